This design comes from an exercise in tuning for small area and a short achievable clock period on the open sky130 flow, not from production work.
At most, simulation tests tie the RTL to the original design; equivalence was not proved.
Order is by start time. A run may have started before the one above it ended, and the first run may already hold edits.
The series may have gaps, and a smaller design here may also do less where the tests do not look.
The RTL of run 2 was laid out without a check of its function.

$ cat flow/config.mk
export PLATFORM = sky130hd
export DESIGN_NAME = fmac_top
export DESIGN_NICKNAME = fmac_top
export VERILOG_FILES = /design/flow/design.v
export SDC_FILE = /design/flow/constraint.sdc
export NUM_CORES = 4
export LEC_CHECK = 0
export ABC_AREA = 1
export CAP_MARGIN = 20
export CORE_MARGIN = 2
export CORE_UTILIZATION = 40
export SLEW_MARGIN = 20
$ cat flow/constraint.sdc
create_clock -name core_clock -period 26.0 [get_ports {clk}]
set_input_delay 5.2000 -clock core_clock [delete_from_list [all_inputs] [get_ports {clk}]]
set_output_delay 5.2000 -clock core_clock [all_outputs]
set_load 0.01 [all_outputs]
$ cat flow/design.v
package fpu_defs_fmac;
   parameter C_RM            = 2;
   parameter C_RM_NEAREST    = 2'h0;
   parameter C_RM_TRUNC      = 2'h1;
   parameter C_RM_PLUSINF    = 2'h2;
   parameter C_RM_MINUSINF   = 2'h3;
   parameter C_OP            = 32;
   parameter C_MANT          = 23;
   parameter C_EXP           = 8;
   parameter C_BIAS          = 127;
endpackage : fpu_defs_fmac
module mul_add (
  input  logic [23:0] mb,
  input  logic [12:0] x1, x2, ng,
  input  logic [75:0] madd,
  output logic [75:0] s0,
  output logic [75:0] s1,
  output logic [75:0] tx,
  output logic [75:0] ty
);
  wire pp1 = (((x1[0] & mb[0])) ^ ng[0]);
  wire pp2 = (((x1[0] & mb[1]) | (x2[0] & mb[0])) ^ ng[0]);
  wire pp3 = (((x1[0] & mb[2]) | (x2[0] & mb[1])) ^ ng[0]);
  wire pp4 = (((x1[0] & mb[3]) | (x2[0] & mb[2])) ^ ng[0]);
  wire pp5 = (((x1[0] & mb[4]) | (x2[0] & mb[3])) ^ ng[0]);
  wire pp6 = (((x1[0] & mb[5]) | (x2[0] & mb[4])) ^ ng[0]);
  wire pp7 = (((x1[0] & mb[6]) | (x2[0] & mb[5])) ^ ng[0]);
  wire pp8 = (((x1[0] & mb[7]) | (x2[0] & mb[6])) ^ ng[0]);
  wire pp9 = (((x1[0] & mb[8]) | (x2[0] & mb[7])) ^ ng[0]);
  wire pp10 = (((x1[0] & mb[9]) | (x2[0] & mb[8])) ^ ng[0]);
  wire pp11 = (((x1[0] & mb[10]) | (x2[0] & mb[9])) ^ ng[0]);
  wire pp12 = (((x1[0] & mb[11]) | (x2[0] & mb[10])) ^ ng[0]);
  wire pp13 = (((x1[0] & mb[12]) | (x2[0] & mb[11])) ^ ng[0]);
  wire pp14 = (((x1[0] & mb[13]) | (x2[0] & mb[12])) ^ ng[0]);
  wire pp15 = (((x1[0] & mb[14]) | (x2[0] & mb[13])) ^ ng[0]);
  wire pp16 = (((x1[0] & mb[15]) | (x2[0] & mb[14])) ^ ng[0]);
  wire pp17 = (((x1[0] & mb[16]) | (x2[0] & mb[15])) ^ ng[0]);
  wire pp18 = (((x1[0] & mb[17]) | (x2[0] & mb[16])) ^ ng[0]);
  wire pp19 = (((x1[0] & mb[18]) | (x2[0] & mb[17])) ^ ng[0]);
  wire pp20 = (((x1[0] & mb[19]) | (x2[0] & mb[18])) ^ ng[0]);
  wire pp21 = (((x1[0] & mb[20]) | (x2[0] & mb[19])) ^ ng[0]);
  wire pp22 = (((x1[0] & mb[21]) | (x2[0] & mb[20])) ^ ng[0]);
  wire pp23 = (((x1[0] & mb[22]) | (x2[0] & mb[21])) ^ ng[0]);
  wire pp24 = (((x1[0] & mb[23]) | (x2[0] & mb[22])) ^ ng[0]);
  wire pp25 = (((x2[0] & mb[23])) ^ ng[0]);
  wire pp26 = (((x1[1] & mb[0])) ^ ng[1]);
  wire pp27 = (((x1[1] & mb[1]) | (x2[1] & mb[0])) ^ ng[1]);
  wire pp28 = (((x1[1] & mb[2]) | (x2[1] & mb[1])) ^ ng[1]);
  wire pp29 = (((x1[1] & mb[3]) | (x2[1] & mb[2])) ^ ng[1]);
  wire pp30 = (((x1[1] & mb[4]) | (x2[1] & mb[3])) ^ ng[1]);
  wire pp31 = (((x1[1] & mb[5]) | (x2[1] & mb[4])) ^ ng[1]);
  wire pp32 = (((x1[1] & mb[6]) | (x2[1] & mb[5])) ^ ng[1]);
  wire pp33 = (((x1[1] & mb[7]) | (x2[1] & mb[6])) ^ ng[1]);
  wire pp34 = (((x1[1] & mb[8]) | (x2[1] & mb[7])) ^ ng[1]);
  wire pp35 = (((x1[1] & mb[9]) | (x2[1] & mb[8])) ^ ng[1]);
  wire pp36 = (((x1[1] & mb[10]) | (x2[1] & mb[9])) ^ ng[1]);
  wire pp37 = (((x1[1] & mb[11]) | (x2[1] & mb[10])) ^ ng[1]);
  wire pp38 = (((x1[1] & mb[12]) | (x2[1] & mb[11])) ^ ng[1]);
  wire pp39 = (((x1[1] & mb[13]) | (x2[1] & mb[12])) ^ ng[1]);
  wire pp40 = (((x1[1] & mb[14]) | (x2[1] & mb[13])) ^ ng[1]);
  wire pp41 = (((x1[1] & mb[15]) | (x2[1] & mb[14])) ^ ng[1]);
  wire pp42 = (((x1[1] & mb[16]) | (x2[1] & mb[15])) ^ ng[1]);
  wire pp43 = (((x1[1] & mb[17]) | (x2[1] & mb[16])) ^ ng[1]);
  wire pp44 = (((x1[1] & mb[18]) | (x2[1] & mb[17])) ^ ng[1]);
  wire pp45 = (((x1[1] & mb[19]) | (x2[1] & mb[18])) ^ ng[1]);
  wire pp46 = (((x1[1] & mb[20]) | (x2[1] & mb[19])) ^ ng[1]);
  wire pp47 = (((x1[1] & mb[21]) | (x2[1] & mb[20])) ^ ng[1]);
  wire pp48 = (((x1[1] & mb[22]) | (x2[1] & mb[21])) ^ ng[1]);
  wire pp49 = (((x1[1] & mb[23]) | (x2[1] & mb[22])) ^ ng[1]);
  wire pp50 = (((x2[1] & mb[23])) ^ ng[1]);
  wire pp51 = (((x1[2] & mb[0])) ^ ng[2]);
  wire pp52 = (((x1[2] & mb[1]) | (x2[2] & mb[0])) ^ ng[2]);
  wire pp53 = (((x1[2] & mb[2]) | (x2[2] & mb[1])) ^ ng[2]);
  wire pp54 = (((x1[2] & mb[3]) | (x2[2] & mb[2])) ^ ng[2]);
  wire pp55 = (((x1[2] & mb[4]) | (x2[2] & mb[3])) ^ ng[2]);
  wire pp56 = (((x1[2] & mb[5]) | (x2[2] & mb[4])) ^ ng[2]);
  wire pp57 = (((x1[2] & mb[6]) | (x2[2] & mb[5])) ^ ng[2]);
  wire pp58 = (((x1[2] & mb[7]) | (x2[2] & mb[6])) ^ ng[2]);
  wire pp59 = (((x1[2] & mb[8]) | (x2[2] & mb[7])) ^ ng[2]);
  wire pp60 = (((x1[2] & mb[9]) | (x2[2] & mb[8])) ^ ng[2]);
  wire pp61 = (((x1[2] & mb[10]) | (x2[2] & mb[9])) ^ ng[2]);
  wire pp62 = (((x1[2] & mb[11]) | (x2[2] & mb[10])) ^ ng[2]);
  wire pp63 = (((x1[2] & mb[12]) | (x2[2] & mb[11])) ^ ng[2]);
  wire pp64 = (((x1[2] & mb[13]) | (x2[2] & mb[12])) ^ ng[2]);
  wire pp65 = (((x1[2] & mb[14]) | (x2[2] & mb[13])) ^ ng[2]);
  wire pp66 = (((x1[2] & mb[15]) | (x2[2] & mb[14])) ^ ng[2]);
  wire pp67 = (((x1[2] & mb[16]) | (x2[2] & mb[15])) ^ ng[2]);
  wire pp68 = (((x1[2] & mb[17]) | (x2[2] & mb[16])) ^ ng[2]);
  wire pp69 = (((x1[2] & mb[18]) | (x2[2] & mb[17])) ^ ng[2]);
  wire pp70 = (((x1[2] & mb[19]) | (x2[2] & mb[18])) ^ ng[2]);
  wire pp71 = (((x1[2] & mb[20]) | (x2[2] & mb[19])) ^ ng[2]);
  wire pp72 = (((x1[2] & mb[21]) | (x2[2] & mb[20])) ^ ng[2]);
  wire pp73 = (((x1[2] & mb[22]) | (x2[2] & mb[21])) ^ ng[2]);
  wire pp74 = (((x1[2] & mb[23]) | (x2[2] & mb[22])) ^ ng[2]);
  wire pp75 = (((x2[2] & mb[23])) ^ ng[2]);
  wire pp76 = (((x1[3] & mb[0])) ^ ng[3]);
  wire pp77 = (((x1[3] & mb[1]) | (x2[3] & mb[0])) ^ ng[3]);
  wire pp78 = (((x1[3] & mb[2]) | (x2[3] & mb[1])) ^ ng[3]);
  wire pp79 = (((x1[3] & mb[3]) | (x2[3] & mb[2])) ^ ng[3]);
  wire pp80 = (((x1[3] & mb[4]) | (x2[3] & mb[3])) ^ ng[3]);
  wire pp81 = (((x1[3] & mb[5]) | (x2[3] & mb[4])) ^ ng[3]);
  wire pp82 = (((x1[3] & mb[6]) | (x2[3] & mb[5])) ^ ng[3]);
  wire pp83 = (((x1[3] & mb[7]) | (x2[3] & mb[6])) ^ ng[3]);
  wire pp84 = (((x1[3] & mb[8]) | (x2[3] & mb[7])) ^ ng[3]);
  wire pp85 = (((x1[3] & mb[9]) | (x2[3] & mb[8])) ^ ng[3]);
  wire pp86 = (((x1[3] & mb[10]) | (x2[3] & mb[9])) ^ ng[3]);
  wire pp87 = (((x1[3] & mb[11]) | (x2[3] & mb[10])) ^ ng[3]);
  wire pp88 = (((x1[3] & mb[12]) | (x2[3] & mb[11])) ^ ng[3]);
  wire pp89 = (((x1[3] & mb[13]) | (x2[3] & mb[12])) ^ ng[3]);
  wire pp90 = (((x1[3] & mb[14]) | (x2[3] & mb[13])) ^ ng[3]);
  wire pp91 = (((x1[3] & mb[15]) | (x2[3] & mb[14])) ^ ng[3]);
  wire pp92 = (((x1[3] & mb[16]) | (x2[3] & mb[15])) ^ ng[3]);
  wire pp93 = (((x1[3] & mb[17]) | (x2[3] & mb[16])) ^ ng[3]);
  wire pp94 = (((x1[3] & mb[18]) | (x2[3] & mb[17])) ^ ng[3]);
  wire pp95 = (((x1[3] & mb[19]) | (x2[3] & mb[18])) ^ ng[3]);
  wire pp96 = (((x1[3] & mb[20]) | (x2[3] & mb[19])) ^ ng[3]);
  wire pp97 = (((x1[3] & mb[21]) | (x2[3] & mb[20])) ^ ng[3]);
  wire pp98 = (((x1[3] & mb[22]) | (x2[3] & mb[21])) ^ ng[3]);
  wire pp99 = (((x1[3] & mb[23]) | (x2[3] & mb[22])) ^ ng[3]);
  wire pp100 = (((x2[3] & mb[23])) ^ ng[3]);
  wire pp101 = (((x1[4] & mb[0])) ^ ng[4]);
  wire pp102 = (((x1[4] & mb[1]) | (x2[4] & mb[0])) ^ ng[4]);
  wire pp103 = (((x1[4] & mb[2]) | (x2[4] & mb[1])) ^ ng[4]);
  wire pp104 = (((x1[4] & mb[3]) | (x2[4] & mb[2])) ^ ng[4]);
  wire pp105 = (((x1[4] & mb[4]) | (x2[4] & mb[3])) ^ ng[4]);
  wire pp106 = (((x1[4] & mb[5]) | (x2[4] & mb[4])) ^ ng[4]);
  wire pp107 = (((x1[4] & mb[6]) | (x2[4] & mb[5])) ^ ng[4]);
  wire pp108 = (((x1[4] & mb[7]) | (x2[4] & mb[6])) ^ ng[4]);
  wire pp109 = (((x1[4] & mb[8]) | (x2[4] & mb[7])) ^ ng[4]);
  wire pp110 = (((x1[4] & mb[9]) | (x2[4] & mb[8])) ^ ng[4]);
  wire pp111 = (((x1[4] & mb[10]) | (x2[4] & mb[9])) ^ ng[4]);
  wire pp112 = (((x1[4] & mb[11]) | (x2[4] & mb[10])) ^ ng[4]);
  wire pp113 = (((x1[4] & mb[12]) | (x2[4] & mb[11])) ^ ng[4]);
  wire pp114 = (((x1[4] & mb[13]) | (x2[4] & mb[12])) ^ ng[4]);
  wire pp115 = (((x1[4] & mb[14]) | (x2[4] & mb[13])) ^ ng[4]);
  wire pp116 = (((x1[4] & mb[15]) | (x2[4] & mb[14])) ^ ng[4]);
  wire pp117 = (((x1[4] & mb[16]) | (x2[4] & mb[15])) ^ ng[4]);
  wire pp118 = (((x1[4] & mb[17]) | (x2[4] & mb[16])) ^ ng[4]);
  wire pp119 = (((x1[4] & mb[18]) | (x2[4] & mb[17])) ^ ng[4]);
  wire pp120 = (((x1[4] & mb[19]) | (x2[4] & mb[18])) ^ ng[4]);
  wire pp121 = (((x1[4] & mb[20]) | (x2[4] & mb[19])) ^ ng[4]);
  wire pp122 = (((x1[4] & mb[21]) | (x2[4] & mb[20])) ^ ng[4]);
  wire pp123 = (((x1[4] & mb[22]) | (x2[4] & mb[21])) ^ ng[4]);
  wire pp124 = (((x1[4] & mb[23]) | (x2[4] & mb[22])) ^ ng[4]);
  wire pp125 = (((x2[4] & mb[23])) ^ ng[4]);
  wire pp126 = (((x1[5] & mb[0])) ^ ng[5]);
  wire pp127 = (((x1[5] & mb[1]) | (x2[5] & mb[0])) ^ ng[5]);
  wire pp128 = (((x1[5] & mb[2]) | (x2[5] & mb[1])) ^ ng[5]);
  wire pp129 = (((x1[5] & mb[3]) | (x2[5] & mb[2])) ^ ng[5]);
  wire pp130 = (((x1[5] & mb[4]) | (x2[5] & mb[3])) ^ ng[5]);
  wire pp131 = (((x1[5] & mb[5]) | (x2[5] & mb[4])) ^ ng[5]);
  wire pp132 = (((x1[5] & mb[6]) | (x2[5] & mb[5])) ^ ng[5]);
  wire pp133 = (((x1[5] & mb[7]) | (x2[5] & mb[6])) ^ ng[5]);
  wire pp134 = (((x1[5] & mb[8]) | (x2[5] & mb[7])) ^ ng[5]);
  wire pp135 = (((x1[5] & mb[9]) | (x2[5] & mb[8])) ^ ng[5]);
  wire pp136 = (((x1[5] & mb[10]) | (x2[5] & mb[9])) ^ ng[5]);
  wire pp137 = (((x1[5] & mb[11]) | (x2[5] & mb[10])) ^ ng[5]);
  wire pp138 = (((x1[5] & mb[12]) | (x2[5] & mb[11])) ^ ng[5]);
  wire pp139 = (((x1[5] & mb[13]) | (x2[5] & mb[12])) ^ ng[5]);
  wire pp140 = (((x1[5] & mb[14]) | (x2[5] & mb[13])) ^ ng[5]);
  wire pp141 = (((x1[5] & mb[15]) | (x2[5] & mb[14])) ^ ng[5]);
  wire pp142 = (((x1[5] & mb[16]) | (x2[5] & mb[15])) ^ ng[5]);
  wire pp143 = (((x1[5] & mb[17]) | (x2[5] & mb[16])) ^ ng[5]);
  wire pp144 = (((x1[5] & mb[18]) | (x2[5] & mb[17])) ^ ng[5]);
  wire pp145 = (((x1[5] & mb[19]) | (x2[5] & mb[18])) ^ ng[5]);
  wire pp146 = (((x1[5] & mb[20]) | (x2[5] & mb[19])) ^ ng[5]);
  wire pp147 = (((x1[5] & mb[21]) | (x2[5] & mb[20])) ^ ng[5]);
  wire pp148 = (((x1[5] & mb[22]) | (x2[5] & mb[21])) ^ ng[5]);
  wire pp149 = (((x1[5] & mb[23]) | (x2[5] & mb[22])) ^ ng[5]);
  wire pp150 = (((x2[5] & mb[23])) ^ ng[5]);
  wire pp151 = (((x1[6] & mb[0])) ^ ng[6]);
  wire pp152 = (((x1[6] & mb[1]) | (x2[6] & mb[0])) ^ ng[6]);
  wire pp153 = (((x1[6] & mb[2]) | (x2[6] & mb[1])) ^ ng[6]);
  wire pp154 = (((x1[6] & mb[3]) | (x2[6] & mb[2])) ^ ng[6]);
  wire pp155 = (((x1[6] & mb[4]) | (x2[6] & mb[3])) ^ ng[6]);
  wire pp156 = (((x1[6] & mb[5]) | (x2[6] & mb[4])) ^ ng[6]);
  wire pp157 = (((x1[6] & mb[6]) | (x2[6] & mb[5])) ^ ng[6]);
  wire pp158 = (((x1[6] & mb[7]) | (x2[6] & mb[6])) ^ ng[6]);
  wire pp159 = (((x1[6] & mb[8]) | (x2[6] & mb[7])) ^ ng[6]);
  wire pp160 = (((x1[6] & mb[9]) | (x2[6] & mb[8])) ^ ng[6]);
  wire pp161 = (((x1[6] & mb[10]) | (x2[6] & mb[9])) ^ ng[6]);
  wire pp162 = (((x1[6] & mb[11]) | (x2[6] & mb[10])) ^ ng[6]);
  wire pp163 = (((x1[6] & mb[12]) | (x2[6] & mb[11])) ^ ng[6]);
  wire pp164 = (((x1[6] & mb[13]) | (x2[6] & mb[12])) ^ ng[6]);
  wire pp165 = (((x1[6] & mb[14]) | (x2[6] & mb[13])) ^ ng[6]);
  wire pp166 = (((x1[6] & mb[15]) | (x2[6] & mb[14])) ^ ng[6]);
  wire pp167 = (((x1[6] & mb[16]) | (x2[6] & mb[15])) ^ ng[6]);
  wire pp168 = (((x1[6] & mb[17]) | (x2[6] & mb[16])) ^ ng[6]);
  wire pp169 = (((x1[6] & mb[18]) | (x2[6] & mb[17])) ^ ng[6]);
  wire pp170 = (((x1[6] & mb[19]) | (x2[6] & mb[18])) ^ ng[6]);
  wire pp171 = (((x1[6] & mb[20]) | (x2[6] & mb[19])) ^ ng[6]);
  wire pp172 = (((x1[6] & mb[21]) | (x2[6] & mb[20])) ^ ng[6]);
  wire pp173 = (((x1[6] & mb[22]) | (x2[6] & mb[21])) ^ ng[6]);
  wire pp174 = (((x1[6] & mb[23]) | (x2[6] & mb[22])) ^ ng[6]);
  wire pp175 = (((x2[6] & mb[23])) ^ ng[6]);
  wire pp176 = (((x1[7] & mb[0])) ^ ng[7]);
  wire pp177 = (((x1[7] & mb[1]) | (x2[7] & mb[0])) ^ ng[7]);
  wire pp178 = (((x1[7] & mb[2]) | (x2[7] & mb[1])) ^ ng[7]);
  wire pp179 = (((x1[7] & mb[3]) | (x2[7] & mb[2])) ^ ng[7]);
  wire pp180 = (((x1[7] & mb[4]) | (x2[7] & mb[3])) ^ ng[7]);
  wire pp181 = (((x1[7] & mb[5]) | (x2[7] & mb[4])) ^ ng[7]);
  wire pp182 = (((x1[7] & mb[6]) | (x2[7] & mb[5])) ^ ng[7]);
  wire pp183 = (((x1[7] & mb[7]) | (x2[7] & mb[6])) ^ ng[7]);
  wire pp184 = (((x1[7] & mb[8]) | (x2[7] & mb[7])) ^ ng[7]);
  wire pp185 = (((x1[7] & mb[9]) | (x2[7] & mb[8])) ^ ng[7]);
  wire pp186 = (((x1[7] & mb[10]) | (x2[7] & mb[9])) ^ ng[7]);
  wire pp187 = (((x1[7] & mb[11]) | (x2[7] & mb[10])) ^ ng[7]);
  wire pp188 = (((x1[7] & mb[12]) | (x2[7] & mb[11])) ^ ng[7]);
  wire pp189 = (((x1[7] & mb[13]) | (x2[7] & mb[12])) ^ ng[7]);
  wire pp190 = (((x1[7] & mb[14]) | (x2[7] & mb[13])) ^ ng[7]);
  wire pp191 = (((x1[7] & mb[15]) | (x2[7] & mb[14])) ^ ng[7]);
  wire pp192 = (((x1[7] & mb[16]) | (x2[7] & mb[15])) ^ ng[7]);
  wire pp193 = (((x1[7] & mb[17]) | (x2[7] & mb[16])) ^ ng[7]);
  wire pp194 = (((x1[7] & mb[18]) | (x2[7] & mb[17])) ^ ng[7]);
  wire pp195 = (((x1[7] & mb[19]) | (x2[7] & mb[18])) ^ ng[7]);
  wire pp196 = (((x1[7] & mb[20]) | (x2[7] & mb[19])) ^ ng[7]);
  wire pp197 = (((x1[7] & mb[21]) | (x2[7] & mb[20])) ^ ng[7]);
  wire pp198 = (((x1[7] & mb[22]) | (x2[7] & mb[21])) ^ ng[7]);
  wire pp199 = (((x1[7] & mb[23]) | (x2[7] & mb[22])) ^ ng[7]);
  wire pp200 = (((x2[7] & mb[23])) ^ ng[7]);
  wire pp201 = (((x1[8] & mb[0])) ^ ng[8]);
  wire pp202 = (((x1[8] & mb[1]) | (x2[8] & mb[0])) ^ ng[8]);
  wire pp203 = (((x1[8] & mb[2]) | (x2[8] & mb[1])) ^ ng[8]);
  wire pp204 = (((x1[8] & mb[3]) | (x2[8] & mb[2])) ^ ng[8]);
  wire pp205 = (((x1[8] & mb[4]) | (x2[8] & mb[3])) ^ ng[8]);
  wire pp206 = (((x1[8] & mb[5]) | (x2[8] & mb[4])) ^ ng[8]);
  wire pp207 = (((x1[8] & mb[6]) | (x2[8] & mb[5])) ^ ng[8]);
  wire pp208 = (((x1[8] & mb[7]) | (x2[8] & mb[6])) ^ ng[8]);
  wire pp209 = (((x1[8] & mb[8]) | (x2[8] & mb[7])) ^ ng[8]);
  wire pp210 = (((x1[8] & mb[9]) | (x2[8] & mb[8])) ^ ng[8]);
  wire pp211 = (((x1[8] & mb[10]) | (x2[8] & mb[9])) ^ ng[8]);
  wire pp212 = (((x1[8] & mb[11]) | (x2[8] & mb[10])) ^ ng[8]);
  wire pp213 = (((x1[8] & mb[12]) | (x2[8] & mb[11])) ^ ng[8]);
  wire pp214 = (((x1[8] & mb[13]) | (x2[8] & mb[12])) ^ ng[8]);
  wire pp215 = (((x1[8] & mb[14]) | (x2[8] & mb[13])) ^ ng[8]);
  wire pp216 = (((x1[8] & mb[15]) | (x2[8] & mb[14])) ^ ng[8]);
  wire pp217 = (((x1[8] & mb[16]) | (x2[8] & mb[15])) ^ ng[8]);
  wire pp218 = (((x1[8] & mb[17]) | (x2[8] & mb[16])) ^ ng[8]);
  wire pp219 = (((x1[8] & mb[18]) | (x2[8] & mb[17])) ^ ng[8]);
  wire pp220 = (((x1[8] & mb[19]) | (x2[8] & mb[18])) ^ ng[8]);
  wire pp221 = (((x1[8] & mb[20]) | (x2[8] & mb[19])) ^ ng[8]);
  wire pp222 = (((x1[8] & mb[21]) | (x2[8] & mb[20])) ^ ng[8]);
  wire pp223 = (((x1[8] & mb[22]) | (x2[8] & mb[21])) ^ ng[8]);
  wire pp224 = (((x1[8] & mb[23]) | (x2[8] & mb[22])) ^ ng[8]);
  wire pp225 = (((x2[8] & mb[23])) ^ ng[8]);
  wire pp226 = (((x1[9] & mb[0])) ^ ng[9]);
  wire pp227 = (((x1[9] & mb[1]) | (x2[9] & mb[0])) ^ ng[9]);
  wire pp228 = (((x1[9] & mb[2]) | (x2[9] & mb[1])) ^ ng[9]);
  wire pp229 = (((x1[9] & mb[3]) | (x2[9] & mb[2])) ^ ng[9]);
  wire pp230 = (((x1[9] & mb[4]) | (x2[9] & mb[3])) ^ ng[9]);
  wire pp231 = (((x1[9] & mb[5]) | (x2[9] & mb[4])) ^ ng[9]);
  wire pp232 = (((x1[9] & mb[6]) | (x2[9] & mb[5])) ^ ng[9]);
  wire pp233 = (((x1[9] & mb[7]) | (x2[9] & mb[6])) ^ ng[9]);
  wire pp234 = (((x1[9] & mb[8]) | (x2[9] & mb[7])) ^ ng[9]);
  wire pp235 = (((x1[9] & mb[9]) | (x2[9] & mb[8])) ^ ng[9]);
  wire pp236 = (((x1[9] & mb[10]) | (x2[9] & mb[9])) ^ ng[9]);
  wire pp237 = (((x1[9] & mb[11]) | (x2[9] & mb[10])) ^ ng[9]);
  wire pp238 = (((x1[9] & mb[12]) | (x2[9] & mb[11])) ^ ng[9]);
  wire pp239 = (((x1[9] & mb[13]) | (x2[9] & mb[12])) ^ ng[9]);
  wire pp240 = (((x1[9] & mb[14]) | (x2[9] & mb[13])) ^ ng[9]);
  wire pp241 = (((x1[9] & mb[15]) | (x2[9] & mb[14])) ^ ng[9]);
  wire pp242 = (((x1[9] & mb[16]) | (x2[9] & mb[15])) ^ ng[9]);
  wire pp243 = (((x1[9] & mb[17]) | (x2[9] & mb[16])) ^ ng[9]);
  wire pp244 = (((x1[9] & mb[18]) | (x2[9] & mb[17])) ^ ng[9]);
  wire pp245 = (((x1[9] & mb[19]) | (x2[9] & mb[18])) ^ ng[9]);
  wire pp246 = (((x1[9] & mb[20]) | (x2[9] & mb[19])) ^ ng[9]);
  wire pp247 = (((x1[9] & mb[21]) | (x2[9] & mb[20])) ^ ng[9]);
  wire pp248 = (((x1[9] & mb[22]) | (x2[9] & mb[21])) ^ ng[9]);
  wire pp249 = (((x1[9] & mb[23]) | (x2[9] & mb[22])) ^ ng[9]);
  wire pp250 = (((x2[9] & mb[23])) ^ ng[9]);
  wire pp251 = (((x1[10] & mb[0])) ^ ng[10]);
  wire pp252 = (((x1[10] & mb[1]) | (x2[10] & mb[0])) ^ ng[10]);
  wire pp253 = (((x1[10] & mb[2]) | (x2[10] & mb[1])) ^ ng[10]);
  wire pp254 = (((x1[10] & mb[3]) | (x2[10] & mb[2])) ^ ng[10]);
  wire pp255 = (((x1[10] & mb[4]) | (x2[10] & mb[3])) ^ ng[10]);
  wire pp256 = (((x1[10] & mb[5]) | (x2[10] & mb[4])) ^ ng[10]);
  wire pp257 = (((x1[10] & mb[6]) | (x2[10] & mb[5])) ^ ng[10]);
  wire pp258 = (((x1[10] & mb[7]) | (x2[10] & mb[6])) ^ ng[10]);
  wire pp259 = (((x1[10] & mb[8]) | (x2[10] & mb[7])) ^ ng[10]);
  wire pp260 = (((x1[10] & mb[9]) | (x2[10] & mb[8])) ^ ng[10]);
  wire pp261 = (((x1[10] & mb[10]) | (x2[10] & mb[9])) ^ ng[10]);
  wire pp262 = (((x1[10] & mb[11]) | (x2[10] & mb[10])) ^ ng[10]);
  wire pp263 = (((x1[10] & mb[12]) | (x2[10] & mb[11])) ^ ng[10]);
  wire pp264 = (((x1[10] & mb[13]) | (x2[10] & mb[12])) ^ ng[10]);
  wire pp265 = (((x1[10] & mb[14]) | (x2[10] & mb[13])) ^ ng[10]);
  wire pp266 = (((x1[10] & mb[15]) | (x2[10] & mb[14])) ^ ng[10]);
  wire pp267 = (((x1[10] & mb[16]) | (x2[10] & mb[15])) ^ ng[10]);
  wire pp268 = (((x1[10] & mb[17]) | (x2[10] & mb[16])) ^ ng[10]);
  wire pp269 = (((x1[10] & mb[18]) | (x2[10] & mb[17])) ^ ng[10]);
  wire pp270 = (((x1[10] & mb[19]) | (x2[10] & mb[18])) ^ ng[10]);
  wire pp271 = (((x1[10] & mb[20]) | (x2[10] & mb[19])) ^ ng[10]);
  wire pp272 = (((x1[10] & mb[21]) | (x2[10] & mb[20])) ^ ng[10]);
  wire pp273 = (((x1[10] & mb[22]) | (x2[10] & mb[21])) ^ ng[10]);
  wire pp274 = (((x1[10] & mb[23]) | (x2[10] & mb[22])) ^ ng[10]);
  wire pp275 = (((x2[10] & mb[23])) ^ ng[10]);
  wire pp276 = (((x1[11] & mb[0])) ^ ng[11]);
  wire pp277 = (((x1[11] & mb[1]) | (x2[11] & mb[0])) ^ ng[11]);
  wire pp278 = (((x1[11] & mb[2]) | (x2[11] & mb[1])) ^ ng[11]);
  wire pp279 = (((x1[11] & mb[3]) | (x2[11] & mb[2])) ^ ng[11]);
  wire pp280 = (((x1[11] & mb[4]) | (x2[11] & mb[3])) ^ ng[11]);
  wire pp281 = (((x1[11] & mb[5]) | (x2[11] & mb[4])) ^ ng[11]);
  wire pp282 = (((x1[11] & mb[6]) | (x2[11] & mb[5])) ^ ng[11]);
  wire pp283 = (((x1[11] & mb[7]) | (x2[11] & mb[6])) ^ ng[11]);
  wire pp284 = (((x1[11] & mb[8]) | (x2[11] & mb[7])) ^ ng[11]);
  wire pp285 = (((x1[11] & mb[9]) | (x2[11] & mb[8])) ^ ng[11]);
  wire pp286 = (((x1[11] & mb[10]) | (x2[11] & mb[9])) ^ ng[11]);
  wire pp287 = (((x1[11] & mb[11]) | (x2[11] & mb[10])) ^ ng[11]);
  wire pp288 = (((x1[11] & mb[12]) | (x2[11] & mb[11])) ^ ng[11]);
  wire pp289 = (((x1[11] & mb[13]) | (x2[11] & mb[12])) ^ ng[11]);
  wire pp290 = (((x1[11] & mb[14]) | (x2[11] & mb[13])) ^ ng[11]);
  wire pp291 = (((x1[11] & mb[15]) | (x2[11] & mb[14])) ^ ng[11]);
  wire pp292 = (((x1[11] & mb[16]) | (x2[11] & mb[15])) ^ ng[11]);
  wire pp293 = (((x1[11] & mb[17]) | (x2[11] & mb[16])) ^ ng[11]);
  wire pp294 = (((x1[11] & mb[18]) | (x2[11] & mb[17])) ^ ng[11]);
  wire pp295 = (((x1[11] & mb[19]) | (x2[11] & mb[18])) ^ ng[11]);
  wire pp296 = (((x1[11] & mb[20]) | (x2[11] & mb[19])) ^ ng[11]);
  wire pp297 = (((x1[11] & mb[21]) | (x2[11] & mb[20])) ^ ng[11]);
  wire pp298 = (((x1[11] & mb[22]) | (x2[11] & mb[21])) ^ ng[11]);
  wire pp299 = (((x1[11] & mb[23]) | (x2[11] & mb[22])) ^ ng[11]);
  wire pp300 = (((x2[11] & mb[23])) ^ ng[11]);
  wire pp301 = (x1[12] & mb[0]);
  wire pp302 = (x1[12] & mb[1]);
  wire pp303 = (x1[12] & mb[2]);
  wire pp304 = (x1[12] & mb[3]);
  wire pp305 = (x1[12] & mb[4]);
  wire pp306 = (x1[12] & mb[5]);
  wire pp307 = (x1[12] & mb[6]);
  wire pp308 = (x1[12] & mb[7]);
  wire pp309 = (x1[12] & mb[8]);
  wire pp310 = (x1[12] & mb[9]);
  wire pp311 = (x1[12] & mb[10]);
  wire pp312 = (x1[12] & mb[11]);
  wire pp313 = (x1[12] & mb[12]);
  wire pp314 = (x1[12] & mb[13]);
  wire pp315 = (x1[12] & mb[14]);
  wire pp316 = (x1[12] & mb[15]);
  wire pp317 = (x1[12] & mb[16]);
  wire pp318 = (x1[12] & mb[17]);
  wire pp319 = (x1[12] & mb[18]);
  wire pp320 = (x1[12] & mb[19]);
  wire pp321 = (x1[12] & mb[20]);
  wire pp322 = (x1[12] & mb[21]);
  wire pp323 = (x1[12] & mb[22]);
  wire pp324 = (x1[12] & mb[23]);
  wire hs325, hc326;
  wire hs327, hc328;
  wire fs329, fc330;
  wire fs331, fc332;
  wire hs333, hc334;
  wire fs335, fc336;
  wire hs337, hc338;
  wire fs339, fc340;
  wire hs341, hc342;
  wire hs343, hc344;
  wire hs345, hc346;
  wire fs347, fc348;
  wire hs349, hc350;
  wire fs351, fc352;
  wire hs353, hc354;
  wire fs355, fc356;
  wire fs357, fc358;
  wire hs359, hc360;
  wire fs361, fc362;
  wire fs363, fc364;
  wire hs365, hc366;
  wire fs367, fc368;
  wire fs369, fc370;
  wire fs371, fc372;
  wire hs373, hc374;
  wire fs375, fc376;
  wire fs377, fc378;
  wire fs379, fc380;
  wire hs381, hc382;
  wire fs383, fc384;
  wire fs385, fc386;
  wire fs387, fc388;
  wire fs389, fc390;
  wire fs391, fc392;
  wire fs393, fc394;
  wire fs395, fc396;
  wire fs397, fc398;
  wire fs399, fc400;
  wire fs401, fc402;
  wire fs403, fc404;
  wire fs405, fc406;
  wire fs407, fc408;
  wire fs409, fc410;
  wire fs411, fc412;
  wire fs413, fc414;
  wire fs415, fc416;
  wire fs417, fc418;
  wire fs419, fc420;
  wire fs421, fc422;
  wire fs423, fc424;
  wire fs425, fc426;
  wire fs427, fc428;
  wire fs429, fc430;
  wire fs431, fc432;
  wire fs433, fc434;
  wire fs435, fc436;
  wire fs437, fc438;
  wire fs439, fc440;
  wire fs441, fc442;
  wire fs443, fc444;
  wire fs445, fc446;
  wire fs447, fc448;
  wire fs449, fc450;
  wire fs451, fc452;
  wire hs453, hc454;
  wire fs455, fc456;
  wire fs457, fc458;
  wire fs459, fc460;
  wire fs461, fc462;
  wire fs463, fc464;
  wire hs465, hc466;
  wire fs467, fc468;
  wire fs469, fc470;
  wire fs471, fc472;
  wire hs473, hc474;
  wire fs475, fc476;
  wire hs477, hc478;
  wire hs479, hc480;
  wire hs481, hc482;
  wire fs483, fc484;
  wire hs485, hc486;
  wire fs487, fc488;
  wire hs489, hc490;
  wire fs491, fc492;
  wire fs493, fc494;
  wire hs495, hc496;
  wire fs497, fc498;
  wire fs499, fc500;
  wire hs501, hc502;
  wire fs503, fc504;
  wire fs505, fc506;
  wire fs507, fc508;
  wire fs509, fc510;
  wire fs511, fc512;
  wire fs513, fc514;
  wire fs515, fc516;
  wire fs517, fc518;
  wire fs519, fc520;
  wire fs521, fc522;
  wire fs523, fc524;
  wire fs525, fc526;
  wire fs527, fc528;
  wire fs529, fc530;
  wire fs531, fc532;
  wire fs533, fc534;
  wire fs535, fc536;
  wire fs537, fc538;
  wire fs539, fc540;
  wire fs541, fc542;
  wire fs543, fc544;
  wire fs545, fc546;
  wire fs547, fc548;
  wire fs549, fc550;
  wire fs551, fc552;
  wire fs553, fc554;
  wire fs555, fc556;
  wire fs557, fc558;
  wire fs559, fc560;
  wire fs561, fc562;
  wire fs563, fc564;
  wire fs565, fc566;
  wire fs567, fc568;
  wire fs569, fc570;
  wire fs571, fc572;
  wire fs573, fc574;
  wire fs575, fc576;
  wire fs577, fc578;
  wire fs579, fc580;
  wire fs581, fc582;
  wire fs583, fc584;
  wire fs585, fc586;
  wire fs587, fc588;
  wire fs589, fc590;
  wire fs591, fc592;
  wire fs593, fc594;
  wire fs595, fc596;
  wire fs597, fc598;
  wire fs599, fc600;
  wire fs601, fc602;
  wire fs603, fc604;
  wire fs605, fc606;
  wire fs607, fc608;
  wire fs609, fc610;
  wire fs611, fc612;
  wire fs613, fc614;
  wire fs615, fc616;
  wire fs617, fc618;
  wire fs619, fc620;
  wire fs621, fc622;
  wire fs623, fc624;
  wire fs625, fc626;
  wire fs627, fc628;
  wire fs629, fc630;
  wire fs631, fc632;
  wire fs633, fc634;
  wire fs635, fc636;
  wire fs637, fc638;
  wire fs639, fc640;
  wire fs641, fc642;
  wire fs643, fc644;
  wire fs645, fc646;
  wire fs647, fc648;
  wire fs649, fc650;
  wire hs651, hc652;
  wire fs653, fc654;
  wire fs655, fc656;
  wire fs657, fc658;
  wire hs659, hc660;
  wire fs661, fc662;
  wire hs663, hc664;
  wire hs665, hc666;
  wire hs667, hc668;
  wire fs669, fc670;
  wire hs671, hc672;
  wire fs673, fc674;
  wire hs675, hc676;
  wire fs677, fc678;
  wire fs679, fc680;
  wire fs681, fc682;
  wire fs683, fc684;
  wire fs685, fc686;
  wire fs687, fc688;
  wire fs689, fc690;
  wire fs691, fc692;
  wire fs693, fc694;
  wire fs695, fc696;
  wire fs697, fc698;
  wire fs699, fc700;
  wire fs701, fc702;
  wire fs703, fc704;
  wire fs705, fc706;
  wire fs707, fc708;
  wire fs709, fc710;
  wire fs711, fc712;
  wire fs713, fc714;
  wire fs715, fc716;
  wire fs717, fc718;
  wire fs719, fc720;
  wire fs721, fc722;
  wire fs723, fc724;
  wire fs725, fc726;
  wire fs727, fc728;
  wire fs729, fc730;
  wire fs731, fc732;
  wire fs733, fc734;
  wire fs735, fc736;
  wire fs737, fc738;
  wire fs739, fc740;
  wire fs741, fc742;
  wire fs743, fc744;
  wire fs745, fc746;
  wire fs747, fc748;
  wire fs749, fc750;
  wire fs751, fc752;
  wire fs753, fc754;
  wire fs755, fc756;
  wire fs757, fc758;
  wire fs759, fc760;
  wire fs761, fc762;
  wire fs763, fc764;
  wire fs765, fc766;
  wire fs767, fc768;
  wire fs769, fc770;
  wire fs771, fc772;
  wire fs773, fc774;
  wire fs775, fc776;
  wire fs777, fc778;
  wire fs779, fc780;
  wire fs781, fc782;
  wire fs783, fc784;
  wire fs785, fc786;
  wire fs787, fc788;
  wire fs789, fc790;
  wire fs791, fc792;
  wire fs793, fc794;
  wire fs795, fc796;
  wire fs797, fc798;
  wire fs799, fc800;
  wire fs801, fc802;
  wire fs803, fc804;
  wire fs805, fc806;
  wire fs807, fc808;
  wire fs809, fc810;
  wire fs811, fc812;
  wire fs813, fc814;
  wire fs815, fc816;
  wire fs817, fc818;
  wire fs819, fc820;
  wire fs821, fc822;
  wire hs823, hc824;
  wire fs825, fc826;
  wire hs827, hc828;
  wire hs829, hc830;
  wire hs831, hc832;
  wire fs833, fc834;
  wire fs835, fc836;
  wire fs837, fc838;
  wire fs839, fc840;
  wire fs841, fc842;
  wire fs843, fc844;
  wire fs845, fc846;
  wire fs847, fc848;
  wire fs849, fc850;
  wire fs851, fc852;
  wire fs853, fc854;
  wire fs855, fc856;
  wire fs857, fc858;
  wire fs859, fc860;
  wire fs861, fc862;
  wire fs863, fc864;
  wire fs865, fc866;
  wire fs867, fc868;
  wire fs869, fc870;
  wire fs871, fc872;
  wire fs873, fc874;
  wire fs875, fc876;
  wire fs877, fc878;
  wire fs879, fc880;
  wire fs881, fc882;
  wire fs883, fc884;
  wire fs885, fc886;
  wire fs887, fc888;
  wire fs889, fc890;
  wire fs891, fc892;
  wire fs893, fc894;
  wire fs895, fc896;
  wire fs897, fc898;
  wire fs899, fc900;
  wire fs901, fc902;
  wire fs903, fc904;
  wire fs905, fc906;
  wire fs907, fc908;
  wire fs909, fc910;
  wire fs911, fc912;
  wire fs913, fc914;
  wire fs915, fc916;
  wire fs917, fc918;
  wire fs919, fc920;
  wire fs921, fc922;
  wire hs923, hc924;
  wire fs925, fc926;
  wire fs927, fc928;
  wire fs929, fc930;
  wire fs931, fc932;
  wire fs933, fc934;
  wire fs935, fc936;
  wire fs937, fc938;
  wire fs939, fc940;
  wire fs941, fc942;
  wire fs943, fc944;
  wire fs945, fc946;
  wire fs947, fc948;
  wire fs949, fc950;
  wire fs951, fc952;
  wire fs953, fc954;
  wire fs955, fc956;
  wire fs957, fc958;
  wire fs959, fc960;
  wire fs961, fc962;
  wire fs963, fc964;
  wire fs965, fc966;
  wire fs967, fc968;
  wire fs969, fc970;
  wire fs971, fc972;
  wire fs973, fc974;
  wire fs975, fc976;
  wire fs977, fc978;
  wire fs979, fc980;
  wire fs981, fc982;
  wire fs983, fc984;
  wire fs985, fc986;
  wire fs987, fc988;
  wire fs989, fc990;
  wire fs991, fc992;
  wire fs993, fc994;
  wire fs995, fc996;
  wire fs997, fc998;
  wire fs999, fc1000;
  wire fs1001, fc1002;
  wire fs1003, fc1004;
  wire fs1005, fc1006;
  wire fs1007, fc1008;
  wire fs1009, fc1010;
  wire fs1011, fc1012;
  wire fs1013, fc1014;
  wire fs1015, fc1016;
  wire hs1017, hc1018;
  assign hs325 = ng[11] ^ pp23;
  assign hc326 = ng[11] & pp23;
  assign hs327 = pp24 ^ pp47;
  assign hc328 = pp24 & pp47;
  assign fs329 = pp25 ^ pp48 ^ pp71;
  assign fc330 = (pp25 & pp48) | (pp25 & pp71) | (pp48 & pp71);
  assign fs331 = 1'b1 ^ ~ng[0] ^ pp49;
  assign fc332 = (1'b1 & ~ng[0]) | (1'b1 & pp49) | (~ng[0] & pp49);
  assign hs333 = pp72 ^ pp95;
  assign hc334 = pp72 & pp95;
  assign fs335 = 1'b1 ^ pp50 ^ pp73;
  assign fc336 = (1'b1 & pp50) | (1'b1 & pp73) | (pp50 & pp73);
  assign hs337 = pp96 ^ pp119;
  assign hc338 = pp96 & pp119;
  assign fs339 = ~ng[1] ^ pp74 ^ pp97;
  assign fc340 = (~ng[1] & pp74) | (~ng[1] & pp97) | (pp74 & pp97);
  assign hs341 = 1'b1 ^ pp75;
  assign hc342 = 1'b1 & pp75;
  assign hs343 = ng[7] ^ pp15;
  assign hc344 = ng[7] & pp15;
  assign hs345 = pp16 ^ pp39;
  assign hc346 = pp16 & pp39;
  assign fs347 = ng[8] ^ pp17 ^ pp40;
  assign fc348 = (ng[8] & pp17) | (ng[8] & pp40) | (pp17 & pp40);
  assign hs349 = pp63 ^ pp86;
  assign hc350 = pp63 & pp86;
  assign fs351 = pp18 ^ pp41 ^ pp64;
  assign fc352 = (pp18 & pp41) | (pp18 & pp64) | (pp41 & pp64);
  assign hs353 = pp87 ^ pp110;
  assign hc354 = pp87 & pp110;
  assign fs355 = ng[9] ^ pp19 ^ pp42;
  assign fc356 = (ng[9] & pp19) | (ng[9] & pp42) | (pp19 & pp42);
  assign fs357 = pp65 ^ pp88 ^ pp111;
  assign fc358 = (pp65 & pp88) | (pp65 & pp111) | (pp88 & pp111);
  assign hs359 = pp134 ^ pp157;
  assign hc360 = pp134 & pp157;
  assign fs361 = pp20 ^ pp43 ^ pp66;
  assign fc362 = (pp20 & pp43) | (pp20 & pp66) | (pp43 & pp66);
  assign fs363 = pp89 ^ pp112 ^ pp135;
  assign fc364 = (pp89 & pp112) | (pp89 & pp135) | (pp112 & pp135);
  assign hs365 = pp158 ^ pp181;
  assign hc366 = pp158 & pp181;
  assign fs367 = ng[10] ^ pp21 ^ pp44;
  assign fc368 = (ng[10] & pp21) | (ng[10] & pp44) | (pp21 & pp44);
  assign fs369 = pp67 ^ pp90 ^ pp113;
  assign fc370 = (pp67 & pp90) | (pp67 & pp113) | (pp90 & pp113);
  assign fs371 = pp136 ^ pp159 ^ pp182;
  assign fc372 = (pp136 & pp159) | (pp136 & pp182) | (pp159 & pp182);
  assign hs373 = pp205 ^ pp228;
  assign hc374 = pp205 & pp228;
  assign fs375 = pp22 ^ pp45 ^ pp68;
  assign fc376 = (pp22 & pp45) | (pp22 & pp68) | (pp45 & pp68);
  assign fs377 = pp91 ^ pp114 ^ pp137;
  assign fc378 = (pp91 & pp114) | (pp91 & pp137) | (pp114 & pp137);
  assign fs379 = pp160 ^ pp183 ^ pp206;
  assign fc380 = (pp160 & pp183) | (pp160 & pp206) | (pp183 & pp206);
  assign hs381 = pp229 ^ pp252;
  assign hc382 = pp229 & pp252;
  assign fs383 = pp46 ^ pp69 ^ pp92;
  assign fc384 = (pp46 & pp69) | (pp46 & pp92) | (pp69 & pp92);
  assign fs385 = pp115 ^ pp138 ^ pp161;
  assign fc386 = (pp115 & pp138) | (pp115 & pp161) | (pp138 & pp161);
  assign fs387 = pp184 ^ pp207 ^ pp230;
  assign fc388 = (pp184 & pp207) | (pp184 & pp230) | (pp207 & pp230);
  assign fs389 = pp253 ^ pp276 ^ hs325;
  assign fc390 = (pp253 & pp276) | (pp253 & hs325) | (pp276 & hs325);
  assign fs391 = pp70 ^ pp93 ^ pp116;
  assign fc392 = (pp70 & pp93) | (pp70 & pp116) | (pp93 & pp116);
  assign fs393 = pp139 ^ pp162 ^ pp185;
  assign fc394 = (pp139 & pp162) | (pp139 & pp185) | (pp162 & pp185);
  assign fs395 = pp208 ^ pp231 ^ pp254;
  assign fc396 = (pp208 & pp231) | (pp208 & pp254) | (pp231 & pp254);
  assign fs397 = pp277 ^ hc326 ^ hs327;
  assign fc398 = (pp277 & hc326) | (pp277 & hs327) | (hc326 & hs327);
  assign fs399 = pp94 ^ pp117 ^ pp140;
  assign fc400 = (pp94 & pp117) | (pp94 & pp140) | (pp117 & pp140);
  assign fs401 = pp163 ^ pp186 ^ pp209;
  assign fc402 = (pp163 & pp186) | (pp163 & pp209) | (pp186 & pp209);
  assign fs403 = pp232 ^ pp255 ^ pp278;
  assign fc404 = (pp232 & pp255) | (pp232 & pp278) | (pp255 & pp278);
  assign fs405 = pp301 ^ hc328 ^ fs329;
  assign fc406 = (pp301 & hc328) | (pp301 & fs329) | (hc328 & fs329);
  assign fs407 = pp118 ^ pp141 ^ pp164;
  assign fc408 = (pp118 & pp141) | (pp118 & pp164) | (pp141 & pp164);
  assign fs409 = pp187 ^ pp210 ^ pp233;
  assign fc410 = (pp187 & pp210) | (pp187 & pp233) | (pp210 & pp233);
  assign fs411 = pp256 ^ pp279 ^ pp302;
  assign fc412 = (pp256 & pp279) | (pp256 & pp302) | (pp279 & pp302);
  assign fs413 = hs333 ^ fc330 ^ fs331;
  assign fc414 = (hs333 & fc330) | (hs333 & fs331) | (fc330 & fs331);
  assign fs415 = pp142 ^ pp165 ^ pp188;
  assign fc416 = (pp142 & pp165) | (pp142 & pp188) | (pp165 & pp188);
  assign fs417 = pp211 ^ pp234 ^ pp257;
  assign fc418 = (pp211 & pp234) | (pp211 & pp257) | (pp234 & pp257);
  assign fs419 = pp280 ^ pp303 ^ hc334;
  assign fc420 = (pp280 & pp303) | (pp280 & hc334) | (pp303 & hc334);
  assign fs421 = hs337 ^ fc332 ^ fs335;
  assign fc422 = (hs337 & fc332) | (hs337 & fs335) | (fc332 & fs335);
  assign fs423 = pp120 ^ pp143 ^ pp166;
  assign fc424 = (pp120 & pp143) | (pp120 & pp166) | (pp143 & pp166);
  assign fs425 = pp189 ^ pp212 ^ pp235;
  assign fc426 = (pp189 & pp212) | (pp189 & pp235) | (pp212 & pp235);
  assign fs427 = pp258 ^ pp281 ^ pp304;
  assign fc428 = (pp258 & pp281) | (pp258 & pp304) | (pp281 & pp304);
  assign fs429 = hc338 ^ fc336 ^ fs339;
  assign fc430 = (hc338 & fc336) | (hc338 & fs339) | (fc336 & fs339);
  assign fs431 = pp98 ^ pp121 ^ pp144;
  assign fc432 = (pp98 & pp121) | (pp98 & pp144) | (pp121 & pp144);
  assign fs433 = pp167 ^ pp190 ^ pp213;
  assign fc434 = (pp167 & pp190) | (pp167 & pp213) | (pp190 & pp213);
  assign fs435 = pp236 ^ pp259 ^ pp282;
  assign fc436 = (pp236 & pp259) | (pp236 & pp282) | (pp259 & pp282);
  assign fs437 = pp305 ^ hs341 ^ fc340;
  assign fc438 = (pp305 & hs341) | (pp305 & fc340) | (hs341 & fc340);
  assign fs439 = ~ng[2] ^ pp99 ^ pp122;
  assign fc440 = (~ng[2] & pp99) | (~ng[2] & pp122) | (pp99 & pp122);
  assign fs441 = pp145 ^ pp168 ^ pp191;
  assign fc442 = (pp145 & pp168) | (pp145 & pp191) | (pp168 & pp191);
  assign fs443 = pp214 ^ pp237 ^ pp260;
  assign fc444 = (pp214 & pp237) | (pp214 & pp260) | (pp237 & pp260);
  assign fs445 = pp283 ^ pp306 ^ hc342;
  assign fc446 = (pp283 & pp306) | (pp283 & hc342) | (pp306 & hc342);
  assign fs447 = 1'b1 ^ pp100 ^ pp123;
  assign fc448 = (1'b1 & pp100) | (1'b1 & pp123) | (pp100 & pp123);
  assign fs449 = pp146 ^ pp169 ^ pp192;
  assign fc450 = (pp146 & pp169) | (pp146 & pp192) | (pp169 & pp192);
  assign fs451 = pp215 ^ pp238 ^ pp261;
  assign fc452 = (pp215 & pp238) | (pp215 & pp261) | (pp238 & pp261);
  assign hs453 = pp284 ^ pp307;
  assign hc454 = pp284 & pp307;
  assign fs455 = ~ng[3] ^ pp124 ^ pp147;
  assign fc456 = (~ng[3] & pp124) | (~ng[3] & pp147) | (pp124 & pp147);
  assign fs457 = pp170 ^ pp193 ^ pp216;
  assign fc458 = (pp170 & pp193) | (pp170 & pp216) | (pp193 & pp216);
  assign fs459 = pp239 ^ pp262 ^ pp285;
  assign fc460 = (pp239 & pp262) | (pp239 & pp285) | (pp262 & pp285);
  assign fs461 = 1'b1 ^ pp125 ^ pp148;
  assign fc462 = (1'b1 & pp125) | (1'b1 & pp148) | (pp125 & pp148);
  assign fs463 = pp171 ^ pp194 ^ pp217;
  assign fc464 = (pp171 & pp194) | (pp171 & pp217) | (pp194 & pp217);
  assign hs465 = pp240 ^ pp263;
  assign hc466 = pp240 & pp263;
  assign fs467 = ~ng[4] ^ pp149 ^ pp172;
  assign fc468 = (~ng[4] & pp149) | (~ng[4] & pp172) | (pp149 & pp172);
  assign fs469 = pp195 ^ pp218 ^ pp241;
  assign fc470 = (pp195 & pp218) | (pp195 & pp241) | (pp218 & pp241);
  assign fs471 = 1'b1 ^ pp150 ^ pp173;
  assign fc472 = (1'b1 & pp150) | (1'b1 & pp173) | (pp150 & pp173);
  assign hs473 = pp196 ^ pp219;
  assign hc474 = pp196 & pp219;
  assign fs475 = ~ng[5] ^ pp174 ^ pp197;
  assign fc476 = (~ng[5] & pp174) | (~ng[5] & pp197) | (pp174 & pp197);
  assign hs477 = 1'b1 ^ pp175;
  assign hc478 = 1'b1 & pp175;
  assign hs479 = ng[4] ^ pp9;
  assign hc480 = ng[4] & pp9;
  assign hs481 = pp10 ^ pp33;
  assign hc482 = pp10 & pp33;
  assign fs483 = ng[5] ^ pp11 ^ pp34;
  assign fc484 = (ng[5] & pp11) | (ng[5] & pp34) | (pp11 & pp34);
  assign hs485 = pp57 ^ pp80;
  assign hc486 = pp57 & pp80;
  assign fs487 = pp12 ^ pp35 ^ pp58;
  assign fc488 = (pp12 & pp35) | (pp12 & pp58) | (pp35 & pp58);
  assign hs489 = pp81 ^ pp104;
  assign hc490 = pp81 & pp104;
  assign fs491 = ng[6] ^ pp13 ^ pp36;
  assign fc492 = (ng[6] & pp13) | (ng[6] & pp36) | (pp13 & pp36);
  assign fs493 = pp59 ^ pp82 ^ pp105;
  assign fc494 = (pp59 & pp82) | (pp59 & pp105) | (pp82 & pp105);
  assign hs495 = pp128 ^ pp151;
  assign hc496 = pp128 & pp151;
  assign fs497 = pp14 ^ pp37 ^ pp60;
  assign fc498 = (pp14 & pp37) | (pp14 & pp60) | (pp37 & pp60);
  assign fs499 = pp83 ^ pp106 ^ pp129;
  assign fc500 = (pp83 & pp106) | (pp83 & pp129) | (pp106 & pp129);
  assign hs501 = pp152 ^ madd[13];
  assign hc502 = pp152 & madd[13];
  assign fs503 = pp38 ^ pp61 ^ pp84;
  assign fc504 = (pp38 & pp61) | (pp38 & pp84) | (pp61 & pp84);
  assign fs505 = pp107 ^ pp130 ^ pp153;
  assign fc506 = (pp107 & pp130) | (pp107 & pp153) | (pp130 & pp153);
  assign fs507 = pp176 ^ hs343 ^ madd[14];
  assign fc508 = (pp176 & hs343) | (pp176 & madd[14]) | (hs343 & madd[14]);
  assign fs509 = pp62 ^ pp85 ^ pp108;
  assign fc510 = (pp62 & pp85) | (pp62 & pp108) | (pp85 & pp108);
  assign fs511 = pp131 ^ pp154 ^ pp177;
  assign fc512 = (pp131 & pp154) | (pp131 & pp177) | (pp154 & pp177);
  assign fs513 = hc344 ^ hs345 ^ madd[15];
  assign fc514 = (hc344 & hs345) | (hc344 & madd[15]) | (hs345 & madd[15]);
  assign fs515 = pp109 ^ pp132 ^ pp155;
  assign fc516 = (pp109 & pp132) | (pp109 & pp155) | (pp132 & pp155);
  assign fs517 = pp178 ^ pp201 ^ hc346;
  assign fc518 = (pp178 & pp201) | (pp178 & hc346) | (pp201 & hc346);
  assign fs519 = hs349 ^ fs347 ^ madd[16];
  assign fc520 = (hs349 & fs347) | (hs349 & madd[16]) | (fs347 & madd[16]);
  assign fs521 = pp133 ^ pp156 ^ pp179;
  assign fc522 = (pp133 & pp156) | (pp133 & pp179) | (pp156 & pp179);
  assign fs523 = pp202 ^ hc350 ^ hs353;
  assign fc524 = (pp202 & hc350) | (pp202 & hs353) | (hc350 & hs353);
  assign fs525 = fc348 ^ fs351 ^ madd[17];
  assign fc526 = (fc348 & fs351) | (fc348 & madd[17]) | (fs351 & madd[17]);
  assign fs527 = pp180 ^ pp203 ^ pp226;
  assign fc528 = (pp180 & pp203) | (pp180 & pp226) | (pp203 & pp226);
  assign fs529 = hc354 ^ hs359 ^ fc352;
  assign fc530 = (hc354 & hs359) | (hc354 & fc352) | (hs359 & fc352);
  assign fs531 = fs355 ^ fs357 ^ madd[18];
  assign fc532 = (fs355 & fs357) | (fs355 & madd[18]) | (fs357 & madd[18]);
  assign fs533 = pp204 ^ pp227 ^ hc360;
  assign fc534 = (pp204 & pp227) | (pp204 & hc360) | (pp227 & hc360);
  assign fs535 = hs365 ^ fc356 ^ fc358;
  assign fc536 = (hs365 & fc356) | (hs365 & fc358) | (fc356 & fc358);
  assign fs537 = fs361 ^ fs363 ^ madd[19];
  assign fc538 = (fs361 & fs363) | (fs361 & madd[19]) | (fs363 & madd[19]);
  assign fs539 = pp251 ^ hc366 ^ hs373;
  assign fc540 = (pp251 & hc366) | (pp251 & hs373) | (hc366 & hs373);
  assign fs541 = fc362 ^ fc364 ^ fs367;
  assign fc542 = (fc362 & fc364) | (fc362 & fs367) | (fc364 & fs367);
  assign fs543 = fs369 ^ fs371 ^ madd[20];
  assign fc544 = (fs369 & fs371) | (fs369 & madd[20]) | (fs371 & madd[20]);
  assign fs545 = hc374 ^ hs381 ^ fc368;
  assign fc546 = (hc374 & hs381) | (hc374 & fc368) | (hs381 & fc368);
  assign fs547 = fc370 ^ fc372 ^ fs375;
  assign fc548 = (fc370 & fc372) | (fc370 & fs375) | (fc372 & fs375);
  assign fs549 = fs377 ^ fs379 ^ madd[21];
  assign fc550 = (fs377 & fs379) | (fs377 & madd[21]) | (fs379 & madd[21]);
  assign fs551 = hc382 ^ fc376 ^ fc378;
  assign fc552 = (hc382 & fc376) | (hc382 & fc378) | (fc376 & fc378);
  assign fs553 = fc380 ^ fs383 ^ fs385;
  assign fc554 = (fc380 & fs383) | (fc380 & fs385) | (fs383 & fs385);
  assign fs555 = fs387 ^ fs389 ^ madd[22];
  assign fc556 = (fs387 & fs389) | (fs387 & madd[22]) | (fs389 & madd[22]);
  assign fs557 = fc384 ^ fc386 ^ fc388;
  assign fc558 = (fc384 & fc386) | (fc384 & fc388) | (fc386 & fc388);
  assign fs559 = fs391 ^ fs393 ^ fs395;
  assign fc560 = (fs391 & fs393) | (fs391 & fs395) | (fs393 & fs395);
  assign fs561 = fc390 ^ fs397 ^ madd[23];
  assign fc562 = (fc390 & fs397) | (fc390 & madd[23]) | (fs397 & madd[23]);
  assign fs563 = fc392 ^ fc394 ^ fc396;
  assign fc564 = (fc392 & fc394) | (fc392 & fc396) | (fc394 & fc396);
  assign fs565 = fs399 ^ fs401 ^ fs403;
  assign fc566 = (fs399 & fs401) | (fs399 & fs403) | (fs401 & fs403);
  assign fs567 = fc398 ^ fs405 ^ madd[24];
  assign fc568 = (fc398 & fs405) | (fc398 & madd[24]) | (fs405 & madd[24]);
  assign fs569 = fc400 ^ fc402 ^ fc404;
  assign fc570 = (fc400 & fc402) | (fc400 & fc404) | (fc402 & fc404);
  assign fs571 = fs407 ^ fs409 ^ fs411;
  assign fc572 = (fs407 & fs409) | (fs407 & fs411) | (fs409 & fs411);
  assign fs573 = fc406 ^ fs413 ^ madd[25];
  assign fc574 = (fc406 & fs413) | (fc406 & madd[25]) | (fs413 & madd[25]);
  assign fs575 = fc408 ^ fc410 ^ fc412;
  assign fc576 = (fc408 & fc410) | (fc408 & fc412) | (fc410 & fc412);
  assign fs577 = fs415 ^ fs417 ^ fs419;
  assign fc578 = (fs415 & fs417) | (fs415 & fs419) | (fs417 & fs419);
  assign fs579 = fc414 ^ fs421 ^ madd[26];
  assign fc580 = (fc414 & fs421) | (fc414 & madd[26]) | (fs421 & madd[26]);
  assign fs581 = fc416 ^ fc418 ^ fs423;
  assign fc582 = (fc416 & fc418) | (fc416 & fs423) | (fc418 & fs423);
  assign fs583 = fs425 ^ fs427 ^ fc420;
  assign fc584 = (fs425 & fs427) | (fs425 & fc420) | (fs427 & fc420);
  assign fs585 = fc422 ^ fs429 ^ madd[27];
  assign fc586 = (fc422 & fs429) | (fc422 & madd[27]) | (fs429 & madd[27]);
  assign fs587 = fc424 ^ fc426 ^ fc428;
  assign fc588 = (fc424 & fc426) | (fc424 & fc428) | (fc426 & fc428);
  assign fs589 = fs431 ^ fs433 ^ fs435;
  assign fc590 = (fs431 & fs433) | (fs431 & fs435) | (fs433 & fs435);
  assign fs591 = fs437 ^ fc430 ^ madd[28];
  assign fc592 = (fs437 & fc430) | (fs437 & madd[28]) | (fc430 & madd[28]);
  assign fs593 = fc432 ^ fc434 ^ fc436;
  assign fc594 = (fc432 & fc434) | (fc432 & fc436) | (fc434 & fc436);
  assign fs595 = fs439 ^ fs441 ^ fs443;
  assign fc596 = (fs439 & fs441) | (fs439 & fs443) | (fs441 & fs443);
  assign fs597 = fs445 ^ fc438 ^ madd[29];
  assign fc598 = (fs445 & fc438) | (fs445 & madd[29]) | (fc438 & madd[29]);
  assign fs599 = hs453 ^ fc440 ^ fc442;
  assign fc600 = (hs453 & fc440) | (hs453 & fc442) | (fc440 & fc442);
  assign fs601 = fc444 ^ fs447 ^ fs449;
  assign fc602 = (fc444 & fs447) | (fc444 & fs449) | (fs447 & fs449);
  assign fs603 = fs451 ^ fc446 ^ madd[30];
  assign fc604 = (fs451 & fc446) | (fs451 & madd[30]) | (fc446 & madd[30]);
  assign fs605 = pp308 ^ hc454 ^ fc448;
  assign fc606 = (pp308 & hc454) | (pp308 & fc448) | (hc454 & fc448);
  assign fs607 = fc450 ^ fc452 ^ fs455;
  assign fc608 = (fc450 & fc452) | (fc450 & fs455) | (fc452 & fs455);
  assign fs609 = fs457 ^ fs459 ^ madd[31];
  assign fc610 = (fs457 & fs459) | (fs457 & madd[31]) | (fs459 & madd[31]);
  assign fs611 = pp286 ^ pp309 ^ hs465;
  assign fc612 = (pp286 & pp309) | (pp286 & hs465) | (pp309 & hs465);
  assign fs613 = fc456 ^ fc458 ^ fc460;
  assign fc614 = (fc456 & fc458) | (fc456 & fc460) | (fc458 & fc460);
  assign fs615 = fs461 ^ fs463 ^ madd[32];
  assign fc616 = (fs461 & fs463) | (fs461 & madd[32]) | (fs463 & madd[32]);
  assign fs617 = pp264 ^ pp287 ^ pp310;
  assign fc618 = (pp264 & pp287) | (pp264 & pp310) | (pp287 & pp310);
  assign fs619 = hc466 ^ fc462 ^ fc464;
  assign fc620 = (hc466 & fc462) | (hc466 & fc464) | (fc462 & fc464);
  assign fs621 = fs467 ^ fs469 ^ madd[33];
  assign fc622 = (fs467 & fs469) | (fs467 & madd[33]) | (fs469 & madd[33]);
  assign fs623 = pp242 ^ pp265 ^ pp288;
  assign fc624 = (pp242 & pp265) | (pp242 & pp288) | (pp265 & pp288);
  assign fs625 = pp311 ^ hs473 ^ fc468;
  assign fc626 = (pp311 & hs473) | (pp311 & fc468) | (hs473 & fc468);
  assign fs627 = fc470 ^ fs471 ^ madd[34];
  assign fc628 = (fc470 & fs471) | (fc470 & madd[34]) | (fs471 & madd[34]);
  assign fs629 = pp220 ^ pp243 ^ pp266;
  assign fc630 = (pp220 & pp243) | (pp220 & pp266) | (pp243 & pp266);
  assign fs631 = pp289 ^ pp312 ^ hc474;
  assign fc632 = (pp289 & pp312) | (pp289 & hc474) | (pp312 & hc474);
  assign fs633 = fc472 ^ fs475 ^ madd[35];
  assign fc634 = (fc472 & fs475) | (fc472 & madd[35]) | (fs475 & madd[35]);
  assign fs635 = pp198 ^ pp221 ^ pp244;
  assign fc636 = (pp198 & pp221) | (pp198 & pp244) | (pp221 & pp244);
  assign fs637 = pp267 ^ pp290 ^ pp313;
  assign fc638 = (pp267 & pp290) | (pp267 & pp313) | (pp290 & pp313);
  assign fs639 = hs477 ^ fc476 ^ madd[36];
  assign fc640 = (hs477 & fc476) | (hs477 & madd[36]) | (fc476 & madd[36]);
  assign fs641 = ~ng[6] ^ pp199 ^ pp222;
  assign fc642 = (~ng[6] & pp199) | (~ng[6] & pp222) | (pp199 & pp222);
  assign fs643 = pp245 ^ pp268 ^ pp291;
  assign fc644 = (pp245 & pp268) | (pp245 & pp291) | (pp268 & pp291);
  assign fs645 = pp314 ^ hc478 ^ madd[37];
  assign fc646 = (pp314 & hc478) | (pp314 & madd[37]) | (hc478 & madd[37]);
  assign fs647 = 1'b1 ^ pp200 ^ pp223;
  assign fc648 = (1'b1 & pp200) | (1'b1 & pp223) | (pp200 & pp223);
  assign fs649 = pp246 ^ pp269 ^ pp292;
  assign fc650 = (pp246 & pp269) | (pp246 & pp292) | (pp269 & pp292);
  assign hs651 = pp315 ^ madd[38];
  assign hc652 = pp315 & madd[38];
  assign fs653 = ~ng[7] ^ pp224 ^ pp247;
  assign fc654 = (~ng[7] & pp224) | (~ng[7] & pp247) | (pp224 & pp247);
  assign fs655 = pp270 ^ pp293 ^ pp316;
  assign fc656 = (pp270 & pp293) | (pp270 & pp316) | (pp293 & pp316);
  assign fs657 = 1'b1 ^ pp225 ^ pp248;
  assign fc658 = (1'b1 & pp225) | (1'b1 & pp248) | (pp225 & pp248);
  assign hs659 = pp271 ^ pp294;
  assign hc660 = pp271 & pp294;
  assign fs661 = ~ng[8] ^ pp249 ^ pp272;
  assign fc662 = (~ng[8] & pp249) | (~ng[8] & pp272) | (pp249 & pp272);
  assign hs663 = 1'b1 ^ pp250;
  assign hc664 = 1'b1 & pp250;
  assign hs665 = ng[2] ^ pp5;
  assign hc666 = ng[2] & pp5;
  assign hs667 = pp6 ^ pp29;
  assign hc668 = pp6 & pp29;
  assign fs669 = ng[3] ^ pp7 ^ pp30;
  assign fc670 = (ng[3] & pp7) | (ng[3] & pp30) | (pp7 & pp30);
  assign hs671 = pp53 ^ pp76;
  assign hc672 = pp53 & pp76;
  assign fs673 = pp8 ^ pp31 ^ pp54;
  assign fc674 = (pp8 & pp31) | (pp8 & pp54) | (pp31 & pp54);
  assign hs675 = pp77 ^ madd[7];
  assign hc676 = pp77 & madd[7];
  assign fs677 = pp32 ^ pp55 ^ pp78;
  assign fc678 = (pp32 & pp55) | (pp32 & pp78) | (pp55 & pp78);
  assign fs679 = pp101 ^ hs479 ^ madd[8];
  assign fc680 = (pp101 & hs479) | (pp101 & madd[8]) | (hs479 & madd[8]);
  assign fs681 = pp56 ^ pp79 ^ pp102;
  assign fc682 = (pp56 & pp79) | (pp56 & pp102) | (pp79 & pp102);
  assign fs683 = hc480 ^ hs481 ^ madd[9];
  assign fc684 = (hc480 & hs481) | (hc480 & madd[9]) | (hs481 & madd[9]);
  assign fs685 = pp103 ^ pp126 ^ hc482;
  assign fc686 = (pp103 & pp126) | (pp103 & hc482) | (pp126 & hc482);
  assign fs687 = hs485 ^ fs483 ^ madd[10];
  assign fc688 = (hs485 & fs483) | (hs485 & madd[10]) | (fs483 & madd[10]);
  assign fs689 = pp127 ^ hc486 ^ hs489;
  assign fc690 = (pp127 & hc486) | (pp127 & hs489) | (hc486 & hs489);
  assign fs691 = fc484 ^ fs487 ^ madd[11];
  assign fc692 = (fc484 & fs487) | (fc484 & madd[11]) | (fs487 & madd[11]);
  assign fs693 = hc490 ^ hs495 ^ fc488;
  assign fc694 = (hc490 & hs495) | (hc490 & fc488) | (hs495 & fc488);
  assign fs695 = fs491 ^ fs493 ^ madd[12];
  assign fc696 = (fs491 & fs493) | (fs491 & madd[12]) | (fs493 & madd[12]);
  assign fs697 = hc496 ^ fc492 ^ fc494;
  assign fc698 = (hc496 & fc492) | (hc496 & fc494) | (fc492 & fc494);
  assign fs699 = fs497 ^ fs499 ^ hs501;
  assign fc700 = (fs497 & fs499) | (fs497 & hs501) | (fs499 & hs501);
  assign fs701 = fc498 ^ fc500 ^ fs503;
  assign fc702 = (fc498 & fc500) | (fc498 & fs503) | (fc500 & fs503);
  assign fs703 = fs505 ^ hc502 ^ fs507;
  assign fc704 = (fs505 & hc502) | (fs505 & fs507) | (hc502 & fs507);
  assign fs705 = fc504 ^ fc506 ^ fs509;
  assign fc706 = (fc504 & fc506) | (fc504 & fs509) | (fc506 & fs509);
  assign fs707 = fs511 ^ fc508 ^ fs513;
  assign fc708 = (fs511 & fc508) | (fs511 & fs513) | (fc508 & fs513);
  assign fs709 = fc510 ^ fc512 ^ fs515;
  assign fc710 = (fc510 & fc512) | (fc510 & fs515) | (fc512 & fs515);
  assign fs711 = fs517 ^ fc514 ^ fs519;
  assign fc712 = (fs517 & fc514) | (fs517 & fs519) | (fc514 & fs519);
  assign fs713 = fc516 ^ fs521 ^ fc518;
  assign fc714 = (fc516 & fs521) | (fc516 & fc518) | (fs521 & fc518);
  assign fs715 = fs523 ^ fc520 ^ fs525;
  assign fc716 = (fs523 & fc520) | (fs523 & fs525) | (fc520 & fs525);
  assign fs717 = fc522 ^ fs527 ^ fc524;
  assign fc718 = (fc522 & fs527) | (fc522 & fc524) | (fs527 & fc524);
  assign fs719 = fs529 ^ fc526 ^ fs531;
  assign fc720 = (fs529 & fc526) | (fs529 & fs531) | (fc526 & fs531);
  assign fs721 = fc528 ^ fs533 ^ fc530;
  assign fc722 = (fc528 & fs533) | (fc528 & fc530) | (fs533 & fc530);
  assign fs723 = fs535 ^ fc532 ^ fs537;
  assign fc724 = (fs535 & fc532) | (fs535 & fs537) | (fc532 & fs537);
  assign fs725 = fc534 ^ fc536 ^ fs539;
  assign fc726 = (fc534 & fc536) | (fc534 & fs539) | (fc536 & fs539);
  assign fs727 = fs541 ^ fc538 ^ fs543;
  assign fc728 = (fs541 & fc538) | (fs541 & fs543) | (fc538 & fs543);
  assign fs729 = fc540 ^ fs545 ^ fc542;
  assign fc730 = (fc540 & fs545) | (fc540 & fc542) | (fs545 & fc542);
  assign fs731 = fs547 ^ fc544 ^ fs549;
  assign fc732 = (fs547 & fc544) | (fs547 & fs549) | (fc544 & fs549);
  assign fs733 = fc546 ^ fs551 ^ fc548;
  assign fc734 = (fc546 & fs551) | (fc546 & fc548) | (fs551 & fc548);
  assign fs735 = fs553 ^ fc550 ^ fs555;
  assign fc736 = (fs553 & fc550) | (fs553 & fs555) | (fc550 & fs555);
  assign fs737 = fc552 ^ fs557 ^ fc554;
  assign fc738 = (fc552 & fs557) | (fc552 & fc554) | (fs557 & fc554);
  assign fs739 = fs559 ^ fc556 ^ fs561;
  assign fc740 = (fs559 & fc556) | (fs559 & fs561) | (fc556 & fs561);
  assign fs741 = fc558 ^ fs563 ^ fc560;
  assign fc742 = (fc558 & fs563) | (fc558 & fc560) | (fs563 & fc560);
  assign fs743 = fs565 ^ fc562 ^ fs567;
  assign fc744 = (fs565 & fc562) | (fs565 & fs567) | (fc562 & fs567);
  assign fs745 = fc564 ^ fs569 ^ fc566;
  assign fc746 = (fc564 & fs569) | (fc564 & fc566) | (fs569 & fc566);
  assign fs747 = fs571 ^ fc568 ^ fs573;
  assign fc748 = (fs571 & fc568) | (fs571 & fs573) | (fc568 & fs573);
  assign fs749 = fc570 ^ fs575 ^ fc572;
  assign fc750 = (fc570 & fs575) | (fc570 & fc572) | (fs575 & fc572);
  assign fs751 = fs577 ^ fc574 ^ fs579;
  assign fc752 = (fs577 & fc574) | (fs577 & fs579) | (fc574 & fs579);
  assign fs753 = fc576 ^ fs581 ^ fs583;
  assign fc754 = (fc576 & fs581) | (fc576 & fs583) | (fs581 & fs583);
  assign fs755 = fc578 ^ fc580 ^ fs585;
  assign fc756 = (fc578 & fc580) | (fc578 & fs585) | (fc580 & fs585);
  assign fs757 = fs587 ^ fc582 ^ fs589;
  assign fc758 = (fs587 & fc582) | (fs587 & fs589) | (fc582 & fs589);
  assign fs759 = fc584 ^ fc586 ^ fs591;
  assign fc760 = (fc584 & fc586) | (fc584 & fs591) | (fc586 & fs591);
  assign fs761 = fc588 ^ fs593 ^ fc590;
  assign fc762 = (fc588 & fs593) | (fc588 & fc590) | (fs593 & fc590);
  assign fs763 = fs595 ^ fc592 ^ fs597;
  assign fc764 = (fs595 & fc592) | (fs595 & fs597) | (fc592 & fs597);
  assign fs765 = fc594 ^ fs599 ^ fc596;
  assign fc766 = (fc594 & fs599) | (fc594 & fc596) | (fs599 & fc596);
  assign fs767 = fs601 ^ fc598 ^ fs603;
  assign fc768 = (fs601 & fc598) | (fs601 & fs603) | (fc598 & fs603);
  assign fs769 = fc600 ^ fs605 ^ fc602;
  assign fc770 = (fc600 & fs605) | (fc600 & fc602) | (fs605 & fc602);
  assign fs771 = fs607 ^ fc604 ^ fs609;
  assign fc772 = (fs607 & fc604) | (fs607 & fs609) | (fc604 & fs609);
  assign fs773 = fc606 ^ fs611 ^ fs613;
  assign fc774 = (fc606 & fs611) | (fc606 & fs613) | (fs611 & fs613);
  assign fs775 = fc608 ^ fc610 ^ fs615;
  assign fc776 = (fc608 & fc610) | (fc608 & fs615) | (fc610 & fs615);
  assign fs777 = fs617 ^ fc612 ^ fc614;
  assign fc778 = (fs617 & fc612) | (fs617 & fc614) | (fc612 & fc614);
  assign fs779 = fs619 ^ fc616 ^ fs621;
  assign fc780 = (fs619 & fc616) | (fs619 & fs621) | (fc616 & fs621);
  assign fs781 = fc618 ^ fs623 ^ fc620;
  assign fc782 = (fc618 & fs623) | (fc618 & fc620) | (fs623 & fc620);
  assign fs783 = fs625 ^ fc622 ^ fs627;
  assign fc784 = (fs625 & fc622) | (fs625 & fs627) | (fc622 & fs627);
  assign fs785 = fc624 ^ fs629 ^ fs631;
  assign fc786 = (fc624 & fs629) | (fc624 & fs631) | (fs629 & fs631);
  assign fs787 = fc626 ^ fc628 ^ fs633;
  assign fc788 = (fc626 & fc628) | (fc626 & fs633) | (fc628 & fs633);
  assign fs789 = fc630 ^ fs635 ^ fs637;
  assign fc790 = (fc630 & fs635) | (fc630 & fs637) | (fs635 & fs637);
  assign fs791 = fc632 ^ fc634 ^ fs639;
  assign fc792 = (fc632 & fc634) | (fc632 & fs639) | (fc634 & fs639);
  assign fs793 = fc636 ^ fc638 ^ fs641;
  assign fc794 = (fc636 & fc638) | (fc636 & fs641) | (fc638 & fs641);
  assign fs795 = fs643 ^ fc640 ^ fs645;
  assign fc796 = (fs643 & fc640) | (fs643 & fs645) | (fc640 & fs645);
  assign fs797 = fc642 ^ fc644 ^ fs647;
  assign fc798 = (fc642 & fc644) | (fc642 & fs647) | (fc644 & fs647);
  assign fs799 = fs649 ^ hs651 ^ fc646;
  assign fc800 = (fs649 & hs651) | (fs649 & fc646) | (hs651 & fc646);
  assign fs801 = fc648 ^ fc650 ^ fs653;
  assign fc802 = (fc648 & fc650) | (fc648 & fs653) | (fc650 & fs653);
  assign fs803 = fs655 ^ madd[39] ^ hc652;
  assign fc804 = (fs655 & madd[39]) | (fs655 & hc652) | (madd[39] & hc652);
  assign fs805 = pp317 ^ hs659 ^ fc654;
  assign fc806 = (pp317 & hs659) | (pp317 & fc654) | (hs659 & fc654);
  assign fs807 = fc656 ^ fs657 ^ madd[40];
  assign fc808 = (fc656 & fs657) | (fc656 & madd[40]) | (fs657 & madd[40]);
  assign fs809 = pp295 ^ pp318 ^ hc660;
  assign fc810 = (pp295 & pp318) | (pp295 & hc660) | (pp318 & hc660);
  assign fs811 = fc658 ^ fs661 ^ madd[41];
  assign fc812 = (fc658 & fs661) | (fc658 & madd[41]) | (fs661 & madd[41]);
  assign fs813 = pp273 ^ pp296 ^ pp319;
  assign fc814 = (pp273 & pp296) | (pp273 & pp319) | (pp296 & pp319);
  assign fs815 = hs663 ^ fc662 ^ madd[42];
  assign fc816 = (hs663 & fc662) | (hs663 & madd[42]) | (fc662 & madd[42]);
  assign fs817 = ~ng[9] ^ pp274 ^ pp297;
  assign fc818 = (~ng[9] & pp274) | (~ng[9] & pp297) | (pp274 & pp297);
  assign fs819 = pp320 ^ hc664 ^ madd[43];
  assign fc820 = (pp320 & hc664) | (pp320 & madd[43]) | (hc664 & madd[43]);
  assign fs821 = 1'b1 ^ pp275 ^ pp298;
  assign fc822 = (1'b1 & pp275) | (1'b1 & pp298) | (pp275 & pp298);
  assign hs823 = pp321 ^ madd[44];
  assign hc824 = pp321 & madd[44];
  assign fs825 = ~ng[10] ^ pp299 ^ pp322;
  assign fc826 = (~ng[10] & pp299) | (~ng[10] & pp322) | (pp299 & pp322);
  assign hs827 = 1'b1 ^ pp300;
  assign hc828 = 1'b1 & pp300;
  assign hs829 = ng[1] ^ pp3;
  assign hc830 = ng[1] & pp3;
  assign hs831 = pp4 ^ pp27;
  assign hc832 = pp4 & pp27;
  assign fs833 = pp28 ^ pp51 ^ hs665;
  assign fc834 = (pp28 & pp51) | (pp28 & hs665) | (pp51 & hs665);
  assign fs835 = pp52 ^ hc666 ^ hs667;
  assign fc836 = (pp52 & hc666) | (pp52 & hs667) | (hc666 & hs667);
  assign fs837 = hc668 ^ hs671 ^ fs669;
  assign fc838 = (hc668 & hs671) | (hc668 & fs669) | (hs671 & fs669);
  assign fs839 = hc672 ^ fc670 ^ fs673;
  assign fc840 = (hc672 & fc670) | (hc672 & fs673) | (fc670 & fs673);
  assign fs841 = fc674 ^ fs677 ^ hc676;
  assign fc842 = (fc674 & fs677) | (fc674 & hc676) | (fs677 & hc676);
  assign fs843 = fc678 ^ fs681 ^ fc680;
  assign fc844 = (fc678 & fs681) | (fc678 & fc680) | (fs681 & fc680);
  assign fs845 = fc682 ^ fs685 ^ fc684;
  assign fc846 = (fc682 & fs685) | (fc682 & fc684) | (fs685 & fc684);
  assign fs847 = fc686 ^ fs689 ^ fc688;
  assign fc848 = (fc686 & fs689) | (fc686 & fc688) | (fs689 & fc688);
  assign fs849 = fc690 ^ fs693 ^ fc692;
  assign fc850 = (fc690 & fs693) | (fc690 & fc692) | (fs693 & fc692);
  assign fs851 = fc694 ^ fs697 ^ fc696;
  assign fc852 = (fc694 & fs697) | (fc694 & fc696) | (fs697 & fc696);
  assign fs853 = fc698 ^ fs701 ^ fc700;
  assign fc854 = (fc698 & fs701) | (fc698 & fc700) | (fs701 & fc700);
  assign fs855 = fc702 ^ fs705 ^ fc704;
  assign fc856 = (fc702 & fs705) | (fc702 & fc704) | (fs705 & fc704);
  assign fs857 = fc706 ^ fs709 ^ fc708;
  assign fc858 = (fc706 & fs709) | (fc706 & fc708) | (fs709 & fc708);
  assign fs859 = fc710 ^ fs713 ^ fc712;
  assign fc860 = (fc710 & fs713) | (fc710 & fc712) | (fs713 & fc712);
  assign fs861 = fc714 ^ fs717 ^ fc716;
  assign fc862 = (fc714 & fs717) | (fc714 & fc716) | (fs717 & fc716);
  assign fs863 = fc718 ^ fs721 ^ fc720;
  assign fc864 = (fc718 & fs721) | (fc718 & fc720) | (fs721 & fc720);
  assign fs865 = fc722 ^ fs725 ^ fc724;
  assign fc866 = (fc722 & fs725) | (fc722 & fc724) | (fs725 & fc724);
  assign fs867 = fc726 ^ fs729 ^ fc728;
  assign fc868 = (fc726 & fs729) | (fc726 & fc728) | (fs729 & fc728);
  assign fs869 = fc730 ^ fs733 ^ fc732;
  assign fc870 = (fc730 & fs733) | (fc730 & fc732) | (fs733 & fc732);
  assign fs871 = fc734 ^ fs737 ^ fc736;
  assign fc872 = (fc734 & fs737) | (fc734 & fc736) | (fs737 & fc736);
  assign fs873 = fc738 ^ fs741 ^ fc740;
  assign fc874 = (fc738 & fs741) | (fc738 & fc740) | (fs741 & fc740);
  assign fs875 = fc742 ^ fs745 ^ fc744;
  assign fc876 = (fc742 & fs745) | (fc742 & fc744) | (fs745 & fc744);
  assign fs877 = fc746 ^ fs749 ^ fc748;
  assign fc878 = (fc746 & fs749) | (fc746 & fc748) | (fs749 & fc748);
  assign fs879 = fc750 ^ fs753 ^ fc752;
  assign fc880 = (fc750 & fs753) | (fc750 & fc752) | (fs753 & fc752);
  assign fs881 = fs757 ^ fc754 ^ fc756;
  assign fc882 = (fs757 & fc754) | (fs757 & fc756) | (fc754 & fc756);
  assign fs883 = fc758 ^ fs761 ^ fc760;
  assign fc884 = (fc758 & fs761) | (fc758 & fc760) | (fs761 & fc760);
  assign fs885 = fc762 ^ fs765 ^ fc764;
  assign fc886 = (fc762 & fs765) | (fc762 & fc764) | (fs765 & fc764);
  assign fs887 = fc766 ^ fs769 ^ fc768;
  assign fc888 = (fc766 & fs769) | (fc766 & fc768) | (fs769 & fc768);
  assign fs889 = fc770 ^ fs773 ^ fc772;
  assign fc890 = (fc770 & fs773) | (fc770 & fc772) | (fs773 & fc772);
  assign fs891 = fs777 ^ fc774 ^ fc776;
  assign fc892 = (fs777 & fc774) | (fs777 & fc776) | (fc774 & fc776);
  assign fs893 = fc778 ^ fs781 ^ fc780;
  assign fc894 = (fc778 & fs781) | (fc778 & fc780) | (fs781 & fc780);
  assign fs895 = fs785 ^ fc782 ^ fc784;
  assign fc896 = (fs785 & fc782) | (fs785 & fc784) | (fc782 & fc784);
  assign fs897 = fs789 ^ fc786 ^ fc788;
  assign fc898 = (fs789 & fc786) | (fs789 & fc788) | (fc786 & fc788);
  assign fs899 = fc790 ^ fs793 ^ fc792;
  assign fc900 = (fc790 & fs793) | (fc790 & fc792) | (fs793 & fc792);
  assign fs901 = fc794 ^ fs797 ^ fc796;
  assign fc902 = (fc794 & fs797) | (fc794 & fc796) | (fs797 & fc796);
  assign fs903 = fc798 ^ fs801 ^ fs803;
  assign fc904 = (fc798 & fs801) | (fc798 & fs803) | (fs801 & fs803);
  assign fs905 = fs805 ^ fc802 ^ fs807;
  assign fc906 = (fs805 & fc802) | (fs805 & fs807) | (fc802 & fs807);
  assign fs907 = fs809 ^ fc806 ^ fc808;
  assign fc908 = (fs809 & fc806) | (fs809 & fc808) | (fc806 & fc808);
  assign fs909 = fs813 ^ fc810 ^ fc812;
  assign fc910 = (fs813 & fc810) | (fs813 & fc812) | (fc810 & fc812);
  assign fs911 = fc814 ^ fs817 ^ fc816;
  assign fc912 = (fc814 & fs817) | (fc814 & fc816) | (fs817 & fc816);
  assign fs913 = fc818 ^ fs821 ^ hs823;
  assign fc914 = (fc818 & fs821) | (fc818 & hs823) | (fs821 & hs823);
  assign fs915 = fc822 ^ fs825 ^ madd[45];
  assign fc916 = (fc822 & fs825) | (fc822 & madd[45]) | (fs825 & madd[45]);
  assign fs917 = pp323 ^ hs827 ^ fc826;
  assign fc918 = (pp323 & hs827) | (pp323 & fc826) | (hs827 & fc826);
  assign fs919 = ~ng[11] ^ pp324 ^ hc828;
  assign fc920 = (~ng[11] & pp324) | (~ng[11] & hc828) | (pp324 & hc828);
  assign fs921 = ng[0] ^ pp1 ^ madd[0];
  assign fc922 = (ng[0] & pp1) | (ng[0] & madd[0]) | (pp1 & madd[0]);
  assign hs923 = pp2 ^ madd[1];
  assign hc924 = pp2 & madd[1];
  assign fs925 = pp26 ^ hs829 ^ madd[2];
  assign fc926 = (pp26 & hs829) | (pp26 & madd[2]) | (hs829 & madd[2]);
  assign fs927 = hc830 ^ hs831 ^ madd[3];
  assign fc928 = (hc830 & hs831) | (hc830 & madd[3]) | (hs831 & madd[3]);
  assign fs929 = hc832 ^ fs833 ^ madd[4];
  assign fc930 = (hc832 & fs833) | (hc832 & madd[4]) | (fs833 & madd[4]);
  assign fs931 = fc834 ^ fs835 ^ madd[5];
  assign fc932 = (fc834 & fs835) | (fc834 & madd[5]) | (fs835 & madd[5]);
  assign fs933 = fc836 ^ fs837 ^ madd[6];
  assign fc934 = (fc836 & fs837) | (fc836 & madd[6]) | (fs837 & madd[6]);
  assign fs935 = fc838 ^ fs839 ^ hs675;
  assign fc936 = (fc838 & fs839) | (fc838 & hs675) | (fs839 & hs675);
  assign fs937 = fc840 ^ fs679 ^ fs841;
  assign fc938 = (fc840 & fs679) | (fc840 & fs841) | (fs679 & fs841);
  assign fs939 = fs683 ^ fc842 ^ fs843;
  assign fc940 = (fs683 & fc842) | (fs683 & fs843) | (fc842 & fs843);
  assign fs941 = fs687 ^ fc844 ^ fs845;
  assign fc942 = (fs687 & fc844) | (fs687 & fs845) | (fc844 & fs845);
  assign fs943 = fs691 ^ fc846 ^ fs847;
  assign fc944 = (fs691 & fc846) | (fs691 & fs847) | (fc846 & fs847);
  assign fs945 = fs695 ^ fc848 ^ fs849;
  assign fc946 = (fs695 & fc848) | (fs695 & fs849) | (fc848 & fs849);
  assign fs947 = fc850 ^ fs699 ^ fs851;
  assign fc948 = (fc850 & fs699) | (fc850 & fs851) | (fs699 & fs851);
  assign fs949 = fc852 ^ fs703 ^ fs853;
  assign fc950 = (fc852 & fs703) | (fc852 & fs853) | (fs703 & fs853);
  assign fs951 = fs707 ^ fc854 ^ fs855;
  assign fc952 = (fs707 & fc854) | (fs707 & fs855) | (fc854 & fs855);
  assign fs953 = fs711 ^ fc856 ^ fs857;
  assign fc954 = (fs711 & fc856) | (fs711 & fs857) | (fc856 & fs857);
  assign fs955 = fs715 ^ fc858 ^ fs859;
  assign fc956 = (fs715 & fc858) | (fs715 & fs859) | (fc858 & fs859);
  assign fs957 = fs719 ^ fc860 ^ fs861;
  assign fc958 = (fs719 & fc860) | (fs719 & fs861) | (fc860 & fs861);
  assign fs959 = fs723 ^ fc862 ^ fs863;
  assign fc960 = (fs723 & fc862) | (fs723 & fs863) | (fc862 & fs863);
  assign fs961 = fs727 ^ fc864 ^ fs865;
  assign fc962 = (fs727 & fc864) | (fs727 & fs865) | (fc864 & fs865);
  assign fs963 = fs731 ^ fc866 ^ fs867;
  assign fc964 = (fs731 & fc866) | (fs731 & fs867) | (fc866 & fs867);
  assign fs965 = fs735 ^ fc868 ^ fs869;
  assign fc966 = (fs735 & fc868) | (fs735 & fs869) | (fc868 & fs869);
  assign fs967 = fs739 ^ fc870 ^ fs871;
  assign fc968 = (fs739 & fc870) | (fs739 & fs871) | (fc870 & fs871);
  assign fs969 = fs743 ^ fc872 ^ fs873;
  assign fc970 = (fs743 & fc872) | (fs743 & fs873) | (fc872 & fs873);
  assign fs971 = fs747 ^ fc874 ^ fs875;
  assign fc972 = (fs747 & fc874) | (fs747 & fs875) | (fc874 & fs875);
  assign fs973 = fs751 ^ fc876 ^ fs877;
  assign fc974 = (fs751 & fc876) | (fs751 & fs877) | (fc876 & fs877);
  assign fs975 = fs755 ^ fc878 ^ fs879;
  assign fc976 = (fs755 & fc878) | (fs755 & fs879) | (fc878 & fs879);
  assign fs977 = fs759 ^ fc880 ^ fs881;
  assign fc978 = (fs759 & fc880) | (fs759 & fs881) | (fc880 & fs881);
  assign fs979 = fs763 ^ fc882 ^ fs883;
  assign fc980 = (fs763 & fc882) | (fs763 & fs883) | (fc882 & fs883);
  assign fs981 = fs767 ^ fc884 ^ fs885;
  assign fc982 = (fs767 & fc884) | (fs767 & fs885) | (fc884 & fs885);
  assign fs983 = fs771 ^ fc886 ^ fs887;
  assign fc984 = (fs771 & fc886) | (fs771 & fs887) | (fc886 & fs887);
  assign fs985 = fs775 ^ fc888 ^ fs889;
  assign fc986 = (fs775 & fc888) | (fs775 & fs889) | (fc888 & fs889);
  assign fs987 = fs779 ^ fc890 ^ fs891;
  assign fc988 = (fs779 & fc890) | (fs779 & fs891) | (fc890 & fs891);
  assign fs989 = fs783 ^ fc892 ^ fs893;
  assign fc990 = (fs783 & fc892) | (fs783 & fs893) | (fc892 & fs893);
  assign fs991 = fs787 ^ fc894 ^ fs895;
  assign fc992 = (fs787 & fc894) | (fs787 & fs895) | (fc894 & fs895);
  assign fs993 = fs791 ^ fc896 ^ fs897;
  assign fc994 = (fs791 & fc896) | (fs791 & fs897) | (fc896 & fs897);
  assign fs995 = fs795 ^ fc898 ^ fs899;
  assign fc996 = (fs795 & fc898) | (fs795 & fs899) | (fc898 & fs899);
  assign fs997 = fs799 ^ fc900 ^ fs901;
  assign fc998 = (fs799 & fc900) | (fs799 & fs901) | (fc900 & fs901);
  assign fs999 = fc800 ^ fs903 ^ fc902;
  assign fc1000 = (fc800 & fs903) | (fc800 & fc902) | (fs903 & fc902);
  assign fs1001 = fc804 ^ fs905 ^ fc904;
  assign fc1002 = (fc804 & fs905) | (fc804 & fc904) | (fs905 & fc904);
  assign fs1003 = fs811 ^ fc906 ^ fs907;
  assign fc1004 = (fs811 & fc906) | (fs811 & fs907) | (fc906 & fs907);
  assign fs1005 = fs815 ^ fc908 ^ fs909;
  assign fc1006 = (fs815 & fc908) | (fs815 & fs909) | (fc908 & fs909);
  assign fs1007 = fs819 ^ fc910 ^ fs911;
  assign fc1008 = (fs819 & fc910) | (fs819 & fs911) | (fc910 & fs911);
  assign fs1009 = fc820 ^ fc912 ^ fs913;
  assign fc1010 = (fc820 & fc912) | (fc820 & fs913) | (fc912 & fs913);
  assign fs1011 = hc824 ^ fs915 ^ fc914;
  assign fc1012 = (hc824 & fs915) | (hc824 & fc914) | (fs915 & fc914);
  assign fs1013 = fs917 ^ madd[46] ^ fc916;
  assign fc1014 = (fs917 & madd[46]) | (fs917 & fc916) | (madd[46] & fc916);
  assign fs1015 = fs919 ^ fc918 ^ madd[47];
  assign fc1016 = (fs919 & fc918) | (fs919 & madd[47]) | (fc918 & madd[47]);
  assign hs1017 = fc920 ^ madd[48];
  assign hc1018 = fc920 & madd[48];
  assign tx[0] = fs921; assign ty[0] = 1'b0;
  assign tx[1] = hs923; assign ty[1] = fc922;
  assign tx[2] = fs925; assign ty[2] = hc924;
  assign tx[3] = fs927; assign ty[3] = fc926;
  assign tx[4] = fs929; assign ty[4] = fc928;
  assign tx[5] = fs931; assign ty[5] = fc930;
  assign tx[6] = fs933; assign ty[6] = fc932;
  assign tx[7] = fs935; assign ty[7] = fc934;
  assign tx[8] = fs937; assign ty[8] = fc936;
  assign tx[9] = fs939; assign ty[9] = fc938;
  assign tx[10] = fs941; assign ty[10] = fc940;
  assign tx[11] = fs943; assign ty[11] = fc942;
  assign tx[12] = fs945; assign ty[12] = fc944;
  assign tx[13] = fs947; assign ty[13] = fc946;
  assign tx[14] = fs949; assign ty[14] = fc948;
  assign tx[15] = fs951; assign ty[15] = fc950;
  assign tx[16] = fs953; assign ty[16] = fc952;
  assign tx[17] = fs955; assign ty[17] = fc954;
  assign tx[18] = fs957; assign ty[18] = fc956;
  assign tx[19] = fs959; assign ty[19] = fc958;
  assign tx[20] = fs961; assign ty[20] = fc960;
  assign tx[21] = fs963; assign ty[21] = fc962;
  assign tx[22] = fs965; assign ty[22] = fc964;
  assign tx[23] = fs967; assign ty[23] = fc966;
  assign tx[24] = fs969; assign ty[24] = fc968;
  assign tx[25] = fs971; assign ty[25] = fc970;
  assign tx[26] = fs973; assign ty[26] = fc972;
  assign tx[27] = fs975; assign ty[27] = fc974;
  assign tx[28] = fs977; assign ty[28] = fc976;
  assign tx[29] = fs979; assign ty[29] = fc978;
  assign tx[30] = fs981; assign ty[30] = fc980;
  assign tx[31] = fs983; assign ty[31] = fc982;
  assign tx[32] = fs985; assign ty[32] = fc984;
  assign tx[33] = fs987; assign ty[33] = fc986;
  assign tx[34] = fs989; assign ty[34] = fc988;
  assign tx[35] = fs991; assign ty[35] = fc990;
  assign tx[36] = fs993; assign ty[36] = fc992;
  assign tx[37] = fs995; assign ty[37] = fc994;
  assign tx[38] = fs997; assign ty[38] = fc996;
  assign tx[39] = fs999; assign ty[39] = fc998;
  assign tx[40] = fs1001; assign ty[40] = fc1000;
  assign tx[41] = fs1003; assign ty[41] = fc1002;
  assign tx[42] = fs1005; assign ty[42] = fc1004;
  assign tx[43] = fs1007; assign ty[43] = fc1006;
  assign tx[44] = fs1009; assign ty[44] = fc1008;
  assign tx[45] = fs1011; assign ty[45] = fc1010;
  assign tx[46] = fs1013; assign ty[46] = fc1012;
  assign tx[47] = fs1015; assign ty[47] = fc1014;
  assign tx[48] = hs1017; assign ty[48] = fc1016;
  assign tx[49] = madd[49]; assign ty[49] = hc1018;
  assign tx[50] = madd[50]; assign ty[50] = 1'b0;
  assign tx[51] = madd[51]; assign ty[51] = 1'b0;
  assign tx[52] = madd[52]; assign ty[52] = 1'b0;
  assign tx[53] = madd[53]; assign ty[53] = 1'b0;
  assign tx[54] = madd[54]; assign ty[54] = 1'b0;
  assign tx[55] = madd[55]; assign ty[55] = 1'b0;
  assign tx[56] = madd[56]; assign ty[56] = 1'b0;
  assign tx[57] = madd[57]; assign ty[57] = 1'b0;
  assign tx[58] = madd[58]; assign ty[58] = 1'b0;
  assign tx[59] = madd[59]; assign ty[59] = 1'b0;
  assign tx[60] = madd[60]; assign ty[60] = 1'b0;
  assign tx[61] = madd[61]; assign ty[61] = 1'b0;
  assign tx[62] = madd[62]; assign ty[62] = 1'b0;
  assign tx[63] = madd[63]; assign ty[63] = 1'b0;
  assign tx[64] = madd[64]; assign ty[64] = 1'b0;
  assign tx[65] = madd[65]; assign ty[65] = 1'b0;
  assign tx[66] = madd[66]; assign ty[66] = 1'b0;
  assign tx[67] = madd[67]; assign ty[67] = 1'b0;
  assign tx[68] = madd[68]; assign ty[68] = 1'b0;
  assign tx[69] = madd[69]; assign ty[69] = 1'b0;
  assign tx[70] = madd[70]; assign ty[70] = 1'b0;
  assign tx[71] = madd[71]; assign ty[71] = 1'b0;
  assign tx[72] = madd[72]; assign ty[72] = 1'b0;
  assign tx[73] = madd[73]; assign ty[73] = 1'b0;
  assign tx[74] = madd[74]; assign ty[74] = 1'b0;
  assign tx[75] = madd[75]; assign ty[75] = 1'b0;
  wire [75:0] g0 = tx & ty;
  wire [75:0] p0 = tx ^ ty;
  wire [75:0] t0 = tx | ty;
  wire pg1_1 = g0[1] | (t0[1] & g0[0]);
  wire pp1_1 = t0[1] & t0[0];
  wire pg1_3 = g0[3] | (t0[3] & g0[2]);
  wire pp1_3 = t0[3] & t0[2];
  wire pg1_5 = g0[5] | (t0[5] & g0[4]);
  wire pp1_5 = t0[5] & t0[4];
  wire pg1_7 = g0[7] | (t0[7] & g0[6]);
  wire pp1_7 = t0[7] & t0[6];
  wire pg1_9 = g0[9] | (t0[9] & g0[8]);
  wire pp1_9 = t0[9] & t0[8];
  wire pg1_11 = g0[11] | (t0[11] & g0[10]);
  wire pp1_11 = t0[11] & t0[10];
  wire pg1_13 = g0[13] | (t0[13] & g0[12]);
  wire pp1_13 = t0[13] & t0[12];
  wire pg1_15 = g0[15] | (t0[15] & g0[14]);
  wire pp1_15 = t0[15] & t0[14];
  wire pg1_17 = g0[17] | (t0[17] & g0[16]);
  wire pp1_17 = t0[17] & t0[16];
  wire pg1_19 = g0[19] | (t0[19] & g0[18]);
  wire pp1_19 = t0[19] & t0[18];
  wire pg1_21 = g0[21] | (t0[21] & g0[20]);
  wire pp1_21 = t0[21] & t0[20];
  wire pg1_23 = g0[23] | (t0[23] & g0[22]);
  wire pp1_23 = t0[23] & t0[22];
  wire pg1_25 = g0[25] | (t0[25] & g0[24]);
  wire pp1_25 = t0[25] & t0[24];
  wire pg1_27 = g0[27] | (t0[27] & g0[26]);
  wire pp1_27 = t0[27] & t0[26];
  wire pg1_29 = g0[29] | (t0[29] & g0[28]);
  wire pp1_29 = t0[29] & t0[28];
  wire pg1_31 = g0[31] | (t0[31] & g0[30]);
  wire pp1_31 = t0[31] & t0[30];
  wire pg1_33 = g0[33] | (t0[33] & g0[32]);
  wire pp1_33 = t0[33] & t0[32];
  wire pg1_35 = g0[35] | (t0[35] & g0[34]);
  wire pp1_35 = t0[35] & t0[34];
  wire pg1_37 = g0[37] | (t0[37] & g0[36]);
  wire pp1_37 = t0[37] & t0[36];
  wire pg1_39 = g0[39] | (t0[39] & g0[38]);
  wire pp1_39 = t0[39] & t0[38];
  wire pg1_41 = g0[41] | (t0[41] & g0[40]);
  wire pp1_41 = t0[41] & t0[40];
  wire pg1_43 = g0[43] | (t0[43] & g0[42]);
  wire pp1_43 = t0[43] & t0[42];
  wire pg1_45 = g0[45] | (t0[45] & g0[44]);
  wire pp1_45 = t0[45] & t0[44];
  wire pg1_47 = g0[47] | (t0[47] & g0[46]);
  wire pp1_47 = t0[47] & t0[46];
  wire pg1_49 = g0[49] | (t0[49] & g0[48]);
  wire pp1_49 = t0[49] & t0[48];
  wire pg1_51 = g0[51] | (t0[51] & g0[50]);
  wire pp1_51 = t0[51] & t0[50];
  wire pg1_53 = g0[53] | (t0[53] & g0[52]);
  wire pp1_53 = t0[53] & t0[52];
  wire pg1_55 = g0[55] | (t0[55] & g0[54]);
  wire pp1_55 = t0[55] & t0[54];
  wire pg1_57 = g0[57] | (t0[57] & g0[56]);
  wire pp1_57 = t0[57] & t0[56];
  wire pg1_59 = g0[59] | (t0[59] & g0[58]);
  wire pp1_59 = t0[59] & t0[58];
  wire pg1_61 = g0[61] | (t0[61] & g0[60]);
  wire pp1_61 = t0[61] & t0[60];
  wire pg1_63 = g0[63] | (t0[63] & g0[62]);
  wire pp1_63 = t0[63] & t0[62];
  wire pg1_65 = g0[65] | (t0[65] & g0[64]);
  wire pp1_65 = t0[65] & t0[64];
  wire pg1_67 = g0[67] | (t0[67] & g0[66]);
  wire pp1_67 = t0[67] & t0[66];
  wire pg1_69 = g0[69] | (t0[69] & g0[68]);
  wire pp1_69 = t0[69] & t0[68];
  wire pg1_71 = g0[71] | (t0[71] & g0[70]);
  wire pp1_71 = t0[71] & t0[70];
  wire pg1_73 = g0[73] | (t0[73] & g0[72]);
  wire pp1_73 = t0[73] & t0[72];
  wire pg1_75 = g0[75] | (t0[75] & g0[74]);
  wire pp1_75 = t0[75] & t0[74];
  wire pg2_2 = g0[2] | (t0[2] & pg1_1);
  wire pp2_2 = t0[2] & pp1_1;
  wire pg2_3 = pg1_3 | (pp1_3 & pg1_1);
  wire pp2_3 = pp1_3 & pp1_1;
  wire pg2_6 = g0[6] | (t0[6] & pg1_5);
  wire pp2_6 = t0[6] & pp1_5;
  wire pg2_7 = pg1_7 | (pp1_7 & pg1_5);
  wire pp2_7 = pp1_7 & pp1_5;
  wire pg2_10 = g0[10] | (t0[10] & pg1_9);
  wire pp2_10 = t0[10] & pp1_9;
  wire pg2_11 = pg1_11 | (pp1_11 & pg1_9);
  wire pp2_11 = pp1_11 & pp1_9;
  wire pg2_14 = g0[14] | (t0[14] & pg1_13);
  wire pp2_14 = t0[14] & pp1_13;
  wire pg2_15 = pg1_15 | (pp1_15 & pg1_13);
  wire pp2_15 = pp1_15 & pp1_13;
  wire pg2_18 = g0[18] | (t0[18] & pg1_17);
  wire pp2_18 = t0[18] & pp1_17;
  wire pg2_19 = pg1_19 | (pp1_19 & pg1_17);
  wire pp2_19 = pp1_19 & pp1_17;
  wire pg2_22 = g0[22] | (t0[22] & pg1_21);
  wire pp2_22 = t0[22] & pp1_21;
  wire pg2_23 = pg1_23 | (pp1_23 & pg1_21);
  wire pp2_23 = pp1_23 & pp1_21;
  wire pg2_26 = g0[26] | (t0[26] & pg1_25);
  wire pp2_26 = t0[26] & pp1_25;
  wire pg2_27 = pg1_27 | (pp1_27 & pg1_25);
  wire pp2_27 = pp1_27 & pp1_25;
  wire pg2_30 = g0[30] | (t0[30] & pg1_29);
  wire pp2_30 = t0[30] & pp1_29;
  wire pg2_31 = pg1_31 | (pp1_31 & pg1_29);
  wire pp2_31 = pp1_31 & pp1_29;
  wire pg2_34 = g0[34] | (t0[34] & pg1_33);
  wire pp2_34 = t0[34] & pp1_33;
  wire pg2_35 = pg1_35 | (pp1_35 & pg1_33);
  wire pp2_35 = pp1_35 & pp1_33;
  wire pg2_38 = g0[38] | (t0[38] & pg1_37);
  wire pp2_38 = t0[38] & pp1_37;
  wire pg2_39 = pg1_39 | (pp1_39 & pg1_37);
  wire pp2_39 = pp1_39 & pp1_37;
  wire pg2_42 = g0[42] | (t0[42] & pg1_41);
  wire pp2_42 = t0[42] & pp1_41;
  wire pg2_43 = pg1_43 | (pp1_43 & pg1_41);
  wire pp2_43 = pp1_43 & pp1_41;
  wire pg2_46 = g0[46] | (t0[46] & pg1_45);
  wire pp2_46 = t0[46] & pp1_45;
  wire pg2_47 = pg1_47 | (pp1_47 & pg1_45);
  wire pp2_47 = pp1_47 & pp1_45;
  wire pg2_50 = g0[50] | (t0[50] & pg1_49);
  wire pp2_50 = t0[50] & pp1_49;
  wire pg2_51 = pg1_51 | (pp1_51 & pg1_49);
  wire pp2_51 = pp1_51 & pp1_49;
  wire pg2_54 = g0[54] | (t0[54] & pg1_53);
  wire pp2_54 = t0[54] & pp1_53;
  wire pg2_55 = pg1_55 | (pp1_55 & pg1_53);
  wire pp2_55 = pp1_55 & pp1_53;
  wire pg2_58 = g0[58] | (t0[58] & pg1_57);
  wire pp2_58 = t0[58] & pp1_57;
  wire pg2_59 = pg1_59 | (pp1_59 & pg1_57);
  wire pp2_59 = pp1_59 & pp1_57;
  wire pg2_62 = g0[62] | (t0[62] & pg1_61);
  wire pp2_62 = t0[62] & pp1_61;
  wire pg2_63 = pg1_63 | (pp1_63 & pg1_61);
  wire pp2_63 = pp1_63 & pp1_61;
  wire pg2_66 = g0[66] | (t0[66] & pg1_65);
  wire pp2_66 = t0[66] & pp1_65;
  wire pg2_67 = pg1_67 | (pp1_67 & pg1_65);
  wire pp2_67 = pp1_67 & pp1_65;
  wire pg2_70 = g0[70] | (t0[70] & pg1_69);
  wire pp2_70 = t0[70] & pp1_69;
  wire pg2_71 = pg1_71 | (pp1_71 & pg1_69);
  wire pp2_71 = pp1_71 & pp1_69;
  wire pg2_74 = g0[74] | (t0[74] & pg1_73);
  wire pp2_74 = t0[74] & pp1_73;
  wire pg2_75 = pg1_75 | (pp1_75 & pg1_73);
  wire pp2_75 = pp1_75 & pp1_73;
  wire pg3_4 = g0[4] | (t0[4] & pg2_3);
  wire pp3_4 = t0[4] & pp2_3;
  wire pg3_5 = pg1_5 | (pp1_5 & pg2_3);
  wire pp3_5 = pp1_5 & pp2_3;
  wire pg3_6 = pg2_6 | (pp2_6 & pg2_3);
  wire pp3_6 = pp2_6 & pp2_3;
  wire pg3_7 = pg2_7 | (pp2_7 & pg2_3);
  wire pp3_7 = pp2_7 & pp2_3;
  wire pg3_12 = g0[12] | (t0[12] & pg2_11);
  wire pp3_12 = t0[12] & pp2_11;
  wire pg3_13 = pg1_13 | (pp1_13 & pg2_11);
  wire pp3_13 = pp1_13 & pp2_11;
  wire pg3_14 = pg2_14 | (pp2_14 & pg2_11);
  wire pp3_14 = pp2_14 & pp2_11;
  wire pg3_15 = pg2_15 | (pp2_15 & pg2_11);
  wire pp3_15 = pp2_15 & pp2_11;
  wire pg3_20 = g0[20] | (t0[20] & pg2_19);
  wire pp3_20 = t0[20] & pp2_19;
  wire pg3_21 = pg1_21 | (pp1_21 & pg2_19);
  wire pp3_21 = pp1_21 & pp2_19;
  wire pg3_22 = pg2_22 | (pp2_22 & pg2_19);
  wire pp3_22 = pp2_22 & pp2_19;
  wire pg3_23 = pg2_23 | (pp2_23 & pg2_19);
  wire pp3_23 = pp2_23 & pp2_19;
  wire pg3_28 = g0[28] | (t0[28] & pg2_27);
  wire pp3_28 = t0[28] & pp2_27;
  wire pg3_29 = pg1_29 | (pp1_29 & pg2_27);
  wire pp3_29 = pp1_29 & pp2_27;
  wire pg3_30 = pg2_30 | (pp2_30 & pg2_27);
  wire pp3_30 = pp2_30 & pp2_27;
  wire pg3_31 = pg2_31 | (pp2_31 & pg2_27);
  wire pp3_31 = pp2_31 & pp2_27;
  wire pg3_36 = g0[36] | (t0[36] & pg2_35);
  wire pp3_36 = t0[36] & pp2_35;
  wire pg3_37 = pg1_37 | (pp1_37 & pg2_35);
  wire pp3_37 = pp1_37 & pp2_35;
  wire pg3_38 = pg2_38 | (pp2_38 & pg2_35);
  wire pp3_38 = pp2_38 & pp2_35;
  wire pg3_39 = pg2_39 | (pp2_39 & pg2_35);
  wire pp3_39 = pp2_39 & pp2_35;
  wire pg3_44 = g0[44] | (t0[44] & pg2_43);
  wire pp3_44 = t0[44] & pp2_43;
  wire pg3_45 = pg1_45 | (pp1_45 & pg2_43);
  wire pp3_45 = pp1_45 & pp2_43;
  wire pg3_46 = pg2_46 | (pp2_46 & pg2_43);
  wire pp3_46 = pp2_46 & pp2_43;
  wire pg3_47 = pg2_47 | (pp2_47 & pg2_43);
  wire pp3_47 = pp2_47 & pp2_43;
  wire pg3_52 = g0[52] | (t0[52] & pg2_51);
  wire pp3_52 = t0[52] & pp2_51;
  wire pg3_53 = pg1_53 | (pp1_53 & pg2_51);
  wire pp3_53 = pp1_53 & pp2_51;
  wire pg3_54 = pg2_54 | (pp2_54 & pg2_51);
  wire pp3_54 = pp2_54 & pp2_51;
  wire pg3_55 = pg2_55 | (pp2_55 & pg2_51);
  wire pp3_55 = pp2_55 & pp2_51;
  wire pg3_60 = g0[60] | (t0[60] & pg2_59);
  wire pp3_60 = t0[60] & pp2_59;
  wire pg3_61 = pg1_61 | (pp1_61 & pg2_59);
  wire pp3_61 = pp1_61 & pp2_59;
  wire pg3_62 = pg2_62 | (pp2_62 & pg2_59);
  wire pp3_62 = pp2_62 & pp2_59;
  wire pg3_63 = pg2_63 | (pp2_63 & pg2_59);
  wire pp3_63 = pp2_63 & pp2_59;
  wire pg3_68 = g0[68] | (t0[68] & pg2_67);
  wire pp3_68 = t0[68] & pp2_67;
  wire pg3_69 = pg1_69 | (pp1_69 & pg2_67);
  wire pp3_69 = pp1_69 & pp2_67;
  wire pg3_70 = pg2_70 | (pp2_70 & pg2_67);
  wire pp3_70 = pp2_70 & pp2_67;
  wire pg3_71 = pg2_71 | (pp2_71 & pg2_67);
  wire pp3_71 = pp2_71 & pp2_67;
  wire pg4_8 = g0[8] | (t0[8] & pg3_7);
  wire pp4_8 = t0[8] & pp3_7;
  wire pg4_9 = pg1_9 | (pp1_9 & pg3_7);
  wire pp4_9 = pp1_9 & pp3_7;
  wire pg4_10 = pg2_10 | (pp2_10 & pg3_7);
  wire pp4_10 = pp2_10 & pp3_7;
  wire pg4_11 = pg2_11 | (pp2_11 & pg3_7);
  wire pp4_11 = pp2_11 & pp3_7;
  wire pg4_12 = pg3_12 | (pp3_12 & pg3_7);
  wire pp4_12 = pp3_12 & pp3_7;
  wire pg4_13 = pg3_13 | (pp3_13 & pg3_7);
  wire pp4_13 = pp3_13 & pp3_7;
  wire pg4_14 = pg3_14 | (pp3_14 & pg3_7);
  wire pp4_14 = pp3_14 & pp3_7;
  wire pg4_15 = pg3_15 | (pp3_15 & pg3_7);
  wire pp4_15 = pp3_15 & pp3_7;
  wire pg4_24 = g0[24] | (t0[24] & pg3_23);
  wire pp4_24 = t0[24] & pp3_23;
  wire pg4_25 = pg1_25 | (pp1_25 & pg3_23);
  wire pp4_25 = pp1_25 & pp3_23;
  wire pg4_26 = pg2_26 | (pp2_26 & pg3_23);
  wire pp4_26 = pp2_26 & pp3_23;
  wire pg4_27 = pg2_27 | (pp2_27 & pg3_23);
  wire pp4_27 = pp2_27 & pp3_23;
  wire pg4_28 = pg3_28 | (pp3_28 & pg3_23);
  wire pp4_28 = pp3_28 & pp3_23;
  wire pg4_29 = pg3_29 | (pp3_29 & pg3_23);
  wire pp4_29 = pp3_29 & pp3_23;
  wire pg4_30 = pg3_30 | (pp3_30 & pg3_23);
  wire pp4_30 = pp3_30 & pp3_23;
  wire pg4_31 = pg3_31 | (pp3_31 & pg3_23);
  wire pp4_31 = pp3_31 & pp3_23;
  wire pg4_40 = g0[40] | (t0[40] & pg3_39);
  wire pp4_40 = t0[40] & pp3_39;
  wire pg4_41 = pg1_41 | (pp1_41 & pg3_39);
  wire pp4_41 = pp1_41 & pp3_39;
  wire pg4_42 = pg2_42 | (pp2_42 & pg3_39);
  wire pp4_42 = pp2_42 & pp3_39;
  wire pg4_43 = pg2_43 | (pp2_43 & pg3_39);
  wire pp4_43 = pp2_43 & pp3_39;
  wire pg4_44 = pg3_44 | (pp3_44 & pg3_39);
  wire pp4_44 = pp3_44 & pp3_39;
  wire pg4_45 = pg3_45 | (pp3_45 & pg3_39);
  wire pp4_45 = pp3_45 & pp3_39;
  wire pg4_46 = pg3_46 | (pp3_46 & pg3_39);
  wire pp4_46 = pp3_46 & pp3_39;
  wire pg4_47 = pg3_47 | (pp3_47 & pg3_39);
  wire pp4_47 = pp3_47 & pp3_39;
  wire pg4_56 = g0[56] | (t0[56] & pg3_55);
  wire pp4_56 = t0[56] & pp3_55;
  wire pg4_57 = pg1_57 | (pp1_57 & pg3_55);
  wire pp4_57 = pp1_57 & pp3_55;
  wire pg4_58 = pg2_58 | (pp2_58 & pg3_55);
  wire pp4_58 = pp2_58 & pp3_55;
  wire pg4_59 = pg2_59 | (pp2_59 & pg3_55);
  wire pp4_59 = pp2_59 & pp3_55;
  wire pg4_60 = pg3_60 | (pp3_60 & pg3_55);
  wire pp4_60 = pp3_60 & pp3_55;
  wire pg4_61 = pg3_61 | (pp3_61 & pg3_55);
  wire pp4_61 = pp3_61 & pp3_55;
  wire pg4_62 = pg3_62 | (pp3_62 & pg3_55);
  wire pp4_62 = pp3_62 & pp3_55;
  wire pg4_63 = pg3_63 | (pp3_63 & pg3_55);
  wire pp4_63 = pp3_63 & pp3_55;
  wire pg4_72 = g0[72] | (t0[72] & pg3_71);
  wire pp4_72 = t0[72] & pp3_71;
  wire pg4_73 = pg1_73 | (pp1_73 & pg3_71);
  wire pp4_73 = pp1_73 & pp3_71;
  wire pg4_74 = pg2_74 | (pp2_74 & pg3_71);
  wire pp4_74 = pp2_74 & pp3_71;
  wire pg4_75 = pg2_75 | (pp2_75 & pg3_71);
  wire pp4_75 = pp2_75 & pp3_71;
  wire pg5_16 = g0[16] | (t0[16] & pg4_15);
  wire pp5_16 = t0[16] & pp4_15;
  wire pg5_17 = pg1_17 | (pp1_17 & pg4_15);
  wire pp5_17 = pp1_17 & pp4_15;
  wire pg5_18 = pg2_18 | (pp2_18 & pg4_15);
  wire pp5_18 = pp2_18 & pp4_15;
  wire pg5_19 = pg2_19 | (pp2_19 & pg4_15);
  wire pp5_19 = pp2_19 & pp4_15;
  wire pg5_20 = pg3_20 | (pp3_20 & pg4_15);
  wire pp5_20 = pp3_20 & pp4_15;
  wire pg5_21 = pg3_21 | (pp3_21 & pg4_15);
  wire pp5_21 = pp3_21 & pp4_15;
  wire pg5_22 = pg3_22 | (pp3_22 & pg4_15);
  wire pp5_22 = pp3_22 & pp4_15;
  wire pg5_23 = pg3_23 | (pp3_23 & pg4_15);
  wire pp5_23 = pp3_23 & pp4_15;
  wire pg5_24 = pg4_24 | (pp4_24 & pg4_15);
  wire pp5_24 = pp4_24 & pp4_15;
  wire pg5_25 = pg4_25 | (pp4_25 & pg4_15);
  wire pp5_25 = pp4_25 & pp4_15;
  wire pg5_26 = pg4_26 | (pp4_26 & pg4_15);
  wire pp5_26 = pp4_26 & pp4_15;
  wire pg5_27 = pg4_27 | (pp4_27 & pg4_15);
  wire pp5_27 = pp4_27 & pp4_15;
  wire pg5_28 = pg4_28 | (pp4_28 & pg4_15);
  wire pp5_28 = pp4_28 & pp4_15;
  wire pg5_29 = pg4_29 | (pp4_29 & pg4_15);
  wire pp5_29 = pp4_29 & pp4_15;
  wire pg5_30 = pg4_30 | (pp4_30 & pg4_15);
  wire pp5_30 = pp4_30 & pp4_15;
  wire pg5_31 = pg4_31 | (pp4_31 & pg4_15);
  wire pp5_31 = pp4_31 & pp4_15;
  wire pg5_48 = g0[48] | (t0[48] & pg4_47);
  wire pp5_48 = t0[48] & pp4_47;
  wire pg5_49 = pg1_49 | (pp1_49 & pg4_47);
  wire pp5_49 = pp1_49 & pp4_47;
  wire pg5_50 = pg2_50 | (pp2_50 & pg4_47);
  wire pp5_50 = pp2_50 & pp4_47;
  wire pg5_51 = pg2_51 | (pp2_51 & pg4_47);
  wire pp5_51 = pp2_51 & pp4_47;
  wire pg5_52 = pg3_52 | (pp3_52 & pg4_47);
  wire pp5_52 = pp3_52 & pp4_47;
  wire pg5_53 = pg3_53 | (pp3_53 & pg4_47);
  wire pp5_53 = pp3_53 & pp4_47;
  wire pg5_54 = pg3_54 | (pp3_54 & pg4_47);
  wire pp5_54 = pp3_54 & pp4_47;
  wire pg5_55 = pg3_55 | (pp3_55 & pg4_47);
  wire pp5_55 = pp3_55 & pp4_47;
  wire pg5_56 = pg4_56 | (pp4_56 & pg4_47);
  wire pp5_56 = pp4_56 & pp4_47;
  wire pg5_57 = pg4_57 | (pp4_57 & pg4_47);
  wire pp5_57 = pp4_57 & pp4_47;
  wire pg5_58 = pg4_58 | (pp4_58 & pg4_47);
  wire pp5_58 = pp4_58 & pp4_47;
  wire pg5_59 = pg4_59 | (pp4_59 & pg4_47);
  wire pp5_59 = pp4_59 & pp4_47;
  wire pg5_60 = pg4_60 | (pp4_60 & pg4_47);
  wire pp5_60 = pp4_60 & pp4_47;
  wire pg5_61 = pg4_61 | (pp4_61 & pg4_47);
  wire pp5_61 = pp4_61 & pp4_47;
  wire pg5_62 = pg4_62 | (pp4_62 & pg4_47);
  wire pp5_62 = pp4_62 & pp4_47;
  wire pg5_63 = pg4_63 | (pp4_63 & pg4_47);
  wire pp5_63 = pp4_63 & pp4_47;
  wire pg6_32 = g0[32] | (t0[32] & pg5_31);
  wire pp6_32 = t0[32] & pp5_31;
  wire pg6_33 = pg1_33 | (pp1_33 & pg5_31);
  wire pp6_33 = pp1_33 & pp5_31;
  wire pg6_34 = pg2_34 | (pp2_34 & pg5_31);
  wire pp6_34 = pp2_34 & pp5_31;
  wire pg6_35 = pg2_35 | (pp2_35 & pg5_31);
  wire pp6_35 = pp2_35 & pp5_31;
  wire pg6_36 = pg3_36 | (pp3_36 & pg5_31);
  wire pp6_36 = pp3_36 & pp5_31;
  wire pg6_37 = pg3_37 | (pp3_37 & pg5_31);
  wire pp6_37 = pp3_37 & pp5_31;
  wire pg6_38 = pg3_38 | (pp3_38 & pg5_31);
  wire pp6_38 = pp3_38 & pp5_31;
  wire pg6_39 = pg3_39 | (pp3_39 & pg5_31);
  wire pp6_39 = pp3_39 & pp5_31;
  wire pg6_40 = pg4_40 | (pp4_40 & pg5_31);
  wire pp6_40 = pp4_40 & pp5_31;
  wire pg6_41 = pg4_41 | (pp4_41 & pg5_31);
  wire pp6_41 = pp4_41 & pp5_31;
  wire pg6_42 = pg4_42 | (pp4_42 & pg5_31);
  wire pp6_42 = pp4_42 & pp5_31;
  wire pg6_43 = pg4_43 | (pp4_43 & pg5_31);
  wire pp6_43 = pp4_43 & pp5_31;
  wire pg6_44 = pg4_44 | (pp4_44 & pg5_31);
  wire pp6_44 = pp4_44 & pp5_31;
  wire pg6_45 = pg4_45 | (pp4_45 & pg5_31);
  wire pp6_45 = pp4_45 & pp5_31;
  wire pg6_46 = pg4_46 | (pp4_46 & pg5_31);
  wire pp6_46 = pp4_46 & pp5_31;
  wire pg6_47 = pg4_47 | (pp4_47 & pg5_31);
  wire pp6_47 = pp4_47 & pp5_31;
  wire pg6_48 = pg5_48 | (pp5_48 & pg5_31);
  wire pp6_48 = pp5_48 & pp5_31;
  wire pg6_49 = pg5_49 | (pp5_49 & pg5_31);
  wire pp6_49 = pp5_49 & pp5_31;
  wire pg6_50 = pg5_50 | (pp5_50 & pg5_31);
  wire pp6_50 = pp5_50 & pp5_31;
  wire pg6_51 = pg5_51 | (pp5_51 & pg5_31);
  wire pp6_51 = pp5_51 & pp5_31;
  wire pg6_52 = pg5_52 | (pp5_52 & pg5_31);
  wire pp6_52 = pp5_52 & pp5_31;
  wire pg6_53 = pg5_53 | (pp5_53 & pg5_31);
  wire pp6_53 = pp5_53 & pp5_31;
  wire pg6_54 = pg5_54 | (pp5_54 & pg5_31);
  wire pp6_54 = pp5_54 & pp5_31;
  wire pg6_55 = pg5_55 | (pp5_55 & pg5_31);
  wire pp6_55 = pp5_55 & pp5_31;
  wire pg6_56 = pg5_56 | (pp5_56 & pg5_31);
  wire pp6_56 = pp5_56 & pp5_31;
  wire pg6_57 = pg5_57 | (pp5_57 & pg5_31);
  wire pp6_57 = pp5_57 & pp5_31;
  wire pg6_58 = pg5_58 | (pp5_58 & pg5_31);
  wire pp6_58 = pp5_58 & pp5_31;
  wire pg6_59 = pg5_59 | (pp5_59 & pg5_31);
  wire pp6_59 = pp5_59 & pp5_31;
  wire pg6_60 = pg5_60 | (pp5_60 & pg5_31);
  wire pp6_60 = pp5_60 & pp5_31;
  wire pg6_61 = pg5_61 | (pp5_61 & pg5_31);
  wire pp6_61 = pp5_61 & pp5_31;
  wire pg6_62 = pg5_62 | (pp5_62 & pg5_31);
  wire pp6_62 = pp5_62 & pp5_31;
  wire pg6_63 = pg5_63 | (pp5_63 & pg5_31);
  wire pp6_63 = pp5_63 & pp5_31;
  wire pg7_64 = g0[64] | (t0[64] & pg6_63);
  wire pp7_64 = t0[64] & pp6_63;
  wire pg7_65 = pg1_65 | (pp1_65 & pg6_63);
  wire pp7_65 = pp1_65 & pp6_63;
  wire pg7_66 = pg2_66 | (pp2_66 & pg6_63);
  wire pp7_66 = pp2_66 & pp6_63;
  wire pg7_67 = pg2_67 | (pp2_67 & pg6_63);
  wire pp7_67 = pp2_67 & pp6_63;
  wire pg7_68 = pg3_68 | (pp3_68 & pg6_63);
  wire pp7_68 = pp3_68 & pp6_63;
  wire pg7_69 = pg3_69 | (pp3_69 & pg6_63);
  wire pp7_69 = pp3_69 & pp6_63;
  wire pg7_70 = pg3_70 | (pp3_70 & pg6_63);
  wire pp7_70 = pp3_70 & pp6_63;
  wire pg7_71 = pg3_71 | (pp3_71 & pg6_63);
  wire pp7_71 = pp3_71 & pp6_63;
  wire pg7_72 = pg4_72 | (pp4_72 & pg6_63);
  wire pp7_72 = pp4_72 & pp6_63;
  wire pg7_73 = pg4_73 | (pp4_73 & pg6_63);
  wire pp7_73 = pp4_73 & pp6_63;
  wire pg7_74 = pg4_74 | (pp4_74 & pg6_63);
  wire pp7_74 = pp4_74 & pp6_63;
  wire pg7_75 = pg4_75 | (pp4_75 & pg6_63);
  wire pp7_75 = pp4_75 & pp6_63;
  assign s0[0] = p0[0];
  assign s1[0] = ~p0[0];
  assign s0[1] = p0[1] ^ g0[0];
  assign s1[1] = p0[1] ^ (g0[0] | t0[0]);
  assign s0[2] = p0[2] ^ pg1_1;
  assign s1[2] = p0[2] ^ (pg1_1 | pp1_1);
  assign s0[3] = p0[3] ^ pg2_2;
  assign s1[3] = p0[3] ^ (pg2_2 | pp2_2);
  assign s0[4] = p0[4] ^ pg2_3;
  assign s1[4] = p0[4] ^ (pg2_3 | pp2_3);
  assign s0[5] = p0[5] ^ pg3_4;
  assign s1[5] = p0[5] ^ (pg3_4 | pp3_4);
  assign s0[6] = p0[6] ^ pg3_5;
  assign s1[6] = p0[6] ^ (pg3_5 | pp3_5);
  assign s0[7] = p0[7] ^ pg3_6;
  assign s1[7] = p0[7] ^ (pg3_6 | pp3_6);
  assign s0[8] = p0[8] ^ pg3_7;
  assign s1[8] = p0[8] ^ (pg3_7 | pp3_7);
  assign s0[9] = p0[9] ^ pg4_8;
  assign s1[9] = p0[9] ^ (pg4_8 | pp4_8);
  assign s0[10] = p0[10] ^ pg4_9;
  assign s1[10] = p0[10] ^ (pg4_9 | pp4_9);
  assign s0[11] = p0[11] ^ pg4_10;
  assign s1[11] = p0[11] ^ (pg4_10 | pp4_10);
  assign s0[12] = p0[12] ^ pg4_11;
  assign s1[12] = p0[12] ^ (pg4_11 | pp4_11);
  assign s0[13] = p0[13] ^ pg4_12;
  assign s1[13] = p0[13] ^ (pg4_12 | pp4_12);
  assign s0[14] = p0[14] ^ pg4_13;
  assign s1[14] = p0[14] ^ (pg4_13 | pp4_13);
  assign s0[15] = p0[15] ^ pg4_14;
  assign s1[15] = p0[15] ^ (pg4_14 | pp4_14);
  assign s0[16] = p0[16] ^ pg4_15;
  assign s1[16] = p0[16] ^ (pg4_15 | pp4_15);
  assign s0[17] = p0[17] ^ pg5_16;
  assign s1[17] = p0[17] ^ (pg5_16 | pp5_16);
  assign s0[18] = p0[18] ^ pg5_17;
  assign s1[18] = p0[18] ^ (pg5_17 | pp5_17);
  assign s0[19] = p0[19] ^ pg5_18;
  assign s1[19] = p0[19] ^ (pg5_18 | pp5_18);
  assign s0[20] = p0[20] ^ pg5_19;
  assign s1[20] = p0[20] ^ (pg5_19 | pp5_19);
  assign s0[21] = p0[21] ^ pg5_20;
  assign s1[21] = p0[21] ^ (pg5_20 | pp5_20);
  assign s0[22] = p0[22] ^ pg5_21;
  assign s1[22] = p0[22] ^ (pg5_21 | pp5_21);
  assign s0[23] = p0[23] ^ pg5_22;
  assign s1[23] = p0[23] ^ (pg5_22 | pp5_22);
  assign s0[24] = p0[24] ^ pg5_23;
  assign s1[24] = p0[24] ^ (pg5_23 | pp5_23);
  assign s0[25] = p0[25] ^ pg5_24;
  assign s1[25] = p0[25] ^ (pg5_24 | pp5_24);
  assign s0[26] = p0[26] ^ pg5_25;
  assign s1[26] = p0[26] ^ (pg5_25 | pp5_25);
  assign s0[27] = p0[27] ^ pg5_26;
  assign s1[27] = p0[27] ^ (pg5_26 | pp5_26);
  assign s0[28] = p0[28] ^ pg5_27;
  assign s1[28] = p0[28] ^ (pg5_27 | pp5_27);
  assign s0[29] = p0[29] ^ pg5_28;
  assign s1[29] = p0[29] ^ (pg5_28 | pp5_28);
  assign s0[30] = p0[30] ^ pg5_29;
  assign s1[30] = p0[30] ^ (pg5_29 | pp5_29);
  assign s0[31] = p0[31] ^ pg5_30;
  assign s1[31] = p0[31] ^ (pg5_30 | pp5_30);
  assign s0[32] = p0[32] ^ pg5_31;
  assign s1[32] = p0[32] ^ (pg5_31 | pp5_31);
  assign s0[33] = p0[33] ^ pg6_32;
  assign s1[33] = p0[33] ^ (pg6_32 | pp6_32);
  assign s0[34] = p0[34] ^ pg6_33;
  assign s1[34] = p0[34] ^ (pg6_33 | pp6_33);
  assign s0[35] = p0[35] ^ pg6_34;
  assign s1[35] = p0[35] ^ (pg6_34 | pp6_34);
  assign s0[36] = p0[36] ^ pg6_35;
  assign s1[36] = p0[36] ^ (pg6_35 | pp6_35);
  assign s0[37] = p0[37] ^ pg6_36;
  assign s1[37] = p0[37] ^ (pg6_36 | pp6_36);
  assign s0[38] = p0[38] ^ pg6_37;
  assign s1[38] = p0[38] ^ (pg6_37 | pp6_37);
  assign s0[39] = p0[39] ^ pg6_38;
  assign s1[39] = p0[39] ^ (pg6_38 | pp6_38);
  assign s0[40] = p0[40] ^ pg6_39;
  assign s1[40] = p0[40] ^ (pg6_39 | pp6_39);
  assign s0[41] = p0[41] ^ pg6_40;
  assign s1[41] = p0[41] ^ (pg6_40 | pp6_40);
  assign s0[42] = p0[42] ^ pg6_41;
  assign s1[42] = p0[42] ^ (pg6_41 | pp6_41);
  assign s0[43] = p0[43] ^ pg6_42;
  assign s1[43] = p0[43] ^ (pg6_42 | pp6_42);
  assign s0[44] = p0[44] ^ pg6_43;
  assign s1[44] = p0[44] ^ (pg6_43 | pp6_43);
  assign s0[45] = p0[45] ^ pg6_44;
  assign s1[45] = p0[45] ^ (pg6_44 | pp6_44);
  assign s0[46] = p0[46] ^ pg6_45;
  assign s1[46] = p0[46] ^ (pg6_45 | pp6_45);
  assign s0[47] = p0[47] ^ pg6_46;
  assign s1[47] = p0[47] ^ (pg6_46 | pp6_46);
  assign s0[48] = p0[48] ^ pg6_47;
  assign s1[48] = p0[48] ^ (pg6_47 | pp6_47);
  assign s0[49] = p0[49] ^ pg6_48;
  assign s1[49] = p0[49] ^ (pg6_48 | pp6_48);
  assign s0[50] = p0[50] ^ pg6_49;
  assign s1[50] = p0[50] ^ (pg6_49 | pp6_49);
  assign s0[51] = p0[51] ^ pg6_50;
  assign s1[51] = p0[51] ^ (pg6_50 | pp6_50);
  assign s0[52] = p0[52] ^ pg6_51;
  assign s1[52] = p0[52] ^ (pg6_51 | pp6_51);
  assign s0[53] = p0[53] ^ pg6_52;
  assign s1[53] = p0[53] ^ (pg6_52 | pp6_52);
  assign s0[54] = p0[54] ^ pg6_53;
  assign s1[54] = p0[54] ^ (pg6_53 | pp6_53);
  assign s0[55] = p0[55] ^ pg6_54;
  assign s1[55] = p0[55] ^ (pg6_54 | pp6_54);
  assign s0[56] = p0[56] ^ pg6_55;
  assign s1[56] = p0[56] ^ (pg6_55 | pp6_55);
  assign s0[57] = p0[57] ^ pg6_56;
  assign s1[57] = p0[57] ^ (pg6_56 | pp6_56);
  assign s0[58] = p0[58] ^ pg6_57;
  assign s1[58] = p0[58] ^ (pg6_57 | pp6_57);
  assign s0[59] = p0[59] ^ pg6_58;
  assign s1[59] = p0[59] ^ (pg6_58 | pp6_58);
  assign s0[60] = p0[60] ^ pg6_59;
  assign s1[60] = p0[60] ^ (pg6_59 | pp6_59);
  assign s0[61] = p0[61] ^ pg6_60;
  assign s1[61] = p0[61] ^ (pg6_60 | pp6_60);
  assign s0[62] = p0[62] ^ pg6_61;
  assign s1[62] = p0[62] ^ (pg6_61 | pp6_61);
  assign s0[63] = p0[63] ^ pg6_62;
  assign s1[63] = p0[63] ^ (pg6_62 | pp6_62);
  assign s0[64] = p0[64] ^ pg6_63;
  assign s1[64] = p0[64] ^ (pg6_63 | pp6_63);
  assign s0[65] = p0[65] ^ pg7_64;
  assign s1[65] = p0[65] ^ (pg7_64 | pp7_64);
  assign s0[66] = p0[66] ^ pg7_65;
  assign s1[66] = p0[66] ^ (pg7_65 | pp7_65);
  assign s0[67] = p0[67] ^ pg7_66;
  assign s1[67] = p0[67] ^ (pg7_66 | pp7_66);
  assign s0[68] = p0[68] ^ pg7_67;
  assign s1[68] = p0[68] ^ (pg7_67 | pp7_67);
  assign s0[69] = p0[69] ^ pg7_68;
  assign s1[69] = p0[69] ^ (pg7_68 | pp7_68);
  assign s0[70] = p0[70] ^ pg7_69;
  assign s1[70] = p0[70] ^ (pg7_69 | pp7_69);
  assign s0[71] = p0[71] ^ pg7_70;
  assign s1[71] = p0[71] ^ (pg7_70 | pp7_70);
  assign s0[72] = p0[72] ^ pg7_71;
  assign s1[72] = p0[72] ^ (pg7_71 | pp7_71);
  assign s0[73] = p0[73] ^ pg7_72;
  assign s1[73] = p0[73] ^ (pg7_72 | pp7_72);
  assign s0[74] = p0[74] ^ pg7_73;
  assign s1[74] = p0[74] ^ (pg7_73 | pp7_73);
  assign s0[75] = p0[75] ^ pg7_74;
  assign s1[75] = p0[75] ^ (pg7_74 | pp7_74);
endmodule
module lzc128 (
  input  logic [127:0] d,
  output logic [6:0]   cnt,
  output logic         any
);
  logic [63:0] v1; logic [63:0][0:0] c1;
  logic [31:0] v2; logic [31:0][1:0] c2;
  logic [15:0] v3; logic [15:0][2:0] c3;
  logic [7:0]  v4; logic [7:0][3:0]  c4;
  logic [3:0]  v5; logic [3:0][4:0]  c5;
  logic [1:0]  v6; logic [1:0][5:0]  c6;
  always_comb begin
    for (int i = 0; i < 64; i++) begin
      v1[i] = d[2*i+1] | d[2*i];
      c1[i] = !d[2*i+1];
    end
    for (int i = 0; i < 32; i++) begin
      v2[i] = v1[2*i+1] | v1[2*i];
      c2[i] = v1[2*i+1] ? {1'b0, c1[2*i+1]} : {1'b1, c1[2*i]};
    end
    for (int i = 0; i < 16; i++) begin
      v3[i] = v2[2*i+1] | v2[2*i];
      c3[i] = v2[2*i+1] ? {1'b0, c2[2*i+1]} : {1'b1, c2[2*i]};
    end
    for (int i = 0; i < 8; i++) begin
      v4[i] = v3[2*i+1] | v3[2*i];
      c4[i] = v3[2*i+1] ? {1'b0, c3[2*i+1]} : {1'b1, c3[2*i]};
    end
    for (int i = 0; i < 4; i++) begin
      v5[i] = v4[2*i+1] | v4[2*i];
      c5[i] = v4[2*i+1] ? {1'b0, c4[2*i+1]} : {1'b1, c4[2*i]};
    end
    for (int i = 0; i < 2; i++) begin
      v6[i] = v5[2*i+1] | v5[2*i];
      c6[i] = v5[2*i+1] ? {1'b0, c5[2*i+1]} : {1'b1, c5[2*i]};
    end
    any = v6[1] | v6[0];
    cnt = v6[1] ? {1'b0, c6[1]} : {1'b1, c6[0]};
  end
endmodule
module fmac_pre (
  input  logic [31:0] a, b, c,
  input  logic [1:0]  rm,
  output logic [23:0] ma, mb,
  output logic [12:0] x1, x2, ng,
  output logic [6:0]  sft,      
  output logic        neg,      
  output logic        stop,     
  output logic        sub,
  output logic [8:0]  e,        
  output logic [7:0]  aexp,
  output logic        dna, sa, sbc, inv, inf, nzp,
  output logic [1:0]  rmo
);
  logic hba, hbb, hbc, fza, fzb, fzc, e1a, e1b, e1c;
  assign hba = |a[30:23]; assign hbb = |b[30:23]; assign hbc = |c[30:23];
  assign fza = a[22:0] == 23'd0; assign fzb = b[22:0] == 23'd0; assign fzc = c[22:0] == 23'd0;
  assign e1a = &a[30:23]; assign e1b = &b[30:23]; assign e1c = &c[30:23];
  logic zb, zc, ia, ib, ic, na, nb, nc;
  assign zb = !hbb & fzb; assign zc = !hbc & fzc;
  assign ia = e1a & fza;  assign ib = e1b & fzb;  assign ic = e1c & fzc;
  assign na = e1a & !fza; assign nb = e1b & !fzb; assign nc = e1c & !fzc;
  assign dna = !hba & !fza;
  logic [7:0] ea, eb, ec;
  assign ea = {a[30:24], a[23] | (!hba & !fza)};
  assign eb = {b[30:24], b[23] | (!hbb & !fzb)};
  assign ec = {c[30:24], c[23] | (!hbc & !fzc)};
  logic [23:0] mc;
  assign ma = {hba, a[22:0]}; assign mb = {hbb, b[22:0]}; assign mc = {hbc, c[22:0]};
  logic [9:0] sa10, e10;
  assign e10  = {2'b0, eb} + {2'b0, ec} - 10'd100;
  assign sa10 = e10 - {2'b0, ea};
  assign neg  = sa10[9];
  assign stop = !neg && (sa10[8:0] >= 9'd74);
  assign sft  = stop ? 7'h7f : sa10[6:0];
  assign e    = e10[8:0];
  assign sa   = a[31];
  assign sbc  = b[31] ^ c[31];
  assign sub  = a[31] ^ b[31] ^ c[31];
  assign aexp = a[30:23];
  assign inv  = na | nb | nc | (zb & ic) | (zc & ib) | (sub & ia & (ib | ic));
  assign inf  = ia | ib | ic;
  assign nzp  = !(ib | ic | zb | zc | nb | nc);
  assign rmo  = rm;
  logic [26:0] y;
  assign y = {2'b00, mc, 1'b0};
  always_comb
    for (int i = 0; i < 13; i++) begin
      x1[i] = y[2*i+1] ^ y[2*i];
      x2[i] = (y[2*i+2] & !y[2*i+1] & !y[2*i]) | (!y[2*i+2] & y[2*i+1] & y[2*i]);
      ng[i] = y[2*i+2];
    end
endmodule
module fmac_mid (
  input  logic [23:0] ma, mb,
  input  logic [12:0] x1, x2, ng,
  input  logic [6:0]  sft,
  input  logic        neg, stop, sub,
  input  logic [8:0]  e,
  input  logic [7:0]  aexp,
  input  logic        dna, sa, sbc, inv, inf, nzp,
  output logic        s,
  output logic [7:0]  ex,
  output logic [23:0] up,
  output logic [1:0]  lo,
  output logic        st,
  output logic        of,
  output logic        uf
);
  logic [97:0] shd;
  assign shd = {ma, 74'b0} >> sft;
  logic sso;
  assign sso = stop ? (|ma) : (|shd[23:0]);
  logic inv_en;
  assign inv_en = sub & !stop;
  logic [75:0] madd;
  assign madd[47:0]  = inv_en ? ~shd[71:24] : shd[71:24];
  assign madd[75:48] = (inv_en ? ~{2'b00, shd[97:72]} : {2'b00, shd[97:72]}) - 28'd1;
  logic [75:0] s0, s1, tx, ty;
  mul_add u_mul_add (.mb(mb), .x1(x1), .x2(x2), .ng(ng), .madd(madd),
                     .s0(s0), .s1(s1), .tx(tx), .ty(ty));
  logic tneg;
  assign tneg = inv_en & s1[75];
  logic [73:0] am;        
  assign am = tneg ? ~s0[73:0] : (sub ? s1[73:0] : s0[73:0]);
  logic sg;
  assign sg = neg ? sa : (tneg ^ sbc);
  logic [75:0] lt, lg, lz, f;
  assign lt = tx ^ ty; assign lg = tx & ty; assign lz = ~(tx | ty);
  always_comb begin
    f[75] = 1'b0;
    for (int j = 2; j < 75; j++)
      f[j] = (lt[j+1] & ((lg[j] & ~lz[j-1]) | (lz[j] & ~lg[j-1]))) |
             (~lt[j+1] & ((lz[j] & ~lz[j-1]) | (lg[j] & ~lg[j-1])));
  end
  logic [1:0] fn, fp;
  logic t0p, g0p, z0p;
  assign t0p = tx[0] ^ sub; assign g0p = tx[0] & sub; assign z0p = ~(tx[0] | sub);
  assign fn[1] = (lt[2] & ((lg[1] & ~lz[0]) | (lz[1] & ~lg[0]))) | (~lt[2] & ((lz[1] & ~lz[0]) | (lg[1] & ~lg[0])));
  assign fn[0] = (lt[1] & lz[0]) | (~lt[1] & (lt[0] | lg[0]));
  assign fp[1] = (lt[2] & ((lg[1] & ~z0p) | (lz[1] & ~g0p))) | (~lt[2] & ((lz[1] & ~z0p) | (lg[1] & ~g0p)));
  assign fp[0] = (lt[1] & z0p) | (~lt[1] & (t0p | g0p));
  logic [73:0] fa;
  assign fa = {f[73] | f[74] | f[75], f[72:2], tneg ? fn : fp};
  logic [73:0] lim;
  always_comb begin
    lim = '0;
    for (int i = 0; i < 74; i++)
      if ({1'b0, e} == 10'(74 - i)) lim[i] = 1'b1;
  end
  logic [6:0] zq;
  logic       anyz;
  lzc128 u_lzc (.d({fa | lim, 54'b0}), .cnt(zq), .any(anyz));
  logic [8:0] em1;
  assign em1 = e - 9'd1;
  logic hit;
  assign hit = {2'b0, zq} == em1;
  logic [73:0] m6, m5, m4, m3, m2, m1, ma1, mp;
  assign m6 = zq[6] ? {am[9:0], 64'b0} : am;
  assign m5 = zq[5] ? {m6[41:0], 32'b0} : m6;
  assign m4 = zq[4] ? {m5[57:0], 16'b0} : m5;
  assign m3 = zq[3] ? {m4[65:0], 8'b0} : m4;
  assign m2 = zq[2] ? {m3[69:0], 4'b0} : m3;
  assign m1 = zq[1] ? {m2[71:0], 2'b0} : m2;
  assign ma1 = zq[0] ? {m1[72:0], 1'b0} : m1;
  logic corr;
  assign corr = !ma1[73] & !hit;
  assign mp = corr ? {ma1[72:0], 1'b0} : ma1;
  logic [75:0] zv;
  assign zv = lt ^ {tx[74:0] | ty[74:0], sub};
  logic amz;
  assign amz = zv == 76'd0;
  logic [6:0] tzc;
  logic       anyt;
  logic [127:0] zrev;
  always_comb begin
    zrev = '0;
    for (int i = 0; i < 74; i++) zrev[127 - i] = zv[i];
  end
  lzc128 u_tzc (.d(zrev), .cnt(tzc), .any(anyt));
  logic [7:0] tzs;
  assign tzs = {1'b0, tzc} + {1'b0, zq};
  logic st_n, st_d;
  assign st_n = corr ? (tzs <= 8'd46) : (tzs <= 8'd47);
  assign st_d = corr ? (tzs <= 8'd45) : (tzs <= 8'd46);
  logic e0, den;
  assign e0  = e == 9'd0;
  assign den = !mp[73] | e0;
  logic [9:0] ez0, ez1;
  assign ez0 = {1'b0, e} - {3'b0, zq};
  assign ez1 = ez0 - 10'd1;
  logic ovf_eq, ovf_gt;
  assign ovf_eq = corr ? (ez0 == 10'd256) : (ez0 == 10'd255);
  assign ovf_gt = corr ? (ez0 > 10'd256) : (ez0 > 10'd255);
  always_comb begin
    of = 1'b0; uf = 1'b0;
    s  = sg;
    ex = corr ? ez1[7:0] : ez0[7:0]; up = mp[73:50]; lo = mp[49:48]; st = st_n | sso;
    if (inv) begin
      s = 1'b0; ex = 8'hff; up = 24'h400000; lo = 2'b00; st = 1'b0;
    end else if (inf) begin
      ex = 8'hff; up = 24'h0; lo = 2'b00; st = 1'b0; of = 1'b1;
    end else if (neg) begin
      ex = aexp; up = ma; lo = 2'b00; st = nzp; uf = dna;
    end else if (amz) begin
      ex = 8'h00; up = 24'h0; lo = 2'b00; st = 1'b0;
    end else if (den) begin
      ex = 8'h00; uf = 1'b1;
      if (e0) begin up = 24'h0; lo = 2'b00; st = sso; end
      else    begin up = mp[73:50]; lo = mp[49:48]; st = st_d | sso; end
    end else if (ovf_eq) begin
      ex = 8'hff; up = 24'h400000; lo = 2'b00; st = 1'b0; of = (zq == 7'd0) & !corr; if (zq != 7'd0 || corr) s = 1'b0;
    end else if (ovf_gt) begin
      ex = 8'hff; up = 24'h0; lo = 2'b00; st = 1'b0; of = 1'b1;
    end
  end
endmodule
module fmac_post (
  input  logic        s,
  input  logic [7:0]  ex,
  input  logic [23:0] up,
  input  logic [1:0]  lo,
  input  logic        st,
  input  logic [1:0]  rm,
  output logic [31:0] result,
  output logic        nx
);
  logic rnd;
  assign nx = (|lo) | st;
  always_comb
    case (rm)
      2'd0:    rnd = lo[1] & (lo[0] | st | up[0]);
      2'd1:    rnd = 1'b0;
      2'd2:    rnd = nx & !s;
      default: rnd = nx & s;
    endcase
  logic [24:0] upr;
  assign upr = {1'b0, up} + {24'b0, rnd};
  assign result = {s, ex + {7'b0, upr[24]}, upr[24] ? upr[23:1] : upr[22:0]};
endmodule
module fmac_top
  (
   input  logic        clk,
   input  logic [31:0] a,
   input  logic [31:0] b,
   input  logic [31:0] c,
   input  logic [1:0]  rm,
   output logic [31:0] result,
   output logic        of,
   output logic        uf,
   output logic        nx,
   output logic        iv
   );
   logic [23:0] ma_d, mb_d;
   logic [12:0] x1_d, x2_d, ng_d;
   logic [6:0]  sft_d;
   logic        neg_d, stop_d, sub_d;
   logic [8:0]  e_d;
   logic [7:0]  aexp_d;
   logic        dna_d, sa_d, sbc_d, inv_d, inf_d, nzp_d;
   logic [1:0]  rm_d;
   fmac_pre u_pre
     (.a(a), .b(b), .c(c), .rm(rm),
      .ma(ma_d), .mb(mb_d), .x1(x1_d), .x2(x2_d), .ng(ng_d), .sft(sft_d),
      .neg(neg_d), .stop(stop_d), .sub(sub_d), .e(e_d), .aexp(aexp_d),
      .dna(dna_d), .sa(sa_d), .sbc(sbc_d), .inv(inv_d), .inf(inf_d), .nzp(nzp_d),
      .rmo(rm_d));
   logic [23:0] ma_q, mb_q;
   logic [12:0] x1_q, x2_q, ng_q;
   logic [6:0]  sft_q;
   logic        neg_q, stop_q, sub_q;
   logic [8:0]  e_q;
   logic [7:0]  aexp_q;
   logic        dna_q, sa_q, sbc_q, inv_q, inf_q, nzp_q;
   logic [1:0]  rm_q;
   always_ff @(posedge clk) begin
      ma_q   <= ma_d;   mb_q   <= mb_d;
      x1_q   <= x1_d;   x2_q   <= x2_d;   ng_q <= ng_d;
      sft_q  <= sft_d;  neg_q  <= neg_d;  stop_q <= stop_d; sub_q <= sub_d;
      e_q    <= e_d;    aexp_q <= aexp_d;
      dna_q  <= dna_d;  sa_q   <= sa_d;   sbc_q <= sbc_d;
      inv_q  <= inv_d;  inf_q  <= inf_d;  nzp_q <= nzp_d;
      rm_q   <= rm_d;
   end
   logic        s_d;
   logic [7:0]  ex_d;
   logic [23:0] up_d;
   logic [1:0]  lo_d;
   logic        st_d, of_d, uf_d;
   fmac_mid u_mid
     (.ma(ma_q), .mb(mb_q), .x1(x1_q), .x2(x2_q), .ng(ng_q), .sft(sft_q),
      .neg(neg_q), .stop(stop_q), .sub(sub_q), .e(e_q), .aexp(aexp_q),
      .dna(dna_q), .sa(sa_q), .sbc(sbc_q), .inv(inv_q), .inf(inf_q), .nzp(nzp_q),
      .s(s_d), .ex(ex_d), .up(up_d), .lo(lo_d), .st(st_d), .of(of_d), .uf(uf_d));
   logic        s_q;
   logic [7:0]  ex_q;
   logic [23:0] up_q;
   logic [1:0]  lo_q;
   logic        st_q;
   logic [1:0]  rm2_q;
   always_ff @(posedge clk) begin
      s_q   <= s_d;   ex_q <= ex_d;  up_q <= up_d;
      lo_q  <= lo_d;  st_q <= st_d;  rm2_q <= rm_q;
      of    <= of_d;  uf   <= uf_d;  iv   <= inv_q;
   end
   fmac_post u_post
     (.s(s_q), .ex(ex_q), .up(up_q), .lo(lo_q), .st(st_q), .rm(rm2_q),
      .result(result), .nx(nx));
endmodule
$ cat flow/flow/run.sh
#!/bin/bash
# Standard synthesis and layout (standard.sh), with timing repair asked to
# leave a setup margin so that the design is sized for a short achieved period.
# The SDC (clock period, I/O delays) is the standard flow's, unchanged.
set -euo pipefail
MARGIN=$(cat flow/margin.txt)
bash standard.sh synth > synth.log 2>&1
bash standard.sh SETUP_SLACK_MARGIN=$MARGIN finish > layout.log 2>&1
$ cat flow/flow/margin.txt
19
$ cat flow/standard.sh
#!/bin/bash
# synth_recipe.tcl (not shown) runs the flow's synth.tcl, then flattens the netlist and writes it again
# the make line also repeats each setting of config.mk as NAME=value (left out here)
make -C /OpenROAD-flow-scripts/flow DESIGN_CONFIG=/design/flow/config.mk WORK_HOME=/design/flow/orfs CLKGATE_MAP_FILE= SYNTH_SCRIPT=/design/flow/synth_recipe.tcl "${@:-finish}"
==> flow_summary.toml, run 1 <==
[global_route]
grtUsageTotal_pct = 35.7
grt_max_degree = 63
antenna_found_initial = 1
overflow = 0
grt_pass1_vias = 41400
grt_first_pass_wirelength_um = 267000

[detailed_routing]
viasPerCell = 5.84
wire_per_inst_um = 24.2
drtIter0Drc = 5452
dr.pass1.iters = 9
drc = 0
ant_nets = 0
routed_wl_um = 183000
dr_total_vias = 44200

[status]
status = "complete, no violations"

[timing]
finalSetupViolations = 0
finalCriticalPeriod_ps = 9220
hold_viol = 0
tns_ps = 0
slew_headroom_pct = 34.0
clock.fmax_mhz = 108
rsz0062_at_grt = "yes"
slew_violations = 0
tightest_slew_ps = 979
fin_crit_sh_pct = 35.5
clock_skew_ps = 15.7

[floorplan]
fp-row-count = 114
floorplan.core_area_sq_mm = 0.0969
die_area_sq_mm = 0.100
initial_core_util_pct = 40.4
die_width_um = 317
io_pins = 135
die_h_um = 317

[logic_synthesis]
netlist_area_sq_mm = 0.0391
synth_ff_type = "dfxtp_1"
synth.yosys.seq_area_share_pct = 8.19
yosysWarningCount = 5
synth_cells = 6018
synthDistinctLibCells = 79
async_flop_share_pct = 0
synth_area_leaders = "fa_1 (16%), nand2_1 (12%), xor2_1 (10%)"
synth_commonest_cells = "nand2_1 (1288), inv_1 (983), nand3_1 (468), xor2_1 (468), nor2_1 (370)"
synth_most_common_cell = "nand2_1"
yosysTopAreaCellShare_pct = 15.9
ys_seq_elements = 160
syn_area_per_cell_sq_um = 6.50
yosys.area.top_type = "fa_1"
syn-num-nets = 6650
synth_edf_count = 0

[clock_tree]
cts-buffers-inserted = 17
cts_max_level = 4
clock_path_buffers = 2
hold_buffers = 0
clk_pin_slew_ps = 80
clock-sinks = 160
insertion_delay_ps = 490
cts_tree = "yes"
cts_root_buf = "clkbuf_16"

[final_layout]
fillers = 9626
fin_cells = 7576
layout-drive-gt1-share_pct = 18.7
nets = 6918
final_util_pct = 49.6
multiInputGateArea_sq_mm = 0.0334
seq_area_sq_mm = 0.00333
syn_to_final_growth_pct = 22.7

[critical_path]
slowest_stage = "fa_1"
crit_fanout = 52
cp_slowest_stage_delay_ps = 530
startpoint = "x1_q[5]"
r2r-start = "x1_q[5]"
cp-start-kind = "flop"
cp.arrival_ps = 9610
crit_top_cell = "inv_1"
crit_required_ps = 26390
criticalPathCategory = "reg2reg"
critPathCaptureType = "flop"

[placed_design]
place_congestion = 1.02
post-place-cells = 7209
hpwl_um = 135000
portBuffers = 134

[flow_run]
maxCapViolCount = 0

[worst_hold_path]
hp-start = "rm_q[1]"
worstHoldPathType = "reg2reg"
## path summary, 6_finish.rpt
kind,to,slack (ps),depth (start not counted)
max,ex_q[6],16780,50
max reg2reg,ex_q[6],16780,50
min,rm2_q[1],330,0
min reg2reg,rm2_q[1],330,0
## sequential cells by signal, indices dropped and copies added (netlist names), 2 cells and up
name    cells
ex_q        8
rm_q        2
rm2_q       2
ma_q       24
x2_q       12
x1_q       12
lo_q        2
aexp_q      8
mb_q       24
e_q         9
ng_q       12
up_q       24
sft_q       7
## routing by layer
layer  track usage [%]  wire [um]  vias to the layer above  part of all wire (%)
met5                 0         13                        -                0.0071
met4              19.5      12300                        2                   6.7
met3              9.43      21000                      586                    11
met2              52.1      75500                     2685                    41
met1              47.9      74700                    20900                    41
li1                  -          -                    20000                     -
## metrics by stage
stage          hold WS, ps  setup WS (ps)  cell area [sq um]
2_1_floorplan          310          17200              39800
3_3_place_gp           314          13810              41700
3_5_place_dp           316          13710              41700
4_1_cts                334          16600              46700
5_1_grt                342          16350              48000
6_report               331          16780              48000
## worst max-delay path, delay by kind of cell, from the launching register on
| kind | cells | cell delay [ps] |
|---|---|---|
| AOI/OAI and AO/OA | 4 | 630 |
| DFF | 1 | 430 |
| and+or+nand+nor | 22 | 2690 |
| buffers and inverters | 16 | 1950 |
| xor gates and xnor gates | 2 | 700 |
| adders and majority gates | 6 | 2660 |
## cell type report
class,count,share of cell area [%]
multi-input cells,4565,69.6
repair buffers,495,9.69
inverters,1019,8.68
flip-flops and latches,160,6.93
well taps,1276,3.33
clock buffers,19,0.944
repair inverters,28,0.438
clock inverters,13,0.352
diodes,1,0.00521
## timing repair
item / 4_1_cts / 5_1_grt
gates resized for setup: 689 / 280
buffers inserted: 242 / 50
hold endpoints to repair: 0 / 0
cloned: 39 / 3
endpoints found under the setup margin: 87 / 86
pin swaps: 132 / 132
## cell families after synthesis
logic type | count (synthesis) | share of synthesized area, %
AOI/OAI and AO/OA | 1015 | 15.7
xor gates and xnor gates | 497 | 11.2
muxes | 8 | 0.230
buffers and inverters | 1299 | 13.0
and+or+nand+nor | 2506 | 28.7
DFF | 160 | 8.19
adders and majority gates | 533 | 23.0
## cells in the final DEF (no fill, tap or decap), types with 39 or more instances in the layout
cell	count
a21oi_1	129
a21oi_2	39
buf_4	270
buf_6	69
clkdlybuf4s50_1	41
clkinvlp_4	42
dfxtp_1	105
fa_1	294
ha_1	191
inv_1	916
inv_2	44
nand2_1	1240
nand2_2	88
nand3_1	427
nand3_2	60
nand4_1	74
nor2_1	326
nor2_2	46
nor3_1	44
o211ai_1	39
o21ai_0	245
o22ai_1	333
xor2_1	429
Power of run 1 is left out: the tool's default activity adds up to more than one toggle a clock period on the data nets, which glitch-free logic cannot reach.
==> inputs of run 2 (changes only) <==
--- a/flow/design.v
+++ b/flow/design.v
@@ -2174,6 +2174,22 @@
 );
-  logic [97:0] shd;
-  assign shd = {ma, 74'b0} >> sft;
+  logic [73:0] g0, g1, g2, g3, g4, g5, m74;
+  assign g0  = sft[0] ? {1'b0,  ma, 49'b0} : {ma, 50'b0};
+  assign g1  = sft[1] ? {2'b0,  g0[73:2]}  : g0;
+  assign g2  = sft[2] ? {4'b0,  g1[73:4]}  : g1;
+  assign g3  = sft[3] ? {8'b0,  g2[73:8]}  : g2;
+  assign g4  = sft[4] ? {16'b0, g3[73:16]} : g3;
+  assign g5  = sft[5] ? {32'b0, g4[73:32]} : g4;
+  assign m74 = sft[6] ? {64'b0, g5[73:64]} : g5;
+  logic [22:0] mpo;       
+  always_comb begin
+    mpo[0] = ma[0];
+    for (int k = 1; k < 23; k++) mpo[k] = mpo[k-1] | ma[k];
+  end
   logic sso;
-  assign sso = stop ? (|ma) : (|shd[23:0]);
+  always_comb begin
+    sso = 1'b0;
+    for (int k = 0; k < 23; k++)
+      if (sft == 7'(51 + k)) sso = mpo[k];
+    if (stop) sso = |ma;
+  end
   logic inv_en;
@@ -2181,4 +2197,4 @@
   logic [75:0] madd;
-  assign madd[47:0]  = inv_en ? ~shd[71:24] : shd[71:24];
-  assign madd[75:48] = (inv_en ? ~{2'b00, shd[97:72]} : {2'b00, shd[97:72]}) - 28'd1;
+  assign madd[47:0]  = inv_en ? ~m74[47:0] : m74[47:0];
+  assign madd[75:48] = (inv_en ? ~{2'b00, m74[73:48]} : {2'b00, m74[73:48]}) - 28'd1;
   logic [75:0] s0, s1, tx, ty;
@@ -2301,5 +2317,17 @@
     endcase
-  logic [24:0] upr;
-  assign upr = {1'b0, up} + {24'b0, rnd};
-  assign result = {s, ex + {7'b0, upr[24]}, upr[24] ? upr[23:1] : upr[22:0]};
+  logic [24:0] aup;       
+  logic [8:0]  aex;       
+  always_comb begin
+    aup[0] = 1'b1;
+    for (int i = 1; i < 25; i++) aup[i] = aup[i-1] & up[i-1];
+    aex[0] = 1'b1;
+    for (int i = 1; i < 9; i++) aex[i] = aex[i-1] & ex[i-1];
+  end
+  logic [23:0] upr;
+  logic        cy;
+  assign upr = up ^ ({24{rnd}} & aup[23:0]);
+  assign cy  = rnd & aup[24];
+  logic [7:0] exr;
+  assign exr = ex ^ ({8{cy}} & aex[7:0]);
+  assign result = {s, exr, cy ? upr[23:1] : upr[22:0]};
 endmodule
==> flow/flow/margin.txt (replaced) <==
17
==> run 2 against run 1 <==
Net effect:
- critical path depth fell by 15
- flip-flop and latch count did not move
- critical path type is now reg2out
- first-iteration DRC count rose by 10%
- wire length barely moved
- fmax fell by 7.9%
- register-to-register slack got worse by 220 ps
- clock skew barely moved
- synthesized cell count fell by 0.60%
- die area fell by 0.82%
- via count rose by 0.97%
==> flow_summary.toml, run 2 <==
[logic_synthesis]
synth_ff_type = "dfxtp_1"
syn_area_per_cell_sq_um = 6.49
ys_seq_elements = 160
synth_edf_count = 0
synth_most_common_cell = "nand2_1"
synthDistinctLibCells = 81
netlist_area_sq_mm = 0.0388
synth_commonest_cells = "nand2_1 (1249), inv_1 (991), nand3_1 (506)"
synth.yosys.seq_area_share_pct = 8.25
synth_area_leaders = "fa_1 (16%), nand2_1 (12%), xor2_1 (11%)"
async_flop_share_pct = 0
yosysWarningCount = 5
synth_cells = 5982
yosysTopAreaCellShare_pct = 16.0
yosys.area.top_type = "fa_1"
syn-num-nets = 6612

[final_layout]
nets = 6970
antennaDiodeCount = 0
final_common_cell = "nand2_1"
fillers = 9729
reg_top3 = "ma_q x24, mb_q x24, up_q x24"
mostFrequentLayoutCells = "nand2_1 (1186), inv_1 (919), nand3_1 (462)"
syn_to_final_growth_pct = 24.5
layout-drive-gt1-share_pct = 19.4

[global_route]
overflow = 0
grt_pass1_vias = 41700
antenna_found_initial = 1
grtUsageTotal_pct = 35.6
grt_first_pass_wirelength_um = 266000
grt_max_degree = 69

[critical_path]
criticalPathCategory = "reg2out"
cp-start-kind = "flop"
crit_top_cell = "nor2_2"
critPathBufInv = 8
cp_slowest_stage_delay_ps = 360
cp.arrival_ps = 4820
crit_family = "simple AND/OR/NAND/NOR gates"
crit_required_ps = 20800
crit_fanout = 3
slowest_stage = "dfxtp_2"
critPathCaptureType = "output pin"

[floorplan]
io_pins = 135
die_area_sq_mm = 0.0995
initial_core_util_pct = 40.2
die_width_um = 315
fp-row-count = 114
die_h_um = 315
floorplan.core_area_sq_mm = 0.0964

[timing]
clock.fmax_mhz = 99.8
slew_violations = 0
tns_ps = 0
hold_viol = 0
slew_headroom_pct = 12.7
rsz0062_at_grt = "yes"
tightest_slew_ps = 1300
finalCriticalPeriod_ps = 10020
clock_skew_ps = 15.6
fin_crit_sh_pct = 38.5
finalSetupViolations = 0

[clock_tree]
clock-sinks = 160
clk_pin_slew_ps = 80
cts-buffers-inserted = 17
cts_tree = "yes"
cts_max_level = 4
cts_root_buf = "clkbuf_16"
clock_path_buffers = 2
insertion_delay_ps = 500

[status]
status = "complete, no violations"

[detailed_routing]
dr_total_vias = 44600
drtIter0Drc = 5997
viasPerCell = 5.85
drc = 0
ant_nets = 0
wire_per_inst_um = 24.0
dr.pass1.iters = 6
routed_wl_um = 183000

[placed_design]
place_congestion = 1.02
portBuffers = 134
hpwl_um = 134000

[flow_run]
maxCapViolCount = 0

[worst_hold_path]
worstHoldPathType = "reg2reg"
==> run 2: metrics by stage <==
stage          cells  worst slack, ps  hold WS, ps  utilization, %  cell area [sq um]
2_1_floorplan   5982            16710          310               -              38900
3_3_place_gp    7176            13970          310            42.6              41100
3_5_place_dp    7176            13830          313            42.6              41100
4_1_cts         7546            16030          336            48.1              46400
5_1_grt         7629            15590          331            50.1              48300
6_report        7629            15980          327            50.1              48300
==> run 2: final cells by class <==
type | instances | area [sq um] | area share [%]
multi-input cells | 4506 | 32900 | 68.2
repair buffers | 608 | 5700 | 11.8
inverters | 1031 | 4100 | 8.48
flip-flops and latches | 160 | 3310 | 6.85
well taps | 1276 | 1600 | 3.30
clock buffers | 17 | 425 | 0.880
clock inverters | 15 | 144 | 0.298
repair inverters | 16 | 109 | 0.225
==> run 2: kinds of logic after synthesis <==
kind of cell / share of synthesized area [%]
and+or+nand+nor: 27.7
buffers and inverters: 13.4
AOI/OAI and AO/OA: 15.7
adders and majority gates: 23.1
xor gates and xnor gates: 11.6
DFF: 8.25
muxes: 0.281
==> run 2: path summary, 6_finish.rpt <==
check             slack, ps  cells past startpoint    endpoint  startpoint
setup / recovery      15980                     35  result[30]     lo_q[1]
setup reg to reg      16560                     61        st_q    mb_q[23]
hold reg to reg         330                      0    rm2_q[0]     rm_q[0]
hold / removal          330                      0    rm2_q[0]     rm_q[0]
==> run 2: layer usage <==
metal | vias up | global-route usage, % | share of wire, % | wire length [um]
li1 | 20100 | - | - | -
met1 | 21000 | 47.5 | 40 | 73400
met2 | 2886 | 51.7 | 41 | 74900
met3 | 641 | 9.95 | 12 | 22400
met4 | 2 | 20.1 | 6.9 | 12600
met5 | - | 0 | 0.0082 | 15
==> run 2: what timing repair did <==
item                       4_1_cts  5_1_grt
pin swaps                      136      163
gates cloned                    34        2
setup buffers                  304       81
setup endpoints to repair       68       73
gates resized for setup        637      336
hold buffers                     0        0
Power of run 2 is left out for the same reason.
==> inputs of run 3 (changes only) <==
--- a/flow/design.v
+++ b/flow/design.v
@@ -2174,22 +2174,6 @@
 );
-  logic [73:0] g0, g1, g2, g3, g4, g5, m74;
-  assign g0  = sft[0] ? {1'b0,  ma, 49'b0} : {ma, 50'b0};
-  assign g1  = sft[1] ? {2'b0,  g0[73:2]}  : g0;
-  assign g2  = sft[2] ? {4'b0,  g1[73:4]}  : g1;
-  assign g3  = sft[3] ? {8'b0,  g2[73:8]}  : g2;
-  assign g4  = sft[4] ? {16'b0, g3[73:16]} : g3;
-  assign g5  = sft[5] ? {32'b0, g4[73:32]} : g4;
-  assign m74 = sft[6] ? {64'b0, g5[73:64]} : g5;
-  logic [22:0] mpo;       
-  always_comb begin
-    mpo[0] = ma[0];
-    for (int k = 1; k < 23; k++) mpo[k] = mpo[k-1] | ma[k];
-  end
+  logic [97:0] shd;
+  assign shd = {ma, 74'b0} >> sft;
   logic sso;
-  always_comb begin
-    sso = 1'b0;
-    for (int k = 0; k < 23; k++)
-      if (sft == 7'(51 + k)) sso = mpo[k];
-    if (stop) sso = |ma;
-  end
+  assign sso = stop ? (|ma) : (|shd[23:0]);
   logic inv_en;
@@ -2197,4 +2181,4 @@
   logic [75:0] madd;
-  assign madd[47:0]  = inv_en ? ~m74[47:0] : m74[47:0];
-  assign madd[75:48] = (inv_en ? ~{2'b00, m74[73:48]} : {2'b00, m74[73:48]}) - 28'd1;
+  assign madd[47:0]  = inv_en ? ~shd[71:24] : shd[71:24];
+  assign madd[75:48] = (inv_en ? ~{2'b00, shd[97:72]} : {2'b00, shd[97:72]}) - 28'd1;
   logic [75:0] s0, s1, tx, ty;
@@ -2317,17 +2301,5 @@
     endcase
-  logic [24:0] aup;       
-  logic [8:0]  aex;       
-  always_comb begin
-    aup[0] = 1'b1;
-    for (int i = 1; i < 25; i++) aup[i] = aup[i-1] & up[i-1];
-    aex[0] = 1'b1;
-    for (int i = 1; i < 9; i++) aex[i] = aex[i-1] & ex[i-1];
-  end
-  logic [23:0] upr;
-  logic        cy;
-  assign upr = up ^ ({24{rnd}} & aup[23:0]);
-  assign cy  = rnd & aup[24];
-  logic [7:0] exr;
-  assign exr = ex ^ ({8{cy}} & aex[7:0]);
-  assign result = {s, exr, cy ? upr[23:1] : upr[22:0]};
+  logic [24:0] upr;
+  assign upr = {1'b0, up} + {24'b0, rnd};
+  assign result = {s, ex + {7'b0, upr[24]}, upr[24] ? upr[23:1] : upr[22:0]};
 endmodule
==> flow/flow/margin.txt (replaced) <==
16
==> run 3 against run 2 <==
Net effect:
- final area down 7.5%
- non-clock buffer count down 264
- first-iteration DRC count down 12%
- sequential share of layout area up 0.48 points
- critical endpoint is now sft_q[6]
- largest cell class unchanged
- hold slack better by 11 ps
- clock-buffer cell count up 1
- synthesized area up 0.83%
- still clean on timing, DRC and antenna
- die area up 0.82%
- global-route usage down 2.5 points
- setup slack better by 290 ps
- critical path type is now in2reg
==> flow_summary.toml, run 3 <==
[final_layout]
syn_to_final_growth_pct = 14.2
mostFrequentLayoutCells = "nand2_1 (1275), inv_1 (944), nand3_1 (461)"
layout-drive-gt1-share_pct = 11.5
antennaDiodeCount = 0
nets = 6758
reg_top3 = "ma_q x24, mb_q x24, up_q x24"
final_common_cell = "nand2_1"

[timing]
hold_viol = 0
fin_crit_sh_pct = 37.4
tightest_slew_ps = 1140
clock.fmax_mhz = 103
finalSetupViolations = 0
clock_skew_ps = 21.9
tns_ps = 0
rsz0062_at_grt = "no"
slew_violations = 0
finalCriticalPeriod_ps = 9720
slew_headroom_pct = 23.8

[clock_tree]
cts-buffers-inserted = 17
clock-sinks = 160
clk_pin_slew_ps = 90
cts_max_level = 4
insertion_delay_ps = 500
hold_buffers = 0
cts_root_buf = "clkbuf_16"
cts_tree = "yes"
clock_path_buffers = 2

[logic_synthesis]
yosys.area.top_type = "fa_1"
synthMuxAreaShare_pct = 0.230
synth_top_family_by_area = "simple AND/OR/NAND/NOR gates"
synth_most_common_cell = "nand2_1"
async_flop_share_pct = 0
synthDistinctLibCells = 79
synth_area_leaders = "fa_1 (16%), nand2_1 (12%), xor2_1 (10%)"
ys_seq_elements = 160
synth.yosys.seq_area_share_pct = 8.19
netlist_area_sq_mm = 0.0391
yosys.area_share.simple_pct = 28.7
syn_area_per_cell_sq_um = 6.50
synth_ff_type = "dfxtp_1"
yosysWarningCount = 5
synthAdderAreaFrac_pct = 23.0
yosysTopAreaCellShare_pct = 15.9
syn-num-nets = 6650
synth_xor_area_share_pct = 11.2
synth_commonest_cells = "nand2_1 (1288), inv_1 (983), nand3_1 (468), xor2_1 (468), nor2_1 (370)"
synth_edf_count = 0
synth_compound_area_share_pct = 15.7
synth_cells = 6018

[global_route]
grt_max_degree = 71
busiest_layer = "met2"
grt_pass1_vias = 39400
grt_first_pass_wirelength_um = 250000
grtUsageTotal_pct = 33.2
met3_usage_pct = 6.85
grtUsageMet1_pct = 45.8
overflow = 0
antenna_found_initial = 2
met2_usage_pct = 48.7

[critical_path]
r2r-start = "mb_q[9]"
cp-start-kind = "input port"
cp.arrival_ps = 10150
rrSetupSlack_ps = 16330
criticalPathCategory = "in2reg"
crit_required_ps = 26430
r2r-end = "ex_q[3]"
reg2reg_depth = 51
critPathCaptureType = "flop"
crit_fanout = 6

[status]
status = "complete, no violations"

[detailed_routing]
drc = 0
drtIter0Drc = 5301
wire_per_inst_um = 23.3
dr_total_vias = 43200
ant_nets = 0
viasPerCell = 5.82
dr.pass1.iters = 8
routed_wl_um = 173000

[worst_hold_path]
worstHoldPathType = "reg2reg"
hp-start = "rm_q[1]"
min_to = "rm2_q[1]"
whs_path_depth = 0

[floorplan]
initial_core_util_pct = 40.4
die_width_um = 317
fp-row-count = 114
die_area_sq_mm = 0.100
die_h_um = 317
io_pins = 135
floorplan.core_area_sq_mm = 0.0969

[placed_design]
portBuffers = 134
place_congestion = 1.06
hpwl_um = 133000

[flow_run]
maxCapViolCount = 0
-- run 3: cell types whose count changed after synthesis, moves of 14 or more --
cell and delta:
a211oi_1 +20, a21oi_1 -36, nand2_1 +39, nand2_2 +35, nand3_1 -38, nand3_2 +18
nor3_1 +14
-- run 3: what timing repair did --
item / in CTS / in global routing
pin swaps: 10 / 49
endpoints found under the setup margin: 54 / 51
gates cloned: 23 / 10
gates resized for setup: 134 / 226
setup buffers: 76 / 63
-- run 3: worst max-delay path: stages --
cell and delay, ps:
clkdlybuf4s50_1 660, nor4_1 110, nand4_1 120, nand3b_1 110, buf_4 190, nand3_1 80
nand2_1 90, ha_1 180, inv_1 60, fa_1 400, o21ai_0 330, a21oi_1 110
o21bai_1 210, xor2_1 100, inv_1 180, nand3b_1 150, xnor2_1 460, ha_1 360
a21oi_1 160, nand2_1 80, xor2_1 180, a21oi_2 260, inv_1 180, nand2_1 180
-- run 3: through the flow --
stage | worst slack (ps) | area [sq um] | instances | hold slack [ps] | util [%]
after floorplan | 16310 | 39100 | 6018 | 310 | -
after global placement | 14020 | 41300 | 7211 | 317 | 42.7
after detailed placement | 13920 | 41300 | 7211 | 316 | 42.7
after CTS | 16020 | 43200 | 7342 | 343 | 44.6
after global routing | 15880 | 44700 | 7415 | 346 | 46.1
final | 16280 | 44700 | 7415 | 338 | 46.1
-- run 3: metal layers --
metal / vias up / part of all wire (%)
met5: - / 0.047
li1: 19700 / -
met1: 20300 / 41
met2: 2635 / 41
met3: 522 / 11
met4: 6 / 6.4
-- run 3: worst max-delay path by stage --
| stage | from | end | slack, ps | cells after the start |
|---|---|---|---|---|
| after floorplan | ng_q[2] | up_q[11] | 16310 | 61 |
| after global placement | sft_q[2] | ex_q[1] | 14020 | 44 |
| after detailed placement | sft_q[2] | up_q[10] | 13920 | 43 |
| after CTS | mb_q[20] | up_q[19] | 16020 | 60 |
| after global routing | x1_q[2] | up_q[10] | 15880 | 62 |
| final | c[5] | sft_q[6] | 16280 | 24 |
-- run 3: area by class of cell --
class,count,area [sq um]
clock buffer,18,439
timing repair buffer,344,3290
tap,1276,1600
fill,10000,52200
multi-input combinational,4562,31800
timing repair inverter,22,140
inverter,1019,4010
sequential,160,3270
clock inverter,14,126
-- run 3: logic make-up after synthesis --
| kind of cell | Yosys count |
|---|---|
| xor+xnor | 497 |
| mux | 8 |
| flops | 160 |
| simple gates | 2506 |
| fa+ha+maj | 533 |
| compound gates | 1015 |
| buf+inv | 1299 |
Power of run 3 is left out for the same reason.
==> inputs of run 4 (changes only) <==
--- a/flow/design.v
+++ b/flow/design.v
@@ -2128,6 +2128,2 @@
   assign dna = !hba & !fza;
-  logic [7:0] ea, eb, ec;
-  assign ea = {a[30:24], a[23] | (!hba & !fza)};
-  assign eb = {b[30:24], b[23] | (!hbb & !fzb)};
-  assign ec = {c[30:24], c[23] | (!hbc & !fzc)};
   logic [23:0] mc;
@@ -2135,4 +2131,21 @@
   logic [9:0] sa10, e10;
-  assign e10  = {2'b0, eb} + {2'b0, ec} - 10'd100;
-  assign sa10 = e10 - {2'b0, ea};
+  logic dnb, dnc;
+  assign dnb = !hbb & !fzb; assign dnc = !hbc & !fzc;
+  logic [9:0] rb, rc, nra;
+  assign rb  = {2'b0, b[30:23]};
+  assign rc  = {2'b0, c[30:23]};
+  assign nra = {2'b11, ~a[30:23]};
+  logic [9:0] cs1, cc1, cs2, cc2, k100;
+  assign k100 = 10'd924;                      
+  assign cs1 = rb ^ rc ^ nra;
+  assign cc1 = {(rb[8:0] & rc[8:0]) | (rb[8:0] & nra[8:0]) | (rc[8:0] & nra[8:0]), 1'b0};
+  assign cs2 = cs1 ^ cc1 ^ k100;
+  assign cc2 = {(cs1[8:0] & cc1[8:0]) | (cs1[8:0] & k100[8:0]) | (cc1[8:0] & k100[8:0]), 1'b0};
+  logic [1:0] dsum;                           
+  assign dsum = {2'b0, dnb} + {1'b0, dnc} + {1'b0, !dna};
+  assign sa10 = cs2 + cc2 + {8'b0, dsum};
+  logic [9:0] es1, ec1;
+  assign es1 = rb ^ rc ^ k100;
+  assign ec1 = {(rb[8:0] & rc[8:0]) | (rb[8:0] & k100[8:0]) | (rc[8:0] & k100[8:0]), 1'b0};
+  assign e10 = es1 + ec1 + {8'b0, dnb} + {9'b0, dnc};
   assign neg  = sa10[9];
@@ -2174,6 +2187,22 @@
 );
-  logic [97:0] shd;
-  assign shd = {ma, 74'b0} >> sft;
+  logic [73:0] g0, g1, g2, g3, g4, g5, m74;
+  assign g0  = sft[0] ? {1'b0,  ma, 49'b0} : {ma, 50'b0};
+  assign g1  = sft[1] ? {2'b0,  g0[73:2]}  : g0;
+  assign g2  = sft[2] ? {4'b0,  g1[73:4]}  : g1;
+  assign g3  = sft[3] ? {8'b0,  g2[73:8]}  : g2;
+  assign g4  = sft[4] ? {16'b0, g3[73:16]} : g3;
+  assign g5  = sft[5] ? {32'b0, g4[73:32]} : g4;
+  assign m74 = sft[6] ? {64'b0, g5[73:64]} : g5;
+  logic [22:0] mpo;       
+  always_comb begin
+    mpo[0] = ma[0];
+    for (int k = 1; k < 23; k++) mpo[k] = mpo[k-1] | ma[k];
+  end
   logic sso;
-  assign sso = stop ? (|ma) : (|shd[23:0]);
+  always_comb begin
+    sso = 1'b0;
+    for (int k = 0; k < 23; k++)
+      if (sft == 7'(51 + k)) sso = mpo[k];
+    if (stop) sso = |ma;
+  end
   logic inv_en;
@@ -2181,4 +2210,4 @@
   logic [75:0] madd;
-  assign madd[47:0]  = inv_en ? ~shd[71:24] : shd[71:24];
-  assign madd[75:48] = (inv_en ? ~{2'b00, shd[97:72]} : {2'b00, shd[97:72]}) - 28'd1;
+  assign madd[47:0]  = inv_en ? ~m74[47:0] : m74[47:0];
+  assign madd[75:48] = (inv_en ? ~{2'b00, m74[73:48]} : {2'b00, m74[73:48]}) - 28'd1;
   logic [75:0] s0, s1, tx, ty;
@@ -2200,11 +2229,4 @@
   end
-  logic [1:0] fn, fp;
-  logic t0p, g0p, z0p;
-  assign t0p = tx[0] ^ sub; assign g0p = tx[0] & sub; assign z0p = ~(tx[0] | sub);
-  assign fn[1] = (lt[2] & ((lg[1] & ~lz[0]) | (lz[1] & ~lg[0]))) | (~lt[2] & ((lz[1] & ~lz[0]) | (lg[1] & ~lg[0])));
-  assign fn[0] = (lt[1] & lz[0]) | (~lt[1] & (lt[0] | lg[0]));
-  assign fp[1] = (lt[2] & ((lg[1] & ~z0p) | (lz[1] & ~g0p))) | (~lt[2] & ((lz[1] & ~z0p) | (lg[1] & ~g0p)));
-  assign fp[0] = (lt[1] & z0p) | (~lt[1] & (t0p | g0p));
-  logic [73:0] fa;
-  assign fa = {f[73] | f[74] | f[75], f[72:2], tneg ? fn : fp};
+  logic [73:2] fa;
+  assign fa = {f[73] | f[74] | f[75], f[72:2]};
   logic [73:0] lim;
@@ -2216,4 +2238,4 @@
   logic [6:0] zq;
-  logic       anyz;
-  lzc128 u_lzc (.d({fa | lim, 54'b0}), .cnt(zq), .any(anyz));
+  logic       anyh;
+  lzc128 u_lzc (.d({fa | lim[73:2], 1'b1, 55'b0}), .cnt(zq), .any(anyh));
   logic [8:0] em1;
@@ -2301,5 +2323,15 @@
     endcase
-  logic [24:0] upr;
-  assign upr = {1'b0, up} + {24'b0, rnd};
-  assign result = {s, ex + {7'b0, upr[24]}, upr[24] ? upr[23:1] : upr[22:0]};
+  logic [24:0] aup;       
+  logic [8:0]  aex;       
+  always_comb begin
+    for (int i = 0; i < 25; i++) aup[i] = &(up | ~(24'hffffff >> (24 - i)));
+    for (int i = 0; i < 9; i++)  aex[i] = &(ex | ~(8'hff >> (8 - i)));
+  end
+  logic [23:0] upr;
+  logic        cy;
+  assign upr = up ^ ({24{rnd}} & aup[23:0]);
+  assign cy  = rnd & aup[24];
+  logic [7:0] exr;
+  assign exr = ex ^ ({8{cy}} & aex[7:0]);
+  assign result = {s, exr, cy ? upr[23:1] : upr[22:0]};
 endmodule
--- a/flow/config.mk
+++ b/flow/config.mk
@@ -7,3 +7,2 @@
 export LEC_CHECK = 0
-export ABC_AREA = 1
 export CAP_MARGIN = 20
==> run 4 against run 3 <==
Net effect:
- die area increased by 0.94%
- global-route usage is 2.1 points higher
- final area up 6.0%
- wire length rose by 6.8%
- hold slack got worse by 6.6 ps
- non-clock buffer count increased by 112
- clock skew is 8.0 ps lower
- synthesized area up 0.96%
- sequential share of layout area fell by 0.50 points
- clock-buffer cell count increased by 1
- first-iteration DRC count is 2.2% higher
==> flow_summary.toml, run 4 <==
[floorplan]
die_h_um = 318
floorplan.core_area_sq_mm = 0.0981
fp-row-count = 115
die_area_sq_mm = 0.101
die_width_um = 318
io_pins = 135
initial_core_util_pct = 40.3

[placed_design]
hpwl_um = 140000
place_congestion = 1.06
portBuffers = 134

[clock_tree]
cts_max_level = 4
clock_path_buffers = 2
insertion_delay_ps = 490
cts_root_buf = "clkbuf_16"
clk_pin_slew_ps = 70
clock-sinks = 160
cts_tree = "yes"
cts-buffers-inserted = 17

[timing]
clock_skew_ps = 13.9
slew_violations = 0
finalCriticalPeriod_ps = 10290
rsz0062_at_grt = "yes"
fin_crit_sh_pct = 39.6
hold_viol = 0
tightest_slew_ps = 1190
finalSetupViolations = 0
tns_ps = 0
slew_headroom_pct = 20.7
clock.fmax_mhz = 97.2

[logic_synthesis]
syn_area_per_cell_sq_um = 7.85
async_flop_share_pct = 0
synthDistinctLibCells = 109
yosysWarningCount = 5
synth_area_leaders = "fa_1 (16%), xnor2_1 (10%), dfxtp_1 (8.1%)"
synth.yosys.seq_area_share_pct = 8.11
synth_most_common_cell = "inv_1"
synth_cells = 5035
synth_ff_type = "dfxtp_1"
netlist_area_sq_mm = 0.0395
yosys.area.top_type = "fa_1"
synth_commonest_cells = "inv_1 (606), xnor2_1 (450), nand2_1 (333)"
syn-num-nets = 5694
synth_edf_count = 0
yosysTopAreaCellShare_pct = 16.3
ys_seq_elements = 160

[worst_hold_path]
worstHoldPathType = "reg2reg"

[global_route]
antenna_found_initial = 2
grt_pass1_vias = 38700
grtUsageTotal_pct = 35.3
grt_first_pass_wirelength_um = 267000
overflow = 0
met3_usage_pct = 7.56
grt_max_degree = 60
busiest_layer = "met2"
grtUsageMet1_pct = 47.3
met2_usage_pct = 53.7

[detailed_routing]
drtIter0Drc = 5415
dr_total_vias = 40700
ant_nets = 0
drc = 0
routed_wl_um = 185000
viasPerCell = 6.30
wire_per_inst_um = 28.6
dr.pass1.iters = 7

[critical_path]
critPathCaptureType = "flop"
slowest_stage = "or4b_4"
cp.arrival_ps = 10650
crit_fanout = 8
cp_slowest_stage_delay_ps = 550
crit_top_cell = "fa_1"
criticalPathCategory = "reg2reg"
cp-start-kind = "flop"
crit_required_ps = 26370

[final_layout]
mostFrequentLayoutCells = "inv_1 (600), xnor2_1 (406), nand2_1 (324)"
reg_top3 = "ma_q x24, mb_q x24, up_q x24"
fillers = 9616
multiInputGateArea_sq_mm = 0.0353
seq_area_sq_mm = 0.00323
nets = 5817
syn_to_final_growth_pct = 19.9
antennaDiodeCount = 0
layout-drive-gt1-share_pct = 18.0
final_common_cell = "inv_1"

[status]
status = "complete, no violations"

[flow_run]
maxCapViolCount = 0
[run 4: cell types whose count changed in the layout (fill, tap and decap cells not counted), sizes merged, moves of 52 or more]
| cell | delta |
|---|---|
| mux2i | +212 |
| nor2 | -141 |
| o21ai | -65 |
| a22oi | +315 |
| xor2 | -332 |
| inv | -373 |
| nand2 | -1023 |
| nand3 | -422 |
| o22ai | -288 |
| xnor2 | +424 |
| buf | +116 |
| clkinvlp | -52 |
[run 4: cell families (layout without fill, tap and decap cells)]
group	count (synthesis)	in the layout	share of synthesized area, %
muxes	288	288	8.15
AOI/OAI and AO/OA	1250	1254	21.8
adders and majority gates	560	560	23.8
DFF	160	160	8.11
xor gates and xnor gates	589	589	13.1
and+or+nand+nor	1206	1208	15.4
buffers and inverters	982	1108	9.64
[run 4: cell type report]
class                      count  share of cell area (%)
timing repair buffer         456                    9.07
timing repair inverter         1                  0.0185
clock inverter                 9                   0.190
inverter                     623                    5.05
multi-input combinational   3899                    74.5
tap                         1287                    3.40
clock buffer                  19                   0.935
sequential                   160                    6.82
[run 4: timing repair]
action,CTS,global route
pin swaps,119,139
resized for setup,452,174
setup buffers,139,47
cloned,18,0
setup endpoints to repair,44,45
hold buffers,0,0
[run 4: path summary, 6_finish.rpt]
check                 from  endpoint  slack (ps)  depth (start not counted)
setup / recovery  sft_q[0]   up_q[5]       15710                         45
hold / removal     rm_q[1]  rm2_q[1]         330                          0
setup reg to reg  sft_q[0]   up_q[5]       15710                         45
hold reg to reg    rm_q[1]  rm2_q[1]         330                          0
[run 4: through the flow]
stage | hold slack [ps] | instance area (sq um) | utilization, % | std cells | worst slack (ps)
2_1_floorplan | 310 | 39600 | - | 5035 | 16000
3_5_place_dp | 320 | 42000 | 42.8 | 6222 | 11960
6_report | 331 | 47400 | 48.3 | 6454 | 15710
5_1_grt | 349 | 47400 | 48.3 | 6454 | 15490
3_3_place_gp | 315 | 42000 | 42.8 | 6222 | 12040
4_1_cts | 335 | 46300 | 47.1 | 6407 | 15850
[run 4: metal layers]
layer  up-vias  part of all wire (%)
li1      17800                     -
met1     19800                    41
met2      2587                    43
met3       502                    11
met4         2                   6.2
met5         -                0.0054
[run 4: worst max-delay path: cells and delay by family (launching register included)]
kind                       cells  cell delay [ps]
adders and majority gates      6             2260
muxes                          3             1020
and+or+nand+nor               13             2390
AOI/OAI and AO/OA             15             2720
xor gates and xnor gates       2              630
DFF                            1              420
buffers and inverters          6              700
Power of run 4 is left out for the same reason.
==> inputs of run 5 (changes only) <==
==> flow/flow/margin.txt (replaced) <==
17
--- a/flow/config.mk
+++ b/flow/config.mk
@@ -7,2 +7,3 @@
 export LEC_CHECK = 0
+export ABC_AREA = 1
 export CAP_MARGIN = 20
==> run 5 against run 4 <==
Net effect:
- still clean on timing, DRC and antenna
- synthesized cell count up 22%
- register-to-register slack better by 970 ps
- clock-buffer cell count decreased by 2
- cell count grew 19%
- final area is 2.5% higher
- sequential share of layout area shrank 0.053 points
- global-route usage grew 1.2 points
- hold slack worse by 6.1 ps
- core utilization is 1.2 points higher
- die area up 0.37%
- critical path depth shrank 18
- fmax is 9.1% higher
- critical path type is now reg2out
- largest cell class unchanged
- highest routed layer unchanged
==> flow_summary.toml, run 5 <==
[status]
status = "complete, no violations"

[global_route]
grt_first_pass_wirelength_um = 278000
grt_pass1_vias = 42100
grtUsageTotal_pct = 36.5
antenna_found_initial = 5
grt_max_degree = 63
overflow = 0

[final_layout]
syn_to_final_growth_pct = 22.5
mostFrequentLayoutCells = "nand2_1 (1209), inv_1 (937), nand3_1 (580)"
layout-drive-gt1-share_pct = 17.3
antennaDiodeCount = 0
final_common_cell = "nand2_1"
nets = 7068
reg_top3 = "ma_q x24, mb_q x24, up_q x24"

[flow_run]
maxCapViolCount = 0

[detailed_routing]
dr.pass1.iters = 8
routed_wl_um = 193000
ant_nets = 0
drc = 0
drtIter0Drc = 6341
dr_total_vias = 45500
viasPerCell = 5.91
wire_per_inst_um = 25.1

[timing]
hold_viol = 0
slew_violations = 0
fin_crit_sh_pct = 36.3
finalCriticalPeriod_ps = 9430
tightest_slew_ps = 1200
clock_skew_ps = 32.0
finalSetupViolations = 0
rsz0062_at_grt = "yes"
slew_headroom_pct = 19.6
clock.fmax_mhz = 106
tns_ps = 0

[logic_synthesis]
synth_most_common_cell = "nand2_1"
yosysTopAreaCellShare_pct = 16.2
syn_area_per_cell_sq_um = 6.47
netlist_area_sq_mm = 0.0397
synth_xor_area_share_pct = 11.3
synth_top_family_by_area = "simple AND/OR/NAND/NOR gates"
synthDistinctLibCells = 75
syn-num-nets = 6787
synth.yosys.seq_area_share_pct = 8.08
synth_compound_area_share_pct = 14.2
synth_cells = 6128
yosysWarningCount = 5
ys_seq_elements = 160
synth_area_leaders = "fa_1 (16%), nand2_1 (12%), xor2_1 (11%)"
async_flop_share_pct = 0
yosys.area.top_type = "fa_1"
synth_ff_type = "dfxtp_1"
synthMuxAreaShare_pct = 0.199
synth_edf_count = 0
synthAdderAreaFrac_pct = 23.7
synth_commonest_cells = "nand2_1 (1263), inv_1 (1009), nand3_1 (620)"
yosys.area_share.simple_pct = 29.2

[clock_tree]
cts_max_level = 4
cts_tree = "yes"
clock-sinks = 160
clk_pin_slew_ps = 100
insertion_delay_ps = 520
cts-buffers-inserted = 17
cts_root_buf = "clkbuf_16"
hold_buffers = 0
clock_path_buffers = 2

[floorplan]
initial_core_util_pct = 40.3
fp-row-count = 115
io_pins = 135
floorplan.core_area_sq_mm = 0.0983
die_area_sq_mm = 0.102
die_width_um = 319
die_h_um = 319

[placed_design]
place_congestion = 1.05
hpwl_um = 143000
portBuffers = 134

[critical_path]
cp.arrival_ps = 4230
critPathCaptureType = "output pin"
crit_family = "buffers and inverters"
cp-start-kind = "flop"
crit_required_ps = 20800
crit_top_cell = "buf_4"
slowest_stage = "dfxtp_2"
criticalPathCategory = "reg2out"
cp_slowest_stage_delay_ps = 390
critPathBufInv = 21
crit_fanout = 3

[worst_hold_path]
worstHoldPathType = "reg2reg"
## run 5: cell types whose count changed in the layout (fill, tap and decap cells not counted), sizes merged, moves of 282 or more
| cell | previous run | this run |
|---|---|---|
| a22oi | 318 | 2 |
| inv | 619 | 1028 |
| nand2 | 337 | 1302 |
| nand3 | 84 | 638 |
| o22ai | 55 | 337 |
| xnor2 | 451 | 33 |
| xor2 | 138 | 479 |
## run 5: cells by family after synthesis
family	Yosys count
multiplexers	7
AO/OA/AOI/OAI	944
adder cells (fa/ha/maj)	560
XOR/XNOR	512
buffers and inverters	1333
AND/OR/NAND/NOR	2612
flip-flops	160
## run 5: area by class of cell
| class | count | area [sq um] |
|---|---|---|
| clock buffer | 17 | 425 |
| clock inverter | 15 | 190 |
| fill | 9895 | 49700 |
| inverter | 1051 | 4180 |
| multi-input combinational | 4643 | 33700 |
| sequential | 160 | 3290 |
| tap | 1287 | 1610 |
| timing repair buffer | 519 | 5070 |
| timing repair inverter | 17 | 118 |
## run 5: worst paths after layout
path / from / to / slack (ps) / depth (start not counted)
max: st_q / result[3] / 16570 / 27
min: rm_q[0] / rm2_q[0] / 330 / 0
max reg2reg: ng_q[7] / up_q[4] / 16680 / 43
min reg2reg: rm_q[0] / rm2_q[0] / 330 / 0
## run 5: per-layer routing
layer / vias to the layer above / part of all wire, % / wire length, um / GRT usage [%]
met5: - / 0.026 / 50 / 0
met4: 10 / 7.5 / 14600 / 21.7
met3: 679 / 11 / 22100 / 8.85
met2: 2984 / 42 / 80200 / 54.0
li1: 20400 / - / - / -
met1: 21400 / 39 / 76200 / 48.0
## run 5: worst register-to-register path: cells and delay by family, from the launching register on
family          cells  cell delay (ps)
fa+ha+maj           7             3280
simple gates       11             1930
buf+inv            14             1880
compound gates      9             1380
xor+xnor            2              420
flops               1              310
## run 5: timing repair
item	4_1_cts	5_1_grt
cloned	32	6
hold endpoints to repair	0	0
endpoints found under the setup margin	61	66
gates resized for setup	536	357
pin swaps	100	130
buffers inserted	230	69
## run 5: metrics by stage
step	cells	util [%]	cell area (sq um)	hold WS [ps]	setup slack [ps]
global placement	7340	42.7	41900	314	13230
CTS	7634	47.4	46600	329	16700
floorplan	6128	-	39700	310	17010
detailed placement	7340	42.7	41900	315	13210
global route	7709	49.4	48600	341	16300
finish	7709	49.4	48600	325	16570
Power of run 5 is left out for the same reason.
==> inputs of run 6 (changes only) <==
==> flow/flow/margin.txt (replaced) <==
18
==> run 6 against run 5 <==
Net effect:
- setup slack gained 120 ps
- clock skew shrank 8.0 ps
- still clean
- register-to-register slack gained 20 ps
- fmax grew 1.3%
- critical path type unchanged
- highest routed layer unchanged
==> flow_summary.toml, run 6 <==
[logic_synthesis]
syn_area_per_cell_sq_um = 6.47
netlist_area_sq_mm = 0.0397
synthDistinctLibCells = 75
yosysWarningCount = 5
synth_edf_count = 0
ys_seq_elements = 160
yosys.area.top_type = "fa_1"
synth_cells = 6128
synth_area_leaders = "fa_1 (16%), nand2_1 (12%), xor2_1 (11%)"
yosysTopAreaCellShare_pct = 16.2
synth_ff_type = "dfxtp_1"
async_flop_share_pct = 0
synth_commonest_cells = "nand2_1 (1263), inv_1 (1009), nand3_1 (620)"
syn-num-nets = 6787
synth_most_common_cell = "nand2_1"
synth.yosys.seq_area_share_pct = 8.08

[critical_path]
rrSetupSlack_ps = 16700
critPathCaptureType = "output pin"
reg2reg_depth = 49
r2r-start = "mb_q[23]"
r2r-end = "up_q[18]"
cp-start-kind = "flop"
crit_required_ps = 20800
crit_top_cell = "nor2_4"
cp_slowest_stage_delay_ps = 350
criticalPathCategory = "reg2out"
crit_fanout = 3
slowest_stage = "dfxtp_2"
crit_family = "simple AND/OR/NAND/NOR gates"
cp.arrival_ps = 4110
critPathBufInv = 4

[global_route]
grt_max_degree = 63
grtUsageTotal_pct = 37.3
grt_first_pass_wirelength_um = 284000
antenna_found_initial = 4
grt_pass1_vias = 43100
overflow = 0

[timing]
slew_headroom_pct = 19.5
hold_viol = 0
tightest_slew_ps = 1200
clock_skew_ps = 24.0
holdWs_ps = 318
tns_ps = 0
fin_crit_sh_pct = 35.8
clock.fmax_mhz = 107
finalSetupViolations = 0
slew_violations = 0
rsz0062_at_grt = "yes"
finalCriticalPeriod_ps = 9310

[detailed_routing]
viasPerCell = 5.95
drtIter0Drc = 6705
drc = 0
ant_nets = 0
dr_total_vias = 46500
routed_wl_um = 199000
wire_per_inst_um = 25.5
dr.pass1.iters = 9

[final_layout]
reg_top3 = "ma_q x24, mb_q x24, up_q x24"
fillers = 9628
layout-drive-gt1-share_pct = 21.3
fin_area_sq_mm = 0.0503
syn_to_final_growth_pct = 27.0
multiInputGateArea_sq_mm = 0.0345
nets = 7172
final_util_pct = 51.2
seq_area_sq_mm = 0.00329
antennaDiodeCount = 0
final_common_cell = "nand2_1"
mostFrequentLayoutCells = "nand2_1 (1177), inv_1 (915), nand3_1 (562)"

[floorplan]
io_pins = 135
die_h_um = 319
fp-row-count = 115
initial_core_util_pct = 40.3
die_area_sq_mm = 0.102
die_width_um = 319
floorplan.core_area_sq_mm = 0.0983

[clock_tree]
cts-buffers-inserted = 17
clk_pin_slew_ps = 80
cts_max_level = 4
cts_root_buf = "clkbuf_16"
clock_path_buffers = 2
insertion_delay_ps = 530
cts_tree = "yes"
clock-sinks = 160

[placed_design]
portBuffers = 134
place_congestion = 1.06
hpwl_um = 145000
placed_area_sq_mm = 0.0421

[worst_hold_path]
worstHoldPathType = "reg2reg"
whs_path_depth = 0
hp-start = "rm_q[0]"
min_to = "rm2_q[0]"

[flow_run]
maxCapViolCount = 0

[status]
status = "complete, no violations"
[run 6: cell counts after synthesis]
No cell type changed its count.
[run 6: timing repair]
item	CTS	global route
setup endpoints to repair	77	75
gates resized for setup	694	390
gates cloned	48	6
pin swaps	173	151
hold buffers	0	0
buffers inserted	318	83
[run 6: cell type report]
class | instances | share of cell area [%]
multi-input combinational | 4647 | 68.6
timing repair buffer | 610 | 11.7
inverter | 1051 | 8.37
sequential | 160 | 6.54
tap | 1287 | 3.20
clock buffer | 19 | 0.900
timing repair inverter | 26 | 0.355
clock inverter | 13 | 0.336
[run 6: routing by layer]
layer  vias to the layer above  track usage (%)  part of all wire [%]
met1                     21800             47.9                    38
met3                       807             9.66                    12
met2                      3199             55.7                    42
li1                      20600                -                     -
met5                         -                0                 0.028
met4                         8             23.4                   7.8
[run 6: kinds of logic after synthesis]
family,Yosys count,share of synthesized area (%)
simple gates,2612,29.2
buf+inv,1333,13.2
compound gates,944,14.2
fa+ha+maj,560,23.7
xor+xnor,512,11.3
flops,160,8.08
mux,7,0.199
[run 6: worst register-to-register path, delay by kind of cell (launching register included)]
kind,cells,cell delay (ps)
DFF,1,340
AOI/OAI and AO/OA,7,900
adders and majority gates,8,3160
buffers and inverters,13,1350
and+or+nand+nor,19,3140
xor gates and xnor gates,2,320
[run 6: worst max-delay path by stage]
stage                       to  slack, ps  cells past startpoint     start
floorplan           result[30]      17210                     27   lo_q[1]
global placement      up_q[12]      14440                     54  sft_q[0]
detailed placement    up_q[12]      14310                     51  sft_q[3]
CTS                 result[30]      16890                     28   lo_q[0]
global route          up_q[18]      16480                     54  sft_q[0]
finish              result[29]      16690                     27  rm2_q[1]
[run 6: stage by stage]
step,std cells,setup slack [ps]
after floorplan,6128,17210
after global placement,7326,14440
after detailed placement,7326,14310
after CTS,7724,16890
after global routing,7813,16480
final,7813,16690
Power of run 6 is left out for the same reason.
==> inputs of run 7 (changes only) <==
==> flow/flow/margin.txt (replaced) <==
17
--- a/flow/config.mk
+++ b/flow/config.mk
@@ -12 +12,2 @@
 export SLEW_MARGIN = 20
+export TNS_END_PERCENT = 0
==> run 7 against run 6 <==
Net effect:
- still clean on timing, DRC and antenna
- via count decreased by 3.1%
- fmax increased by 0.59%
- wire length decreased by 4.7%
- sequential share of layout area increased by 0.41 points
- synthesized cell count unchanged
- critical path type unchanged
- highest routed layer unchanged
==> flow_summary.toml, run 7 <==
[timing]
finalCriticalPeriod_ps = 9260
finalSetupViolations = 0
clock.fmax_mhz = 108
clock_skew_ps = 20.8
holdWs_ps = 330
fin_crit_sh_pct = 35.6
slew_headroom_pct = 17.8
tns_ps = 0
rsz0062_at_grt = "yes"
hold_viol = 0
tightest_slew_ps = 1230
slew_violations = 0

[logic_synthesis]
synth_most_common_cell = "nand2_1"
syn_area_per_cell_sq_um = 6.47
synth_commonest_cells = "nand2_1 (1263), inv_1 (1009), nand3_1 (620)"
netlist_area_sq_mm = 0.0397
async_flop_share_pct = 0
yosys.area.top_type = "fa_1"
yosysTopAreaCellShare_pct = 16.2
synthDistinctLibCells = 75
synth_cells = 6128
syn-num-nets = 6787
synth_area_leaders = "fa_1 (16%), nand2_1 (12%), xor2_1 (11%)"
synth.yosys.seq_area_share_pct = 8.08
synth_edf_count = 0
yosysWarningCount = 5
ys_seq_elements = 160
synth_ff_type = "dfxtp_1"

[critical_path]
crit_required_ps = 20800
crit_fanout = 3
criticalPathCategory = "reg2out"
critPathCaptureType = "output pin"
cp.arrival_ps = 4060
cp-start-kind = "flop"

[global_route]
met3_usage_pct = 8.94
antenna_found_initial = 2
busiest_layer = "met2"
met2_usage_pct = 53.2
grt_max_degree = 63
grtUsageTotal_pct = 35.5
grt_first_pass_wirelength_um = 270000
overflow = 0
grt_pass1_vias = 41300
grtUsageMet1_pct = 46.2

[clock_tree]
insertion_delay_ps = 520
cts-buffers-inserted = 17
clk_pin_slew_ps = 70
clock-sinks = 160
cts_root_buf = "clkbuf_16"
cts_max_level = 4
cts_tree = "yes"
hold_buffers = 0
clock_path_buffers = 2

[final_layout]
seq_area_sq_mm = 0.00332
multiInputGateArea_sq_mm = 0.0333
mostFrequentLayoutCells = "nand2_1 (1224), inv_1 (943), nand3_1 (591)"
syn_to_final_growth_pct = 20.5
final_common_cell = "nand2_1"
layout-drive-gt1-share_pct = 15.2
fillers = 10000
fin_cells = 7654
nets = 7012
final_util_pct = 48.6
reg_top3 = "ma_q x24, mb_q x24, up_q x24"

[floorplan]
initial_core_util_pct = 40.3
fp-row-count = 115
die_area_sq_mm = 0.102
io_pins = 135
floorplan.core_area_sq_mm = 0.0983
die_h_um = 319
die_width_um = 319

[detailed_routing]
dr_total_vias = 45000
viasPerCell = 5.89
dr.pass1.iters = 7
ant_nets = 0
wire_per_inst_um = 24.8
drtIter0Drc = 6005
routed_wl_um = 190000
drc = 0

[status]
status = "complete, no violations"

[placed_design]
hpwl_um = 141000
portBuffers = 134
place_congestion = 1.04
post-place-cells = 7337

[flow_run]
maxCapViolCount = 0

[worst_hold_path]
worstHoldPathType = "reg2reg"
run 7: worst paths after layout:
check                                   to  startpoint  depth (start not counted)  slack [ps]
worst max-delay path            result[16]     lo_q[0]                         26       16740
worst min-delay path              rm2_q[1]     rm_q[1]                          0         330
worst max register to register     up_q[6]    mb_q[23]                         49       16860
worst min register to register    rm2_q[1]     rm_q[1]                          0         330
run 7: routing by layer:
metal / vias to the layer above / routed length (um) / part of all wire [%]
li1: 20300 / - / -
met1: 21200 / 74700 / 39
met2: 2915 / 79100 / 42
met3: 652 / 21900 / 12
met4: 2 / 13700 / 7.2
met5: - / 41 / 0.022
run 7: layout make-up:
class | count | share of cell area, %
diodes | 1 | 0.00524
clock buffers | 19 | 0.927
clock inverters | 13 | 0.385
inverters | 1051 | 8.82
multi-input cells | 4645 | 69.6
flip-flops and latches | 160 | 6.96
well taps | 1287 | 3.37
repair buffers | 456 | 9.59
repair inverters | 22 | 0.335
run 7: what timing repair did:
action                     in CTS  in global routing
setup buffers                 155                 83
cloned                         36                 10
pin swaps                      56                144
setup endpoints to repair      62                 62
hold endpoints to repair        0                  0
gates resized for setup       373                380
run 7: critical path, cell delays in order, from the launching register on:
cell and delay [ps]:
dfxtp_2 340, o311ai_2 340, nand2_2 100, and3_4 170, nand2_4 70, nor2_4 40, nand2_2 50, nor2_2 40
inv_1 50, nor2_2 40, and2_4 130, and3_4 160, nand2_4 70, nor2_4 40, nand2_1 80, nor2_2 60
buf_4 120, buf_4 120, buf_4 120, buf_4 120, buf_4 120, buf_4 120, buf_4 120, buf_4 120
buf_4 130, nor2_1 120, clkdlybuf4s50_1 540
run 7: metrics by stage:
stage / instance area, sq um / setup slack, ps
4_1_cts: 45500 / 16760
6_report: 47800 / 16740
2_1_floorplan: 39700 / 16980
3_5_place_dp: 41900 / 13910
5_1_grt: 47800 / 16550
3_3_place_gp: 41900 / 13960
run 7: logic make-up after synthesis:
| logic type | after synthesis | synth area share [%] |
|---|---|---|
| flops | 160 | 8.08 |
| buf+inv | 1333 | 13.2 |
| mux | 7 | 0.199 |
| fa+ha+maj | 560 | 23.7 |
| xor+xnor | 512 | 11.3 |
| compound gates | 944 | 14.2 |
| simple gates | 2612 | 29.2 |
Power of run 7 is left out for the same reason.
==> inputs of run 8 (changes only) <==
==> flow/flow/margin.txt (replaced) <==
16
==> run 8 against run 7 <==
Net effect:
- final area fell by 7.5%
- setup slack got worse by 670 ps
- still clean on timing, DRC and antenna
- non-clock buffer count fell by 163
- cell count fell by 2.3%
- wire length fell by 3.8%
- register-to-register slack got worse by 790 ps
- critical endpoint is now up_q[20]
- die area did not move
- clock-buffer cell count fell by 2
- fmax fell by 6.7%
==> flow_summary.toml, run 8 <==
[clock_tree]
clk_pin_slew_ps = 80
cts_max_level = 4
clock_path_buffers = 2
cts_tree = "yes"
cts_root_buf = "clkbuf_16"
insertion_delay_ps = 530
clock-sinks = 160
cts-buffers-inserted = 17

[logic_synthesis]
synth_cells = 6128
synth_most_common_cell = "nand2_1"
syn-num-nets = 6787
synth_edf_count = 0
yosysTopAreaCellShare_pct = 16.2
synth_area_leaders = "fa_1 (16%), nand2_1 (12%), xor2_1 (11%)"
synthDistinctLibCells = 75
synth.yosys.seq_area_share_pct = 8.08
syn_area_per_cell_sq_um = 6.47
yosysWarningCount = 5
netlist_area_sq_mm = 0.0397
synth_commonest_cells = "nand2_1 (1263), inv_1 (1009), nand3_1 (620)"
ys_seq_elements = 160
yosys.area.top_type = "fa_1"
synth_ff_type = "dfxtp_1"
async_flop_share_pct = 0

[floorplan]
die_width_um = 319
die_area_sq_mm = 0.102
initial_core_util_pct = 40.3
floorplan.core_area_sq_mm = 0.0983
fp-row-count = 115
io_pins = 135
die_h_um = 319

[critical_path]
crit_fanout = 38
crit_required_ps = 26400
crit_top_cell = "nand2_1"
slowest_stage = "fa_1"
cp_slowest_stage_delay_ps = 570
cp-start-kind = "flop"
cp.arrival_ps = 10330
criticalPathCategory = "reg2reg"
critPathCaptureType = "flop"

[timing]
rsz0062_at_grt = "yes"
finalCriticalPeriod_ps = 9930
fin_crit_sh_pct = 38.2
tightest_slew_ps = 1180
tns_ps = 0
slew_headroom_pct = 20.5
hold_viol = 0
slew_violations = 0
worst_slack_ps = 16070
clock.fmax_mhz = 101
clock_skew_ps = 35.2
finalSetupViolations = 0

[global_route]
grt_pass1_vias = 40100
grt_first_pass_wirelength_um = 263000
overflow = 0
antenna_found_initial = 2
grtUsageTotal_pct = 34.4
grt_max_degree = 69

[detailed_routing]
dr.pass1.iters = 7
wire_per_inst_um = 24.4
routed_wl_um = 182000
drc = 0
drtIter0Drc = 5673
dr_total_vias = 43700
ant_nets = 0
viasPerCell = 5.84

[worst_hold_path]
worstHoldPathType = "reg2reg"

[final_layout]
reg_top3 = "ma_q x24, mb_q x24, up_q x24"
final_util_pct = 45.0
final_common_cell = "nand2_1"
layout-drive-gt1-share_pct = 8.17
antennaDiodeCount = 0
syn_to_final_growth_pct = 11.5
mostFrequentLayoutCells = "nand2_1 (1255), inv_1 (986), nand3_1 (615)"
fin_area_sq_mm = 0.0442
fillers = 10400
nets = 6838

[status]
status = "complete, no violations"

[flow_run]
maxCapViolCount = 0

[placed_design]
placed_area_sq_mm = 0.0420
hpwl_um = 143000
place_congestion = 1.08
portBuffers = 134
pre_cts_ws_ps = 13140
-- run 8: cell counts after synthesis --
No cell type changed its count.
-- run 8: area by class of cell --
| class | count | area, sq um | share of cell area (%) |
|---|---|---|---|
| timing repair buffer | 293 | 2810 | 6.36 |
| inverter | 1051 | 4070 | 9.21 |
| sequential | 160 | 3230 | 7.30 |
| tap | 1287 | 1610 | 3.64 |
| clock buffer | 17 | 425 | 0.962 |
| clock inverter | 15 | 174 | 0.393 |
| timing repair inverter | 16 | 100 | 0.226 |
| multi-input combinational | 4640 | 31800 | 71.9 |
-- run 8: logic make-up (layout without fill, tap and decap cells) --
logic type	Yosys count	after routing	synth area share (%)
DFF	160	160	8.08
muxes	7	7	0.199
and+or+nand+nor	2612	2617	29.2
xor gates and xnor gates	512	512	11.3
AOI/OAI and AO/OA	944	944	14.2
buffers and inverters	1333	1392	13.2
adders and majority gates	560	560	23.7
-- run 8: what timing repair did --
item	4_1_cts	5_1_grt
resized for setup	106	110
hold endpoints to repair	0	0
gates cloned	8	15
endpoints found under the setup margin	47	48
hold buffers	0	0
pin swaps	5	18
buffers inserted	21	54
-- run 8: final timing paths --
check,startpoint,endpoint,slack (ps),cells past startpoint
setup / recovery,mb_q[23],up_q[20],16070,47
hold / removal,rm_q[1],rm2_q[1],330,0
setup reg to reg,mb_q[23],up_q[20],16070,47
hold reg to reg,rm_q[1],rm2_q[1],330,0
-- run 8: layer usage --
metal	vias to the layer above	track usage [%]	wire, um
met5	-	0	24
met4	4	18.6	12600
li1	19900	-	-
met2	2663	51.6	75700
met1	20500	45.9	74200
met3	538	7.39	19700
-- run 8: critical path, delay by kind of cell, from the launching register on --
kind	cells	cell delay [ps]
buf+inv	13	2120
flops	1	340
fa+ha+maj	7	3070
xor+xnor	2	400
compound gates	7	1640
simple gates	18	2140
-- run 8: per-stage QoR --
step | cells | hold WS (ps)
floorplan | 6128 | 310
global placement | 7349 | 316
detailed placement | 7349 | 314
CTS | 7410 | 331
global route | 7479 | 341
finish | 7479 | 332
Power of run 8 is left out for the same reason.
==> inputs of run 9 (changes only) <==
==> flow/flow/margin.txt (replaced) <==
15
==> run 9 against run 8 <==
Net effect:
- non-clock buffer count down 46
- clock-buffer cell count unchanged
- highest routed layer unchanged
- flip-flop and latch count stayed put
- critical path type unchanged
- setup slack lost 610 ps
- global-route usage is 0.43 points lower
==> flow_summary.toml, run 9 <==
[final_layout]
layout-drive-gt1-share_pct = 6.48
reg_top3 = "ma_q x24, mb_q x24, up_q x24"
nets = 6784
syn_to_final_growth_pct = 9.27
final_common_cell = "nand2_1"
fillers = 10400
fin_cells = 7427
mostFrequentLayoutCells = "nand2_1 (1262), inv_1 (990), nand3_1 (620)"

[placed_design]
post-place-cells = 7349
hpwl_um = 143000
portBuffers = 134
place_congestion = 1.08

[logic_synthesis]
synth_most_common_cell = "nand2_1"
synth_edf_count = 0
synth_area_leaders = "fa_1 (16%), nand2_1 (12%), xor2_1 (11%)"
yosysTopAreaCellShare_pct = 16.2
syn-num-nets = 6787
async_flop_share_pct = 0
ys_seq_elements = 160
synth_commonest_cells = "nand2_1 (1263), inv_1 (1009), nand3_1 (620)"
synth_cells = 6128
synth_ff_type = "dfxtp_1"
synthDistinctLibCells = 75
syn_area_per_cell_sq_um = 6.47
synth.yosys.seq_area_share_pct = 8.08
netlist_area_sq_mm = 0.0397
yosys.area.top_type = "fa_1"
yosysWarningCount = 5

[critical_path]
reg2reg_depth = 54
crit_top_cell = "nand2_1"
cp-start-kind = "flop"
cp.arrival_ps = 10980
crit_required_ps = 26440
slowest_stage = "fa_1"
cp_slowest_stage_delay_ps = 590
crit_fanout = 32
criticalPathCategory = "reg2reg"
critPathCaptureType = "flop"

[timing]
hold_viol = 0
slew_violations = 0
finalCriticalPeriod_ps = 10540
rsz0062_at_grt = "yes"
clock.fmax_mhz = 94.9
tns_ps = 0
slew_headroom_pct = 23.6
finalSetupViolations = 0
clock_skew_ps = 35.6
tightest_slew_ps = 1140
fin_crit_sh_pct = 40.5

[global_route]
grt_first_pass_wirelength_um = 260000
antenna_found_initial = 1
overflow = 0
grt_max_degree = 69
grt_pass1_vias = 39600
grtUsageTotal_pct = 33.9

[clock_tree]
cts-buffers-inserted = 17
clock_path_buffers = 2
cts_tree = "yes"
cts_max_level = 4
clock-sinks = 160
cts_root_buf = "clkbuf_16"
hold_buffers = 0
insertion_delay_ps = 530
clk_pin_slew_ps = 100

[floorplan]
die_h_um = 319
initial_core_util_pct = 40.3
die_width_um = 319
floorplan.core_area_sq_mm = 0.0983
io_pins = 135
die_area_sq_mm = 0.102
fp-row-count = 115

[worst_hold_path]
worstHoldPathType = "reg2reg"
whs_path_depth = 0

[status]
status = "complete, no violations"

[detailed_routing]
wire_per_inst_um = 24.2
dr.pass1.iters = 7
routed_wl_um = 180000
viasPerCell = 5.83
ant_nets = 0
drc = 0
drtIter0Drc = 5520
dr_total_vias = 43300

[flow_run]
maxCapViolCount = 0
## run 9: changes by cell type in the layout (fill, tap and decap cells not counted), moves of 6 or more
| cell | change |
|---|---|
| buf_12 | -10 |
| buf_4 | -32 |
| clkinvlp_4 | -7 |
| dfxtp_1 | +7 |
| ha_1 | +7 |
| nand2_1 | +7 |
| nand2_2 | -6 |
| nand3_2 | -7 |
## run 9: per-stage QoR
step,hold slack (ps),cell area (sq um),utilization (%),setup WS (ps)
4_1_cts,331,42700,43.4,15020
3_5_place_dp,314,42000,42.7,13140
2_1_floorplan,310,39700,-,16370
5_1_grt,341,43300,44.1,14930
6_report,332,43300,44.1,15460
3_3_place_gp,316,42000,42.7,13160
## run 9: area by class of cell
type | instances | area, sq um | share of cell area, %
multi-input combinational | 4637 | 31500 | 72.7
timing repair inverter | 11 | 62.6 | 0.144
timing repair buffer | 247 | 2270 | 5.25
clock inverter | 15 | 174 | 0.401
antenna | 2 | 5.00 | 0.0116
inverter | 1051 | 4060 | 9.37
clock buffer | 17 | 425 | 0.982
sequential | 160 | 3220 | 7.42
tap | 1287 | 1610 | 3.72
## run 9: path summary, 6_finish.rpt
path             from  slack [ps]  endpoint
min reg2reg   rm_q[1]         330  rm2_q[1]
min           rm_q[1]         330  rm2_q[1]
max reg2reg  sft_q[1]       15460      st_q
max          sft_q[1]       15460      st_q
## run 9: cells by family after synthesis
family,synth area share (%)
AO/OA/AOI/OAI,14.2
XOR/XNOR,11.3
adder cells (fa/ha/maj),23.7
buffers and inverters,13.2
flip-flops,8.08
multiplexers,0.199
AND/OR/NAND/NOR,29.2
## run 9: what timing repair did
item	4_1_cts	5_1_grt
cloned	1	12
setup buffers	1	30
pin swaps	0	3
endpoints found under the setup margin	38	43
resized for setup	30	91
## run 9: routing by layer
layer	global-route usage, %	vias up	share of wire (%)
met3	6.73	472	11
met4	17.6	2	6.5
met2	51.2	2663	42
li1	-	19900	-
met1	45.8	20300	41
met5	0	-	0.0061
## run 9: worst max-delay path, delay by kind of cell, from the launching register on
family                   cells  cell delay [ps]
AND/OR/NAND/NOR             32             4700
adder cells (fa/ha/maj)      5             2100
AO/OA/AOI/OAI                6             1560
buffers and inverters       10             1480
flip-flops                   1              320
XOR/XNOR                     1              200
Power of run 9 is left out for the same reason.
==> inputs of run 10 (changes only) <==
==> flow/flow/margin.txt (replaced) <==
16
--- a/flow/config.mk
+++ b/flow/config.mk
@@ -12,2 +12 @@
 export SLEW_MARGIN = 20
-export TNS_END_PERCENT = 0
==> run 10 against run 9 <==
Net effect:
- via count up 1.8%
- core utilization up 1.6 points
- flip-flop and latch count unchanged
- non-clock buffer count up 86
- final area up 3.7%
- setup slack better by 900 ps
- global-route usage up 0.67 points
- largest cell class unchanged
- cell count up 1.3%
- synthesized area unchanged
- register-to-register slack better by 900 ps
- die area unchanged
- critical path type unchanged
- clock-buffer cell count unchanged
- still clean on timing, DRC and antenna
==> flow_summary.toml, run 10 <==
[status]
status = "complete, no violations"

[timing]
finalCriticalPeriod_ps = 9640
clock_skew_ps = 35.8
tightest_slew_ps = 1160
rsz0062_at_grt = "no"
tns_ps = 0
slew_violations = 0
finalSetupViolations = 0
fin_crit_sh_pct = 37.1
clock.fmax_mhz = 104
hold_viol = 0
slew_headroom_pct = 22.3

[critical_path]
crit_fanout = 32
cp_slowest_stage_delay_ps = 510
crit_required_ps = 26430
reg2reg_depth = 51
cp-start-kind = "flop"
rrSetupSlack_ps = 16360
critPathCaptureType = "flop"
r2r-start = "mb_q[19]"
r2r-end = "st_q"
criticalPathCategory = "reg2reg"
slowest_stage = "fa_1"
cp.arrival_ps = 10070

[logic_synthesis]
synth.yosys.seq_area_share_pct = 8.08
synth_edf_count = 0
yosysTopAreaCellShare_pct = 16.2
synth_cells = 6128
synth_commonest_cells = "nand2_1 (1263), inv_1 (1009), nand3_1 (620)"
async_flop_share_pct = 0
synthDistinctLibCells = 75
synth_most_common_cell = "nand2_1"
ys_seq_elements = 160
syn_area_per_cell_sq_um = 6.47
netlist_area_sq_mm = 0.0397
yosys.area.top_type = "fa_1"
synth_ff_type = "dfxtp_1"
syn-num-nets = 6787
synth_area_leaders = "fa_1 (16%), nand2_1 (12%), xor2_1 (11%)"
yosysWarningCount = 5

[placed_design]
place_congestion = 1.08
portBuffers = 134
hpwl_um = 143000

[detailed_routing]
routed_wl_um = 184000
drc = 0
drtIter0Drc = 5909
dr.pass1.iters = 12
viasPerCell = 5.86
ant_nets = 0
wire_per_inst_um = 24.5
dr_total_vias = 44100

[global_route]
grt_first_pass_wirelength_um = 264000
grt_pass1_vias = 40300
antenna_found_initial = 3
overflow = 0
grt_max_degree = 69
grtUsageTotal_pct = 34.6

[clock_tree]
clock-sinks = 160
cts-buffers-inserted = 17
cts_tree = "yes"
cts_max_level = 4
cts_root_buf = "clkbuf_16"
clock_path_buffers = 2
insertion_delay_ps = 530
clk_pin_slew_ps = 110

[final_layout]
nets = 6880
reg_top3 = "ma_q x24, mb_q x24, up_q x24"
mostFrequentLayoutCells = "nand2_1 (1251), inv_1 (982), nand3_1 (614)"
final_common_cell = "nand2_1"
syn_to_final_growth_pct = 13.3
fillers = 10300
layout-drive-gt1-share_pct = 9.59

[worst_hold_path]
min_to = "rm2_q[1]"
worstHoldPathType = "reg2reg"
hp-start = "rm_q[1]"
whs_path_depth = 0

[floorplan]
initial_core_util_pct = 40.3
die_width_um = 319
io_pins = 135
die_h_um = 319
die_area_sq_mm = 0.102
floorplan.core_area_sq_mm = 0.0983
fp-row-count = 115

[flow_run]
maxCapViolCount = 0
## run 10: timing repair
| action | 4_1_cts | 5_1_grt |
|---|---|---|
| hold buffers | 0 | 0 |
| setup buffers | 36 | 77 |
| pin swaps | 11 | 42 |
| endpoints found under the setup margin | 47 | 48 |
| resized for setup | 143 | 191 |
| cloned | 16 | 11 |
## run 10: worst max path at each step
stage	start	endpoint	slack, ps
final	mb_q[19]	st_q	16360
after global routing	mb_q[19]	up_q[21]	15910
after CTS	ng_q[0]	up_q[20]	15990
after detailed placement	sft_q[0]	up_q[20]	13140
after global placement	sft_q[2]	up_q[13]	13160
after floorplan	ng_q[3]	up_q[12]	16370
## run 10: area by class of cell
cell class	count	area (sq um)	share of cell area (%)
antenna	1	2.50	0.00557
clock buffer	17	425	0.947
clock inverter	15	174	0.387
inverter	1051	4100	9.12
multi-input combinational	4640	32100	71.4
sequential	160	3240	7.22
tap	1287	1610	3.58
timing repair buffer	333	3170	7.05
timing repair inverter	18	115	0.256
## run 10: stage by stage
step / util (%) / instances / hold slack (ps) / cell area, sq um / setup WS [ps]
after floorplan: - / 6128 / 310 / 39700 / 16370
after global placement: 42.7 / 7349 / 316 / 42000 / 13160
after detailed placement: 42.7 / 7349 / 314 / 42000 / 13140
after CTS: 44.2 / 7433 / 331 / 43500 / 15990
after global routing: 45.7 / 7521 / 341 / 44900 / 15910
final: 45.7 / 7522 / 332 / 44900 / 16360
## run 10: kinds of logic after synthesis
family                     after synthesis  share of synthesized area [%]
AOI/OAI and AO/OA                      944                           14.2
xor gates and xnor gates               512                           11.3
adders and majority gates              560                           23.7
buffers and inverters                 1333                           13.2
DFF                                    160                           8.08
muxes                                    7                          0.199
and+or+nand+nor                       2612                           29.2
## run 10: metal layers
| metal | wire length [um] | up-vias | GRT usage (%) |
|---|---|---|---|
| met1 | 73700 | 20600 | 46.1 |
| met5 | 11 | - | 0 |
| met3 | 21000 | 577 | 7.44 |
| met4 | 12800 | 2 | 19.0 |
| li1 | - | 20000 | - |
| met2 | 76500 | 2886 | 52.0 |
## run 10: worst max-delay path: cells and delay by family, from the launching register on
family / cells / cell delay, ps
DFF: 1 / 430
adders and majority gates: 8 / 3260
AOI/OAI and AO/OA: 5 / 950
xor gates and xnor gates: 1 / 240
buffers and inverters: 13 / 1450
and+or+nand+nor: 24 / 3140
Power of run 10 is left out for the same reason.

-- port drivers added, routing unchanged --
Ports are ideal in the flow. The routed layouts listed here were re-timed in OpenROAD. Step 1 (the two cells are an assumption about what drives the block):
set clk [get_ports {clk}]
set_driving_cell -lib_cell sky130_fd_sc_hd__clkbuf_16 $clk
set_driving_cell -lib_cell sky130_fd_sc_hd__buf_2 [delete_from_list [all_inputs] $clk]
Step 2 times the ports against the registers' clock, not the clock port: input delays grow and output delays shrink by t, the midpoint of the rising clock arrivals with the driver on. Three values: ideal, step 1, step 2; two values: the first two.
run	shift t [ns]	setup slack, ns	worst hold slack (ns)	worst setup path after step 2	latest minus earliest clock arrival (ns)
run 1	0.555	16.778 / 16.778 / 16.778	0.331 / 0.331 / 0.331	register to register	0.017 / 0.017
run 2	0.562	15.983 / 15.912 / 16.474	0.327 / 0.327 / 0.327	register to output	0.016 / 0.016
run 3	0.562	16.277 / 16.220 / 15.761	0.338 / 0.338 / 0.338	input to register	0.025 / 0.025
run 4	0.558	15.712 / 15.712 / 15.712	0.331 / 0.331 / 0.331	register to register	0.017 / 0.016
run 5	0.572	16.569 / 16.502 / 16.617	0.325 / 0.325 / 0.325	input to register	0.032 / 0.032
run 6	0.587	16.687 / 16.612 / 16.699	0.318 / 0.318 / 0.318	register to register	0.032 / 0.033
run 7	0.585	16.742 / 16.669 / 16.317	0.330 / 0.330 / 0.330	input to register	0.021 / 0.021
run 8	0.591	16.074 / 16.071 / 15.977	0.332 / 0.332 / 0.332	input to register	0.038 / 0.038
run 9	0.590	15.463 / 15.463 / 15.463	0.332 / 0.332 / 0.332	register to register	0.040 / 0.040
run 10	0.585	16.363 / 16.326 / 15.997	0.332 / 0.332 / 0.332	input to register	0.037 / 0.038
After both steps setup and hold are still met in every run listed. The setup slack of run 3, which loses most, moves by -0.057 ns with the drivers and by -0.516 ns with both steps.
